Context: an optimization exercise on an open-source flow, tuned for small area. The choices shown serve that exercise and are no tape-out recipe.
RTL that was checked went through simulation tests only; none was proved equivalent to the original.
Order is by start time. A run may have started before the one above it ended, and the first run may already hold edits.
Some runs may be left out. An edit can pass the tests and still lose a function that they never use.
Only the layout flow was run in run 1; the RTL was not checked for function there.

<file path="flow/design.v">
module not_gate (
	input a,
	output out
);
	assign out = !a;
endmodule
module xor_gatelevel_gate (
input a, b,
output out
);
wire not_a_out, not_b_out;
wire and_1_out, and_2_out;
not_gate not_1(.a(a), .out(not_a_out));
not_gate not_2(.a(b), .out(not_b_out));
and_gate and_1(.a(not_a_out), .b(b), .out(and_1_out));
and_gate and_2(.a(a), .b(not_b_out), .out(and_2_out));
or_gate or_1(.a(and_1_out), .b(and_2_out), .out(out));
endmodule
module xnor_gatelevel_gate (
    input a, b,
    output out
);
    wire not_a_out, not_b_out;
    wire and_1_out, and_2_out;
    not_gate NOT1 (.a(a), .out(not_a_out));
    not_gate NOT2 (.a(b), .out(not_b_out));
    and_gate AND1 (.a(not_a_out), .b(not_b_out), .out(and_1_out));
    and_gate AND2 (.a(a), .b(b), .out(and_2_out));
    or_gate OR1 (.a(and_1_out), .b(and_2_out), .out(out));
endmodule
module full_adder_gatelevel_module (
input a, b, cin,
output sum, cout
);
wire xor_out_1;
wire xnor_out_1;
wire not_out_1;
wire and_out_1, and_out_2, and_out_3, and_out_4;
wire or_out_1, and_out_5;
not_gate not_1(.a(a), .out(not_out_1));
xor_gatelevel_gate xor_2(.a(b),.b(cin), .out(xor_out_1));
xnor_gatelevel_gate xnor_1(.a(b), .b(cin), .out(xnor_out_1));
and_gate and_1(.a(not_out_1), .b(xor_out_1), .out(and_out_1));
and_gate and_2(.a(a), .b(xnor_out_1), .out(and_out_2));
or_gate or_1(.a(and_out_1), .b(and_out_2), .out(sum));
and_gate and_3(.a(b),.b(cin),.out(and_out_3));
and_gate and_4(.a(not_out_1),.b(and_out_3),.out(and_out_4));
or_gate or_2(.a(b), .b(cin), .out(or_out_1));
and_gate and_5(.a(a), .b(or_out_1), .out(and_out_5));
or_gate or_3(.a(and_out_5), .b(and_out_4), .out(cout));
endmodule
module sixteen_bit_ripple_carry_adder_module (
input [15:0] a, b,       
input cin,               
output [15:0] sum,       
output cout              
);
wire cout_1, cout_2, cout_3, cout_4, cout_5, cout_6, cout_7;
wire cout_8, cout_9, cout_10, cout_11, cout_12, cout_13, cout_14, cout_15;  
full_adder_gatelevel_module full_adder_0(.a(a[0]), .b(b[0]), .cin(cin), .sum(sum[0]), .cout(cout_1));
full_adder_gatelevel_module full_adder_1(.a(a[1]), .b(b[1]), .cin(cout_1), .sum(sum[1]), .cout(cout_2));
full_adder_gatelevel_module full_adder_2(.a(a[2]), .b(b[2]), .cin(cout_2), .sum(sum[2]), .cout(cout_3));
full_adder_gatelevel_module full_adder_3(.a(a[3]), .b(b[3]), .cin(cout_3), .sum(sum[3]), .cout(cout_4));
full_adder_gatelevel_module full_adder_4(.a(a[4]), .b(b[4]), .cin(cout_4), .sum(sum[4]), .cout(cout_5));
full_adder_gatelevel_module full_adder_5(.a(a[5]), .b(b[5]), .cin(cout_5), .sum(sum[5]), .cout(cout_6));
full_adder_gatelevel_module full_adder_6(.a(a[6]), .b(b[6]), .cin(cout_6), .sum(sum[6]), .cout(cout_7));
full_adder_gatelevel_module full_adder_7(.a(a[7]), .b(b[7]), .cin(cout_7), .sum(sum[7]), .cout(cout_8));
full_adder_gatelevel_module full_adder_8(.a(a[8]), .b(b[8]), .cin(cout_8), .sum(sum[8]), .cout(cout_9));
full_adder_gatelevel_module full_adder_9(.a(a[9]), .b(b[9]), .cin(cout_9), .sum(sum[9]), .cout(cout_10));
full_adder_gatelevel_module full_adder_10(.a(a[10]), .b(b[10]), .cin(cout_10), .sum(sum[10]), .cout(cout_11));
full_adder_gatelevel_module full_adder_11(.a(a[11]), .b(b[11]), .cin(cout_11), .sum(sum[11]), .cout(cout_12));
full_adder_gatelevel_module full_adder_12(.a(a[12]), .b(b[12]), .cin(cout_12), .sum(sum[12]), .cout(cout_13));
full_adder_gatelevel_module full_adder_13(.a(a[13]), .b(b[13]), .cin(cout_13), .sum(sum[13]), .cout(cout_14));
full_adder_gatelevel_module full_adder_14(.a(a[14]), .b(b[14]), .cin(cout_14), .sum(sum[14]), .cout(cout_15));
full_adder_gatelevel_module full_adder_15(.a(a[15]), .b(b[15]), .cin(cout_15), .sum(sum[15]), .cout(cout));
endmodule
module eight_bit_multiplier_structural_module (
input [7:0] a,           
input [7:0] b,           
output [15:0] result
);
wire [7:0] and_layer_0, and_layer_1, and_layer_2, and_layer_3;
wire [7:0] and_layer_4, and_layer_5, and_layer_6, and_layer_7;
wire [15:0] partialSum1, partialSum2, partialSum3, partialSum4, partialSum5, partialSum6, partialSum7;
wire cout_1, cout_2, cout_3, cout_4, cout_5, cout_6;
and_gate and_00(.a(a[0]), .b(b[0]), .out(and_layer_0[0]));
and_gate and_10(.a(a[1]), .b(b[0]), .out(and_layer_0[1]));
and_gate and_20(.a(a[2]), .b(b[0]), .out(and_layer_0[2]));
and_gate and_30(.a(a[3]), .b(b[0]), .out(and_layer_0[3]));
and_gate and_40(.a(a[4]), .b(b[0]), .out(and_layer_0[4]));
and_gate and_50(.a(a[5]), .b(b[0]), .out(and_layer_0[5]));
and_gate and_60(.a(a[6]), .b(b[0]), .out(and_layer_0[6]));
and_gate and_70(.a(a[7]), .b(b[0]), .out(and_layer_0[7]));
and_gate and_01(.a(a[0]), .b(b[1]), .out(and_layer_1[0]));
and_gate and_11(.a(a[1]), .b(b[1]), .out(and_layer_1[1]));
and_gate and_21(.a(a[2]), .b(b[1]), .out(and_layer_1[2]));
and_gate and_31(.a(a[3]), .b(b[1]), .out(and_layer_1[3]));
and_gate and_41(.a(a[4]), .b(b[1]), .out(and_layer_1[4]));
and_gate and_51(.a(a[5]), .b(b[1]), .out(and_layer_1[5]));
and_gate and_61(.a(a[6]), .b(b[1]), .out(and_layer_1[6]));
and_gate and_71(.a(a[7]), .b(b[1]), .out(and_layer_1[7]));
and_gate and_02(.a(a[0]), .b(b[2]), .out(and_layer_2[0]));
and_gate and_12(.a(a[1]), .b(b[2]), .out(and_layer_2[1]));
and_gate and_22(.a(a[2]), .b(b[2]), .out(and_layer_2[2]));
and_gate and_32(.a(a[3]), .b(b[2]), .out(and_layer_2[3]));
and_gate and_42(.a(a[4]), .b(b[2]), .out(and_layer_2[4]));
and_gate and_52(.a(a[5]), .b(b[2]), .out(and_layer_2[5]));
and_gate and_62(.a(a[6]), .b(b[2]), .out(and_layer_2[6]));
and_gate and_72(.a(a[7]), .b(b[2]), .out(and_layer_2[7]));
and_gate and_03(.a(a[0]), .b(b[3]), .out(and_layer_3[0]));
and_gate and_13(.a(a[1]), .b(b[3]), .out(and_layer_3[1]));
and_gate and_23(.a(a[2]), .b(b[3]), .out(and_layer_3[2]));
and_gate and_33(.a(a[3]), .b(b[3]), .out(and_layer_3[3]));
and_gate and_43(.a(a[4]), .b(b[3]), .out(and_layer_3[4]));
and_gate and_53(.a(a[5]), .b(b[3]), .out(and_layer_3[5]));
and_gate and_63(.a(a[6]), .b(b[3]), .out(and_layer_3[6]));
and_gate and_73(.a(a[7]), .b(b[3]), .out(and_layer_3[7]));
and_gate and_04(.a(a[0]), .b(b[4]), .out(and_layer_4[0]));
and_gate and_14(.a(a[1]), .b(b[4]), .out(and_layer_4[1]));
and_gate and_24(.a(a[2]), .b(b[4]), .out(and_layer_4[2]));
and_gate and_34(.a(a[3]), .b(b[4]), .out(and_layer_4[3]));
and_gate and_44(.a(a[4]), .b(b[4]), .out(and_layer_4[4]));
and_gate and_54(.a(a[5]), .b(b[4]), .out(and_layer_4[5]));
and_gate and_64(.a(a[6]), .b(b[4]), .out(and_layer_4[6]));
and_gate and_74(.a(a[7]), .b(b[4]), .out(and_layer_4[7]));
and_gate and_05(.a(a[0]), .b(b[5]), .out(and_layer_5[0]));
and_gate and_15(.a(a[1]), .b(b[5]), .out(and_layer_5[1]));
and_gate and_25(.a(a[2]), .b(b[5]), .out(and_layer_5[2]));
and_gate and_35(.a(a[3]), .b(b[5]), .out(and_layer_5[3]));
and_gate and_45(.a(a[4]), .b(b[5]), .out(and_layer_5[4]));
and_gate and_55(.a(a[5]), .b(b[5]), .out(and_layer_5[5]));
and_gate and_65(.a(a[6]), .b(b[5]), .out(and_layer_5[6]));
and_gate and_75(.a(a[7]), .b(b[5]), .out(and_layer_5[7]));
and_gate and_06(.a(a[0]), .b(b[6]), .out(and_layer_6[0]));
and_gate and_16(.a(a[1]), .b(b[6]), .out(and_layer_6[1]));
and_gate and_26(.a(a[2]), .b(b[6]), .out(and_layer_6[2]));
and_gate and_36(.a(a[3]), .b(b[6]), .out(and_layer_6[3]));
and_gate and_46(.a(a[4]), .b(b[6]), .out(and_layer_6[4]));
and_gate and_56(.a(a[5]), .b(b[6]), .out(and_layer_6[5]));
and_gate and_66(.a(a[6]), .b(b[6]), .out(and_layer_6[6]));
and_gate and_76(.a(a[7]), .b(b[6]), .out(and_layer_6[7]));
and_gate and_07(.a(a[0]), .b(b[7]), .out(and_layer_7[0]));
and_gate and_17(.a(a[1]), .b(b[7]), .out(and_layer_7[1]));
and_gate and_27(.a(a[2]), .b(b[7]), .out(and_layer_7[2]));
and_gate and_37(.a(a[3]), .b(b[7]), .out(and_layer_7[3]));
and_gate and_47(.a(a[4]), .b(b[7]), .out(and_layer_7[4]));
and_gate and_57(.a(a[5]), .b(b[7]), .out(and_layer_7[5]));
and_gate and_67(.a(a[6]), .b(b[7]), .out(and_layer_7[6]));
and_gate and_77(.a(a[7]), .b(b[7]), .out(and_layer_7[7]));
sixteen_bit_ripple_carry_adder_module first_step(
    .a({8'b00000000, and_layer_0}),
    .b({7'b0000000, and_layer_1, 1'b0}),
    .cin(1'b0),
    .sum(partialSum1),
    .cout(cout_1)
);
sixteen_bit_ripple_carry_adder_module second_step(
    .a(partialSum1),
    .b({6'b000000, and_layer_2, 2'b00}),
    .cin(1'b0),
    .sum(partialSum2),
    .cout(cout_2)
);
sixteen_bit_ripple_carry_adder_module third_step(
    .a(partialSum2),
    .b({5'b00000, and_layer_3, 3'b000}),
    .cin(1'b0),
    .sum(partialSum3),
    .cout(cout_3)
);
sixteen_bit_ripple_carry_adder_module fourth_step(
    .a(partialSum3),
    .b({4'b0000, and_layer_4, 4'b0000}),
    .cin(1'b0),
    .sum(partialSum4),
    .cout(cout_4)
);
sixteen_bit_ripple_carry_adder_module fifth_step(
    .a(partialSum4),
    .b({3'b000, and_layer_5, 5'b000}),
    .cin(1'b0),
    .sum(partialSum5),
    .cout(cout_5)
);
sixteen_bit_ripple_carry_adder_module sixth_step(
    .a(partialSum5),
    .b({2'b00, and_layer_6, 6'b000000}),
    .cin(1'b0),
    .sum(partialSum6),
    .cout(cout_6)
);
sixteen_bit_ripple_carry_adder_module seventh_step(
    .a(partialSum6),
    .b({1'b0, and_layer_7, 7'b0000000}),
    .cin(1'b0),
    .sum(partialSum7),
    .cout()
);
assign result = partialSum7;
endmodule
module computation_module (
input [7:0] x0, x1, x2, x3, x4, x5, x6, x7,
input [7:0] w0, w1, w2, w3, w4, w5, w6, w7,
output [7:0] result
);
wire [15:0] o0, o1, o2, o3, o4, o5, o6, o7, o8, o9, o10, o11, o12, o13, o14;
eight_bit_multiplier_structural_module ebm1 (.a(x0), .b(w0), .result(o0));
eight_bit_multiplier_structural_module ebm2 (.a(x1), .b(w1), .result(o1));
sixteen_bit_ripple_carry_adder_module sba1 (.a(o0), .b(o1), .cin(0), .sum(o2), .cout());
eight_bit_multiplier_structural_module ebm3 (.a(x2), .b(w2), .result(o3));
sixteen_bit_ripple_carry_adder_module sba2 (.a(o2), .b(o3), .cin(0), .sum(o4), .cout());
eight_bit_multiplier_structural_module ebm4 (.a(x3), .b(w3), .result(o5));
sixteen_bit_ripple_carry_adder_module sba3 (.a(o4), .b(o5), .cin(0), .sum(o6), .cout());
eight_bit_multiplier_structural_module ebm5 (.a(x4), .b(w4), .result(o7));
sixteen_bit_ripple_carry_adder_module sba4 (.a(o6), .b(o7), .cin(0), .sum(o8), .cout());
eight_bit_multiplier_structural_module ebm6 (.a(x5), .b(w5), .result(o9));
sixteen_bit_ripple_carry_adder_module sba5 (.a(o8), .b(o9), .cin(0), .sum(o10), .cout());
eight_bit_multiplier_structural_module ebm7 (.a(x6), .b(w6), .result(o11));
sixteen_bit_ripple_carry_adder_module sba6 (.a(o10), .b(o11), .cin(0), .sum(o12), .cout());
eight_bit_multiplier_structural_module ebm8 (.a(x7), .b(w7), .result(o13));
sixteen_bit_ripple_carry_adder_module sba7 (.a(o12), .b(o13), .cin(0), .sum(o14), .cout());
assign result = o14[7:0];
endmodule
module d_flip_flop_en_asyncRst (
    input d,
    input clk, rst, en,
    output reg q
);
    always @(posedge clk or posedge rst) begin
        if (rst) begin
            q <= 1'b0;
        end
        else if (en) begin
            q <= d;
        end
    end
endmodule
module d_flip_flop_8bit (
    input [7:0] d,
    input clk, rst, en,
    output [7:0] q
);
    d_flip_flop_en_asyncRst dff0 (.d(d[0]), .clk(clk), .rst(rst), .en(en), .q(q[0]));
    d_flip_flop_en_asyncRst dff1 (.d(d[1]), .clk(clk), .rst(rst), .en(en), .q(q[1]));
    d_flip_flop_en_asyncRst dff2 (.d(d[2]), .clk(clk), .rst(rst), .en(en), .q(q[2]));
    d_flip_flop_en_asyncRst dff3 (.d(d[3]), .clk(clk), .rst(rst), .en(en), .q(q[3]));
    d_flip_flop_en_asyncRst dff4 (.d(d[4]), .clk(clk), .rst(rst), .en(en), .q(q[4]));
    d_flip_flop_en_asyncRst dff5 (.d(d[5]), .clk(clk), .rst(rst), .en(en), .q(q[5]));
    d_flip_flop_en_asyncRst dff6 (.d(d[6]), .clk(clk), .rst(rst), .en(en), .q(q[6]));
    d_flip_flop_en_asyncRst dff7 (.d(d[7]), .clk(clk), .rst(rst), .en(en), .q(q[7]));
endmodule
module memory_module (
    input [127:0] in,        
    input clk, rst, en, mode,    
    output [127:0] out       
);
    wire [7:0] q [0:15];     
    wire write_enable, read_enable;
    wire not_mode;
    wire [127:0] mux_out;
    wire [7:0] out_reset;
    not_gate notmode (.a(mode), .out(not_mode));
    and_gate writeenable (.a(en), .b(mode), .out(write_enable));
    and_gate readenable (.a(en), .b(not_mode), .out(read_enable));
    d_flip_flop_8bit mem0 (.d(write_enable ? in[7:0] : q[0]), .clk(clk), .rst(rst), .en(en), .q(q[0]));
    d_flip_flop_8bit mem1 (.d(write_enable ? in[15:8] : q[1]), .clk(clk), .rst(rst), .en(en), .q(q[1]));
    d_flip_flop_8bit mem2 (.d(write_enable ? in[23:16] : q[2]), .clk(clk), .rst(rst), .en(en), .q(q[2]));
    d_flip_flop_8bit mem3 (.d(write_enable ? in[31:24] : q[3]), .clk(clk), .rst(rst), .en(en), .q(q[3]));
    d_flip_flop_8bit mem4 (.d(write_enable ? in[39:32] : q[4]), .clk(clk), .rst(rst), .en(en), .q(q[4]));
    d_flip_flop_8bit mem5 (.d(write_enable ? in[47:40] : q[5]), .clk(clk), .rst(rst), .en(en), .q(q[5]));
    d_flip_flop_8bit mem6 (.d(write_enable ? in[55:48] : q[6]), .clk(clk), .rst(rst), .en(en), .q(q[6]));
    d_flip_flop_8bit mem7 (.d(write_enable ? in[63:56] : q[7]), .clk(clk), .rst(rst), .en(en), .q(q[7]));
    d_flip_flop_8bit mem8 (.d(write_enable ? in[71:64] : q[8]), .clk(clk), .rst(rst), .en(en), .q(q[8]));
    d_flip_flop_8bit mem9 (.d(write_enable ? in[79:72] : q[9]), .clk(clk), .rst(rst), .en(en), .q(q[9]));
    d_flip_flop_8bit mem10 (.d(write_enable ? in[87:80] : q[10]), .clk(clk), .rst(rst), .en(en), .q(q[10]));
    d_flip_flop_8bit mem11 (.d(write_enable ? in[95:88] : q[11]), .clk(clk), .rst(rst), .en(en), .q(q[11]));
    d_flip_flop_8bit mem12 (.d(write_enable ? in[103:96] : q[12]), .clk(clk), .rst(rst), .en(en), .q(q[12]));
    d_flip_flop_8bit mem13 (.d(write_enable ? in[111:104] : q[13]), .clk(clk), .rst(rst), .en(en), .q(q[13]));
    d_flip_flop_8bit mem14 (.d(write_enable ? in[119:112] : q[14]), .clk(clk), .rst(rst), .en(en), .q(q[14]));
    d_flip_flop_8bit mem15 (.d(write_enable ? in[127:120] : q[15]), .clk(clk), .rst(rst), .en(en), .q(q[15]));  
    assign out_reset = 8'b0;
    assign mux_out[7:0]     = (en == 1'b0) ? out_reset : (read_enable ? q[0] : 8'b0);    
    assign mux_out[15:8]    = (en == 1'b0) ? out_reset : (read_enable ? q[1] : 8'b0);  
    assign mux_out[23:16]   = (en == 1'b0) ? out_reset : (read_enable ? q[2] : 8'b0);  
    assign mux_out[31:24]   = (en == 1'b0) ? out_reset : (read_enable ? q[3] : 8'b0);  
    assign mux_out[39:32]   = (en == 1'b0) ? out_reset : (read_enable ? q[4] : 8'b0);  
    assign mux_out[47:40]   = (en == 1'b0) ? out_reset : (read_enable ? q[5] : 8'b0);  
    assign mux_out[55:48]   = (en == 1'b0) ? out_reset : (read_enable ? q[6] : 8'b0);  
    assign mux_out[63:56]   = (en == 1'b0) ? out_reset : (read_enable ? q[7] : 8'b0);  
    assign mux_out[71:64]   = (en == 1'b0) ? out_reset : (read_enable ? q[8] : 8'b0);  
    assign mux_out[79:72]   = (en == 1'b0) ? out_reset : (read_enable ? q[9] : 8'b0);  
    assign mux_out[87:80]   = (en == 1'b0) ? out_reset : (read_enable ? q[10] : 8'b0);  
    assign mux_out[95:88]   = (en == 1'b0) ? out_reset : (read_enable ? q[11] : 8'b0);  
    assign mux_out[103:96]  = (en == 1'b0) ? out_reset : (read_enable ? q[12] : 8'b0);  
    assign mux_out[111:104] = (en == 1'b0) ? out_reset : (read_enable ? q[13] : 8'b0);  
    assign mux_out[119:112] = (en == 1'b0) ? out_reset : (read_enable ? q[14] : 8'b0);
    assign mux_out[127:120] = (en == 1'b0) ? out_reset : (read_enable ? q[15] : 8'b0);  
    d_flip_flop_8bit out_ff0 (.d(mux_out[7:0]), .clk(clk), .rst(rst), .en(1'b1), .q(out[7:0]));
    d_flip_flop_8bit out_ff1 (.d(mux_out[15:8]), .clk(clk), .rst(rst), .en(1'b1), .q(out[15:8]));
    d_flip_flop_8bit out_ff2 (.d(mux_out[23:16]), .clk(clk), .rst(rst), .en(1'b1), .q(out[23:16]));
    d_flip_flop_8bit out_ff3 (.d(mux_out[31:24]), .clk(clk), .rst(rst), .en(1'b1), .q(out[31:24]));
    d_flip_flop_8bit out_ff4 (.d(mux_out[39:32]), .clk(clk), .rst(rst), .en(1'b1), .q(out[39:32]));
    d_flip_flop_8bit out_ff5 (.d(mux_out[47:40]), .clk(clk), .rst(rst), .en(1'b1), .q(out[47:40]));
    d_flip_flop_8bit out_ff6 (.d(mux_out[55:48]), .clk(clk), .rst(rst), .en(1'b1), .q(out[55:48]));
    d_flip_flop_8bit out_ff7 (.d(mux_out[63:56]), .clk(clk), .rst(rst), .en(1'b1), .q(out[63:56]));
    d_flip_flop_8bit out_ff8 (.d(mux_out[71:64]), .clk(clk), .rst(rst), .en(1'b1), .q(out[71:64]));
    d_flip_flop_8bit out_ff9 (.d(mux_out[79:72]), .clk(clk), .rst(rst), .en(1'b1), .q(out[79:72]));
    d_flip_flop_8bit out_ff10 (.d(mux_out[87:80]), .clk(clk), .rst(rst), .en(1'b1), .q(out[87:80]));
    d_flip_flop_8bit out_ff11 (.d(mux_out[95:88]), .clk(clk), .rst(rst), .en(1'b1), .q(out[95:88]));
    d_flip_flop_8bit out_ff12 (.d(mux_out[103:96]), .clk(clk), .rst(rst), .en(1'b1), .q(out[103:96]));
    d_flip_flop_8bit out_ff13 (.d(mux_out[111:104]), .clk(clk), .rst(rst), .en(1'b1), .q(out[111:104]));
    d_flip_flop_8bit out_ff14 (.d(mux_out[119:112]), .clk(clk), .rst(rst), .en(1'b1), .q(out[119:112]));
    d_flip_flop_8bit out_ff15 (.d(mux_out[127:120]), .clk(clk), .rst(rst), .en(1'b1), .q(out[127:120]));
endmodule
module controller_module (
	input clk, rst, 
	input init,
	output reg [1:0] out, state, next_state
);
	parameter S0 = 0, S1 = 1, S2 = 2, S3 = 3;
	always @(*) begin
		if (rst == 1'b1) begin
			next_state = S0;
		end
		else begin
			case (state)
				S0: next_state = init ? S1 : S0;
				S1: next_state = init ? S0 : S2;
				S2: next_state = init ? S0 : S3;
				S3: next_state = init ? S0 : S3;
				default: next_state = S0;
			endcase
		end
	end
	always @(*) begin
		case (state)
			S0: out = S0;
			S1: out = S1;
			S2: out = S2;
			S3: out = S3;
			default: out = S0;
		endcase
	end
	always @(posedge clk) begin
	    state <= next_state;
	end
endmodule
module submodule_gatelevel_module (
    input [3:0] in,
    output [3:0] out
);
    wire not_1_out, not_2_out, not_3_out, not_4_out, not_5_out;
    wire and_1_out, and_2_out, and_3_out, and_4_out, and_5_out, and_6_out, and_7_out, and_8_out, and_9_out, and_10_out;
    wire or_1_out, or_2_out;
    not_gate not_1(.a(in[3]), .out(not_1_out));  
    not_gate not_2(.a(in[2]), .out(not_2_out));  
    not_gate not_3(.a(in[1]), .out(not_3_out));  
    not_gate not_4(.a(in[0]), .out(not_4_out));  
    and_gate and_1(.a(in[2]), .b(in[1]), .out(and_1_out));  
    and_gate and_2(.a(in[2]), .b(in[0]), .out(and_2_out));  
    or_gate or_1(.a(in[3]), .b(and_1_out), .out(or_1_out));  
    or_gate or_2(.a(or_1_out), .b(and_2_out), .out(out[3]));
    and_gate and_3(.a(in[3]), .b(in[0]), .out(and_3_out));  
    and_gate and_4(.a(in[2]), .b(not_4_out), .out(and_4_out));  
    and_gate and_5(.a(and_4_out), .b(not_3_out), .out(and_5_out));  
    or_gate or_3(.a(and_3_out), .b(and_5_out), .out(out[2]));
    not_gate not_5(.a(and_4_out), .out(not_5_out));  
    and_gate and_6(.a(not_5_out), .b(in[1]), .out(and_6_out));  
    and_gate and_7(.a(in[3]), .b(not_4_out), .out(and_7_out));  
    or_gate or_4(.a(and_6_out), .b(and_7_out), .out(out[1])); 
    and_gate and_8(.a(not_1_out), .b(not_2_out), .out(and_8_out));
    and_gate and_9(.a(and_8_out),.b(in[0]), .out(and_9_out));
    and_gate and_10(.a(and_1_out),.b(not_4_out),.out(and_10_out));
    or_gate or_5(.a(and_7_out), .b(and_9_out), .out(or_2_out));
    or_gate or_6(.a(or_2_out), .b(and_10_out), .out(out[0]));
endmodule
module binary_to_BCD_converter_structural_module (
    input [7:0] eight_bit_input,
    output [11:0] BCD_code
);
    wire [18:0] t;
    assign BCD_code[0] = eight_bit_input[0];
    assign BCD_code[11:10]= 2'b00;
    submodule_gatelevel_module C1 (.in({1'b0, eight_bit_input[7:5]}), .out(t[3:0]));
    submodule_gatelevel_module C2 (.in({t[2:0], eight_bit_input[4]}), .out(t[7:4]));
    submodule_gatelevel_module C3 (.in({t[6:4], eight_bit_input[3]}), .out(t[11:8]));
    submodule_gatelevel_module C4 (.in({t[10:8], eight_bit_input[2]}), .out(t[15:12]));
    submodule_gatelevel_module C5 (.in({t[14:12], eight_bit_input[1]}), .out(BCD_code[4:1]));
    submodule_gatelevel_module C6 (.in({1'b0, t[3], t[7], t[11]}), .out({BCD_code[9], t[18:16]}));
    submodule_gatelevel_module C7 (.in(t[18:15]), .out(BCD_code[8:5]));
endmodule
module BCD_to_7segment_gatelevel (
    input wire [3:0] BCD,
    output wire A, B, C, D, E, F, G
);
    reg [6:0] gfedcba;
    always @(*) begin
        case (BCD)
            4'd0: gfedcba = 7'b1000000;
            4'd1: gfedcba = 7'b1111001;
            4'd2: gfedcba = 7'b0100100;
            4'd3: gfedcba = 7'b0110000;
            4'd4: gfedcba = 7'b0011001;
            4'd5: gfedcba = 7'b0010010;
            4'd6: gfedcba = 7'b0000010;
            4'd7: gfedcba = 7'b1111000;
            4'd8: gfedcba = 7'b0000000;
            4'd9: gfedcba = 7'b0010000;
            default: gfedcba = 7'b1111111;
        endcase
    end
    assign {G, F, E, D, C, B, A} = gfedcba;
endmodule
module counter_3bit_structural (
    input clk, rst,
    output reg [2:0] count
);
    always @(posedge clk or posedge rst) begin
        if (rst)
            count <= 3'b000;
        else
            count <= count + 3'b001;
    end
endmodule
module com_decoder (
    input [2:0] cnt_scan,
    output [7:0] com
);
    assign com = 8'b00000001 << cnt_scan;
endmodule
module seg_mux (
    input [2:0] cnt_scan,
    input [6:0] seg0, seg1, seg2, seg3, seg4, seg5, seg6, seg7,
    output reg [6:0] seven_seg
);
    always @(*) begin
        case (cnt_scan)
            3'd0: seven_seg = seg0;
            3'd1: seven_seg = seg1;
            3'd2: seven_seg = seg2;
            3'd3: seven_seg = seg3;
            3'd4: seven_seg = seg4;
            3'd5: seven_seg = seg5;
            3'd6: seven_seg = seg6;
            default: seven_seg = seg7;
        endcase
    end
endmodule
module seven_segment_controller_structural (
    input clk, rst,
    input [6:0] seg0, seg1, seg2, seg3, seg4, seg5, seg6, seg7,  
    output [7:0] com,     
    output [6:0] seven_seg  
);
    wire [2:0] cnt_scan;  
    counter_3bit_structural counter (
        .clk(clk),
        .rst(rst),
        .count(cnt_scan)
    );
    com_decoder com_dec (
        .cnt_scan(cnt_scan),
        .com(com)
    );
    seg_mux seg_decoder (
        .cnt_scan(cnt_scan),
        .seg0(seg0), .seg1(seg1), .seg2(seg2), .seg3(seg3),
        .seg4(seg4), .seg5(seg5), .seg6(seg6), .seg7(seg7),
        .seven_seg(seven_seg)
    );
endmodule
module display_module (
    input clk,                   
    input rst,                   
    input [7:0] binary_value,    
    output [7:0] com,            
    output [6:0] seven_seg       
);
    wire [11:0] BCD_code;        
    wire [6:0] seg0, seg1, seg2;  
    binary_to_BCD_converter_structural_module binary_to_BCD (
        .eight_bit_input(binary_value),
        .BCD_code(BCD_code)
    );
    BCD_to_7segment_gatelevel BCD_to_7seg_hundreds (
        .BCD(BCD_code[11:8]),    
        .A(seg0[0]), .B(seg0[1]), .C(seg0[2]),
        .D(seg0[3]), .E(seg0[4]), .F(seg0[5]), .G(seg0[6])
    );
    BCD_to_7segment_gatelevel BCD_to_7seg_tens (
        .BCD(BCD_code[7:4]),     
        .A(seg1[0]), .B(seg1[1]), .C(seg1[2]),
        .D(seg1[3]), .E(seg1[4]), .F(seg1[5]), .G(seg1[6])
    );
    BCD_to_7segment_gatelevel BCD_to_7seg_units (
        .BCD(BCD_code[3:0]),     
        .A(seg2[0]), .B(seg2[1]), .C(seg2[2]),
        .D(seg2[3]), .E(seg2[4]), .F(seg2[5]), .G(seg2[6])
    );
    seven_segment_controller_structural seven_seg_ctrl (
        .clk(clk),
        .rst(rst),
        .seg0(seg0), 
        .seg1(seg1), 
        .seg2(seg2), 
        .seg3(7'b0000000), 
        .seg4(7'b0000000), 
        .seg5(7'b0000000), 
        .seg6(7'b0000000), 
        .seg7(7'b0000000),
        .com(com),
        .seven_seg(seven_seg)
    );
endmodule
module top_module (
    input clk,                   
    input rst,                   
    input en,                    
    input init,                  
    input [127:0] in_data,       
    output [6:0] seven_seg,      
    output [7:0] com             
);
    wire [127:0] mem_out;         
    wire [7:0] computation_result;  
    wire [127:0] mem_input_mux;   
    wire [7:0] display_mux;       
    wire mode, mem_en;            
    wire [1:0] state, next_state;  
    wire [1:0] controller_out;    
    controller_module ctrl_inst (
        .clk(clk),
        .rst(rst),
        .init(init),
        .out(controller_out),
        .state(state),
        .next_state(next_state)
    );
    mux2_1_128bit mem_input_mux_inst (
        .a(128'b0),            
        .b(in_data),           
        .sel(controller_out == 2'b00 || controller_out == 2'b01),  
        .out(mem_input_mux)
    );
    memory_module mem_inst (
        .in(mem_input_mux),
        .clk(clk),
        .rst(rst),
        .en(mem_en),
        .mode(mode),
        .out(mem_out)
    );
    and_gate mem_enable_logic (
        .a(en),
        .b(controller_out != 2'b00),  
        .out(mem_en)
    );
    or_gate mem_mode_logic (
        .a(controller_out == 2'b01),  
        .b(1'b0),                     
        .out(mode)
    );
    computation_module comp_inst (
        .x0(mem_out[7:0]), 
        .x1(mem_out[15:8]), 
        .x2(mem_out[23:16]), 
        .x3(mem_out[31:24]), 
        .x4(mem_out[39:32]), 
        .x5(mem_out[47:40]), 
        .x6(mem_out[55:48]), 
        .x7(mem_out[63:56]),
        .w0(mem_out[71:64]), 
        .w1(mem_out[79:72]), 
        .w2(mem_out[87:80]), 
        .w3(mem_out[95:88]), 
        .w4(mem_out[103:96]), 
        .w5(mem_out[111:104]), 
        .w6(mem_out[119:112]), 
        .w7(mem_out[127:120]),
        .result(computation_result)
    );
    mux2_1_8bit display_mux_inst (
        .a(mem_out[7:0]),           
        .b(computation_result),     
        .sel(controller_out == 2'b11),  
        .out(display_mux)
    );
    display_module disp_inst (
        .clk(clk),
        .rst(rst),
        .binary_value(display_mux),
        .com(com),
        .seven_seg(seven_seg)
    );
endmodule
module mux2_1_128bit (
    input [127:0] a, b,    
    input sel,             
    output [127:0] out     
);
    assign out = sel ? b : a;
endmodule
module mux2_1_8bit (
    input [7:0] a, b,      
    input sel,             
    output [7:0] out       
);
    assign out = sel ? b : a;
endmodule
module and_gate (
    input a, b,            
    output out             
);
    assign out = a & b;
endmodule
module or_gate (
    input a, b,            
    output out             
);
    assign out = a | b;
endmodule
</file>
<file path="flow/run.sh">
#!/bin/bash
# synth_recipe.tcl (not shown) runs the flow's synth.tcl, then flattens the netlist and writes it again
# the make line also repeats each setting of config.mk as NAME=value (left out here)
make -C /OpenROAD-flow-scripts/flow DESIGN_CONFIG=/design/flow/config.mk WORK_HOME=/design/flow/orfs CLKGATE_MAP_FILE= SYNTH_SCRIPT=/design/flow/synth_recipe.tcl finish
</file>
<file path="flow/config.mk">
export PLATFORM = sky130hd
export DESIGN_NAME = top_module
export DESIGN_NICKNAME = top_module
export VERILOG_FILES = /design/flow/design.v
export SDC_FILE = /design/flow/constraint.sdc
export NUM_CORES = 4
export LEC_CHECK = 0
export CAP_MARGIN = 20
export CORE_MARGIN = 2
export CORE_UTILIZATION = 40
export SLEW_MARGIN = 20
</file>
<file path="flow/constraint.sdc">
create_clock -name core_clock -period 18.0 [get_ports {clk}]
set_input_delay 3.6000 -clock core_clock [delete_from_list [all_inputs] [get_ports {clk}]]
set_output_delay 3.6000 -clock core_clock [all_outputs]
set_load 0.01 [all_outputs]
</file>
==> impl_metrics.env, run 1 <==
export IMPL_cp_depth=48
export IMPL_fillers=5366
export IMPL_drc=0
export IMPL_io_pin_count=147
export IMPL_ys_seq_area_frac=0.293
export IMPL_postSynthCellCount=2402
export IMPL_synth_fp_nets=2941
export IMPL_grt_max_degree=118
export IMPL_antenna_found_initial=1
export IMPL_placedCellCount=3247
export IMPL_period_minus_slack_ns=16.31
export IMPL_rsz0062_at_grt="false"
export IMPL_ant_nets=0
export IMPL_wl_per_cell_um=16.4
export IMPL_synthTopCellsByArea="dfrtp_1 (29%), ha_1 (23%), mux2_2 (7.4%)"
export IMPL_ys_flop_type="dfrtp_1"
export IMPL_dp_hpwl_mm=43.9
export IMPL_syn_avg_cell_area_sq_um=9.28
export IMPL_whs_ns=0.492
export IMPL_final_cell_mix="ha_1 (407), inv_1 (401), nand2_1 (277), dfrtp_1 (259), xnor2_1 (148)"
export IMPL_syn2layout_area_growth_pct=14.5
export IMPL_cp_end_kind="primary output"
export IMPL_cp_required_ns=14.40
export IMPL_final_period_utilization=0.906
export IMPL_clkTransAtPathRegs_ns=0.06
export IMPL_arrival_ns=12.71
export IMPL_regArea_sq_um=6530
export IMPL_maxClockFrequency_mhz=61.3
export IMPL_synth_area_sq_um=22300
export IMPL_post_cts_setup_buffer_count=0
export IMPL_skew_ns=0.0299
export IMPL_cp_slowest_cell="mux2i_1"
export IMPL_final_common_cell="ha_1"
export IMPL_grt_pass1_wl_mm=86.9
export IMPL_wl_mm=54.1
export IMPL_grt_usage=0.192
export IMPL_numClockSinks=261
export IMPL_slew_violations=0
export IMPL_yosysTopAreaCellShare=0.291
export IMPL_drive_above_1_share=0.0861
export IMPL_cts_made_buffers=30
export IMPL_setup_viol=0
export IMPL_worstSetupStartpoint="mem_inst.out_ff9.dff0.q"
export IMPL_num_vias=15900
export IMPL_die_h_um=240
export IMPL_synth_seq_cells=261
export IMPL_r2r_slack_ns=14.69
export IMPL_holdCritPathClass="reg2reg"
export IMPL_outcome="no timing/DRC/antenna violations"
export IMPL_synth_edf_count=0
export IMPL_multi_input_area_sq_um=14000
export IMPL_cts_resized=0
export IMPL_synth_top_area_cell="dfrtp_1"
export IMPL_clockRootBuffer="clkbuf_16"
export IMPL_layout_nets=3070
export IMPL_core_area_sq_um=55100
export IMPL_cts_tree="yes"
export IMPL_via_per_inst=4.81
export IMPL_overflow=0
export IMPL_hold_viol_final=0
export IMPL_setup_tns_ns=0
export IMPL_timing_worst_setup_path_type="reg2out"
export IMPL_reg_top3="disp_inst.seven_seg_ctrl.counter.count: 3 flops, ctrl_inst.state: 2 flops"
export IMPL_cp_max_fo=11
export IMPL_r2r_end="mem_inst.mem12.dff4.q"
export IMPL_grt_pass1_vias=16400
export IMPL_cts_buffer_depth=3
export IMPL_synth_cell_types=61
export IMPL_clk_latency_ns=0.60
export IMPL_crit_family="XOR/XNOR gates"
export IMPL_dieArea_sq_um=57600
export IMPL_drv_cap=0
export IMPL_rows=86
export IMPL_postCtsHoldBufs=0
export IMPL_gp_congestion=0.880
export IMPL_fp_dieW_um=240
export IMPL_path_buf_inv=7
export IMPL_ff2ff_path_depth=4
export IMPL_drtPass1Iterations=5
export IMPL_fin_cells=3304
export IMPL_start_util=0.405
export IMPL_worst_setup_path_start_kind="flop"
export IMPL_drt_iter0_drc=786
export IMPL_crit_path_end="seven_seg[6]"
export IMPL_maxSlewHeadroom=0.321
export IMPL_regMostFlops="disp_inst.seven_seg_ctrl.counter.count"
export IMPL_synth_warnings=13
export IMPL_crit_top_cell="ha_1"
export IMPL_max_stage_delay_ns=0.86
export IMPL_htree_levels=1
export IMPL_synth_async_reset_ratio=0.992
export IMPL_rr_startpoint="ctrl_inst.state[1]"
export IMPL_largest_reg_flops=3
export IMPL_port_buffers=146
export IMPL_worst_slew_pin_slew_ns=0.990
## layer usage
layer  GRT usage  vias to the layer above  wire [um]
met5           0                        -          0
met4      0.0375                        0        923
met3      0.0250                       48       2100
met2       0.319                      229      24600
met1       0.270                     7689      26500
li1            -                     7941          -
## cell usage after synthesis (all sizes together), types with 2 or more instances
cell type,count
o21a,14
xor2,99
nand4,2
xor3,3
a21boi,4
and2,110
inv,402
o2111ai,5
nor2,69
a21o,39
o211ai,2
nand3,8
a31oi,5
dfrtp,259
and3,130
nand2b,3
or3,3
nor3,2
o22ai,2
nand2,277
or2,4
xnor2,151
dfxtp,2
a21oi,39
clkbuf,48
nor2b,3
ha,407
o21ai,79
buf,7
mux2i,50
xnor3,10
o31ai,3
mux2,148
## per-stage QoR
stage / cell area [sq um] / util / worst slack, ns
after floorplan: 22300 / - / 4.47
after global placement: 24500 / 0.445 / 2.66
after detailed placement: 24500 / 0.445 / 2.34
after CTS: 25500 / 0.463 / 1.62
after global routing: 25500 / 0.463 / 0.732
final: 25500 / 0.463 / 1.69
## cell families (layout without fill, tap and decap cells)
family / after synthesis / after routing / share of synthesized area
compound gates: 203 / 203 / 0.0577
xor+xnor: 263 / 263 / 0.113
fa+ha+maj: 407 / 407 / 0.228
buf+inv: 457 / 610 / 0.0781
flops: 261 / 261 / 0.293
mux: 198 / 198 / 0.0974
other cells: 0 / 1 / 0
simple gates: 613 / 613 / 0.133
## worst min-delay path by stage
| stage | from | endpoint | slack (ns) | depth (start not counted) |
|---|---|---|---|---|
| floorplan | disp_inst.seven_seg_ctrl.counter.count[0] | disp_inst.seven_seg_ctrl.counter.count[0] | 0.46 | 1 |
| global placement | mem_inst.mem12.dff7.q | mem_inst.mem12.dff7.q | 0.48 | 1 |
| detailed placement | mem_inst.mem7.dff7.q | mem_inst.mem7.dff7.q | 0.49 | 1 |
| CTS | mem_inst.mem13.dff1.q | mem_inst.out_ff13.dff1.q | 0.49 | 1 |
| global route | mem_inst.mem2.dff1.q | mem_inst.mem2.dff1.q | 0.51 | 1 |
| finish | mem_inst.mem9.dff2.q | mem_inst.out_ff9.dff2.q | 0.49 | 1 |
## area by class of cell
cell class | instances | area share
timing repair buffer | 152 | 0.0590
inverter | 402 | 0.0594
clock inverter | 13 | 0.00549
tap | 748 | 0.0367
antenna | 1 | 0.0000981
multi-input combinational | 1684 | 0.550
clock buffer | 43 | 0.0337
sequential | 261 | 0.256
Power of run 1 is not shown: the default activity estimate is doubtful for this run.
==> run 2, diff against run 1 <==
==> flow/design.v (replaced) <==
module g_a21o (input A1, A2, B1, output X);
    assign X = (A1&A2) | (B1);
endmodule
module g_a221o (input A1, A2, B1, B2, C1, output X);
    assign X = (B1&B2) | (A1&A2) | (C1);
endmodule
module g_a311oi (input A1, A2, A3, B1, C1, output Y);
    assign Y = (~A1&~B1&~C1) | (~A2&~B1&~C1) | (~A3&~B1&~C1);
endmodule
module g_a31oi (input A1, A2, A3, B1, output Y);
    assign Y = (~A1&~B1) | (~A2&~B1) | (~A3&~B1);
endmodule
module g_a32oi (input A1, A2, A3, B1, B2, output Y);
    assign Y = (~A1&~B1) | (~A1&~B2) | (~A2&~B1) | (~A3&~B1) | (~A2&~B2) | (~A3&~B2);
endmodule
module g_and2 (input A, B, output X);
    assign X = (A&B);
endmodule
module g_and3 (input A, B, C, output X);
    assign X = (A&B&C);
endmodule
module g_inv (input A, output Y);
    assign Y = (~A);
endmodule
module g_nand2 (input A, B, output Y);
    assign Y = (~A) | (~B);
endmodule
module g_nand2b (input A_N, B, output Y);
    assign Y = (A_N) | (~B);
endmodule
module g_nand3 (input A, B, C, output Y);
    assign Y = (~A) | (~B) | (~C);
endmodule
module g_nand4 (input A, B, C, D, output Y);
    assign Y = (~A) | (~B) | (~C) | (~D);
endmodule
module g_nor2 (input A, B, output Y);
    assign Y = (~A&~B);
endmodule
module g_o211a (input A1, A2, B1, C1, output X);
    assign X = (A1&B1&C1) | (A2&B1&C1);
endmodule
module g_o21a (input A1, A2, B1, output X);
    assign X = (A1&B1) | (A2&B1);
endmodule
module g_o21ai (input A1, A2, B1, output Y);
    assign Y = (~A1&~A2) | (~B1);
endmodule
module g_or2 (input A, B, output X);
    assign X = (A) | (B);
endmodule
module g_xnor2 (input A, B, output Y);
    assign Y = (~A&~B) | (A&B);
endmodule
module g_xor2 (input A, B, output X);
    assign X = (A&~B) | (~A&B);
endmodule
module dot8 (input [63:0] x, input [63:0] w, output [7:0] r);
    wire n1, n2, n3, n4, n5, n6, n7, n8, n9, n10, n11, n12, n13, n14, n15, n16, n17, n18, n19, n20, n21, n22, n23, n24, n25, n26, n27, n28, n29, n30, n31, n32, n33, n34, n35, n36, n37, n38, n39, n40, n41, n42, n43, n44, n45, n46, n47, n48, n49, n50, n51, n52, n53, n54, n55, n56, n57, n58, n59, n60, n61, n62, n63, n64, n65, n66, n67, n68, n69, n70, n71, n72, n73, n74, n75, n76, n77, n78, n79, n80, n81, n82, n83, n84, n85, n86, n87, n88, n89, n90, n91, n92, n93, n94, n95, n96, n97, n98, n99, n100, n101, n102, n103, n104, n105, n106, n107, n108, n109, n110, n111, n112, n113, n114, n115, n116, n117, n118, n119, n120, n121, n122, n123, n124, n125, n126, n127, n128, n129, n130, n131, n132, n133, n134, n135, n136, n137, n138, n139, n140, n141, n142, n143, n144, n145, n146, n147, n148, n149, n150, n151, n152, n153, n154, n155, n156, n157, n158, n159, n160, n161, n162, n163, n164, n165, n166, n167, n168, n169, n170, n171, n172, n173, n174, n175, n176, n177, n178, n179, n180, n181, n182, n183, n184, n185, n186, n187, n188, n189, n190, n191, n192, n193, n194, n195, n196, n197, n198, n199, n200, n201, n202, n203, n204, n205, n206, n207, n208, n209, n210, n211, n212, n213, n214, n215, n216, n217, n218, n219, n220, n221, n222, n223, n224, n225, n226, n227, n228, n229, n230, n231, n232, n233, n234, n235, n236, n237, n238, n239, n240, n241, n242, n243, n244, n245, n246, n247, n248, n249, n250, n251, n252, n253, n254, n255, n256, n257, n258, n259, n260, n261, n262, n263, n264, n265, n266, n267, n268, n269, n270, n271, n272, n273, n274, n275, n276, n277, n278, n279, n280, n281, n282, n283, n284, n285, n286, n287, n288, n289, n290, n291, n292, n293, n294, n295, n296, n297, n298, n299, n300, n301, n302, n303, n304, n305, n306, n307, n308, n309, n310, n311, n312, n313, n314, n315, n316, n317, n318, n319, n320, n321, n322, n323, n324, n325, n326, n327, n328, n329, n330, n331, n332, n333, n334, n335, n336, n337, n338, n339, n340, n341, n342, n343, n344, n345, n346, n347, n348, n349, n350, n351, n352, n353, n354, n355, n356, n357, n358, n359, n360, n361, n362, n363, n364, n365, n366, n367, n368, n369, n370, n371, n372, n373, n374, n375, n376, n377, n378, n379, n380, n381, n382, n383, n384, n385, n386, n387, n388, n389, n390, n391, n392, n393, n394, n395, n396, n397, n398, n399, n400, n401, n402, n403, n404, n405, n406, n407, n408, n409, n410, n411, n412, n413, n414, n415, n416, n417, n418, n419, n420, n421, n422, n423, n424, n425, n426, n427, n428, n429, n430, n431, n432, n433, n434, n435, n436, n437, n438, n439, n440, n441, n442, n443, n444, n445, n446, n447, n448, n449, n450, n451, n452, n453, n454, n455, n456, n457, n458, n459, n460, n461, n462, n463, n464, n465, n466, n467, n468, n469, n470, n471, n472, n473, n474, n475, n476, n477, n478, n479, n480, n481, n482, n483, n484, n485, n486, n487, n488, n489, n490, n491, n492, n493, n494, n495, n496, n497, n498, n499, n500, n501, n502, n503, n504, n505, n506, n507, n508, n509, n510, n511, n512, n513, n514, n515, n516, n517, n518, n519, n520, n521, n522, n523, n524, n525, n526, n527, n528, n529, n530, n531, n532, n533, n534, n535, n536, n537, n538, n539, n540, n541, n542, n543, n544, n545, n546, n547, n548, n549, n550, n551, n552, n553, n554, n555, n556, n557, n558, n559, n560, n561, n562, n563, n564, n565, n566, n567, n568, n569, n570, n571, n572, n573, n574, n575, n576, n577, n578, n579, n580, n581, n582, n583, n584, n585, n586, n587, n588, n589, n590, n591, n592, n593, n594, n595, n596, n597, n598, n599, n600, n601, n602, n603, n604, n605, n606, n607, n608, n609, n610, n611, n612, n613, n614, n615, n616, n617, n618, n619, n620, n621, n622, n623, n624, n625, n626, n627, n628, n629, n630, n631, n632, n633, n634, n635, n636, n637, n638, n639, n640, n641, n642, n643, n644, n645, n646, n647, n648, n649, n650, n651, n652, n653, n654, n655, n656, n657, n658, n659, n660, n661, n662, n663, n664, n665, n666, n667, n668, n669, n670, n671, n672, n673, n674, n675, n676, n677, n678, n679, n680, n681, n682, n683, n684, n685, n686, n687, n688, n689, n690, n691, n692, n693, n694, n695, n696, n697, n698, n699, n700, n701, n702, n703, n704, n705, n706, n707, n708, n709, n710, n711, n712, n713, n714, n715, n716, n717, n718, n719, n720, n721, n722, n723, n724, n725, n726, n727, n728, n729, n730, n731, n732, n733, n734, n735, n736, n737, n738, n739, n740, n741, n742, n743, n744, n745, n746, n747, n748, n749;
    g_nand2 cn1 (.A(x[0]), .B(w[0]), .Y(n1));
    g_nand2 cn2 (.A(x[0]), .B(w[1]), .Y(n2));
    g_nand2 cn3 (.A(x[0]), .B(w[2]), .Y(n3));
    g_nand2 cn4 (.A(x[0]), .B(w[3]), .Y(n4));
    g_nand2 cn5 (.A(x[0]), .B(w[4]), .Y(n5));
    g_nand2 cn6 (.A(x[0]), .B(w[5]), .Y(n6));
    g_nand2 cn7 (.A(x[0]), .B(w[6]), .Y(n7));
    g_nand2 cn8 (.A(x[0]), .B(w[7]), .Y(n8));
    g_nand2 cn9 (.A(x[1]), .B(w[0]), .Y(n9));
    g_nand2 cn10 (.A(x[1]), .B(w[1]), .Y(n10));
    g_nand2 cn11 (.A(x[1]), .B(w[2]), .Y(n11));
    g_nand2 cn12 (.A(x[1]), .B(w[3]), .Y(n12));
    g_nand2 cn13 (.A(x[1]), .B(w[4]), .Y(n13));
    g_nand2 cn14 (.A(x[1]), .B(w[5]), .Y(n14));
    g_nand2 cn15 (.A(x[1]), .B(w[6]), .Y(n15));
    g_nand2 cn16 (.A(x[2]), .B(w[0]), .Y(n16));
    g_nand2 cn17 (.A(x[2]), .B(w[1]), .Y(n17));
    g_nand2 cn18 (.A(x[2]), .B(w[2]), .Y(n18));
    g_nand2 cn19 (.A(x[2]), .B(w[3]), .Y(n19));
    g_nand2 cn20 (.A(x[2]), .B(w[4]), .Y(n20));
    g_nand2 cn21 (.A(x[2]), .B(w[5]), .Y(n21));
    g_nand2 cn22 (.A(x[3]), .B(w[0]), .Y(n22));
    g_nand2 cn23 (.A(x[3]), .B(w[1]), .Y(n23));
    g_nand2 cn24 (.A(x[3]), .B(w[2]), .Y(n24));
    g_nand2 cn25 (.A(x[3]), .B(w[3]), .Y(n25));
    g_nand2 cn26 (.A(x[3]), .B(w[4]), .Y(n26));
    g_nand2 cn27 (.A(x[4]), .B(w[0]), .Y(n27));
    g_nand2 cn28 (.A(x[4]), .B(w[1]), .Y(n28));
    g_nand2 cn29 (.A(x[4]), .B(w[2]), .Y(n29));
    g_nand2 cn30 (.A(x[4]), .B(w[3]), .Y(n30));
    g_nand2 cn31 (.A(x[5]), .B(w[0]), .Y(n31));
    g_nand2 cn32 (.A(x[5]), .B(w[1]), .Y(n32));
    g_nand2 cn33 (.A(x[5]), .B(w[2]), .Y(n33));
    g_nand2 cn34 (.A(x[6]), .B(w[0]), .Y(n34));
    g_nand2 cn35 (.A(x[6]), .B(w[1]), .Y(n35));
    g_nand2 cn36 (.A(x[7]), .B(w[0]), .Y(n36));
    g_nand2 cn37 (.A(x[8]), .B(w[8]), .Y(n37));
    g_nand2 cn38 (.A(x[8]), .B(w[9]), .Y(n38));
    g_nand2 cn39 (.A(x[8]), .B(w[10]), .Y(n39));
    g_nand2 cn40 (.A(x[8]), .B(w[11]), .Y(n40));
    g_nand2 cn41 (.A(x[8]), .B(w[12]), .Y(n41));
    g_nand2 cn42 (.A(x[8]), .B(w[13]), .Y(n42));
    g_nand2 cn43 (.A(x[8]), .B(w[14]), .Y(n43));
    g_nand2 cn44 (.A(x[8]), .B(w[15]), .Y(n44));
    g_nand2 cn45 (.A(x[9]), .B(w[8]), .Y(n45));
    g_nand2 cn46 (.A(x[9]), .B(w[9]), .Y(n46));
    g_nand2 cn47 (.A(x[9]), .B(w[10]), .Y(n47));
    g_nand2 cn48 (.A(x[9]), .B(w[11]), .Y(n48));
    g_nand2 cn49 (.A(x[9]), .B(w[12]), .Y(n49));
    g_nand2 cn50 (.A(x[9]), .B(w[13]), .Y(n50));
    g_nand2 cn51 (.A(x[9]), .B(w[14]), .Y(n51));
    g_nand2 cn52 (.A(x[10]), .B(w[8]), .Y(n52));
    g_nand2 cn53 (.A(x[10]), .B(w[9]), .Y(n53));
    g_nand2 cn54 (.A(x[10]), .B(w[10]), .Y(n54));
    g_nand2 cn55 (.A(x[10]), .B(w[11]), .Y(n55));
    g_nand2 cn56 (.A(x[10]), .B(w[12]), .Y(n56));
    g_nand2 cn57 (.A(x[10]), .B(w[13]), .Y(n57));
    g_nand2 cn58 (.A(x[11]), .B(w[8]), .Y(n58));
    g_nand2 cn59 (.A(x[11]), .B(w[9]), .Y(n59));
    g_nand2 cn60 (.A(x[11]), .B(w[10]), .Y(n60));
    g_nand2 cn61 (.A(x[11]), .B(w[11]), .Y(n61));
    g_nand2 cn62 (.A(x[11]), .B(w[12]), .Y(n62));
    g_nand2 cn63 (.A(x[12]), .B(w[8]), .Y(n63));
    g_nand2 cn64 (.A(x[12]), .B(w[9]), .Y(n64));
    g_nand2 cn65 (.A(x[12]), .B(w[10]), .Y(n65));
    g_nand2 cn66 (.A(x[12]), .B(w[11]), .Y(n66));
    g_nand2 cn67 (.A(x[13]), .B(w[8]), .Y(n67));
    g_nand2 cn68 (.A(x[13]), .B(w[9]), .Y(n68));
    g_nand2 cn69 (.A(x[13]), .B(w[10]), .Y(n69));
    g_nand2 cn70 (.A(x[14]), .B(w[8]), .Y(n70));
    g_nand2 cn71 (.A(x[14]), .B(w[9]), .Y(n71));
    g_nand2 cn72 (.A(x[15]), .B(w[8]), .Y(n72));
    g_nand2 cn73 (.A(x[16]), .B(w[16]), .Y(n73));
    g_nand2 cn74 (.A(x[16]), .B(w[17]), .Y(n74));
    g_nand2 cn75 (.A(x[16]), .B(w[18]), .Y(n75));
    g_nand2 cn76 (.A(x[16]), .B(w[19]), .Y(n76));
    g_nand2 cn77 (.A(x[16]), .B(w[20]), .Y(n77));
    g_nand2 cn78 (.A(x[16]), .B(w[21]), .Y(n78));
    g_nand2 cn79 (.A(x[16]), .B(w[22]), .Y(n79));
    g_nand2 cn80 (.A(x[16]), .B(w[23]), .Y(n80));
    g_nand2 cn81 (.A(x[17]), .B(w[16]), .Y(n81));
    g_nand2 cn82 (.A(x[17]), .B(w[17]), .Y(n82));
    g_nand2 cn83 (.A(x[17]), .B(w[18]), .Y(n83));
    g_nand2 cn84 (.A(x[17]), .B(w[19]), .Y(n84));
    g_nand2 cn85 (.A(x[17]), .B(w[20]), .Y(n85));
    g_nand2 cn86 (.A(x[17]), .B(w[21]), .Y(n86));
    g_nand2 cn87 (.A(x[17]), .B(w[22]), .Y(n87));
    g_nand2 cn88 (.A(x[18]), .B(w[16]), .Y(n88));
    g_nand2 cn89 (.A(x[18]), .B(w[17]), .Y(n89));
    g_nand2 cn90 (.A(x[18]), .B(w[18]), .Y(n90));
    g_nand2 cn91 (.A(x[18]), .B(w[19]), .Y(n91));
    g_nand2 cn92 (.A(x[18]), .B(w[20]), .Y(n92));
    g_nand2 cn93 (.A(x[18]), .B(w[21]), .Y(n93));
    g_nand2 cn94 (.A(x[19]), .B(w[16]), .Y(n94));
    g_nand2 cn95 (.A(x[19]), .B(w[17]), .Y(n95));
    g_nand2 cn96 (.A(x[19]), .B(w[18]), .Y(n96));
    g_nand2 cn97 (.A(x[19]), .B(w[19]), .Y(n97));
    g_nand2 cn98 (.A(x[19]), .B(w[20]), .Y(n98));
    g_nand2 cn99 (.A(x[20]), .B(w[16]), .Y(n99));
    g_nand2 cn100 (.A(x[20]), .B(w[17]), .Y(n100));
    g_nand2 cn101 (.A(x[20]), .B(w[18]), .Y(n101));
    g_nand2 cn102 (.A(x[20]), .B(w[19]), .Y(n102));
    g_nand2 cn103 (.A(x[21]), .B(w[16]), .Y(n103));
    g_nand2 cn104 (.A(x[21]), .B(w[17]), .Y(n104));
    g_nand2 cn105 (.A(x[21]), .B(w[18]), .Y(n105));
    g_nand2 cn106 (.A(x[22]), .B(w[16]), .Y(n106));
    g_nand2 cn107 (.A(x[22]), .B(w[17]), .Y(n107));
    g_nand2 cn108 (.A(x[23]), .B(w[16]), .Y(n108));
    g_nand2 cn109 (.A(x[24]), .B(w[24]), .Y(n109));
    g_nand2 cn110 (.A(x[24]), .B(w[25]), .Y(n110));
    g_nand2 cn111 (.A(x[24]), .B(w[26]), .Y(n111));
    g_nand2 cn112 (.A(x[24]), .B(w[27]), .Y(n112));
    g_nand2 cn113 (.A(x[24]), .B(w[28]), .Y(n113));
    g_nand2 cn114 (.A(x[24]), .B(w[29]), .Y(n114));
    g_nand2 cn115 (.A(x[24]), .B(w[30]), .Y(n115));
    g_nand2 cn116 (.A(x[24]), .B(w[31]), .Y(n116));
    g_nand2 cn117 (.A(x[25]), .B(w[24]), .Y(n117));
    g_nand2 cn118 (.A(x[25]), .B(w[25]), .Y(n118));
    g_nand2 cn119 (.A(x[25]), .B(w[26]), .Y(n119));
    g_nand2 cn120 (.A(x[25]), .B(w[27]), .Y(n120));
    g_nand2 cn121 (.A(x[25]), .B(w[28]), .Y(n121));
    g_nand2 cn122 (.A(x[25]), .B(w[29]), .Y(n122));
    g_nand2 cn123 (.A(x[25]), .B(w[30]), .Y(n123));
    g_nand2 cn124 (.A(x[26]), .B(w[24]), .Y(n124));
    g_nand2 cn125 (.A(x[26]), .B(w[25]), .Y(n125));
    g_nand2 cn126 (.A(x[26]), .B(w[26]), .Y(n126));
    g_nand2 cn127 (.A(x[26]), .B(w[27]), .Y(n127));
    g_nand2 cn128 (.A(x[26]), .B(w[28]), .Y(n128));
    g_nand2 cn129 (.A(x[26]), .B(w[29]), .Y(n129));
    g_nand2 cn130 (.A(x[27]), .B(w[24]), .Y(n130));
    g_nand2 cn131 (.A(x[27]), .B(w[25]), .Y(n131));
    g_nand2 cn132 (.A(x[27]), .B(w[26]), .Y(n132));
    g_nand2 cn133 (.A(x[27]), .B(w[27]), .Y(n133));
    g_nand2 cn134 (.A(x[27]), .B(w[28]), .Y(n134));
    g_nand2 cn135 (.A(x[28]), .B(w[24]), .Y(n135));
    g_nand2 cn136 (.A(x[28]), .B(w[25]), .Y(n136));
    g_nand2 cn137 (.A(x[28]), .B(w[26]), .Y(n137));
    g_nand2 cn138 (.A(x[28]), .B(w[27]), .Y(n138));
    g_nand2 cn139 (.A(x[29]), .B(w[24]), .Y(n139));
    g_nand2 cn140 (.A(x[29]), .B(w[25]), .Y(n140));
    g_nand2 cn141 (.A(x[29]), .B(w[26]), .Y(n141));
    g_nand2 cn142 (.A(x[30]), .B(w[24]), .Y(n142));
    g_nand2 cn143 (.A(x[30]), .B(w[25]), .Y(n143));
    g_nand2 cn144 (.A(x[31]), .B(w[24]), .Y(n144));
    g_nand2 cn145 (.A(x[32]), .B(w[32]), .Y(n145));
    g_nand2 cn146 (.A(x[32]), .B(w[33]), .Y(n146));
    g_nand2 cn147 (.A(x[32]), .B(w[34]), .Y(n147));
    g_nand2 cn148 (.A(x[32]), .B(w[35]), .Y(n148));
    g_nand2 cn149 (.A(x[32]), .B(w[36]), .Y(n149));
    g_nand2 cn150 (.A(x[32]), .B(w[37]), .Y(n150));
    g_nand2 cn151 (.A(x[32]), .B(w[38]), .Y(n151));
    g_nand2 cn152 (.A(x[32]), .B(w[39]), .Y(n152));
    g_nand2 cn153 (.A(x[33]), .B(w[32]), .Y(n153));
    g_nand2 cn154 (.A(x[33]), .B(w[33]), .Y(n154));
    g_nand2 cn155 (.A(x[33]), .B(w[34]), .Y(n155));
    g_nand2 cn156 (.A(x[33]), .B(w[35]), .Y(n156));
    g_nand2 cn157 (.A(x[33]), .B(w[36]), .Y(n157));
    g_nand2 cn158 (.A(x[33]), .B(w[37]), .Y(n158));
    g_nand2 cn159 (.A(x[33]), .B(w[38]), .Y(n159));
    g_nand2 cn160 (.A(x[34]), .B(w[32]), .Y(n160));
    g_nand2 cn161 (.A(x[34]), .B(w[33]), .Y(n161));
    g_nand2 cn162 (.A(x[34]), .B(w[34]), .Y(n162));
    g_nand2 cn163 (.A(x[34]), .B(w[35]), .Y(n163));
    g_nand2 cn164 (.A(x[34]), .B(w[36]), .Y(n164));
    g_nand2 cn165 (.A(x[34]), .B(w[37]), .Y(n165));
    g_nand2 cn166 (.A(x[35]), .B(w[32]), .Y(n166));
    g_nand2 cn167 (.A(x[35]), .B(w[33]), .Y(n167));
    g_nand2 cn168 (.A(x[35]), .B(w[34]), .Y(n168));
    g_nand2 cn169 (.A(x[35]), .B(w[35]), .Y(n169));
    g_nand2 cn170 (.A(x[35]), .B(w[36]), .Y(n170));
    g_nand2 cn171 (.A(x[36]), .B(w[32]), .Y(n171));
    g_nand2 cn172 (.A(x[36]), .B(w[33]), .Y(n172));
    g_nand2 cn173 (.A(x[36]), .B(w[34]), .Y(n173));
    g_nand2 cn174 (.A(x[36]), .B(w[35]), .Y(n174));
    g_nand2 cn175 (.A(x[37]), .B(w[32]), .Y(n175));
    g_nand2 cn176 (.A(x[37]), .B(w[33]), .Y(n176));
    g_nand2 cn177 (.A(x[37]), .B(w[34]), .Y(n177));
    g_nand2 cn178 (.A(x[38]), .B(w[32]), .Y(n178));
    g_nand2 cn179 (.A(x[38]), .B(w[33]), .Y(n179));
    g_nand2 cn180 (.A(x[39]), .B(w[32]), .Y(n180));
    g_nand2 cn181 (.A(x[40]), .B(w[40]), .Y(n181));
    g_nand2 cn182 (.A(x[40]), .B(w[41]), .Y(n182));
    g_nand2 cn183 (.A(x[40]), .B(w[42]), .Y(n183));
    g_nand2 cn184 (.A(x[40]), .B(w[43]), .Y(n184));
    g_nand2 cn185 (.A(x[40]), .B(w[44]), .Y(n185));
    g_nand2 cn186 (.A(x[40]), .B(w[45]), .Y(n186));
    g_nand2 cn187 (.A(x[40]), .B(w[46]), .Y(n187));
    g_nand2 cn188 (.A(x[40]), .B(w[47]), .Y(n188));
    g_nand2 cn189 (.A(x[41]), .B(w[40]), .Y(n189));
    g_nand2 cn190 (.A(x[41]), .B(w[41]), .Y(n190));
    g_nand2 cn191 (.A(x[41]), .B(w[42]), .Y(n191));
    g_nand2 cn192 (.A(x[41]), .B(w[43]), .Y(n192));
    g_nand2 cn193 (.A(x[41]), .B(w[44]), .Y(n193));
    g_nand2 cn194 (.A(x[41]), .B(w[45]), .Y(n194));
    g_nand2 cn195 (.A(x[41]), .B(w[46]), .Y(n195));
    g_nand2 cn196 (.A(x[42]), .B(w[40]), .Y(n196));
    g_nand2 cn197 (.A(x[42]), .B(w[41]), .Y(n197));
    g_nand2 cn198 (.A(x[42]), .B(w[42]), .Y(n198));
    g_nand2 cn199 (.A(x[42]), .B(w[43]), .Y(n199));
    g_nand2 cn200 (.A(x[42]), .B(w[44]), .Y(n200));
    g_nand2 cn201 (.A(x[42]), .B(w[45]), .Y(n201));
    g_nand2 cn202 (.A(x[43]), .B(w[40]), .Y(n202));
    g_nand2 cn203 (.A(x[43]), .B(w[41]), .Y(n203));
    g_nand2 cn204 (.A(x[43]), .B(w[42]), .Y(n204));
    g_nand2 cn205 (.A(x[43]), .B(w[43]), .Y(n205));
    g_nand2 cn206 (.A(x[43]), .B(w[44]), .Y(n206));
    g_nand2 cn207 (.A(x[44]), .B(w[40]), .Y(n207));
    g_nand2 cn208 (.A(x[44]), .B(w[41]), .Y(n208));
    g_nand2 cn209 (.A(x[44]), .B(w[42]), .Y(n209));
    g_nand2 cn210 (.A(x[44]), .B(w[43]), .Y(n210));
    g_nand2 cn211 (.A(x[45]), .B(w[40]), .Y(n211));
    g_nand2 cn212 (.A(x[45]), .B(w[41]), .Y(n212));
    g_nand2 cn213 (.A(x[45]), .B(w[42]), .Y(n213));
    g_nand2 cn214 (.A(x[46]), .B(w[40]), .Y(n214));
    g_nand2 cn215 (.A(x[46]), .B(w[41]), .Y(n215));
    g_nand2 cn216 (.A(x[47]), .B(w[40]), .Y(n216));
    g_nand2 cn217 (.A(x[48]), .B(w[48]), .Y(n217));
    g_nand2 cn218 (.A(x[48]), .B(w[49]), .Y(n218));
    g_nand2 cn219 (.A(x[48]), .B(w[50]), .Y(n219));
    g_nand2 cn220 (.A(x[48]), .B(w[51]), .Y(n220));
    g_nand2 cn221 (.A(x[48]), .B(w[52]), .Y(n221));
    g_nand2 cn222 (.A(x[48]), .B(w[53]), .Y(n222));
    g_nand2 cn223 (.A(x[48]), .B(w[54]), .Y(n223));
    g_nand2 cn224 (.A(x[48]), .B(w[55]), .Y(n224));
    g_nand2 cn225 (.A(x[49]), .B(w[48]), .Y(n225));
    g_nand2 cn226 (.A(x[49]), .B(w[49]), .Y(n226));
    g_nand2 cn227 (.A(x[49]), .B(w[50]), .Y(n227));
    g_nand2 cn228 (.A(x[49]), .B(w[51]), .Y(n228));
    g_nand2 cn229 (.A(x[49]), .B(w[52]), .Y(n229));
    g_nand2 cn230 (.A(x[49]), .B(w[53]), .Y(n230));
    g_nand2 cn231 (.A(x[49]), .B(w[54]), .Y(n231));
    g_nand2 cn232 (.A(x[50]), .B(w[48]), .Y(n232));
    g_nand2 cn233 (.A(x[50]), .B(w[49]), .Y(n233));
    g_nand2 cn234 (.A(x[50]), .B(w[50]), .Y(n234));
    g_nand2 cn235 (.A(x[50]), .B(w[51]), .Y(n235));
    g_nand2 cn236 (.A(x[50]), .B(w[52]), .Y(n236));
    g_nand2 cn237 (.A(x[50]), .B(w[53]), .Y(n237));
    g_nand2 cn238 (.A(x[51]), .B(w[48]), .Y(n238));
    g_nand2 cn239 (.A(x[51]), .B(w[49]), .Y(n239));
    g_nand2 cn240 (.A(x[51]), .B(w[50]), .Y(n240));
    g_nand2 cn241 (.A(x[51]), .B(w[51]), .Y(n241));
    g_nand2 cn242 (.A(x[51]), .B(w[52]), .Y(n242));
    g_nand2 cn243 (.A(x[52]), .B(w[48]), .Y(n243));
    g_nand2 cn244 (.A(x[52]), .B(w[49]), .Y(n244));
    g_nand2 cn245 (.A(x[52]), .B(w[50]), .Y(n245));
    g_nand2 cn246 (.A(x[52]), .B(w[51]), .Y(n246));
    g_nand2 cn247 (.A(x[53]), .B(w[48]), .Y(n247));
    g_nand2 cn248 (.A(x[53]), .B(w[49]), .Y(n248));
    g_nand2 cn249 (.A(x[53]), .B(w[50]), .Y(n249));
    g_nand2 cn250 (.A(x[54]), .B(w[48]), .Y(n250));
    g_nand2 cn251 (.A(x[54]), .B(w[49]), .Y(n251));
    g_nand2 cn252 (.A(x[55]), .B(w[48]), .Y(n252));
    g_nand2 cn253 (.A(x[56]), .B(w[56]), .Y(n253));
    g_nand2 cn254 (.A(x[56]), .B(w[57]), .Y(n254));
    g_nand2 cn255 (.A(x[56]), .B(w[58]), .Y(n255));
    g_nand2 cn256 (.A(x[56]), .B(w[59]), .Y(n256));
    g_nand2 cn257 (.A(x[56]), .B(w[60]), .Y(n257));
    g_nand2 cn258 (.A(x[56]), .B(w[61]), .Y(n258));
    g_nand2 cn259 (.A(x[56]), .B(w[62]), .Y(n259));
    g_nand2 cn260 (.A(x[56]), .B(w[63]), .Y(n260));
    g_nand2 cn261 (.A(x[57]), .B(w[56]), .Y(n261));
    g_nand2 cn262 (.A(x[57]), .B(w[57]), .Y(n262));
    g_nand2 cn263 (.A(x[57]), .B(w[58]), .Y(n263));
    g_nand2 cn264 (.A(x[57]), .B(w[59]), .Y(n264));
    g_nand2 cn265 (.A(x[57]), .B(w[60]), .Y(n265));
    g_nand2 cn266 (.A(x[57]), .B(w[61]), .Y(n266));
    g_nand2 cn267 (.A(x[57]), .B(w[62]), .Y(n267));
    g_nand2 cn268 (.A(x[58]), .B(w[56]), .Y(n268));
    g_nand2 cn269 (.A(x[58]), .B(w[57]), .Y(n269));
    g_nand2 cn270 (.A(x[58]), .B(w[58]), .Y(n270));
    g_nand2 cn271 (.A(x[58]), .B(w[59]), .Y(n271));
    g_nand2 cn272 (.A(x[58]), .B(w[60]), .Y(n272));
    g_nand2 cn273 (.A(x[58]), .B(w[61]), .Y(n273));
    g_nand2 cn274 (.A(x[59]), .B(w[56]), .Y(n274));
    g_nand2 cn275 (.A(x[59]), .B(w[57]), .Y(n275));
    g_nand2 cn276 (.A(x[59]), .B(w[58]), .Y(n276));
    g_nand2 cn277 (.A(x[59]), .B(w[59]), .Y(n277));
    g_nand2 cn278 (.A(x[59]), .B(w[60]), .Y(n278));
    g_nand2 cn279 (.A(x[60]), .B(w[56]), .Y(n279));
    g_nand2 cn280 (.A(x[60]), .B(w[57]), .Y(n280));
    g_nand2 cn281 (.A(x[60]), .B(w[58]), .Y(n281));
    g_nand2 cn282 (.A(x[60]), .B(w[59]), .Y(n282));
    g_nand2 cn283 (.A(x[61]), .B(w[56]), .Y(n283));
    g_nand2 cn284 (.A(x[61]), .B(w[57]), .Y(n284));
    g_nand2 cn285 (.A(x[61]), .B(w[58]), .Y(n285));
    g_nand2 cn286 (.A(x[62]), .B(w[56]), .Y(n286));
    g_nand2 cn287 (.A(x[62]), .B(w[57]), .Y(n287));
    g_nand2 cn288 (.A(x[63]), .B(w[56]), .Y(n288));
    fa cn289 (.a(n1), .b(n109), .c(n145), .s(n289), .co(n290));
    fa cn291 (.a(n181), .b(n217), .c(n253), .s(n291), .co(n292));
    fa cn293 (.a(n37), .b(n73), .c(n289), .s(n293), .co(n294));
    g_xnor2 cn295 (.A(n291), .B(n293), .Y(n295));
    g_or2 cn296 (.A(n291), .B(n293), .X(n296));
    fa cn297 (.a(n110), .b(n117), .c(n146), .s(n297), .co(n298));
    fa cn299 (.a(n153), .b(n182), .c(n189), .s(n299), .co(n300));
    fa cn301 (.a(n2), .b(n218), .c(n225), .s(n301), .co(n302));
    fa cn303 (.a(n254), .b(n261), .c(n38), .s(n303), .co(n304));
    fa cn305 (.a(n45), .b(n74), .c(n81), .s(n305), .co(n306));
    fa cn307 (.a(n9), .b(n290), .c(n292), .s(n307), .co(n308));
    fa cn309 (.a(n297), .b(n299), .c(n301), .s(n309), .co(n310));
    fa cn311 (.a(n303), .b(n305), .c(n294), .s(n311), .co(n312));
    fa cn313 (.a(n307), .b(n309), .c(n296), .s(n313), .co(n314));
    g_xnor2 cn315 (.A(n311), .B(n313), .Y(n315));
    g_or2 cn316 (.A(n311), .B(n313), .X(n316));
    fa cn317 (.a(n10), .b(n111), .c(n118), .s(n317), .co(n318));
    fa cn319 (.a(n124), .b(n147), .c(n154), .s(n319), .co(n320));
    fa cn321 (.a(n16), .b(n160), .c(n183), .s(n321), .co(n322));
    fa cn323 (.a(n190), .b(n196), .c(n219), .s(n323), .co(n324));
    fa cn325 (.a(n226), .b(n232), .c(n255), .s(n325), .co(n326));
    fa cn327 (.a(n262), .b(n268), .c(n3), .s(n327), .co(n328));
    fa cn329 (.a(n39), .b(n46), .c(n52), .s(n329), .co(n330));
    fa cn331 (.a(n75), .b(n82), .c(n88), .s(n331), .co(n332));
    fa cn333 (.a(n298), .b(n300), .c(n302), .s(n333), .co(n334));
    fa cn335 (.a(n304), .b(n306), .c(n317), .s(n335), .co(n336));
    fa cn337 (.a(n319), .b(n321), .c(n323), .s(n337), .co(n338));
    fa cn339 (.a(n325), .b(n327), .c(n329), .s(n339), .co(n340));
    fa cn341 (.a(n331), .b(n308), .c(n310), .s(n341), .co(n342));
    fa cn343 (.a(n333), .b(n335), .c(n337), .s(n343), .co(n344));
    fa cn345 (.a(n339), .b(n312), .c(n341), .s(n345), .co(n346));
    fa cn347 (.a(n343), .b(n314), .c(n345), .s(n347), .co(n348));
    g_xnor2 cn349 (.A(n316), .B(n347), .Y(n349));
    g_or2 cn350 (.A(n316), .B(n347), .X(n350));
    fa cn351 (.a(n11), .b(n112), .c(n119), .s(n351), .co(n352));
    fa cn353 (.a(n125), .b(n130), .c(n148), .s(n353), .co(n354));
    fa cn355 (.a(n155), .b(n161), .c(n166), .s(n355), .co(n356));
    fa cn357 (.a(n17), .b(n184), .c(n191), .s(n357), .co(n358));
    fa cn359 (.a(n197), .b(n202), .c(n22), .s(n359), .co(n360));
    fa cn361 (.a(n220), .b(n227), .c(n233), .s(n361), .co(n362));
    fa cn363 (.a(n238), .b(n256), .c(n263), .s(n363), .co(n364));
    fa cn365 (.a(n269), .b(n274), .c(n4), .s(n365), .co(n366));
    fa cn367 (.a(n40), .b(n47), .c(n53), .s(n367), .co(n368));
    fa cn369 (.a(n58), .b(n76), .c(n83), .s(n369), .co(n370));
    fa cn371 (.a(n89), .b(n94), .c(n318), .s(n371), .co(n372));
    fa cn373 (.a(n320), .b(n322), .c(n324), .s(n373), .co(n374));
    fa cn375 (.a(n326), .b(n328), .c(n330), .s(n375), .co(n376));
    fa cn377 (.a(n332), .b(n351), .c(n353), .s(n377), .co(n378));
    fa cn379 (.a(n355), .b(n357), .c(n359), .s(n379), .co(n380));
    fa cn381 (.a(n361), .b(n363), .c(n365), .s(n381), .co(n382));
    fa cn383 (.a(n367), .b(n369), .c(n334), .s(n383), .co(n384));
    fa cn385 (.a(n336), .b(n338), .c(n340), .s(n385), .co(n386));
    fa cn387 (.a(n371), .b(n373), .c(n375), .s(n387), .co(n388));
    fa cn389 (.a(n377), .b(n379), .c(n381), .s(n389), .co(n390));
    fa cn391 (.a(n342), .b(n383), .c(n344), .s(n391), .co(n392));
    fa cn393 (.a(n385), .b(n387), .c(n389), .s(n393), .co(n394));
    fa cn395 (.a(n346), .b(n391), .c(n393), .s(n395), .co(n396));
    fa cn397 (.a(n348), .b(n395), .c(n350), .s(n397), .co(n398));
    fa cn399 (.a(n113), .b(n12), .c(n120), .s(n399), .co(n400));
    fa cn401 (.a(n126), .b(n131), .c(n135), .s(n401), .co(n402));
    fa cn403 (.a(n149), .b(n156), .c(n162), .s(n403), .co(n404));
    fa cn405 (.a(n167), .b(n171), .c(n18), .s(n405), .co(n406));
    fa cn407 (.a(n185), .b(n192), .c(n198), .s(n407), .co(n408));
    fa cn409 (.a(n203), .b(n207), .c(n221), .s(n409), .co(n410));
    fa cn411 (.a(n228), .b(n23), .c(n234), .s(n411), .co(n412));
    fa cn413 (.a(n239), .b(n243), .c(n257), .s(n413), .co(n414));
    fa cn415 (.a(n264), .b(n27), .c(n270), .s(n415), .co(n416));
    fa cn417 (.a(n275), .b(n279), .c(n41), .s(n417), .co(n418));
    fa cn419 (.a(n48), .b(n5), .c(n54), .s(n419), .co(n420));
    fa cn421 (.a(n59), .b(n63), .c(n77), .s(n421), .co(n422));
    fa cn423 (.a(n84), .b(n90), .c(n95), .s(n423), .co(n424));
    fa cn425 (.a(n99), .b(n352), .c(n354), .s(n425), .co(n426));
    fa cn427 (.a(n356), .b(n358), .c(n360), .s(n427), .co(n428));
    fa cn429 (.a(n362), .b(n364), .c(n366), .s(n429), .co(n430));
    fa cn431 (.a(n368), .b(n370), .c(n399), .s(n431), .co(n432));
    fa cn433 (.a(n401), .b(n403), .c(n405), .s(n433), .co(n434));
    fa cn435 (.a(n407), .b(n409), .c(n411), .s(n435), .co(n436));
    fa cn437 (.a(n413), .b(n415), .c(n417), .s(n437), .co(n438));
    fa cn439 (.a(n419), .b(n421), .c(n423), .s(n439), .co(n440));
    fa cn441 (.a(n372), .b(n374), .c(n376), .s(n441), .co(n442));
    fa cn443 (.a(n378), .b(n380), .c(n382), .s(n443), .co(n444));
    fa cn445 (.a(n425), .b(n427), .c(n429), .s(n445), .co(n446));
    fa cn447 (.a(n431), .b(n433), .c(n435), .s(n447), .co(n448));
    fa cn449 (.a(n437), .b(n439), .c(n384), .s(n449), .co(n450));
    fa cn451 (.a(n386), .b(n388), .c(n441), .s(n451), .co(n452));
    fa cn453 (.a(n390), .b(n443), .c(n445), .s(n453), .co(n454));
    fa cn455 (.a(n447), .b(n449), .c(n392), .s(n455), .co(n456));
    fa cn457 (.a(n451), .b(n394), .c(n453), .s(n457), .co(n458));
    fa cn459 (.a(n455), .b(n396), .c(n457), .s(n459), .co(n460));
    g_xnor2 cn461 (.A(n459), .B(n398), .Y(n461));
    g_or2 cn462 (.A(n459), .B(n398), .X(n462));
    fa cn463 (.a(n100), .b(n103), .c(n114), .s(n463), .co(n464));
    fa cn465 (.a(n121), .b(n127), .c(n13), .s(n465), .co(n466));
    fa cn467 (.a(n132), .b(n136), .c(n139), .s(n467), .co(n468));
    fa cn469 (.a(n150), .b(n157), .c(n163), .s(n469), .co(n470));
    fa cn471 (.a(n168), .b(n172), .c(n175), .s(n471), .co(n472));
    fa cn473 (.a(n186), .b(n19), .c(n193), .s(n473), .co(n474));
    fa cn475 (.a(n199), .b(n204), .c(n208), .s(n475), .co(n476));
    fa cn477 (.a(n211), .b(n222), .c(n229), .s(n477), .co(n478));
    fa cn479 (.a(n235), .b(n24), .c(n240), .s(n479), .co(n480));
    fa cn481 (.a(n244), .b(n247), .c(n258), .s(n481), .co(n482));
    fa cn483 (.a(n265), .b(n271), .c(n276), .s(n483), .co(n484));
    fa cn485 (.a(n28), .b(n280), .c(n283), .s(n485), .co(n486));
    fa cn487 (.a(n31), .b(n42), .c(n49), .s(n487), .co(n488));
    fa cn489 (.a(n55), .b(n6), .c(n60), .s(n489), .co(n490));
    fa cn491 (.a(n64), .b(n67), .c(n78), .s(n491), .co(n492));
    fa cn493 (.a(n85), .b(n91), .c(n96), .s(n493), .co(n494));
    fa cn495 (.a(n400), .b(n402), .c(n404), .s(n495), .co(n496));
    fa cn497 (.a(n406), .b(n408), .c(n410), .s(n497), .co(n498));
    fa cn499 (.a(n412), .b(n414), .c(n416), .s(n499), .co(n500));
    fa cn501 (.a(n418), .b(n420), .c(n422), .s(n501), .co(n502));
    fa cn503 (.a(n424), .b(n463), .c(n465), .s(n503), .co(n504));
    fa cn505 (.a(n467), .b(n469), .c(n471), .s(n505), .co(n506));
    fa cn507 (.a(n473), .b(n475), .c(n477), .s(n507), .co(n508));
    fa cn509 (.a(n479), .b(n481), .c(n483), .s(n509), .co(n510));
    fa cn511 (.a(n485), .b(n487), .c(n489), .s(n511), .co(n512));
    fa cn513 (.a(n491), .b(n493), .c(n426), .s(n513), .co(n514));
    fa cn515 (.a(n428), .b(n430), .c(n432), .s(n515), .co(n516));
    fa cn517 (.a(n434), .b(n436), .c(n438), .s(n517), .co(n518));
    fa cn519 (.a(n440), .b(n495), .c(n497), .s(n519), .co(n520));
    fa cn521 (.a(n499), .b(n501), .c(n503), .s(n521), .co(n522));
    fa cn523 (.a(n505), .b(n507), .c(n509), .s(n523), .co(n524));
    fa cn525 (.a(n511), .b(n442), .c(n444), .s(n525), .co(n526));
    fa cn527 (.a(n446), .b(n513), .c(n448), .s(n527), .co(n528));
    fa cn529 (.a(n515), .b(n517), .c(n519), .s(n529), .co(n530));
    fa cn531 (.a(n521), .b(n523), .c(n450), .s(n531), .co(n532));
    fa cn533 (.a(n452), .b(n454), .c(n525), .s(n533), .co(n534));
    fa cn535 (.a(n527), .b(n529), .c(n531), .s(n535), .co(n536));
    fa cn537 (.a(n456), .b(n458), .c(n533), .s(n537), .co(n538));
    fa cn539 (.a(n535), .b(n460), .c(n537), .s(n539), .co(n540));
    g_xnor2 cn541 (.A(n462), .B(n539), .Y(n541));
    g_or2 cn542 (.A(n462), .B(n539), .X(n542));
    fa cn543 (.a(n101), .b(n104), .c(n106), .s(n543), .co(n544));
    fa cn545 (.a(n115), .b(n122), .c(n128), .s(n545), .co(n546));
    fa cn547 (.a(n133), .b(n137), .c(n14), .s(n547), .co(n548));
    fa cn549 (.a(n140), .b(n142), .c(n151), .s(n549), .co(n550));
    fa cn551 (.a(n158), .b(n164), .c(n169), .s(n551), .co(n552));
    fa cn553 (.a(n173), .b(n176), .c(n178), .s(n553), .co(n554));
    fa cn555 (.a(n187), .b(n194), .c(n20), .s(n555), .co(n556));
    fa cn557 (.a(n200), .b(n205), .c(n209), .s(n557), .co(n558));
    fa cn559 (.a(n212), .b(n214), .c(n223), .s(n559), .co(n560));
    fa cn561 (.a(n230), .b(n236), .c(n241), .s(n561), .co(n562));
    fa cn563 (.a(n245), .b(n248), .c(n25), .s(n563), .co(n564));
    fa cn565 (.a(n250), .b(n259), .c(n266), .s(n565), .co(n566));
    fa cn567 (.a(n272), .b(n277), .c(n281), .s(n567), .co(n568));
    fa cn569 (.a(n284), .b(n286), .c(n29), .s(n569), .co(n570));
    fa cn571 (.a(n32), .b(n34), .c(n43), .s(n571), .co(n572));
    fa cn573 (.a(n50), .b(n56), .c(n61), .s(n573), .co(n574));
    fa cn575 (.a(n65), .b(n68), .c(n7), .s(n575), .co(n576));
    fa cn577 (.a(n70), .b(n79), .c(n86), .s(n577), .co(n578));
    fa cn579 (.a(n92), .b(n97), .c(n464), .s(n579), .co(n580));
    fa cn581 (.a(n466), .b(n468), .c(n470), .s(n581), .co(n582));
    fa cn583 (.a(n472), .b(n474), .c(n476), .s(n583), .co(n584));
    fa cn585 (.a(n478), .b(n480), .c(n482), .s(n585), .co(n586));
    fa cn587 (.a(n484), .b(n486), .c(n488), .s(n587), .co(n588));
    fa cn589 (.a(n490), .b(n492), .c(n494), .s(n589), .co(n590));
    fa cn591 (.a(n543), .b(n545), .c(n547), .s(n591), .co(n592));
    fa cn593 (.a(n549), .b(n551), .c(n553), .s(n593), .co(n594));
    fa cn595 (.a(n555), .b(n557), .c(n559), .s(n595), .co(n596));
    fa cn597 (.a(n561), .b(n563), .c(n565), .s(n597), .co(n598));
    fa cn599 (.a(n567), .b(n569), .c(n571), .s(n599), .co(n600));
    fa cn601 (.a(n573), .b(n575), .c(n577), .s(n601), .co(n602));
    fa cn603 (.a(n496), .b(n498), .c(n500), .s(n603), .co(n604));
    fa cn605 (.a(n502), .b(n504), .c(n506), .s(n605), .co(n606));
    fa cn607 (.a(n508), .b(n510), .c(n512), .s(n607), .co(n608));
    fa cn609 (.a(n579), .b(n581), .c(n583), .s(n609), .co(n610));
    fa cn611 (.a(n585), .b(n587), .c(n589), .s(n611), .co(n612));
    fa cn613 (.a(n591), .b(n593), .c(n595), .s(n613), .co(n614));
    fa cn615 (.a(n597), .b(n599), .c(n601), .s(n615), .co(n616));
    fa cn617 (.a(n514), .b(n516), .c(n518), .s(n617), .co(n618));
    fa cn619 (.a(n520), .b(n603), .c(n522), .s(n619), .co(n620));
    fa cn621 (.a(n524), .b(n605), .c(n607), .s(n621), .co(n622));
    fa cn623 (.a(n609), .b(n611), .c(n613), .s(n623), .co(n624));
    fa cn625 (.a(n615), .b(n526), .c(n528), .s(n625), .co(n626));
    fa cn627 (.a(n530), .b(n617), .c(n619), .s(n627), .co(n628));
    fa cn629 (.a(n621), .b(n532), .c(n623), .s(n629), .co(n630));
    fa cn631 (.a(n534), .b(n625), .c(n627), .s(n631), .co(n632));
    fa cn633 (.a(n536), .b(n629), .c(n538), .s(n633), .co(n634));
    fa cn635 (.a(n631), .b(n540), .c(n633), .s(n635), .co(n636));
    g_xnor2 cn637 (.A(n542), .B(n635), .Y(n637));
    g_or2 cn638 (.A(n542), .B(n635), .X(n638));
    g_xor2 cn639 (.A(n102), .B(n105), .X(n639));
    g_xor2 cn640 (.A(n107), .B(n108), .X(n640));
    g_xor2 cn641 (.A(n116), .B(n123), .X(n641));
    g_xor2 cn642 (.A(n129), .B(n134), .X(n642));
    g_xor2 cn643 (.A(n138), .B(n141), .X(n643));
    g_xor2 cn644 (.A(n143), .B(n144), .X(n644));
    g_xor2 cn645 (.A(n15), .B(n152), .X(n645));
    g_xor2 cn646 (.A(n159), .B(n165), .X(n646));
    g_xor2 cn647 (.A(n170), .B(n174), .X(n647));
    g_xor2 cn648 (.A(n177), .B(n179), .X(n648));
    g_xor2 cn649 (.A(n180), .B(n188), .X(n649));
    g_xor2 cn650 (.A(n195), .B(n201), .X(n650));
    g_xor2 cn651 (.A(n206), .B(n21), .X(n651));
    g_xor2 cn652 (.A(n210), .B(n213), .X(n652));
    g_xor2 cn653 (.A(n215), .B(n216), .X(n653));
    g_xor2 cn654 (.A(n224), .B(n231), .X(n654));
    g_xor2 cn655 (.A(n237), .B(n242), .X(n655));
    g_xor2 cn656 (.A(n246), .B(n249), .X(n656));
    g_xor2 cn657 (.A(n251), .B(n252), .X(n657));
    g_xor2 cn658 (.A(n26), .B(n260), .X(n658));
    g_xor2 cn659 (.A(n267), .B(n273), .X(n659));
    g_xor2 cn660 (.A(n278), .B(n282), .X(n660));
    g_xor2 cn661 (.A(n285), .B(n287), .X(n661));
    g_xor2 cn662 (.A(n288), .B(n30), .X(n662));
    g_xor2 cn663 (.A(n33), .B(n35), .X(n663));
    g_xor2 cn664 (.A(n36), .B(n44), .X(n664));
    g_xor2 cn665 (.A(n51), .B(n57), .X(n665));
    g_xor2 cn666 (.A(n62), .B(n66), .X(n666));
    g_xor2 cn667 (.A(n69), .B(n71), .X(n667));
    g_xor2 cn668 (.A(n72), .B(n8), .X(n668));
    g_xor2 cn669 (.A(n80), .B(n87), .X(n669));
    g_xor2 cn670 (.A(n93), .B(n98), .X(n670));
    g_xor2 cn671 (.A(n639), .B(n640), .X(n671));
    g_xor2 cn672 (.A(n641), .B(n642), .X(n672));
    g_xor2 cn673 (.A(n643), .B(n644), .X(n673));
    g_xor2 cn674 (.A(n645), .B(n646), .X(n674));
    g_xor2 cn675 (.A(n647), .B(n648), .X(n675));
    g_xor2 cn676 (.A(n649), .B(n650), .X(n676));
    g_xor2 cn677 (.A(n651), .B(n652), .X(n677));
    g_xor2 cn678 (.A(n653), .B(n654), .X(n678));
    g_xor2 cn679 (.A(n655), .B(n656), .X(n679));
    g_xor2 cn680 (.A(n657), .B(n658), .X(n680));
    g_xor2 cn681 (.A(n659), .B(n660), .X(n681));
    g_xor2 cn682 (.A(n661), .B(n662), .X(n682));
    g_xor2 cn683 (.A(n663), .B(n664), .X(n683));
    g_xor2 cn684 (.A(n665), .B(n666), .X(n684));
    g_xor2 cn685 (.A(n667), .B(n668), .X(n685));
    g_xor2 cn686 (.A(n669), .B(n670), .X(n686));
    g_xor2 cn687 (.A(n544), .B(n546), .X(n687));
    g_xor2 cn688 (.A(n548), .B(n550), .X(n688));
    g_xor2 cn689 (.A(n552), .B(n554), .X(n689));
    g_xor2 cn690 (.A(n556), .B(n558), .X(n690));
    g_xor2 cn691 (.A(n560), .B(n562), .X(n691));
    g_xor2 cn692 (.A(n564), .B(n566), .X(n692));
    g_xor2 cn693 (.A(n568), .B(n570), .X(n693));
    g_xor2 cn694 (.A(n572), .B(n574), .X(n694));
    g_xor2 cn695 (.A(n576), .B(n578), .X(n695));
    g_xor2 cn696 (.A(n671), .B(n672), .X(n696));
    g_xor2 cn697 (.A(n673), .B(n674), .X(n697));
    g_xor2 cn698 (.A(n675), .B(n676), .X(n698));
    g_xor2 cn699 (.A(n677), .B(n678), .X(n699));
    g_xor2 cn700 (.A(n679), .B(n680), .X(n700));
    g_xor2 cn701 (.A(n681), .B(n682), .X(n701));
    g_xor2 cn702 (.A(n683), .B(n684), .X(n702));
    g_xor2 cn703 (.A(n685), .B(n686), .X(n703));
    g_xor2 cn704 (.A(n687), .B(n688), .X(n704));
    g_xor2 cn705 (.A(n689), .B(n690), .X(n705));
    g_xor2 cn706 (.A(n691), .B(n692), .X(n706));
    g_xor2 cn707 (.A(n693), .B(n694), .X(n707));
    g_xor2 cn708 (.A(n695), .B(n696), .X(n708));
    g_xor2 cn709 (.A(n697), .B(n698), .X(n709));
    g_xor2 cn710 (.A(n699), .B(n700), .X(n710));
    g_xor2 cn711 (.A(n701), .B(n702), .X(n711));
    g_xor2 cn712 (.A(n703), .B(n580), .X(n712));
    g_xor2 cn713 (.A(n582), .B(n584), .X(n713));
    g_xor2 cn714 (.A(n586), .B(n588), .X(n714));
    g_xor2 cn715 (.A(n590), .B(n592), .X(n715));
    g_xor2 cn716 (.A(n594), .B(n596), .X(n716));
    g_xor2 cn717 (.A(n598), .B(n600), .X(n717));
    g_xor2 cn718 (.A(n602), .B(n704), .X(n718));
    g_xor2 cn719 (.A(n705), .B(n706), .X(n719));
    g_xor2 cn720 (.A(n707), .B(n708), .X(n720));
    g_xor2 cn721 (.A(n709), .B(n710), .X(n721));
    g_xor2 cn722 (.A(n711), .B(n712), .X(n722));
    g_xor2 cn723 (.A(n713), .B(n714), .X(n723));
    g_xor2 cn724 (.A(n715), .B(n716), .X(n724));
    g_xor2 cn725 (.A(n717), .B(n718), .X(n725));
    g_xor2 cn726 (.A(n719), .B(n604), .X(n726));
    g_xor2 cn727 (.A(n720), .B(n721), .X(n727));
    g_xor2 cn728 (.A(n606), .B(n608), .X(n728));
    g_xor2 cn729 (.A(n610), .B(n612), .X(n729));
    g_xor2 cn730 (.A(n722), .B(n723), .X(n730));
    g_xor2 cn731 (.A(n614), .B(n616), .X(n731));
    g_xor2 cn732 (.A(n724), .B(n725), .X(n732));
    g_xor2 cn733 (.A(n726), .B(n727), .X(n733));
    g_xor2 cn734 (.A(n728), .B(n729), .X(n734));
    g_xor2 cn735 (.A(n730), .B(n731), .X(n735));
    g_xor2 cn736 (.A(n732), .B(n618), .X(n736));
    g_xor2 cn737 (.A(n733), .B(n620), .X(n737));
    g_xor2 cn738 (.A(n622), .B(n734), .X(n738));
    g_xor2 cn739 (.A(n624), .B(n735), .X(n739));
    g_xor2 cn740 (.A(n736), .B(n737), .X(n740));
    g_xor2 cn741 (.A(n738), .B(n739), .X(n741));
    g_xor2 cn742 (.A(n626), .B(n628), .X(n742));
    g_xor2 cn743 (.A(n740), .B(n630), .X(n743));
    g_xor2 cn744 (.A(n741), .B(n742), .X(n744));
    g_xor2 cn745 (.A(n743), .B(n632), .X(n745));
    g_xor2 cn746 (.A(n744), .B(n745), .X(n746));
    g_xor2 cn747 (.A(n634), .B(n746), .X(n747));
    g_xor2 cn748 (.A(n747), .B(n636), .X(n748));
    g_xor2 cn749 (.A(n748), .B(n638), .X(n749));
    assign r = {n749, n637, n541, n461, n397, n349, n315, n295};
endmodule
module fa (input a, input b, input c, output s, output co);
    assign s = a ^ b ^ c;
    assign co = (a & b) | (a & c) | (b & c);
endmodule
module ctl (state, cnt, m, qv, en, init, rst, dr, q0, state_n, cnt_n, m_n, qv_n, write, seg, com);
    input [1:0] state;
    wire [1:0] state;
    input [2:0] cnt;
    wire [2:0] cnt;
    input m;
    wire m;
    input qv;
    wire qv;
    input en;
    wire en;
    input init;
    wire init;
    input rst;
    wire rst;
    input [7:0] dr;
    wire [7:0] dr;
    input [7:0] q0;
    wire [7:0] q0;
    output [1:0] state_n;
    wire [1:0] state_n;
    output [2:0] cnt_n;
    wire [2:0] cnt_n;
    output m_n;
    wire m_n;
    output qv_n;
    wire qv_n;
    output write;
    wire write;
    output [6:0] seg;
    wire [6:0] seg;
    output [7:0] com;
    wire [7:0] com;
    wire _000_;
    wire _001_;
    wire _002_;
    wire _003_;
    wire _004_;
    wire _005_;
    wire _006_;
    wire _007_;
    wire _008_;
    wire _009_;
    wire _010_;
    wire _011_;
    wire _012_;
    wire _013_;
    wire _014_;
    wire _015_;
    wire _016_;
    wire _017_;
    wire _018_;
    wire _019_;
    wire _020_;
    wire _021_;
    wire _022_;
    wire _023_;
    wire _024_;
    wire _025_;
    wire _026_;
    wire _027_;
    wire _028_;
    wire _029_;
    wire _030_;
    wire _031_;
    wire _032_;
    wire _033_;
    wire _034_;
    wire _035_;
    wire _036_;
    wire _037_;
    wire _038_;
    wire _039_;
    wire _040_;
    wire _041_;
    wire _042_;
    wire _043_;
    wire _044_;
    wire _045_;
    wire _046_;
    wire _047_;
    wire _048_;
    wire _049_;
    wire _050_;
    wire _051_;
    wire _052_;
    wire _053_;
    wire _054_;
    wire _055_;
    wire _056_;
    wire _057_;
    wire _058_;
    wire _059_;
    wire _060_;
    wire _061_;
    wire _062_;
    wire _063_;
    wire _064_;
    wire _065_;
    wire _066_;
    wire _067_;
    wire _068_;
    wire _069_;
    wire _070_;
    wire _071_;
    wire _072_;
    wire _073_;
    wire _074_;
    wire _075_;
    wire _076_;
    wire _077_;
    wire _078_;
    wire _079_;
    wire _080_;
    wire _081_;
    wire _082_;
    wire _083_;
    wire _084_;
    wire _085_;
    wire _086_;
    wire _087_;
    wire _088_;
    wire _089_;
    wire _090_;
    wire _091_;
    wire _092_;
    wire _093_;
    wire _094_;
    wire _095_;
    wire _096_;
    wire _097_;
    wire _098_;
    wire _099_;
    wire _100_;
    wire _101_;
    wire _102_;
    wire _103_;
    wire _104_;
    wire _105_;
    wire _106_;
    wire _107_;
    wire _108_;
    wire _109_;
    wire _110_;
    wire _111_;
    wire _112_;
    wire _113_;
    wire _114_;
    wire _115_;
    wire _116_;
    wire _117_;
    wire _118_;
    wire _119_;
    wire _120_;
    wire _121_;
    wire _122_;
    wire _123_;
    wire _124_;
    wire _125_;
    wire _126_;
    wire _127_;
    wire _128_;
    wire _129_;
    wire _130_;
    wire _131_;
    g_inv c_132_ (.A(cnt[1]), .Y(_086_));
    g_nor2 c_133_ (.A(cnt[0]), .B(_086_), .Y(_087_));
    g_inv c_134_ (.A(_087_), .Y(_088_));
    g_nor2 c_135_ (.A(cnt[2]), .B(_088_), .Y(com[2]));
    g_nand2 c_136_ (.A(_086_), .B(cnt[0]), .Y(_089_));
    g_nor2 c_137_ (.A(cnt[2]), .B(_089_), .Y(com[1]));
    g_inv c_138_ (.A(cnt[0]), .Y(cnt_n[0]));
    g_nand2 c_139_ (.A(cnt_n[0]), .B(_086_), .Y(_090_));
    g_nor2 c_140_ (.A(cnt[2]), .B(_090_), .Y(com[0]));
    g_inv c_141_ (.A(state[1]), .Y(_091_));
    g_inv c_142_ (.A(state[0]), .Y(_092_));
    g_nor2 c_143_ (.A(_091_), .B(_092_), .Y(_093_));
    g_inv c_144_ (.A(_093_), .Y(_094_));
    g_nand2 c_145_ (.A(_094_), .B(q0[5]), .Y(_095_));
    g_o21ai c_146_ (.A1(dr[5]), .A2(_094_), .B1(_095_), .Y(_096_));
    g_nand2 c_147_ (.A(_096_), .B(m), .Y(_097_));
    g_nand2b c_148_ (.A_N(q0[7]), .B(_094_), .Y(_098_));
    g_nand2b c_149_ (.A_N(dr[7]), .B(_093_), .Y(_099_));
    g_nand3 c_150_ (.A(_098_), .B(m), .C(_099_), .Y(_100_));
    g_inv c_151_ (.A(_100_), .Y(_101_));
    g_nor2 c_152_ (.A(_097_), .B(_101_), .Y(_102_));
    g_nand2b c_153_ (.A_N(q0[4]), .B(_094_), .Y(_103_));
    g_nand2 c_154_ (.A(_093_), .B(dr[4]), .Y(_104_));
    g_nand3 c_155_ (.A(_103_), .B(m), .C(_104_), .Y(_105_));
    g_inv c_156_ (.A(_105_), .Y(_106_));
    g_nand2b c_157_ (.A_N(q0[6]), .B(_094_), .Y(_107_));
    g_nand2 c_158_ (.A(_093_), .B(dr[6]), .Y(_108_));
    g_and3 c_159_ (.A(_107_), .B(m), .C(_108_), .X(_109_));
    g_inv c_160_ (.A(_109_), .Y(_110_));
    g_nand2 c_161_ (.A(_101_), .B(_097_), .Y(_111_));
    g_inv c_162_ (.A(_111_), .Y(_112_));
    g_nor2 c_163_ (.A(_110_), .B(_112_), .Y(_113_));
    g_o21ai c_164_ (.A1(_102_), .A2(_106_), .B1(_113_), .Y(_114_));
    g_nand2 c_165_ (.A(_110_), .B(_097_), .Y(_115_));
    g_inv c_166_ (.A(_115_), .Y(_116_));
    g_nor2 c_167_ (.A(_100_), .B(_116_), .Y(_117_));
    g_and2 c_168_ (.A(_114_), .B(_117_), .X(_118_));
    g_o21ai c_169_ (.A1(_109_), .A2(_111_), .B1(_114_), .Y(_119_));
    g_xor2 c_170_ (.A(_105_), .B(_119_), .X(_120_));
    g_nand2b c_171_ (.A_N(q0[3]), .B(_094_), .Y(_121_));
    g_nand2 c_172_ (.A(_093_), .B(dr[3]), .Y(_122_));
    g_nand3 c_173_ (.A(_121_), .B(m), .C(_122_), .Y(_123_));
    g_inv c_174_ (.A(_123_), .Y(_124_));
    g_nor2 c_175_ (.A(_102_), .B(_112_), .Y(_125_));
    g_nand2 c_176_ (.A(_113_), .B(_105_), .Y(_126_));
    g_nand3 c_177_ (.A(_116_), .B(_101_), .C(_106_), .Y(_127_));
    g_nand2 c_178_ (.A(_126_), .B(_127_), .Y(_128_));
    g_nor2 c_179_ (.A(_125_), .B(_128_), .Y(_129_));
    g_inv c_180_ (.A(_129_), .Y(_130_));
    g_nor2 c_181_ (.A(_124_), .B(_130_), .Y(_131_));
    g_inv c_182_ (.A(_131_), .Y(_000_));
    g_nor2 c_183_ (.A(_120_), .B(_000_), .Y(_001_));
    g_inv c_184_ (.A(_001_), .Y(_002_));
    g_inv c_185_ (.A(_102_), .Y(_003_));
    g_nand2 c_186_ (.A(_128_), .B(_003_), .Y(_004_));
    g_o21a c_187_ (.A1(_123_), .A2(_130_), .B1(_004_), .X(_005_));
    g_nand2 c_188_ (.A(_002_), .B(_005_), .Y(_006_));
    g_inv c_189_ (.A(_119_), .Y(_007_));
    g_inv c_190_ (.A(_006_), .Y(_008_));
    g_nand2 c_191_ (.A(_008_), .B(_118_), .Y(_009_));
    g_o21ai c_192_ (.A1(_007_), .A2(_008_), .B1(_009_), .Y(_010_));
    g_nand2 c_193_ (.A(_093_), .B(dr[2]), .Y(_011_));
    g_o211a c_194_ (.A1(q0[2]), .A2(_093_), .B1(m), .C1(_011_), .X(_012_));
    g_nand3 c_195_ (.A(_128_), .B(_123_), .C(_003_), .Y(_013_));
    g_nand2 c_196_ (.A(_120_), .B(_013_), .Y(_014_));
    g_nand2 c_197_ (.A(_002_), .B(_014_), .Y(_015_));
    g_nor2 c_198_ (.A(_012_), .B(_015_), .Y(_016_));
    g_nand2 c_199_ (.A(_005_), .B(_124_), .Y(_017_));
    g_nand3 c_200_ (.A(_002_), .B(_013_), .C(_017_), .Y(_018_));
    g_nand2 c_201_ (.A(_016_), .B(_018_), .Y(_019_));
    g_nand3 c_202_ (.A(_002_), .B(_012_), .C(_014_), .Y(_020_));
    g_a21o c_203_ (.A1(_000_), .A2(_004_), .B1(_014_), .X(_021_));
    g_and2 c_204_ (.A(_020_), .B(_021_), .X(_022_));
    g_nand3 c_205_ (.A(_010_), .B(_019_), .C(_022_), .Y(_023_));
    g_o21ai c_206_ (.A1(_006_), .A2(_117_), .B1(_023_), .Y(_024_));
    g_xnor2 c_207_ (.A(_118_), .B(_024_), .Y(_025_));
    g_nand2 c_208_ (.A(_025_), .B(com[1]), .Y(_026_));
    g_nand2 c_209_ (.A(_093_), .B(dr[1]), .Y(_027_));
    g_o211a c_210_ (.A1(q0[1]), .A2(_093_), .B1(m), .C1(_027_), .X(_028_));
    g_nor2 c_211_ (.A(_012_), .B(_021_), .Y(_029_));
    g_nor2 c_212_ (.A(_018_), .B(_029_), .Y(_030_));
    g_inv c_213_ (.A(_030_), .Y(_031_));
    g_nand2 c_214_ (.A(_031_), .B(_019_), .Y(_032_));
    g_a221o c_215_ (.A1(_016_), .A2(_018_), .B1(_022_), .B2(_012_), .C1(_029_), .X(_033_));
    g_o21ai c_216_ (.A1(_028_), .A2(_032_), .B1(_033_), .Y(_034_));
    g_o21ai c_217_ (.A1(_012_), .A2(_015_), .B1(_021_), .Y(_035_));
    g_nand2 c_218_ (.A(_035_), .B(_030_), .Y(_036_));
    g_inv c_219_ (.A(_036_), .Y(_037_));
    g_nand2b c_220_ (.A_N(_028_), .B(_037_), .Y(_038_));
    g_nand2 c_221_ (.A(_034_), .B(_038_), .Y(_039_));
    g_nand2 c_222_ (.A(_039_), .B(com[2]), .Y(_040_));
    g_nand2 c_223_ (.A(_026_), .B(_040_), .Y(_041_));
    g_inv c_224_ (.A(_032_), .Y(_042_));
    g_o21ai c_225_ (.A1(_028_), .A2(_033_), .B1(_042_), .Y(_043_));
    g_nand2 c_226_ (.A(_043_), .B(_036_), .Y(_044_));
    g_nand2 c_227_ (.A(_044_), .B(com[1]), .Y(_045_));
    g_nand2 c_228_ (.A(_094_), .B(q0[0]), .Y(_046_));
    g_o21ai c_229_ (.A1(dr[0]), .A2(_094_), .B1(_046_), .Y(_047_));
    g_nand3 c_230_ (.A(_047_), .B(m), .C(com[2]), .Y(_048_));
    g_nand2 c_231_ (.A(_019_), .B(_022_), .Y(_049_));
    g_nand2 c_232_ (.A(_049_), .B(_119_), .Y(_050_));
    g_inv c_233_ (.A(_010_), .Y(_051_));
    g_nand2 c_234_ (.A(_050_), .B(_051_), .Y(_052_));
    g_nand2 c_235_ (.A(_052_), .B(com[0]), .Y(_053_));
    g_nand3 c_236_ (.A(_045_), .B(_048_), .C(_053_), .Y(_054_));
    g_inv c_237_ (.A(_054_), .Y(_055_));
    g_nand2 c_238_ (.A(_034_), .B(_033_), .Y(_056_));
    g_nor2 c_239_ (.A(_037_), .B(_042_), .Y(_057_));
    g_nand2 c_240_ (.A(_057_), .B(_028_), .Y(_058_));
    g_a311oi c_241_ (.A1(_056_), .A2(_058_), .A3(_038_), .B1(cnt[2]), .C1(_088_), .Y(_059_));
    g_nand3 c_242_ (.A(_051_), .B(_007_), .C(_049_), .Y(_060_));
    g_nand2 c_243_ (.A(_060_), .B(_023_), .Y(_061_));
    g_a32oi c_244_ (.A1(com[0]), .A2(_101_), .A3(_051_), .B1(_061_), .B2(com[1]), .Y(_062_));
    g_nand2b c_245_ (.A_N(_059_), .B(_062_), .Y(_063_));
    g_inv c_246_ (.A(_063_), .Y(_064_));
    g_nor2 c_247_ (.A(_055_), .B(_064_), .Y(_065_));
    g_inv c_248_ (.A(_041_), .Y(_066_));
    g_inv c_249_ (.A(_057_), .Y(_067_));
    g_nand4 c_250_ (.A(_043_), .B(_087_), .C(_067_), .D(_038_), .Y(_068_));
    g_nor2 c_251_ (.A(cnt_n[0]), .B(_086_), .Y(_069_));
    g_nor2 c_252_ (.A(cnt[2]), .B(_069_), .Y(_070_));
    g_o21ai c_253_ (.A1(_007_), .A2(_117_), .B1(_051_), .Y(_071_));
    g_nand4 c_254_ (.A(_071_), .B(com[1]), .C(_050_), .D(_023_), .Y(_072_));
    g_and3 c_255_ (.A(_068_), .B(_070_), .C(_072_), .X(_073_));
    g_o21ai c_256_ (.A1(_055_), .A2(_066_), .B1(_073_), .Y(_074_));
    g_o21ai c_257_ (.A1(_054_), .A2(_041_), .B1(_064_), .Y(_075_));
    g_nor2 c_258_ (.A(_074_), .B(_075_), .Y(seg[0]));
    g_a21o c_259_ (.A1(_041_), .A2(_065_), .B1(seg[0]), .X(seg[3]));
    g_nor2 c_260_ (.A(_054_), .B(_063_), .Y(_076_));
    g_nor2 c_261_ (.A(_066_), .B(_065_), .Y(_077_));
    g_inv c_262_ (.A(_077_), .Y(_078_));
    g_nor2 c_263_ (.A(_076_), .B(_078_), .Y(seg[1]));
    g_inv c_264_ (.A(cnt[2]), .Y(_079_));
    g_inv c_265_ (.A(_069_), .Y(_080_));
    g_nor2 c_266_ (.A(_079_), .B(_080_), .Y(com[7]));
    g_nor2 c_267_ (.A(_070_), .B(com[7]), .Y(cnt_n[2]));
    g_nand2 c_268_ (.A(_078_), .B(_073_), .Y(_081_));
    g_nor2 c_269_ (.A(_076_), .B(_081_), .Y(seg[5]));
    g_inv c_270_ (.A(rst), .Y(_082_));
    g_nand2b c_271_ (.A_N(init), .B(_082_), .Y(_083_));
    g_nor2 c_272_ (.A(state[1]), .B(state[0]), .Y(_084_));
    g_nand3 c_273_ (.A(_084_), .B(_082_), .C(init), .Y(_085_));
    g_o21ai c_274_ (.A1(_091_), .A2(_083_), .B1(_085_), .Y(state_n[0]));
    g_nand2 c_275_ (.A(_088_), .B(_089_), .Y(cnt_n[1]));
    g_nor2 c_276_ (.A(_079_), .B(_089_), .Y(com[5]));
    g_nor2 c_277_ (.A(_079_), .B(_088_), .Y(com[6]));
    g_nor2 c_278_ (.A(_079_), .B(_090_), .Y(com[4]));
    g_nand2 c_279_ (.A(_075_), .B(_055_), .Y(seg[4]));
    g_a31oi c_280_ (.A1(_063_), .A2(_040_), .A3(_026_), .B1(_081_), .Y(seg[6]));
    g_nor2 c_281_ (.A(cnt[2]), .B(_080_), .Y(com[3]));
    g_and3 c_282_ (.A(_091_), .B(state[0]), .C(en), .X(write));
    g_or2 c_283_ (.A(qv), .B(write), .X(qv_n));
    g_and3 c_284_ (.A(state[1]), .B(en), .C(qv), .X(m_n));
    g_nor2 c_285_ (.A(_084_), .B(_083_), .Y(state_n[1]));
    g_and3 c_286_ (.A(_063_), .B(_055_), .C(_066_), .X(seg[2]));
endmodule
module top_module (
    input clk,
    input rst,
    input en,
    input init,
    input [127:0] in_data,
    output [6:0] seven_seg,
    output [7:0] com
);
    reg [1:0] state;
    reg [2:0] cnt;
    reg       m, qv;
    reg [7:0] dr, q0;
    wire [1:0] state_n;
    wire [2:0] cnt_n;
    wire m_n, qv_n, write;
    wire [7:0] dot_r;
    dot8 u_dot (.x(in_data[63:0]), .w(in_data[127:64]), .r(dot_r));
    ctl u_ctl (.state(state), .cnt(cnt), .m(m), .qv(qv), .en(en), .init(init),
               .rst(rst), .dr(dr), .q0(q0), .state_n(state_n), .cnt_n(cnt_n),
               .m_n(m_n), .qv_n(qv_n), .write(write), .seg(seven_seg), .com(com));
    always @(posedge clk)
        state <= state_n;
    always @(posedge clk or posedge rst) begin
        if (rst) begin
            cnt <= 3'd0;
            m   <= 1'b0;
            qv  <= 1'b0;
        end else begin
            cnt <= cnt_n;
            m   <= m_n;
            qv  <= qv_n;
        end
    end
    always @(posedge clk) begin
        if (write) begin
            dr <= dot_r;
            q0 <= in_data[7:0];
        end
    end
endmodule
--- a/flow/config.mk
+++ b/flow/config.mk
@@ -9,3 +9,5 @@
 export CORE_MARGIN = 2
 export CORE_UTILIZATION = 40
 export SLEW_MARGIN = 20
+export SYNTH_HIERARCHICAL = 1
+export SYNTH_MINIMUM_KEEP_SIZE = 0
==> run 2 against run 1 <==
Net effect: final cell count decreased by 66%; cell area fell by 66%; critical endpoint is now dr[7]; sequential share of layout area down 18 points; synthesized area is 69% lower; first-iteration DRC count shrank 65%; still clean.
==> impl_metrics.env, run 2 <==
export IMPL_fp_dieW_um=136
export IMPL_hold_viol_final=0
export IMPL_num_vias=5669
export IMPL_synth_edf_count=16
export IMPL_worst_setup_path_start_kind="primary input"
export IMPL_grt_pass1_wl_mm=32.9
export IMPL_ys_seq_area_frac=0.0929
export IMPL_syn2layout_area_growth_pct=25.4
export IMPL_post_cts_setup_buffer_count=0
export IMPL_final_critical_path_setup_slack_ns=9.25
export IMPL_dieArea_sq_um=18400
export IMPL_cts_tree="yes"
export IMPL_final_common_cell="nand2_1"
export IMPL_multi_input_area_sq_um=6120
export IMPL_port_buffers=146
export IMPL_via_per_inst=5.00
export IMPL_synth_warnings=7
export IMPL_syn_avg_cell_area_sq_um=9.06
export IMPL_grt_usage=0.236
export IMPL_final_cell_mix="nand2_1 (327), fa_1 (169), clkdlybuf4s50_1 (146), xor2_1 (112), nor2_1 (32)"
export IMPL_reg_top3="dr: 8 flops, q0: 8 flops, cnt: 3 flops"
export IMPL_dp_hpwl_mm=18.5
export IMPL_drtPass1Iterations=5
export IMPL_setup_viol=0
export IMPL_drc=0
export IMPL_arrival_ns=8.75
export IMPL_clockRootBuffer="clkbuf_16"
export IMPL_postSynthCellCount=767
export IMPL_cp_end_kind="flop"
export IMPL_synthTopCellsByCount="nand2_1 (327), fa_1 (169), xor2_1 (112)"
export IMPL_cts_made_buffers=3
export IMPL_yosysTopAreaCellShare=0.487
export IMPL_post_synth_top_count_cell="nand2_1"
export IMPL_overflow=0
export IMPL_wl_mm=20.5
export IMPL_cp_required_ns=18.00
export IMPL_skew_ns=0.00176
export IMPL_fillers=1635
export IMPL_gp_congestion=0.910
export IMPL_synth_async_reset_ratio=0.217
export IMPL_clkTransAtPathRegs_ns=0.05
export IMPL_synth_cell_types=24
export IMPL_drive_above_1_share=0.00330
export IMPL_wl_met2_mm=10.9
export IMPL_final_period_utilization=0.486
export IMPL_core_area_sq_um=17100
export IMPL_numClockSinks=23
export IMPL_rsz0062_at_grt="false"
export IMPL_layout_nets=1211
export IMPL_cts_resized=0
export IMPL_wl_met3_mm=1.03
export IMPL_fin_area_sq_um=8710
export IMPL_cp_max_fo=6
export IMPL_io_pin_count=147
export IMPL_slew_violations=0
export IMPL_maxSlewHeadroom=0.519
export IMPL_grt_max_degree=18
export IMPL_dp_slack_ns=8.98
export IMPL_htree_levels=1
export IMPL_timing_worst_setup_path_type="in2reg"
export IMPL_wl_per_cell_um=18.1
export IMPL_highest_layer="met4"
export IMPL_drv_cap=0
export IMPL_met1_length_mm=8.23
export IMPL_worst_slew_pin_slew_ns=0.722
export IMPL_postCtsHoldBufs=0
export IMPL_grt_pass1_vias=6108
export IMPL_synth_fp_nets=1068
export IMPL_synth_seq_cells=23
export IMPL_die_h_um=136
export IMPL_holdCritPathClass="reg2reg"
export IMPL_cts_buffer_depth=2
export IMPL_start_util=0.406
export IMPL_synthTopCellsByArea="fa_1 (49%), nand2_1 (18%), xor2_1 (14%)"
export IMPL_maxClockFrequency_mhz=114
export IMPL_rows=48
export IMPL_synth_area_sq_um=6950
export IMPL_drt_iter0_drc=274
export IMPL_outcome="no timing/DRC/antenna violations"
export IMPL_diodes=0
export IMPL_regArea_sq_um=646
export IMPL_post_dp_cell_area_sq_um=8630
export IMPL_synth_top_area_cell="fa_1"
export IMPL_antenna_found_initial=0
export IMPL_period_minus_slack_ns=8.75
export IMPL_ys_flop_type="edfxtp_1"
export IMPL_clk_latency_ns=0.25
export IMPL_setup_tns_ns=0
export IMPL_ant_nets=0
-- run 2: changes by cell type after synthesis, sizes merged, moves of 108 or more --
cell and change:
ha -407, inv -371, dfrtp -254, fa +169
mux2 -148, xnor2 -144, and3 -125, and2 -108
-- run 2: critical path: stages --
cell             delay [ns]
clkdlybuf4s50_1        0.74
nand2_1                0.14
fa_1                   0.58
fa_1                   0.47
fa_1                   0.47
fa_1                   0.58
fa_1                   0.44
fa_1                   0.41
fa_1                   0.42
fa_1                   0.49
or2_1                  0.25
xor2_1                 0.16
-- run 2: path summary, 6_finish.rpt --
path	start	end	depth (start not counted)	slack, ns
min in group asynchronous	rst	cnt[0]	2	3.58
worst max-delay path	in_data[66]	dr[7]	12	9.25
worst min-delay path	qv	qv	1	0.46
worst max register to register	state[1]	q0[7]	2	16.60
worst min register to register	qv	qv	1	0.46
max in group asynchronous	rst	qv	2	14.26
-- run 2: per-module statistics from Yosys (local to each module, per instance), excerpt --
module | copies in the design | cells | flip-flops and latches | cell area [sq um]
g_xnor2 | 7 | 1 | 0 | 8.76
g_and3 | 5 | 1 | 0 | 6.26
g_nand2 | 327 | 1 | 0 | 3.75
top_module | 1 | 24 | 23 | 649
g_xor2 | 112 | 1 | 0 | 8.76
g_a21o | 2 | 1 | 0 | 7.51
g_and2 | 2 | 1 | 0 | 6.26
g_nand3 | 12 | 1 | 0 | 5.00
g_nor2 | 32 | 1 | 0 | 3.75
g_a31oi | 1 | 1 | 0 | 6.26
-- run 2: per-layer routing --
| layer | GRT usage | vias to the layer above |
|---|---|---|
| li1 | - | 2622 |
| met1 | 0.303 | 2836 |
| met2 | 0.441 | 190 |
| met3 | 0.0168 | 21 |
| met4 | 0.0469 | 0 |
| met5 | 0 | - |
-- run 2: per-stage QoR --
step / cells / hold slack [ns] / util
2_1_floorplan: 767 / 0.424 / -
3_3_place_gp: 1130 / 0.441 / 0.504
3_5_place_dp: 1130 / 0.447 / 0.504
4_1_cts: 1134 / 0.464 / 0.509
5_1_grt: 1134 / 0.495 / 0.509
6_report: 1134 / 0.461 / 0.509
-- run 2: area by class of cell --
class	count	share of cell area
inverter	31	0.0134
tap	225	0.0323
sequential	23	0.0741
clock buffer	4	0.00905
multi-input combinational	705	0.703
timing repair buffer	146	0.168
-- run 2: kinds of logic after synthesis --
group / after synthesis / synth area share
AO/OA/AOI/OAI: 22 / 0.0204
XOR/XNOR: 119 / 0.150
adder cells (fa/ha/maj): 169 / 0.487
buffers and inverters: 39 / 0.0254
flip-flops: 23 / 0.0929
AND/OR/NAND/NOR: 395 / 0.224
Power of run 2 is not shown: the default activity estimate is doubtful for this run.
==> run 3, diff against run 2 <==
==> flow/flow/run.sh (new file) <==
#!/bin/bash
# Standard layout, with the port buffers made of the smallest buffer cell.
set -e
cp standard.sh standard_sh.log
export BUFFER_PORTS_ARGS="-buffer_cell sky130_fd_sc_hd__buf_1"
bash standard.sh > standard.log 2>&1
==> flow/standard.sh (new file) <==
#!/bin/bash
# synth_recipe.tcl (not shown) runs the flow's synth.tcl, then flattens the netlist and writes it again
# the make line also repeats each setting of config.mk as NAME=value (left out here)
make -C /OpenROAD-flow-scripts/flow DESIGN_CONFIG=/design/flow/config.mk WORK_HOME=/design/flow/orfs CLKGATE_MAP_FILE= SYNTH_SCRIPT=/design/flow/synth_recipe.tcl "${@:-finish}"
removed: flow/run.sh
==> run 3 against run 2 <==
Net effect: utilization shrank 5.3 points; clock-buffer cell count shrank 1; non-clock buffer count is the same; final cell count is the same; die area is the same; cell area shrank 10%; critical endpoint unchanged.
==> impl_metrics.env, run 3 <==
export IMPL_worst_slew_pin_slew_ns=0.725
export IMPL_rows=48
export IMPL_final_common_cell="nand2_1"
export IMPL_maxClockFrequency_mhz=119
export IMPL_start_util=0.406
export IMPL_post_cts_setup_buffer_count=0
export IMPL_postCtsHoldBufs=0
export IMPL_syn2layout_area_growth_pct=12.2
export IMPL_drv_cap=0
export IMPL_core_area_sq_um=17100
export IMPL_drtPass1Iterations=5
export IMPL_via_per_inst=4.92
export IMPL_outcome="no timing/DRC/antenna violations"
export IMPL_wl_per_cell_um=17.6
export IMPL_cts_made_buffers=3
export IMPL_grt_max_degree=18
export IMPL_cts_resized=0
export IMPL_dieArea_sq_um=18400
export IMPL_crit_chain="buf_1, nand2_1, fa_1, fa_1, fa_1, fa_1, fa_1, fa_1, fa_1, fa_1, or2_1, xor2_1"
export IMPL_synth_cell_types=24
export IMPL_drt_iter0_drc=208
export IMPL_antenna_found_initial=0
export IMPL_arrival_ns=8.41
export IMPL_worst_setup_path_start_kind="primary input"
export IMPL_ys_flop_type="edfxtp_1"
export IMPL_clkTransAtPathRegs_ns=0.06
export IMPL_layout_nets=1211
export IMPL_grt_usage=0.230
export IMPL_gp_congestion=0.909
export IMPL_final_period_utilization=0.467
export IMPL_diodes=0
export IMPL_synth_seq_cells=23
export IMPL_yosysTopAreaCellShare=0.487
export IMPL_synth_area_sq_um=6950
export IMPL_cp_max_fo=8
export IMPL_dp_hpwl_mm=17.9
export IMPL_synth_warnings=7
export IMPL_drive_above_1_share=0.00440
export IMPL_reg_top3="dr: 8 flops, q0: 8 flops, cnt: 3 flops"
export IMPL_ys_seq_area_frac=0.0929
export IMPL_period_minus_slack_ns=8.41
export IMPL_slew_violations=0
export IMPL_setup_tns_ns=0
export IMPL_overflow=0
export IMPL_holdCritPathClass="reg2reg"
export IMPL_cp_end_kind="flop"
export IMPL_skew_ns=0.00194
export IMPL_grt_pass1_wl_mm=31.7
export IMPL_post_synth_top_count_cell="nand2_1"
export IMPL_port_buffers=146
export IMPL_ant_nets=0
export IMPL_final_cell_mix="nand2_1 (327), fa_1 (169), buf_1 (146), xor2_1 (112), nor2_1 (32)"
export IMPL_synthTopCellsByCount="nand2_1 (327), fa_1 (169), xor2_1 (112)"
export IMPL_num_vias=5584
export IMPL_postSynthCellCount=767
export IMPL_numClockSinks=23
export IMPL_io_pin_count=147
export IMPL_syn_avg_cell_area_sq_um=9.06
export IMPL_max_stage_delay_ns=0.58
export IMPL_rsz0062_at_grt="false"
export IMPL_grt_pass1_vias=6148
export IMPL_htree_levels=1
export IMPL_cp_slowest_cell="fa_1"
export IMPL_crit_top_cell="fa_1"
export IMPL_synth_top_area_cell="fa_1"
export IMPL_maxSlewHeadroom=0.516
export IMPL_synth_edf_count=16
export IMPL_fin_util=0.455
export IMPL_synth_fp_nets=1068
export IMPL_clockRootBuffer="clkbuf_16"
export IMPL_synth_async_reset_ratio=0.217
export IMPL_synthTopCellsByArea="fa_1 (49%), nand2_1 (18%), xor2_1 (14%)"
export IMPL_clk_latency_ns=0.26
export IMPL_timing_worst_setup_path_type="in2reg"
export IMPL_cp_required_ns=18.00
export IMPL_cts_tree="yes"
export IMPL_setup_viol=0
export IMPL_drc=0
export IMPL_die_h_um=136
export IMPL_hold_viol_final=0
export IMPL_cts_buffer_depth=2
export IMPL_fp_dieW_um=136
export IMPL_wl_mm=19.9
==> run 3: critical path: cells and delay by family <==
kind,cells,cell delay [ns]
xor+xnor,1,0.15
simple gates,2,0.41
buf+inv,1,0.41
fa+ha+maj,8,3.84
==> run 3: worst paths after layout <==
| kind | slack, ns | to | depth (start not counted) | startpoint |
|---|---|---|---|---|
| min reg2reg | 0.46 | qv | 1 | qv |
| max reg2reg | 16.59 | q0[7] | 2 | state[1] |
| max in group asynchronous | 14.60 | m | 2 | rst |
| min | 0.46 | qv | 1 | qv |
| min in group asynchronous | 3.23 | cnt[2] | 2 | rst |
| max | 9.59 | dr[7] | 12 | in_data[1] |
==> run 3: area by class of cell <==
cell class	instances	area, sq um
inverter	31	116
clock buffer	3	75.1
sequential	23	646
timing repair buffer	146	548
fill	1740	9320
clock inverter	1	5.00
tap	225	282
multi-input combinational	705	6120
==> run 3: per-layer routing <==
metal,vias to the layer above,global-route usage,share of wire
met3,32,0.0262,0.054
li1,2622,-,-
met4,0,0.0747,0.034
met2,175,0.419,0.52
met5,-,0,0
met1,2755,0.283,0.40
==> run 3: cells by family (layout without fill, tap and decap cells) <==
logic type	Yosys count	in the layout	synth area share
simple gates	395	395	0.224
fa+ha+maj	169	169	0.487
xor+xnor	119	119	0.150
buf+inv	39	181	0.0254
flops	23	23	0.0929
compound gates	22	22	0.0204
==> run 3: per-stage QoR <==
stage                     worst slack, ns  cells  cell area, sq um  hold slack (ns)
after global routing                 9.25   1134              7800            0.467
after CTS                            9.56   1134              7800            0.462
final                                9.59   1134              7800            0.458
after global placement               9.30   1130              7720            0.440
after detailed placement             9.28   1130              7720            0.444
after floorplan                      9.84    767              6950            0.424
==> run 3: per-module statistics from Yosys (local to each module, per instance), a selection <==
| module | cell area, sq um | cells inside |
|---|---|---|
| dot8 | 60.1 | 8 |
| g_xnor2 | 8.76 | 1 |
| g_a32oi | 8.76 | 1 |
| g_nand2 | 3.75 | 1 |
| g_xor2 | 8.76 | 1 |
| g_nand4 | 6.26 | 1 |
| g_a221o | 10.0 | 1 |
| g_a311oi | 8.76 | 1 |
| g_nor2 | 3.75 | 1 |
| g_a31oi | 6.26 | 1 |
| g_o211a | 10.0 | 1 |
| g_a21o | 7.51 | 1 |
| g_o21a | 7.51 | 1 |
Power of run 3 is not shown: the default activity estimate is doubtful for this run.
==> run 4, diff against run 3 <==
--- a/flow/config.mk
+++ b/flow/config.mk
@@ -7,7 +7,8 @@
 export LEC_CHECK = 0
 export CAP_MARGIN = 20
 export CORE_MARGIN = 2
-export CORE_UTILIZATION = 40
+export CORE_UTILIZATION = 60
+export CTS_BUF_LIST = sky130_fd_sc_hd__clkbuf_8
 export SLEW_MARGIN = 20
 export SYNTH_HIERARCHICAL = 1
 export SYNTH_MINIMUM_KEEP_SIZE = 0
==> run 4 against run 3 <==
Net effect: global-route usage increased by 12 points; first-iteration DRC count increased by 94%; sequential share of layout area increased by 0.14 points; clock skew decreased by 0.0012 ns; final cell count decreased by 7.2%; routed wire length increased by 2.8%; critical path depth increased by 15; critical endpoint is now seven_seg[6].
==> impl_metrics.env, run 4 <==
export IMPL_outcome="no timing/DRC/antenna violations"
export IMPL_drtPass1Iterations=8
export IMPL_grtUsageMet1=0.436
export IMPL_r2r_end="q0[1]"
export IMPL_crit_top_cell="inv_1"
export IMPL_cts_buffer_depth=2
export IMPL_slew_violations=0
export IMPL_overflow=0
export IMPL_synth_warnings=7
export IMPL_arrival_ns=5.01
export IMPL_cp_max_fo=9
export IMPL_grt_usage=0.346
export IMPL_synth_cell_types=24
export IMPL_cts_made_buffers=3
export IMPL_muxShareOfSynthArea=0
export IMPL_period_minus_slack_ns=8.61
export IMPL_drive_above_1_share=0.00440
export IMPL_max_stage_delay_ns=0.53
export IMPL_wl_mm=20.5
export IMPL_post_synth_fa_ha_maj_area_fraction=0.487
export IMPL_timing_worst_setup_path_type="reg2out"
export IMPL_skew_ns=0.000722
export IMPL_fillers=926
export IMPL_dieArea_sq_um=12500
export IMPL_final_cell_mix="nand2_1 (327), fa_1 (169), buf_1 (146), xor2_1 (112), nor2_1 (32)"
export IMPL_hp_start="qv"
export IMPL_maxClockFrequency_mhz=116
export IMPL_worst_slew_pin_slew_ns=0.762
export IMPL_busiest_layer="met2"
export IMPL_via_per_inst=5.54
export IMPL_core_area_sq_um=11400
export IMPL_synth_top_area_cell="fa_1"
export IMPL_layout_nets=1211
export IMPL_postCtsHoldBufs=0
export IMPL_r2r_slack_ns=16.54
export IMPL_ys_flop_type="edfxtp_1"
export IMPL_antenna_found_initial=0
export IMPL_cts_resized=0
export IMPL_yosysTopAreaCellShare=0.487
export IMPL_postSynthCellCount=767
export IMPL_synth_edf_count=16
export IMPL_maxSlewHeadroom=0.492
export IMPL_dp_hpwl_mm=18.4
export IMPL_reg_top3="dr: 8 flops, q0: 8 flops, cnt: 3 flops"
export IMPL_synth_compound_area_frac=0.0204
export IMPL_drt_iter0_drc=404
export IMPL_synth_xor_area_share=0.150
export IMPL_synth_area_sq_um=6950
export IMPL_yosys_area_share_simple=0.224
export IMPL_drv_cap=0
export IMPL_ys_seq_area_frac=0.0929
export IMPL_met3_usage=0.0435
export IMPL_htree_levels=1
export IMPL_cp_required_ns=14.40
export IMPL_io_pin_count=147
export IMPL_start_util=0.611
export IMPL_final_period_utilization=0.478
export IMPL_post_cts_setup_buffer_count=0
export IMPL_met2_usage=0.612
export IMPL_hold_viol_final=0
export IMPL_clk_latency_ns=0.27
export IMPL_post_synth_top_count_cell="nand2_1"
export IMPL_fp_dieW_um=112
export IMPL_num_vias=5832
export IMPL_gp_congestion=0.986
export IMPL_clkTransAtPathRegs_ns=0.08
export IMPL_min_to="qv"
export IMPL_drc=0
export IMPL_synthTopCellsByArea="fa_1 (49%), nand2_1 (18%), xor2_1 (14%)"
export IMPL_rows=39
export IMPL_worst_setup_path_start_kind="flop"
export IMPL_grt_max_degree=18
export IMPL_setup_tns_ns=0
export IMPL_numClockSinks=23
export IMPL_synth_top_family_by_area="adder cells"
export IMPL_die_h_um=112
export IMPL_cp_end_kind="primary output"
export IMPL_synthTopCellsByCount="nand2_1 (327), fa_1 (169), xor2_1 (112)"
export IMPL_setup_viol=0
export IMPL_hold_depth=1
export IMPL_rr_startpoint="state[1]"
export IMPL_cp_slowest_cell="nor2_1"
export IMPL_rsz0062_at_grt="false"
export IMPL_synth_seq_cells=23
export IMPL_holdCritPathClass="reg2reg"
export IMPL_ff2ff_path_depth=2
export IMPL_clockRootBuffer="clkbuf_8"
export IMPL_syn_avg_cell_area_sq_um=9.06
export IMPL_ant_nets=0
export IMPL_synth_fp_nets=1068
export IMPL_synth_async_reset_ratio=0.217
export IMPL_cts_tree="yes"
export IMPL_grt_pass1_wl_mm=32.6
export IMPL_final_common_cell="nand2_1"
export IMPL_wl_per_cell_um=19.5
export IMPL_port_buffers=146
export IMPL_syn2layout_area_growth_pct=10.3
export IMPL_grt_pass1_vias=6262
export IMPL_diodes=0
==> run 4: cell count changes in the layout (fill, tap and decap cells not counted), sizes merged <==
| cell | previous run | this run |
|---|---|---|
| clkinv | 1 | 0 |
| clkinvlp | 0 | 1 |
==> run 4: critical path, delay by kind of cell, from the launching register on <==
kind / cells / cell delay (ns)
AND/OR/NAND/NOR: 12 / 1.84
AO/OA/AOI/OAI: 7 / 1.36
buffers and inverters: 7 / 0.95
flip-flops: 1 / 0.35
XOR/XNOR: 1 / 0.23
==> run 4: how the worst max path moves through the flow <==
stage	startpoint	endpoint	slack, ns
2_1_floorplan	in_data[1]	dr[7]	9.84
3_3_place_gp	in_data[1]	dr[7]	9.32
3_5_place_dp	in_data[2]	dr[7]	9.29
4_1_cts	state[1]	seven_seg[6]	9.44
5_1_grt	state[1]	seven_seg[6]	8.85
6_report	state[1]	seven_seg[6]	9.39
==> run 4: layer usage <==
layer,vias to the layer above,share of wire,wire [um]
li1,2625,-,-
met2,254,0.52,10600
met3,46,0.057,1170
met4,0,0.042,865
met1,2907,0.38,7830
met5,-,0,0
==> run 4: cell type report <==
type	instances	area, sq um	share of cell area
Clock buffer	3	41.3	0.00539
Clock inverter	1	7.51	0.000980
Inverter	31	116	0.0152
Multi-Input combinational cell	705	6120	0.799
Sequential cell	23	646	0.0843
Tap cell	143	179	0.0234
Timing Repair Buffer	146	548	0.0715
==> run 4: cell families after synthesis <==
| group | count (synthesis) |
|---|---|
| compound gates | 22 |
| buf+inv | 39 |
| fa+ha+maj | 169 |
| flops | 23 |
| simple gates | 395 |
| xor+xnor | 119 |
==> run 4: through the flow <==
stage               utilization  instance area (sq um)  hold WS, ns  setup WS, ns  cells
floorplan                     -                   6950        0.424          9.84    767
global placement          0.670                   7610        0.440          9.32   1048
detailed placement        0.670                   7610        0.447          9.29   1048
CTS                       0.674                   7660        0.471          9.44   1052
global route              0.674                   7660        0.504          8.85   1052
finish                    0.674                   7660        0.476          9.39   1052
==> run 4: modules after synthesis (local to each module, per instance), a selection <==
module	cells inside	times used
g_or2	1	7
g_nand2b	1	8
g_inv	1	30
g_a32oi	1	1
g_a31oi	1	1
g_xor2	1	112
g_nor2	1	32
g_nand3	1	12
g_nand2	1	327
g_a21o	1	2
g_and2	1	2
g_o21ai	1	13
fa	1	169
top_module	24	1
g_a311oi	1	1
Power of run 4 is not shown: the default activity estimate is doubtful for this run.
==> run 5, diff against run 4 <==
--- a/flow/config.mk
+++ b/flow/config.mk
@@ -8,7 +8,7 @@
 export CAP_MARGIN = 20
 export CORE_MARGIN = 2
 export CORE_UTILIZATION = 60
-export CTS_BUF_LIST = sky130_fd_sc_hd__clkbuf_8
+export CTS_BUF_LIST = sky130_fd_sc_hd__clkbuf_4 sky130_fd_sc_hd__clkbuf_8
 export SLEW_MARGIN = 20
 export SYNTH_HIERARCHICAL = 1
 export SYNTH_MINIMUM_KEEP_SIZE = 0
==> run 5 against run 4 <==
Net effect: clock skew did not move; via count did not move; critical path type unchanged; final cell count did not move; register-to-register slack barely moved; hold slack did not move; clock-buffer cell count did not move; synthesized cell count did not move; largest cell class unchanged; worst setup slack did not move.
==> impl_metrics.env, run 5 <==
export IMPL_arrival_ns=5.01
export IMPL_setup_tns_ns=0
export IMPL_worst_slew_pin_slew_ns=0.762
export IMPL_holdCritPathClass="reg2reg"
export IMPL_skew_ns=0.000722
export IMPL_fin_area_sq_um=7660
export IMPL_fp_dieW_um=112
export IMPL_ys_flop_type="edfxtp_1"
export IMPL_dp_hpwl_mm=18.4
export IMPL_postSynthCellCount=767
export IMPL_grt_max_degree=18
export IMPL_maxClockFrequency_mhz=116
export IMPL_synth_seq_cells=23
export IMPL_synthTopCellsByArea="fa_1 (49%), nand2_1 (18%), xor2_1 (14%)"
export IMPL_crit_path_end="seven_seg[6]"
export IMPL_cp_end_kind="primary output"
export IMPL_worstSetupStartpoint="state[1]"
export IMPL_die_h_um=112
export IMPL_synth_top_area_cell="fa_1"
export IMPL_drive_above_1_share=0.00440
export IMPL_clockRootBuffer="clkbuf_8"
export IMPL_cts_buffer_depth=2
export IMPL_via_per_inst=5.54
export IMPL_overflow=0
export IMPL_post_synth_top_count_cell="nand2_1"
export IMPL_cts_resized=0
export IMPL_drtPass1Iterations=8
export IMPL_post_dp_cell_area_sq_um=7610
export IMPL_hp_start="qv"
export IMPL_ys_seq_area_frac=0.0929
export IMPL_ant_nets=0
export IMPL_outcome="no timing/DRC/antenna violations"
export IMPL_r2r_end="q0[1]"
export IMPL_diodes=0
export IMPL_rows=39
export IMPL_postCtsHoldBufs=0
export IMPL_final_common_cell="nand2_1"
export IMPL_grt_usage=0.346
export IMPL_dieArea_sq_um=12500
export IMPL_final_period_utilization=0.478
export IMPL_reg_top3="dr: 8 flops, q0: 8 flops, cnt: 3 flops"
export IMPL_grt_pass1_vias=6262
export IMPL_start_util=0.611
export IMPL_setup_viol=0
export IMPL_synth_cell_types=24
export IMPL_synth_edf_count=16
export IMPL_numClockSinks=23
export IMPL_wl_mm=20.5
export IMPL_maxSlewHeadroom=0.492
export IMPL_grt_pass1_wl_mm=32.6
export IMPL_synth_fp_nets=1068
export IMPL_ff2ff_path_depth=2
export IMPL_drv_cap=0
export IMPL_period_minus_slack_ns=8.61
export IMPL_layout_nets=1211
export IMPL_synthTopCellsByCount="nand2_1 (327), fa_1 (169), xor2_1 (112)"
export IMPL_timing_worst_setup_path_type="reg2out"
export IMPL_rsz0062_at_grt="false"
export IMPL_clk_latency_ns=0.27
export IMPL_cp_required_ns=14.40
export IMPL_port_buffers=146
export IMPL_yosysTopAreaCellShare=0.487
export IMPL_cts_made_buffers=3
export IMPL_rr_startpoint="state[1]"
export IMPL_synth_area_sq_um=6950
export IMPL_post_cts_setup_buffer_count=0
export IMPL_clkTransAtPathRegs_ns=0.08
export IMPL_cp_max_fo=9
export IMPL_num_vias=5832
export IMPL_r2r_slack_ns=16.54
export IMPL_antenna_found_initial=0
export IMPL_syn_avg_cell_area_sq_um=9.06
export IMPL_synth_async_reset_ratio=0.217
export IMPL_drc=0
export IMPL_drt_iter0_drc=404
export IMPL_gp_congestion=0.986
export IMPL_syn2layout_area_growth_pct=10.3
export IMPL_synth_warnings=7
export IMPL_htree_levels=1
export IMPL_wl_per_cell_um=19.5
export IMPL_final_cell_mix="nand2_1 (327), fa_1 (169), buf_1 (146), xor2_1 (112), nor2_1 (32)"
export IMPL_slew_violations=0
export IMPL_io_pin_count=147
export IMPL_worst_setup_path_start_kind="flop"
export IMPL_hold_viol_final=0
export IMPL_core_area_sq_um=11400
export IMPL_cts_tree="yes"
## run 5: final cells by class
| cell class | instances | area [sq um] |
|---|---|---|
| multi-input cells | 705 | 6120 |
| flip-flops and latches | 23 | 646 |
| fillers | 926 | 3710 |
| well taps | 143 | 179 |
| repair buffers | 146 | 548 |
| inverters | 31 | 116 |
| clock inverters | 1 | 7.51 |
| clock buffers | 3 | 41.3 |
## run 5: critical path: stages, from the launching register on
cell and delay, ns:
dfxtp_1 0.35, inv_1 0.08, nor2_1 0.53, inv_1 0.32
nand2b_1 0.19, nand3_1 0.12, inv_1 0.16, nand2_1 0.10
inv_1 0.09, nor2_1 0.06, o21ai_1 0.09, o21ai_1 0.14
xor2_1 0.23, nand2_1 0.12, a21o_1 0.19, and2_1 0.18
a221o_1 0.41, o21ai_1 0.12, nand2_1 0.08, a311oi_1 0.27
nand2b_1 0.19, inv_1 0.07, nor2_1 0.14, nor2_1 0.06
inv_1 0.07, nand2_1 0.07, a31oi_1 0.14, buf_1 0.16
## run 5: routing by layer
layer	track usage	vias to the layer above	wire length (um)	share of wire
li1	-	2625	-	-
met1	0.436	2907	7830	0.38
met2	0.612	254	10600	0.52
met3	0.0435	46	1170	0.057
met4	0.138	0	865	0.042
met5	0	-	0	0
## run 5: worst min-delay path by stage
stage | endpoint | slack (ns) | cells past startpoint
floorplan | qv | 0.42 | 1
global placement | qv | 0.44 | 1
detailed placement | qv | 0.45 | 1
CTS | qv | 0.47 | 1
global route | qv | 0.50 | 1
finish | qv | 0.48 | 1
## run 5: metrics by stage
| stage | util | hold WS [ns] | std cells | setup WS (ns) |
|---|---|---|---|---|
| after global routing | 0.674 | 0.504 | 1052 | 8.85 |
| after global placement | 0.670 | 0.440 | 1048 | 9.32 |
| after detailed placement | 0.670 | 0.447 | 1048 | 9.29 |
| after floorplan | - | 0.424 | 767 | 9.84 |
| final | 0.674 | 0.476 | 1052 | 9.39 |
| after CTS | 0.674 | 0.471 | 1052 | 9.44 |
## run 5: logic make-up (layout without fill, tap and decap cells)
group / count (synthesis) / count (layout) / share of synthesized area
compound gates: 22 / 22 / 0.0204
xor+xnor: 119 / 119 / 0.150
fa+ha+maj: 169 / 169 / 0.487
buf+inv: 39 / 181 / 0.0254
flops: 23 / 23 / 0.0929
simple gates: 395 / 395 / 0.224
## run 5: per-module statistics from Yosys, one instance, submodules excluded, excerpt
module / flip-flops and latches / cells / area (sq um)
g_a221o: 0 / 1 / 10.0
g_nand2: 0 / 1 / 3.75
g_a21o: 0 / 1 / 7.51
g_xor2: 0 / 1 / 8.76
g_or2: 0 / 1 / 6.26
g_xnor2: 0 / 1 / 8.76
Power of run 5 is not shown: the default activity estimate is doubtful for this run.
==> run 6, diff against run 5 <==
--- a/flow/design.v
+++ b/flow/design.v
@@ -1,15 +1,15 @@
 module g_a21o (input A1, A2, B1, output X);
     assign X = (A1&A2) | (B1);
 endmodule
-module g_a221o (input A1, A2, B1, B2, C1, output X);
-    assign X = (B1&B2) | (A1&A2) | (C1);
-endmodule
-module g_a311oi (input A1, A2, A3, B1, C1, output Y);
-    assign Y = (~A1&~B1&~C1) | (~A2&~B1&~C1) | (~A3&~B1&~C1);
+module g_a22o (input A1, A2, B1, B2, output X);
+    assign X = (B1&B2) | (A1&A2);
 endmodule
 module g_a31oi (input A1, A2, A3, B1, output Y);
     assign Y = (~A1&~B1) | (~A2&~B1) | (~A3&~B1);
 endmodule
+module g_a32o (input A1, A2, A3, B1, B2, output X);
+    assign X = (A1&A2&A3) | (B1&B2);
+endmodule
 module g_a32oi (input A1, A2, A3, B1, B2, output Y);
     assign Y = (~A1&~B1) | (~A1&~B2) | (~A2&~B1) | (~A3&~B1) | (~A2&~B2) | (~A3&~B2);
 endmodule
@@ -25,27 +25,24 @@
 module g_nand2 (input A, B, output Y);
     assign Y = (~A) | (~B);
 endmodule
-module g_nand2b (input A_N, B, output Y);
-    assign Y = (A_N) | (~B);
-endmodule
 module g_nand3 (input A, B, C, output Y);
     assign Y = (~A) | (~B) | (~C);
 endmodule
-module g_nand4 (input A, B, C, D, output Y);
-    assign Y = (~A) | (~B) | (~C) | (~D);
-endmodule
 module g_nor2 (input A, B, output Y);
     assign Y = (~A&~B);
 endmodule
-module g_o211a (input A1, A2, B1, C1, output X);
-    assign X = (A1&B1&C1) | (A2&B1&C1);
-endmodule
 module g_o21a (input A1, A2, B1, output X);
     assign X = (A1&B1) | (A2&B1);
 endmodule
 module g_o21ai (input A1, A2, B1, output Y);
     assign Y = (~A1&~A2) | (~B1);
 endmodule
+module g_o21bai (input A1, A2, B1_N, output Y);
+    assign Y = (~A1&~A2) | (B1_N);
+endmodule
+module g_o22ai (input A1, A2, B1, B2, output Y);
+    assign Y = (~B1&~B2) | (~A1&~A2);
+endmodule
 module g_or2 (input A, B, output X);
     assign X = (A) | (B);
 endmodule
@@ -782,187 +779,135 @@
     wire _103_;
     wire _104_;
     wire _105_;
-    wire _106_;
-    wire _107_;
-    wire _108_;
-    wire _109_;
-    wire _110_;
-    wire _111_;
-    wire _112_;
-    wire _113_;
-    wire _114_;
-    wire _115_;
-    wire _116_;
-    wire _117_;
-    wire _118_;
-    wire _119_;
-    wire _120_;
-    wire _121_;
-    wire _122_;
-    wire _123_;
-    wire _124_;
-    wire _125_;
-    wire _126_;
-    wire _127_;
-    wire _128_;
-    wire _129_;
-    wire _130_;
-    wire _131_;
-    g_inv c_132_ (.A(cnt[1]), .Y(_086_));
-    g_nor2 c_133_ (.A(cnt[0]), .B(_086_), .Y(_087_));
-    g_inv c_134_ (.A(_087_), .Y(_088_));
-    g_nor2 c_135_ (.A(cnt[2]), .B(_088_), .Y(com[2]));
-    g_nand2 c_136_ (.A(_086_), .B(cnt[0]), .Y(_089_));
-    g_nor2 c_137_ (.A(cnt[2]), .B(_089_), .Y(com[1]));
-    g_inv c_138_ (.A(cnt[0]), .Y(cnt_n[0]));
-    g_nand2 c_139_ (.A(cnt_n[0]), .B(_086_), .Y(_090_));
-    g_nor2 c_140_ (.A(cnt[2]), .B(_090_), .Y(com[0]));
-    g_inv c_141_ (.A(state[1]), .Y(_091_));
-    g_inv c_142_ (.A(state[0]), .Y(_092_));
-    g_nor2 c_143_ (.A(_091_), .B(_092_), .Y(_093_));
-    g_inv c_144_ (.A(_093_), .Y(_094_));
-    g_nand2 c_145_ (.A(_094_), .B(q0[5]), .Y(_095_));
-    g_o21ai c_146_ (.A1(dr[5]), .A2(_094_), .B1(_095_), .Y(_096_));
-    g_nand2 c_147_ (.A(_096_), .B(m), .Y(_097_));
-    g_nand2b c_148_ (.A_N(q0[7]), .B(_094_), .Y(_098_));
-    g_nand2b c_149_ (.A_N(dr[7]), .B(_093_), .Y(_099_));
-    g_nand3 c_150_ (.A(_098_), .B(m), .C(_099_), .Y(_100_));
-    g_inv c_151_ (.A(_100_), .Y(_101_));
-    g_nor2 c_152_ (.A(_097_), .B(_101_), .Y(_102_));
-    g_nand2b c_153_ (.A_N(q0[4]), .B(_094_), .Y(_103_));
-    g_nand2 c_154_ (.A(_093_), .B(dr[4]), .Y(_104_));
-    g_nand3 c_155_ (.A(_103_), .B(m), .C(_104_), .Y(_105_));
-    g_inv c_156_ (.A(_105_), .Y(_106_));
-    g_nand2b c_157_ (.A_N(q0[6]), .B(_094_), .Y(_107_));
-    g_nand2 c_158_ (.A(_093_), .B(dr[6]), .Y(_108_));
-    g_and3 c_159_ (.A(_107_), .B(m), .C(_108_), .X(_109_));
-    g_inv c_160_ (.A(_109_), .Y(_110_));
-    g_nand2 c_161_ (.A(_101_), .B(_097_), .Y(_111_));
-    g_inv c_162_ (.A(_111_), .Y(_112_));
-    g_nor2 c_163_ (.A(_110_), .B(_112_), .Y(_113_));
-    g_o21ai c_164_ (.A1(_102_), .A2(_106_), .B1(_113_), .Y(_114_));
-    g_nand2 c_165_ (.A(_110_), .B(_097_), .Y(_115_));
-    g_inv c_166_ (.A(_115_), .Y(_116_));
-    g_nor2 c_167_ (.A(_100_), .B(_116_), .Y(_117_));
-    g_and2 c_168_ (.A(_114_), .B(_117_), .X(_118_));
-    g_o21ai c_169_ (.A1(_109_), .A2(_111_), .B1(_114_), .Y(_119_));
-    g_xor2 c_170_ (.A(_105_), .B(_119_), .X(_120_));
-    g_nand2b c_171_ (.A_N(q0[3]), .B(_094_), .Y(_121_));
-    g_nand2 c_172_ (.A(_093_), .B(dr[3]), .Y(_122_));
-    g_nand3 c_173_ (.A(_121_), .B(m), .C(_122_), .Y(_123_));
-    g_inv c_174_ (.A(_123_), .Y(_124_));
-    g_nor2 c_175_ (.A(_102_), .B(_112_), .Y(_125_));
-    g_nand2 c_176_ (.A(_113_), .B(_105_), .Y(_126_));
-    g_nand3 c_177_ (.A(_116_), .B(_101_), .C(_106_), .Y(_127_));
-    g_nand2 c_178_ (.A(_126_), .B(_127_), .Y(_128_));
-    g_nor2 c_179_ (.A(_125_), .B(_128_), .Y(_129_));
-    g_inv c_180_ (.A(_129_), .Y(_130_));
-    g_nor2 c_181_ (.A(_124_), .B(_130_), .Y(_131_));
-    g_inv c_182_ (.A(_131_), .Y(_000_));
-    g_nor2 c_183_ (.A(_120_), .B(_000_), .Y(_001_));
-    g_inv c_184_ (.A(_001_), .Y(_002_));
-    g_inv c_185_ (.A(_102_), .Y(_003_));
-    g_nand2 c_186_ (.A(_128_), .B(_003_), .Y(_004_));
-    g_o21a c_187_ (.A1(_123_), .A2(_130_), .B1(_004_), .X(_005_));
-    g_nand2 c_188_ (.A(_002_), .B(_005_), .Y(_006_));
-    g_inv c_189_ (.A(_119_), .Y(_007_));
-    g_inv c_190_ (.A(_006_), .Y(_008_));
-    g_nand2 c_191_ (.A(_008_), .B(_118_), .Y(_009_));
-    g_o21ai c_192_ (.A1(_007_), .A2(_008_), .B1(_009_), .Y(_010_));
-    g_nand2 c_193_ (.A(_093_), .B(dr[2]), .Y(_011_));
-    g_o211a c_194_ (.A1(q0[2]), .A2(_093_), .B1(m), .C1(_011_), .X(_012_));
-    g_nand3 c_195_ (.A(_128_), .B(_123_), .C(_003_), .Y(_013_));
-    g_nand2 c_196_ (.A(_120_), .B(_013_), .Y(_014_));
-    g_nand2 c_197_ (.A(_002_), .B(_014_), .Y(_015_));
-    g_nor2 c_198_ (.A(_012_), .B(_015_), .Y(_016_));
-    g_nand2 c_199_ (.A(_005_), .B(_124_), .Y(_017_));
-    g_nand3 c_200_ (.A(_002_), .B(_013_), .C(_017_), .Y(_018_));
-    g_nand2 c_201_ (.A(_016_), .B(_018_), .Y(_019_));
-    g_nand3 c_202_ (.A(_002_), .B(_012_), .C(_014_), .Y(_020_));
-    g_a21o c_203_ (.A1(_000_), .A2(_004_), .B1(_014_), .X(_021_));
-    g_and2 c_204_ (.A(_020_), .B(_021_), .X(_022_));
-    g_nand3 c_205_ (.A(_010_), .B(_019_), .C(_022_), .Y(_023_));
-    g_o21ai c_206_ (.A1(_006_), .A2(_117_), .B1(_023_), .Y(_024_));
-    g_xnor2 c_207_ (.A(_118_), .B(_024_), .Y(_025_));
-    g_nand2 c_208_ (.A(_025_), .B(com[1]), .Y(_026_));
-    g_nand2 c_209_ (.A(_093_), .B(dr[1]), .Y(_027_));
-    g_o211a c_210_ (.A1(q0[1]), .A2(_093_), .B1(m), .C1(_027_), .X(_028_));
-    g_nor2 c_211_ (.A(_012_), .B(_021_), .Y(_029_));
-    g_nor2 c_212_ (.A(_018_), .B(_029_), .Y(_030_));
-    g_inv c_213_ (.A(_030_), .Y(_031_));
-    g_nand2 c_214_ (.A(_031_), .B(_019_), .Y(_032_));
-    g_a221o c_215_ (.A1(_016_), .A2(_018_), .B1(_022_), .B2(_012_), .C1(_029_), .X(_033_));
-    g_o21ai c_216_ (.A1(_028_), .A2(_032_), .B1(_033_), .Y(_034_));
-    g_o21ai c_217_ (.A1(_012_), .A2(_015_), .B1(_021_), .Y(_035_));
-    g_nand2 c_218_ (.A(_035_), .B(_030_), .Y(_036_));
-    g_inv c_219_ (.A(_036_), .Y(_037_));
-    g_nand2b c_220_ (.A_N(_028_), .B(_037_), .Y(_038_));
-    g_nand2 c_221_ (.A(_034_), .B(_038_), .Y(_039_));
-    g_nand2 c_222_ (.A(_039_), .B(com[2]), .Y(_040_));
-    g_nand2 c_223_ (.A(_026_), .B(_040_), .Y(_041_));
-    g_inv c_224_ (.A(_032_), .Y(_042_));
-    g_o21ai c_225_ (.A1(_028_), .A2(_033_), .B1(_042_), .Y(_043_));
-    g_nand2 c_226_ (.A(_043_), .B(_036_), .Y(_044_));
-    g_nand2 c_227_ (.A(_044_), .B(com[1]), .Y(_045_));
-    g_nand2 c_228_ (.A(_094_), .B(q0[0]), .Y(_046_));
-    g_o21ai c_229_ (.A1(dr[0]), .A2(_094_), .B1(_046_), .Y(_047_));
-    g_nand3 c_230_ (.A(_047_), .B(m), .C(com[2]), .Y(_048_));
-    g_nand2 c_231_ (.A(_019_), .B(_022_), .Y(_049_));
-    g_nand2 c_232_ (.A(_049_), .B(_119_), .Y(_050_));
-    g_inv c_233_ (.A(_010_), .Y(_051_));
-    g_nand2 c_234_ (.A(_050_), .B(_051_), .Y(_052_));
-    g_nand2 c_235_ (.A(_052_), .B(com[0]), .Y(_053_));
-    g_nand3 c_236_ (.A(_045_), .B(_048_), .C(_053_), .Y(_054_));
-    g_inv c_237_ (.A(_054_), .Y(_055_));
-    g_nand2 c_238_ (.A(_034_), .B(_033_), .Y(_056_));
-    g_nor2 c_239_ (.A(_037_), .B(_042_), .Y(_057_));
-    g_nand2 c_240_ (.A(_057_), .B(_028_), .Y(_058_));
-    g_a311oi c_241_ (.A1(_056_), .A2(_058_), .A3(_038_), .B1(cnt[2]), .C1(_088_), .Y(_059_));
-    g_nand3 c_242_ (.A(_051_), .B(_007_), .C(_049_), .Y(_060_));
-    g_nand2 c_243_ (.A(_060_), .B(_023_), .Y(_061_));
-    g_a32oi c_244_ (.A1(com[0]), .A2(_101_), .A3(_051_), .B1(_061_), .B2(com[1]), .Y(_062_));
-    g_nand2b c_245_ (.A_N(_059_), .B(_062_), .Y(_063_));
-    g_inv c_246_ (.A(_063_), .Y(_064_));
-    g_nor2 c_247_ (.A(_055_), .B(_064_), .Y(_065_));
-    g_inv c_248_ (.A(_041_), .Y(_066_));
-    g_inv c_249_ (.A(_057_), .Y(_067_));
-    g_nand4 c_250_ (.A(_043_), .B(_087_), .C(_067_), .D(_038_), .Y(_068_));
-    g_nor2 c_251_ (.A(cnt_n[0]), .B(_086_), .Y(_069_));
-    g_nor2 c_252_ (.A(cnt[2]), .B(_069_), .Y(_070_));
-    g_o21ai c_253_ (.A1(_007_), .A2(_117_), .B1(_051_), .Y(_071_));
-    g_nand4 c_254_ (.A(_071_), .B(com[1]), .C(_050_), .D(_023_), .Y(_072_));
-    g_and3 c_255_ (.A(_068_), .B(_070_), .C(_072_), .X(_073_));
-    g_o21ai c_256_ (.A1(_055_), .A2(_066_), .B1(_073_), .Y(_074_));
-    g_o21ai c_257_ (.A1(_054_), .A2(_041_), .B1(_064_), .Y(_075_));
-    g_nor2 c_258_ (.A(_074_), .B(_075_), .Y(seg[0]));
-    g_a21o c_259_ (.A1(_041_), .A2(_065_), .B1(seg[0]), .X(seg[3]));
-    g_nor2 c_260_ (.A(_054_), .B(_063_), .Y(_076_));
-    g_nor2 c_261_ (.A(_066_), .B(_065_), .Y(_077_));
-    g_inv c_262_ (.A(_077_), .Y(_078_));
-    g_nor2 c_263_ (.A(_076_), .B(_078_), .Y(seg[1]));
-    g_inv c_264_ (.A(cnt[2]), .Y(_079_));
-    g_inv c_265_ (.A(_069_), .Y(_080_));
-    g_nor2 c_266_ (.A(_079_), .B(_080_), .Y(com[7]));
-    g_nor2 c_267_ (.A(_070_), .B(com[7]), .Y(cnt_n[2]));
-    g_nand2 c_268_ (.A(_078_), .B(_073_), .Y(_081_));
-    g_nor2 c_269_ (.A(_076_), .B(_081_), .Y(seg[5]));
-    g_inv c_270_ (.A(rst), .Y(_082_));
-    g_nand2b c_271_ (.A_N(init), .B(_082_), .Y(_083_));
-    g_nor2 c_272_ (.A(state[1]), .B(state[0]), .Y(_084_));
-    g_nand3 c_273_ (.A(_084_), .B(_082_), .C(init), .Y(_085_));
-    g_o21ai c_274_ (.A1(_091_), .A2(_083_), .B1(_085_), .Y(state_n[0]));
-    g_nand2 c_275_ (.A(_088_), .B(_089_), .Y(cnt_n[1]));
-    g_nor2 c_276_ (.A(_079_), .B(_089_), .Y(com[5]));
-    g_nor2 c_277_ (.A(_079_), .B(_088_), .Y(com[6]));
-    g_nor2 c_278_ (.A(_079_), .B(_090_), .Y(com[4]));
-    g_nand2 c_279_ (.A(_075_), .B(_055_), .Y(seg[4]));
-    g_a31oi c_280_ (.A1(_063_), .A2(_040_), .A3(_026_), .B1(_081_), .Y(seg[6]));
-    g_nor2 c_281_ (.A(cnt[2]), .B(_080_), .Y(com[3]));
-    g_and3 c_282_ (.A(_091_), .B(state[0]), .C(en), .X(write));
-    g_or2 c_283_ (.A(qv), .B(write), .X(qv_n));
-    g_and3 c_284_ (.A(state[1]), .B(en), .C(qv), .X(m_n));
-    g_nor2 c_285_ (.A(_084_), .B(_083_), .Y(state_n[1]));
-    g_and3 c_286_ (.A(_063_), .B(_055_), .C(_066_), .X(seg[2]));
+    g_inv c_106_ (.A(cnt[1]), .Y(_064_));
+    g_nand2 c_107_ (.A(_064_), .B(cnt[0]), .Y(_065_));
+    g_nor2 c_108_ (.A(cnt[2]), .B(_065_), .Y(com[1]));
+    g_inv c_109_ (.A(cnt[2]), .Y(_066_));
+    g_nor2 c_110_ (.A(cnt[0]), .B(cnt[1]), .Y(_067_));
+    g_inv c_111_ (.A(_067_), .Y(_068_));
+    g_nor2 c_112_ (.A(_066_), .B(_068_), .Y(com[4]));
+    g_inv c_113_ (.A(cnt[0]), .Y(cnt_n[0]));
+    g_nand2 c_114_ (.A(cnt_n[0]), .B(cnt[1]), .Y(_069_));
+    g_nor2 c_115_ (.A(cnt[2]), .B(_069_), .Y(com[2]));
+    g_nor2 c_116_ (.A(cnt[2]), .B(_068_), .Y(com[0]));
+    g_nor2 c_117_ (.A(cnt_n[0]), .B(_064_), .Y(_070_));
+    g_inv c_118_ (.A(_070_), .Y(_071_));
+    g_nor2 c_119_ (.A(_066_), .B(_071_), .Y(com[7]));
+    g_nor2 c_120_ (.A(_066_), .B(_065_), .Y(com[5]));
+    g_nor2 c_121_ (.A(_066_), .B(_069_), .Y(com[6]));
+    g_nand2 c_122_ (.A(state[0]), .B(state[1]), .Y(_072_));
+    g_nand2 c_123_ (.A(_072_), .B(q0[1]), .Y(_073_));
+    g_o21ai c_124_ (.A1(dr[1]), .A2(_072_), .B1(_073_), .Y(_074_));
+    g_nand2 c_125_ (.A(_072_), .B(q0[4]), .Y(_075_));
+    g_o21ai c_126_ (.A1(dr[4]), .A2(_072_), .B1(_075_), .Y(_076_));
+    g_nand2 c_127_ (.A(_072_), .B(q0[6]), .Y(_077_));
+    g_o21ai c_128_ (.A1(dr[6]), .A2(_072_), .B1(_077_), .Y(_078_));
+    g_inv c_129_ (.A(_078_), .Y(_079_));
+    g_nor2 c_130_ (.A(_076_), .B(_079_), .Y(_080_));
+    g_inv c_131_ (.A(_080_), .Y(_081_));
+    g_nand2 c_132_ (.A(_072_), .B(q0[5]), .Y(_082_));
+    g_o21ai c_133_ (.A1(dr[5]), .A2(_072_), .B1(_082_), .Y(_083_));
+    g_inv c_134_ (.A(_083_), .Y(_084_));
+    g_inv c_135_ (.A(dr[7]), .Y(_085_));
+    g_nand2 c_136_ (.A(_072_), .B(q0[7]), .Y(_086_));
+    g_o21ai c_137_ (.A1(_085_), .A2(_072_), .B1(_086_), .Y(_087_));
+    g_nand2 c_138_ (.A(_084_), .B(_087_), .Y(_088_));
+    g_inv c_139_ (.A(_087_), .Y(_089_));
+    g_nand2 c_140_ (.A(_089_), .B(_083_), .Y(_090_));
+    g_nand2 c_141_ (.A(_072_), .B(q0[3]), .Y(_091_));
+    g_o21ai c_142_ (.A1(dr[3]), .A2(_072_), .B1(_091_), .Y(_092_));
+    g_nand3 c_143_ (.A(_088_), .B(_090_), .C(_092_), .Y(_093_));
+    g_nand2 c_144_ (.A(_093_), .B(_088_), .Y(_094_));
+    g_a21o c_145_ (.A1(_088_), .A2(_090_), .B1(_092_), .X(_095_));
+    g_nand2 c_146_ (.A(_095_), .B(_093_), .Y(_096_));
+    g_o21ai c_147_ (.A1(_081_), .A2(_094_), .B1(_096_), .Y(_097_));
+    g_nand2 c_148_ (.A(_072_), .B(q0[2]), .Y(_098_));
+    g_o21ai c_149_ (.A1(dr[2]), .A2(_072_), .B1(_098_), .Y(_099_));
+    g_inv c_150_ (.A(_099_), .Y(_100_));
+    g_a31oi c_151_ (.A1(_094_), .A2(_076_), .A3(_079_), .B1(_100_), .Y(_101_));
+    g_inv c_152_ (.A(_094_), .Y(_102_));
+    g_nand2 c_153_ (.A(_079_), .B(_076_), .Y(_103_));
+    g_nand2 c_154_ (.A(_102_), .B(_103_), .Y(_104_));
+    g_nand2 c_155_ (.A(_104_), .B(_081_), .Y(_105_));
+    g_xor2 c_156_ (.A(_096_), .B(_105_), .X(_000_));
+    g_nand3 c_157_ (.A(_102_), .B(_095_), .C(_080_), .Y(_001_));
+    g_nand2 c_158_ (.A(_001_), .B(_097_), .Y(_002_));
+    g_nand2 c_159_ (.A(_002_), .B(_105_), .Y(_003_));
+    g_nand3 c_160_ (.A(_000_), .B(_003_), .C(_101_), .Y(_004_));
+    g_a22o c_161_ (.A1(_097_), .A2(_101_), .B1(_004_), .B2(_000_), .X(_005_));
+    g_nor2 c_162_ (.A(_074_), .B(_005_), .Y(_006_));
+    g_inv c_163_ (.A(_006_), .Y(_007_));
+    g_nand2 c_164_ (.A(_005_), .B(_074_), .Y(_008_));
+    g_nand2 c_165_ (.A(_007_), .B(_008_), .Y(_009_));
+    g_o21ai c_166_ (.A1(_102_), .A2(_103_), .B1(_003_), .Y(_010_));
+    g_nand2 c_167_ (.A(_010_), .B(_100_), .Y(_011_));
+    g_nand2 c_168_ (.A(_004_), .B(_011_), .Y(_012_));
+    g_inv c_169_ (.A(_012_), .Y(_013_));
+    g_nand3 c_170_ (.A(_013_), .B(_002_), .C(_074_), .Y(_014_));
+    g_nor2 c_171_ (.A(_100_), .B(_000_), .Y(_015_));
+    g_nor2 c_172_ (.A(_010_), .B(_015_), .Y(_016_));
+    g_inv c_173_ (.A(_016_), .Y(_017_));
+    g_nand2 c_174_ (.A(_089_), .B(_078_), .Y(_018_));
+    g_nand2 c_175_ (.A(_079_), .B(_087_), .Y(_019_));
+    g_nand2 c_176_ (.A(_018_), .B(_019_), .Y(_020_));
+    g_nand2 c_177_ (.A(_017_), .B(_020_), .Y(_021_));
+    g_o21a c_178_ (.A1(_083_), .A2(_003_), .B1(_021_), .X(_022_));
+    g_nand2 c_179_ (.A(_089_), .B(_092_), .Y(_023_));
+    g_nand2 c_180_ (.A(_083_), .B(_078_), .Y(_024_));
+    g_a32oi c_181_ (.A1(_022_), .A2(_019_), .A3(_023_), .B1(_089_), .B2(_024_), .Y(_025_));
+    g_o21ai c_182_ (.A1(_017_), .A2(_025_), .B1(com[1]), .Y(_026_));
+    g_nand3 c_183_ (.A(com[0]), .B(_087_), .C(_078_), .Y(_027_));
+    g_nand2 c_184_ (.A(_026_), .B(_027_), .Y(_028_));
+    g_a32o c_185_ (.A1(com[2]), .A2(_009_), .A3(_014_), .B1(_028_), .B2(_022_), .X(_029_));
+    g_nand2 c_186_ (.A(_029_), .B(m), .Y(_030_));
+    g_nand2 c_187_ (.A(_009_), .B(com[2]), .Y(_031_));
+    g_o21ai c_188_ (.A1(_074_), .A2(_002_), .B1(cnt[1]), .Y(_032_));
+    g_xor2 c_189_ (.A(_083_), .B(_078_), .X(_033_));
+    g_o21ai c_190_ (.A1(_033_), .A2(_016_), .B1(cnt[0]), .Y(_034_));
+    g_nand2 c_191_ (.A(_003_), .B(_018_), .Y(_035_));
+    g_nor2 c_192_ (.A(_035_), .B(_017_), .Y(_036_));
+    g_o22ai c_193_ (.A1(_012_), .A2(_032_), .B1(_034_), .B2(_036_), .Y(_037_));
+    g_nand3 c_194_ (.A(_031_), .B(_037_), .C(m), .Y(_038_));
+    g_inv c_195_ (.A(m), .Y(_039_));
+    g_nand2 c_196_ (.A(_007_), .B(_013_), .Y(_040_));
+    g_nand2 c_197_ (.A(_006_), .B(_012_), .Y(_041_));
+    g_o21ai c_198_ (.A1(_084_), .A2(_035_), .B1(_021_), .Y(_042_));
+    g_o21a c_199_ (.A1(_084_), .A2(_021_), .B1(com[1]), .X(_043_));
+    g_a32oi c_200_ (.A1(_040_), .A2(com[2]), .A3(_041_), .B1(_042_), .B2(_043_), .Y(_044_));
+    g_nor2 c_201_ (.A(_039_), .B(_044_), .Y(_045_));
+    g_nor2 c_202_ (.A(cnt[2]), .B(_070_), .Y(_046_));
+    g_nand3 c_203_ (.A(_030_), .B(_038_), .C(_046_), .Y(_047_));
+    g_nand2 c_204_ (.A(_072_), .B(q0[0]), .Y(_048_));
+    g_o21ai c_205_ (.A1(dr[0]), .A2(_072_), .B1(_048_), .Y(_049_));
+    g_nand2 c_206_ (.A(_014_), .B(_005_), .Y(_050_));
+    g_a22o c_207_ (.A1(com[2]), .A2(_049_), .B1(_050_), .B2(com[1]), .X(_051_));
+    g_nand2 c_208_ (.A(_045_), .B(_051_), .Y(_052_));
+    g_a32oi c_209_ (.A1(_030_), .A2(_038_), .A3(_045_), .B1(_047_), .B2(_052_), .Y(seg[6]));
+    g_a31oi c_210_ (.A1(_025_), .A2(_066_), .A3(_067_), .B1(_051_), .Y(_053_));
+    g_inv c_211_ (.A(_053_), .Y(_054_));
+    g_nand3 c_212_ (.A(seg[6]), .B(m), .C(_054_), .Y(_055_));
+    g_nand3 c_213_ (.A(_029_), .B(m), .C(_044_), .Y(_056_));
+    g_nand2 c_214_ (.A(_055_), .B(_056_), .Y(seg[5]));
+    g_nand3 c_215_ (.A(_030_), .B(_038_), .C(_045_), .Y(_057_));
+    g_o21ai c_216_ (.A1(_039_), .A2(_053_), .B1(_057_), .Y(seg[4]));
+    g_o21ai c_217_ (.A1(_053_), .A2(seg[6]), .B1(seg[4]), .Y(_058_));
+    g_inv c_218_ (.A(_058_), .Y(seg[3]));
+    g_nor2 c_219_ (.A(_054_), .B(_056_), .Y(seg[2]));
+    g_and2 c_220_ (.A(_058_), .B(_045_), .X(seg[1]));
+    g_nor2 c_221_ (.A(_047_), .B(_058_), .Y(seg[0]));
+    g_nor2 c_222_ (.A(_046_), .B(com[7]), .Y(cnt_n[2]));
+    g_nor2 c_223_ (.A(_067_), .B(_070_), .Y(cnt_n[1]));
+    g_nor2 c_224_ (.A(state[1]), .B(init), .Y(_059_));
+    g_inv c_225_ (.A(init), .Y(_060_));
+    g_nor2 c_226_ (.A(state[0]), .B(state[1]), .Y(_061_));
+    g_o21bai c_227_ (.A1(_060_), .A2(_061_), .B1_N(rst), .Y(_062_));
+    g_nor2 c_228_ (.A(_059_), .B(_062_), .Y(state_n[0]));
+    g_nor2 c_229_ (.A(cnt[2]), .B(_071_), .Y(com[3]));
+    g_nand2 c_230_ (.A(state[0]), .B(en), .Y(_063_));
+    g_nor2 c_231_ (.A(state[1]), .B(_063_), .Y(write));
+    g_or2 c_232_ (.A(qv), .B(write), .X(qv_n));
+    g_and3 c_233_ (.A(state[1]), .B(en), .C(qv), .X(m_n));
+    g_nor2 c_234_ (.A(_061_), .B(_062_), .Y(state_n[1]));
 endmodule
 module top_module (
     input clk,
--- a/flow/config.mk
+++ b/flow/config.mk
@@ -8,7 +8,7 @@
 export CAP_MARGIN = 20
 export CORE_MARGIN = 2
 export CORE_UTILIZATION = 60
-export CTS_BUF_LIST = sky130_fd_sc_hd__clkbuf_4 sky130_fd_sc_hd__clkbuf_8
+export CTS_BUF_LIST = sky130_fd_sc_hd__clkbuf_8
 export SLEW_MARGIN = 20
 export SYNTH_HIERARCHICAL = 1
 export SYNTH_MINIMUM_KEEP_SIZE = 0
==> run 6 against run 5 <==
Net effect: still clean on timing, DRC and antenna; utilization is 1.3 points higher; critical path depth is 15 lower; largest cell class unchanged; sequential share of layout area is 0.14 points higher; critical endpoint is now dr[7]; via count is 2.6% lower.
==> impl_metrics.env, run 6 <==
export IMPL_period_minus_slack_ns=8.54
export IMPL_diodes=0
export IMPL_numClockSinks=23
export IMPL_cp_required_ns=18.00
export IMPL_rows=38
export IMPL_slew_violations=0
export IMPL_wl_mm=19.6
export IMPL_reg_top3="dr: 8 flops, q0: 8 flops, cnt: 3 flops"
export IMPL_setup_tns_ns=0
export IMPL_crit_family="adder cells"
export IMPL_drt_iter0_drc=443
export IMPL_ys_flop_type="edfxtp_1"
export IMPL_synthTopCellsByArea="fa_1 (50%), nand2_1 (18%), xor2_1 (15%)"
export IMPL_postSynthCellCount=741
export IMPL_timing_worst_setup_path_type="in2reg"
export IMPL_post_dp_cell_area_sq_um=7490
export IMPL_clkTransAtPathRegs_ns=0.07
export IMPL_final_cell_mix="nand2_1 (328), fa_1 (169), buf_1 (146), xor2_1 (113), nor2_1 (26)"
export IMPL_final_common_cell="nand2_1"
export IMPL_worst_setup_path_start_kind="primary input"
export IMPL_synth_warnings=7
export IMPL_layout_nets=1186
export IMPL_synth_seq_cells=23
export IMPL_cts_buffer_depth=2
export IMPL_overflow=0
export IMPL_placedCellCount=1020
export IMPL_synth_top_area_cell="fa_1"
export IMPL_htree_levels=1
export IMPL_maxSlewHeadroom=0.596
export IMPL_via_per_inst=5.55
export IMPL_drive_above_1_share=0.00452
export IMPL_synth_fp_nets=1042
export IMPL_worst_slew_pin_slew_ns=0.605
export IMPL_yosysTopAreaCellShare=0.496
export IMPL_synth_cell_types=23
export IMPL_synth_edf_count=16
export IMPL_path_buf_inv=1
export IMPL_antenna_found_initial=0
export IMPL_hold_viol_final=0
export IMPL_cts_resized=0
export IMPL_synth_async_reset_ratio=0.217
export IMPL_clk_latency_ns=0.26
export IMPL_fin_cells=1024
export IMPL_ys_seq_area_frac=0.0946
export IMPL_fin_area_sq_um=7540
export IMPL_fillers=893
export IMPL_regArea_sq_um=646
export IMPL_cts_tree="yes"
export IMPL_rsz0062_at_grt="false"
export IMPL_ant_nets=0
export IMPL_cp_end_kind="flop"
export IMPL_cp_slowest_cell="fa_1"
export IMPL_arrival_ns=8.55
export IMPL_max_stage_delay_ns=0.60
export IMPL_post_cts_setup_buffer_count=0
export IMPL_outcome="no timing/DRC/antenna violations"
export IMPL_post_synth_top_count_cell="nand2_1"
export IMPL_wl_per_cell_um=19.1
export IMPL_skew_ns=0.00199
export IMPL_crit_top_cell="fa_1"
export IMPL_io_pin_count=147
export IMPL_dp_hpwl_mm=17.5
export IMPL_num_vias=5680
export IMPL_core_area_sq_um=11000
export IMPL_final_period_utilization=0.475
export IMPL_fin_util=0.686
export IMPL_synth_area_sq_um=6820
export IMPL_drc=0
export IMPL_maxClockFrequency_mhz=117
export IMPL_holdCritPathClass="reg2reg"
export IMPL_cp_max_fo=7
export IMPL_grt_usage=0.336
export IMPL_setup_viol=0
export IMPL_synthTopCellsByCount="nand2_1 (328), fa_1 (169), xor2_1 (113)"
export IMPL_clockRootBuffer="clkbuf_8"
export IMPL_postCtsHoldBufs=0
export IMPL_syn2layout_area_growth_pct=10.5
export IMPL_crit_chain="buf_1, nand2_1, fa_1, fa_1, fa_1, fa_1, fa_1, fa_1, fa_1, fa_1, or2_1, xor2_1"
export IMPL_die_h_um=111
export IMPL_start_util=0.621
export IMPL_drv_cap=0
export IMPL_cts_made_buffers=3
export IMPL_grt_max_degree=18
export IMPL_port_buffers=146
export IMPL_dieArea_sq_um=12200
export IMPL_fp_dieW_um=111
export IMPL_multi_input_area_sq_um=6040
export IMPL_gp_congestion=0.964
export IMPL_drtPass1Iterations=5
export IMPL_grt_pass1_wl_mm=31.7
export IMPL_syn_avg_cell_area_sq_um=9.21
export IMPL_grt_pass1_vias=6198
==> run 6: cell type report <==
type / instances / share of cell area
clock buffer: 3 / 0.00548
clock inverter: 1 / 0.000498
inverter: 20 / 0.00996
multi-input combinational: 690 / 0.802
sequential: 23 / 0.0856
tap: 140 / 0.0232
timing repair buffer: 147 / 0.0737
==> run 6: worst paths after layout <==
| path | start | end | slack, ns | cells after the start |
|---|---|---|---|---|
| worst max-delay path | in_data[65] | dr[7] | 9.46 | 12 |
| worst max register to register | state[0] | dr[7] | 16.93 | 3 |
| worst min register to register | qv | qv | 0.48 | 1 |
| max in group asynchronous | rst | qv | 14.61 | 2 |
| min in group asynchronous | rst | cnt[2] | 3.22 | 2 |
| worst min-delay path | qv | qv | 0.48 | 1 |
==> run 6: layer usage <==
metal	track usage	up-vias	wire length (um)
met5	0	-	0
met4	0.115	0	706
met3	0.0384	40	1140
met2	0.604	243	10200
met1	0.424	2838	7550
li1	-	2559	-
==> run 6: Yosys stat by module, one instance, submodules excluded, excerpt <==
module	flops+latches	area, sq um	cells
fa	0	20.0	1
g_a21o	0	7.51	1
g_a22o	0	8.76	1
g_a31oi	0	6.26	1
g_a32o	0	10.0	1
g_and2	0	6.26	1
g_and3	0	6.26	1
g_nand2	0	3.75	1
g_nor2	0	3.75	1
g_o21a	0	7.51	1
g_o21ai	0	5.00	1
g_o21bai	0	7.51	1
g_o22ai	0	6.26	1
g_or2	0	6.26	1
top_module	23	649	24
==> run 6: cell families after synthesis <==
group | share of synthesized area
xor gates and xnor gates | 0.153
DFF | 0.0946
buffers and inverters | 0.0198
and+or+nand+nor | 0.210
adders and majority gates | 0.496
AOI/OAI and AO/OA | 0.0268
==> run 6: worst reg2reg max path: stages (launching register included) <==
cell     delay [ns]
dfxtp_1        0.36
nand2_1        0.06
nor2_1         0.10
buf_4          0.25
==> run 6: through the flow <==
step | setup slack, ns | hold slack [ns]
2_1_floorplan | 9.84 | 0.424
3_3_place_gp | 9.29 | 0.447
3_5_place_dp | 9.19 | 0.455
4_1_cts | 9.47 | 0.479
5_1_grt | 9.14 | 0.494
6_report | 9.46 | 0.478
Power of run 6 is not shown: the default activity estimate is doubtful for this run.
==> run 7, diff against run 6 <==
--- a/flow/design.v
+++ b/flow/design.v
@@ -924,7 +924,8 @@
     reg [7:0] dr, q0;
     wire [1:0] state_n;
     wire [2:0] cnt_n;
-    wire m_n, qv_n, write;
+    wire m_n, qv_n, write, write_n;
+    wire [7:0] dr_d, q0_d;
     wire [7:0] dot_r;
     dot8 u_dot (.x(in_data[63:0]), .w(in_data[127:64]), .r(dot_r));
     ctl u_ctl (.state(state), .cnt(cnt), .m(m), .qv(qv), .en(en), .init(init),
@@ -943,10 +944,16 @@
             qv  <= qv_n;
         end
     end
-    always @(posedge clk) begin
-        if (write) begin
-            dr <= dot_r;
-            q0 <= in_data[7:0];
+    g_inv u_wn (.A(write), .Y(write_n));
+    genvar k;
+    generate
+        for (k = 0; k < 8; k = k + 1) begin : hold
+            g_a22o u_dr (.A1(write), .A2(dot_r[k]), .B1(write_n), .B2(dr[k]), .X(dr_d[k]));
+            g_a22o u_q0 (.A1(write), .A2(in_data[k]), .B1(write_n), .B2(q0[k]), .X(q0_d[k]));
         end
+    endgenerate
+    always @(posedge clk) begin
+        dr <= dr_d;
+        q0 <= q0_d;
     end
 endmodule
==> run 7 against run 6 <==
Net effect: global-route usage up 0.91 points; still clean; non-clock buffer count stayed put; highest routed layer unchanged; hold slack better by 0.0032 ns; register-to-register slack got worse by 0.39 ns; flip-flop and latch count unchanged.
==> impl_metrics.env, run 7 <==
export IMPL_overflow=0
export IMPL_fillers=925
export IMPL_drive_above_1_share=0.00444
export IMPL_ys_flop_type="dfxtp_1"
export IMPL_synth_area_sq_um=6810
export IMPL_cts_made_buffers=3
export IMPL_final_cell_mix="nand2_1 (328), fa_1 (169), buf_1 (146), xor2_1 (113), nor2_1 (26)"
export IMPL_path_buf_inv=1
export IMPL_synth_warnings=7
export IMPL_synthTopCellsByArea="fa_1 (50%), nand2_1 (18%), xor2_1 (15%)"
export IMPL_drt_iter0_drc=585
export IMPL_postSynthCellCount=758
export IMPL_reg_top3="dr: 8 flops, q0: 8 flops, cnt: 3 flops"
export IMPL_maxClockFrequency_mhz=119
export IMPL_grt_usage=0.345
export IMPL_port_buffers=146
export IMPL_wl_per_cell_um=19.3
export IMPL_gp_congestion=0.957
export IMPL_dp_slack_ns=9.33
export IMPL_fp_dieW_um=111
export IMPL_cts_tree="yes"
export IMPL_outcome="no timing/DRC/antenna violations"
export IMPL_dieArea_sq_um=12200
export IMPL_hold_depth=1
export IMPL_final_common_cell="nand2_1"
export IMPL_setup_tns_ns=0
export IMPL_clockRootBuffer="clkbuf_8"
export IMPL_die_h_um=111
export IMPL_skew_ns=0.00325
export IMPL_arrival_ns=8.60
export IMPL_htree_levels=1
export IMPL_clkTransAtPathRegs_ns=0.07
export IMPL_fin_area_sq_um=7520
export IMPL_num_vias=5837
export IMPL_post_synth_top_count_cell="nand2_1"
export IMPL_synth_cell_types=22
export IMPL_cp_end_kind="flop"
export IMPL_syn2layout_area_growth_pct=10.5
export IMPL_cp_required_ns=18.16
export IMPL_clk_latency_ns=0.27
export IMPL_multi_input_area_sq_um=6180
export IMPL_ys_seq_area_frac=0.0713
export IMPL_period_minus_slack_ns=8.43
export IMPL_postCtsHoldBufs=0
export IMPL_drv_cap=0
export IMPL_worst_setup_path_start_kind="primary input"
export IMPL_rows=38
export IMPL_io_pin_count=147
export IMPL_grt_pass1_wl_mm=32.7
export IMPL_cts_buffer_depth=2
export IMPL_cts_resized=0
export IMPL_layout_nets=1203
export IMPL_post_dp_cell_area_sq_um=7480
export IMPL_whs_ns=0.482
export IMPL_dp_hpwl_mm=17.9
export IMPL_antenna_found_initial=0
export IMPL_crit_family="adder cells"
export IMPL_hold_viol_final=0
export IMPL_cp_max_fo=6
export IMPL_ff2ff_path_depth=5
export IMPL_start_util=0.623
export IMPL_timing_worst_setup_path_type="in2reg"
export IMPL_ant_nets=0
export IMPL_synth_edf_count=0
export IMPL_yosysTopAreaCellShare=0.497
export IMPL_synth_seq_cells=23
export IMPL_slew_violations=0
export IMPL_synth_top_area_cell="fa_1"
export IMPL_cp_slowest_cell="fa_1"
export IMPL_max_stage_delay_ns=0.58
export IMPL_crit_top_cell="fa_1"
export IMPL_crit_chain="buf_1, nand2_1, fa_1, fa_1, fa_1, fa_1, fa_1, fa_1, fa_1, fa_1, or2_1, xor2_1, a22o_1"
export IMPL_cp_depth=13
export IMPL_core_area_sq_um=10900
export IMPL_via_per_inst=5.61
export IMPL_setup_viol=0
export IMPL_wl_mm=20.1
export IMPL_syn_avg_cell_area_sq_um=8.98
export IMPL_post_cts_setup_buffer_count=0
export IMPL_numClockSinks=23
export IMPL_rsz0062_at_grt="false"
export IMPL_grt_max_degree=19
export IMPL_grt_pass1_vias=6353
export IMPL_maxSlewHeadroom=0.618
export IMPL_worst_slew_pin_slew_ns=0.573
export IMPL_drc=0
export IMPL_synth_async_reset_ratio=0.217
export IMPL_final_critical_path_setup_slack_ns=9.57
export IMPL_synth_fp_nets=1059
export IMPL_final_period_utilization=0.468
export IMPL_regArea_sq_um=485
export IMPL_holdCritPathClass="reg2reg"
export IMPL_synthTopCellsByCount="nand2_1 (328), fa_1 (169), xor2_1 (113)"
export IMPL_diodes=0
export IMPL_drtPass1Iterations=7
## run 7: kinds of logic after synthesis
logic type,count (synthesis),share of synthesized area
xor gates and xnor gates,119,0.153
DFF,23,0.0713
AOI/OAI and AO/OA,45,0.0474
adders and majority gates,169,0.497
buffers and inverters,29,0.0204
and+or+nand+nor,373,0.211
## run 7: path summary, 6_finish.rpt
path                          end        start  slack (ns)
hold reg to reg                qv           qv        0.48
hold / removal                 qv           qv        0.48
setup / recovery            dr[7]  in_data[66]        9.57
max in group asynchronous  cnt[1]          rst       14.62
setup reg to reg            q0[5]     state[0]       16.54
min in group asynchronous  cnt[2]          rst        3.21
## run 7: routing by layer
layer / GRT usage / vias to the layer above / wire [um]
met4: 0.108 / 0 / 684
met2: 0.629 / 248 / 10400
met3: 0.0291 / 38 / 1160
li1: - / 2627 / -
met5: 0 / - / 0
met1: 0.438 / 2924 / 7800
## run 7: Yosys stat by module, one instance, submodules excluded, excerpt
| module | cells inside | flops+latches | area [sq um] | times used |
|---|---|---|---|---|
| g_a21o | 1 | 0 | 7.51 | 1 |
| g_and3 | 1 | 0 | 6.26 | 1 |
| g_inv | 1 | 0 | 3.75 | 20 |
| g_xnor2 | 1 | 0 | 8.76 | 6 |
| g_a31oi | 1 | 0 | 6.26 | 2 |
| g_a22o | 1 | 0 | 8.76 | 18 |
| g_o21bai | 1 | 0 | 7.51 | 1 |
| fa | 1 | 0 | 20.0 | 169 |
| g_nand3 | 1 | 0 | 5.00 | 10 |
## run 7: stage by stage
step | util | instances
after global placement | 0.684 | 1037
after detailed placement | 0.684 | 1037
after global routing | 0.688 | 1041
after floorplan | - | 758
after CTS | 0.688 | 1041
final | 0.688 | 1041
## run 7: area by class of cell
cell class / count / share of cell area
well taps: 140 / 0.0233
inverters: 21 / 0.0105
repair buffers: 147 / 0.0738
multi-input cells: 706 / 0.822
flip-flops and latches: 23 / 0.0645
clock inverters: 1 / 0.000499
clock buffers: 3 / 0.00549
## run 7: worst reg2reg max path, delay by kind of cell, from the launching register on
family          cells  cell delay (ns)
compound gates      1             0.32
buf+inv             2             0.53
flops               1             0.36
simple gates        2             0.16
Power of run 7 is not shown: the default activity estimate is doubtful for this run.
==> run 8, diff against run 7 <==
--- a/flow/design.v
+++ b/flow/design.v
@@ -1,5 +1,5 @@
-module g_a21o (input A1, A2, B1, output X);
-    assign X = (A1&A2) | (B1);
+module g_a21oi (input A1, A2, B1, output Y);
+    assign Y = (~A1&~B1) | (~A2&~B1);
 endmodule
 module g_a22o (input A1, A2, B1, B2, output X);
     assign X = (B1&B2) | (A1&A2);
@@ -7,9 +7,6 @@
 module g_a31oi (input A1, A2, A3, B1, output Y);
     assign Y = (~A1&~B1) | (~A2&~B1) | (~A3&~B1);
 endmodule
-module g_a32o (input A1, A2, A3, B1, B2, output X);
-    assign X = (A1&A2&A3) | (B1&B2);
-endmodule
 module g_a32oi (input A1, A2, A3, B1, B2, output Y);
     assign Y = (~A1&~B1) | (~A1&~B2) | (~A2&~B1) | (~A3&~B1) | (~A2&~B2) | (~A3&~B2);
 endmodule
@@ -25,24 +22,45 @@
 module g_nand2 (input A, B, output Y);
     assign Y = (~A) | (~B);
 endmodule
+module g_nand2b (input A_N, B, output Y);
+    assign Y = (A_N) | (~B);
+endmodule
 module g_nand3 (input A, B, C, output Y);
     assign Y = (~A) | (~B) | (~C);
 endmodule
 module g_nor2 (input A, B, output Y);
     assign Y = (~A&~B);
 endmodule
+module g_nor2b (input A, B_N, output Y);
+    assign Y = (~A&B_N);
+endmodule
+module g_nor3 (input A, B, C, output Y);
+    assign Y = (~A&~B&~C);
+endmodule
 module g_o21a (input A1, A2, B1, output X);
     assign X = (A1&B1) | (A2&B1);
 endmodule
 module g_o21ai (input A1, A2, B1, output Y);
     assign Y = (~A1&~A2) | (~B1);
 endmodule
-module g_o21bai (input A1, A2, B1_N, output Y);
-    assign Y = (~A1&~A2) | (B1_N);
+module g_o221a (input A1, A2, B1, B2, C1, output X);
+    assign X = (A1&B1&C1) | (A2&B1&C1) | (A1&B2&C1) | (A2&B2&C1);
+endmodule
+module g_o221ai (input A1, A2, B1, B2, C1, output Y);
+    assign Y = (~B1&~B2) | (~A1&~A2) | (~C1);
 endmodule
 module g_o22ai (input A1, A2, B1, B2, output Y);
     assign Y = (~B1&~B2) | (~A1&~A2);
 endmodule
+module g_o311ai (input A1, A2, A3, B1, C1, output Y);
+    assign Y = (~A1&~A2&~A3) | (~B1) | (~C1);
+endmodule
+module g_o31ai (input A1, A2, A3, B1, output Y);
+    assign Y = (~A1&~A2&~A3) | (~B1);
+endmodule
+module g_o41a (input A1, A2, A3, A4, B1, output X);
+    assign X = (A1&B1) | (A2&B1) | (A3&B1) | (A4&B1);
+endmodule
 module g_or2 (input A, B, output X);
     assign X = (A) | (B);
 endmodule
@@ -765,149 +783,121 @@
     wire _089_;
     wire _090_;
     wire _091_;
-    wire _092_;
-    wire _093_;
-    wire _094_;
-    wire _095_;
-    wire _096_;
-    wire _097_;
-    wire _098_;
-    wire _099_;
-    wire _100_;
-    wire _101_;
-    wire _102_;
-    wire _103_;
-    wire _104_;
-    wire _105_;
-    g_inv c_106_ (.A(cnt[1]), .Y(_064_));
-    g_nand2 c_107_ (.A(_064_), .B(cnt[0]), .Y(_065_));
-    g_nor2 c_108_ (.A(cnt[2]), .B(_065_), .Y(com[1]));
-    g_inv c_109_ (.A(cnt[2]), .Y(_066_));
-    g_nor2 c_110_ (.A(cnt[0]), .B(cnt[1]), .Y(_067_));
-    g_inv c_111_ (.A(_067_), .Y(_068_));
-    g_nor2 c_112_ (.A(_066_), .B(_068_), .Y(com[4]));
-    g_inv c_113_ (.A(cnt[0]), .Y(cnt_n[0]));
-    g_nand2 c_114_ (.A(cnt_n[0]), .B(cnt[1]), .Y(_069_));
-    g_nor2 c_115_ (.A(cnt[2]), .B(_069_), .Y(com[2]));
-    g_nor2 c_116_ (.A(cnt[2]), .B(_068_), .Y(com[0]));
-    g_nor2 c_117_ (.A(cnt_n[0]), .B(_064_), .Y(_070_));
-    g_inv c_118_ (.A(_070_), .Y(_071_));
-    g_nor2 c_119_ (.A(_066_), .B(_071_), .Y(com[7]));
-    g_nor2 c_120_ (.A(_066_), .B(_065_), .Y(com[5]));
-    g_nor2 c_121_ (.A(_066_), .B(_069_), .Y(com[6]));
-    g_nand2 c_122_ (.A(state[0]), .B(state[1]), .Y(_072_));
-    g_nand2 c_123_ (.A(_072_), .B(q0[1]), .Y(_073_));
-    g_o21ai c_124_ (.A1(dr[1]), .A2(_072_), .B1(_073_), .Y(_074_));
-    g_nand2 c_125_ (.A(_072_), .B(q0[4]), .Y(_075_));
-    g_o21ai c_126_ (.A1(dr[4]), .A2(_072_), .B1(_075_), .Y(_076_));
-    g_nand2 c_127_ (.A(_072_), .B(q0[6]), .Y(_077_));
-    g_o21ai c_128_ (.A1(dr[6]), .A2(_072_), .B1(_077_), .Y(_078_));
-    g_inv c_129_ (.A(_078_), .Y(_079_));
-    g_nor2 c_130_ (.A(_076_), .B(_079_), .Y(_080_));
-    g_inv c_131_ (.A(_080_), .Y(_081_));
-    g_nand2 c_132_ (.A(_072_), .B(q0[5]), .Y(_082_));
-    g_o21ai c_133_ (.A1(dr[5]), .A2(_072_), .B1(_082_), .Y(_083_));
-    g_inv c_134_ (.A(_083_), .Y(_084_));
-    g_inv c_135_ (.A(dr[7]), .Y(_085_));
-    g_nand2 c_136_ (.A(_072_), .B(q0[7]), .Y(_086_));
-    g_o21ai c_137_ (.A1(_085_), .A2(_072_), .B1(_086_), .Y(_087_));
-    g_nand2 c_138_ (.A(_084_), .B(_087_), .Y(_088_));
-    g_inv c_139_ (.A(_087_), .Y(_089_));
-    g_nand2 c_140_ (.A(_089_), .B(_083_), .Y(_090_));
-    g_nand2 c_141_ (.A(_072_), .B(q0[3]), .Y(_091_));
-    g_o21ai c_142_ (.A1(dr[3]), .A2(_072_), .B1(_091_), .Y(_092_));
-    g_nand3 c_143_ (.A(_088_), .B(_090_), .C(_092_), .Y(_093_));
-    g_nand2 c_144_ (.A(_093_), .B(_088_), .Y(_094_));
-    g_a21o c_145_ (.A1(_088_), .A2(_090_), .B1(_092_), .X(_095_));
-    g_nand2 c_146_ (.A(_095_), .B(_093_), .Y(_096_));
-    g_o21ai c_147_ (.A1(_081_), .A2(_094_), .B1(_096_), .Y(_097_));
-    g_nand2 c_148_ (.A(_072_), .B(q0[2]), .Y(_098_));
-    g_o21ai c_149_ (.A1(dr[2]), .A2(_072_), .B1(_098_), .Y(_099_));
-    g_inv c_150_ (.A(_099_), .Y(_100_));
-    g_a31oi c_151_ (.A1(_094_), .A2(_076_), .A3(_079_), .B1(_100_), .Y(_101_));
-    g_inv c_152_ (.A(_094_), .Y(_102_));
-    g_nand2 c_153_ (.A(_079_), .B(_076_), .Y(_103_));
-    g_nand2 c_154_ (.A(_102_), .B(_103_), .Y(_104_));
-    g_nand2 c_155_ (.A(_104_), .B(_081_), .Y(_105_));
-    g_xor2 c_156_ (.A(_096_), .B(_105_), .X(_000_));
-    g_nand3 c_157_ (.A(_102_), .B(_095_), .C(_080_), .Y(_001_));
-    g_nand2 c_158_ (.A(_001_), .B(_097_), .Y(_002_));
-    g_nand2 c_159_ (.A(_002_), .B(_105_), .Y(_003_));
-    g_nand3 c_160_ (.A(_000_), .B(_003_), .C(_101_), .Y(_004_));
-    g_a22o c_161_ (.A1(_097_), .A2(_101_), .B1(_004_), .B2(_000_), .X(_005_));
-    g_nor2 c_162_ (.A(_074_), .B(_005_), .Y(_006_));
-    g_inv c_163_ (.A(_006_), .Y(_007_));
-    g_nand2 c_164_ (.A(_005_), .B(_074_), .Y(_008_));
-    g_nand2 c_165_ (.A(_007_), .B(_008_), .Y(_009_));
-    g_o21ai c_166_ (.A1(_102_), .A2(_103_), .B1(_003_), .Y(_010_));
-    g_nand2 c_167_ (.A(_010_), .B(_100_), .Y(_011_));
-    g_nand2 c_168_ (.A(_004_), .B(_011_), .Y(_012_));
-    g_inv c_169_ (.A(_012_), .Y(_013_));
-    g_nand3 c_170_ (.A(_013_), .B(_002_), .C(_074_), .Y(_014_));
-    g_nor2 c_171_ (.A(_100_), .B(_000_), .Y(_015_));
-    g_nor2 c_172_ (.A(_010_), .B(_015_), .Y(_016_));
-    g_inv c_173_ (.A(_016_), .Y(_017_));
-    g_nand2 c_174_ (.A(_089_), .B(_078_), .Y(_018_));
-    g_nand2 c_175_ (.A(_079_), .B(_087_), .Y(_019_));
-    g_nand2 c_176_ (.A(_018_), .B(_019_), .Y(_020_));
-    g_nand2 c_177_ (.A(_017_), .B(_020_), .Y(_021_));
-    g_o21a c_178_ (.A1(_083_), .A2(_003_), .B1(_021_), .X(_022_));
-    g_nand2 c_179_ (.A(_089_), .B(_092_), .Y(_023_));
-    g_nand2 c_180_ (.A(_083_), .B(_078_), .Y(_024_));
-    g_a32oi c_181_ (.A1(_022_), .A2(_019_), .A3(_023_), .B1(_089_), .B2(_024_), .Y(_025_));
-    g_o21ai c_182_ (.A1(_017_), .A2(_025_), .B1(com[1]), .Y(_026_));
-    g_nand3 c_183_ (.A(com[0]), .B(_087_), .C(_078_), .Y(_027_));
-    g_nand2 c_184_ (.A(_026_), .B(_027_), .Y(_028_));
-    g_a32o c_185_ (.A1(com[2]), .A2(_009_), .A3(_014_), .B1(_028_), .B2(_022_), .X(_029_));
-    g_nand2 c_186_ (.A(_029_), .B(m), .Y(_030_));
-    g_nand2 c_187_ (.A(_009_), .B(com[2]), .Y(_031_));
-    g_o21ai c_188_ (.A1(_074_), .A2(_002_), .B1(cnt[1]), .Y(_032_));
-    g_xor2 c_189_ (.A(_083_), .B(_078_), .X(_033_));
-    g_o21ai c_190_ (.A1(_033_), .A2(_016_), .B1(cnt[0]), .Y(_034_));
-    g_nand2 c_191_ (.A(_003_), .B(_018_), .Y(_035_));
-    g_nor2 c_192_ (.A(_035_), .B(_017_), .Y(_036_));
-    g_o22ai c_193_ (.A1(_012_), .A2(_032_), .B1(_034_), .B2(_036_), .Y(_037_));
-    g_nand3 c_194_ (.A(_031_), .B(_037_), .C(m), .Y(_038_));
-    g_inv c_195_ (.A(m), .Y(_039_));
-    g_nand2 c_196_ (.A(_007_), .B(_013_), .Y(_040_));
-    g_nand2 c_197_ (.A(_006_), .B(_012_), .Y(_041_));
-    g_o21ai c_198_ (.A1(_084_), .A2(_035_), .B1(_021_), .Y(_042_));
-    g_o21a c_199_ (.A1(_084_), .A2(_021_), .B1(com[1]), .X(_043_));
-    g_a32oi c_200_ (.A1(_040_), .A2(com[2]), .A3(_041_), .B1(_042_), .B2(_043_), .Y(_044_));
-    g_nor2 c_201_ (.A(_039_), .B(_044_), .Y(_045_));
-    g_nor2 c_202_ (.A(cnt[2]), .B(_070_), .Y(_046_));
-    g_nand3 c_203_ (.A(_030_), .B(_038_), .C(_046_), .Y(_047_));
-    g_nand2 c_204_ (.A(_072_), .B(q0[0]), .Y(_048_));
-    g_o21ai c_205_ (.A1(dr[0]), .A2(_072_), .B1(_048_), .Y(_049_));
-    g_nand2 c_206_ (.A(_014_), .B(_005_), .Y(_050_));
-    g_a22o c_207_ (.A1(com[2]), .A2(_049_), .B1(_050_), .B2(com[1]), .X(_051_));
-    g_nand2 c_208_ (.A(_045_), .B(_051_), .Y(_052_));
-    g_a32oi c_209_ (.A1(_030_), .A2(_038_), .A3(_045_), .B1(_047_), .B2(_052_), .Y(seg[6]));
-    g_a31oi c_210_ (.A1(_025_), .A2(_066_), .A3(_067_), .B1(_051_), .Y(_053_));
-    g_inv c_211_ (.A(_053_), .Y(_054_));
-    g_nand3 c_212_ (.A(seg[6]), .B(m), .C(_054_), .Y(_055_));
-    g_nand3 c_213_ (.A(_029_), .B(m), .C(_044_), .Y(_056_));
-    g_nand2 c_214_ (.A(_055_), .B(_056_), .Y(seg[5]));
-    g_nand3 c_215_ (.A(_030_), .B(_038_), .C(_045_), .Y(_057_));
-    g_o21ai c_216_ (.A1(_039_), .A2(_053_), .B1(_057_), .Y(seg[4]));
-    g_o21ai c_217_ (.A1(_053_), .A2(seg[6]), .B1(seg[4]), .Y(_058_));
-    g_inv c_218_ (.A(_058_), .Y(seg[3]));
-    g_nor2 c_219_ (.A(_054_), .B(_056_), .Y(seg[2]));
-    g_and2 c_220_ (.A(_058_), .B(_045_), .X(seg[1]));
-    g_nor2 c_221_ (.A(_047_), .B(_058_), .Y(seg[0]));
-    g_nor2 c_222_ (.A(_046_), .B(com[7]), .Y(cnt_n[2]));
-    g_nor2 c_223_ (.A(_067_), .B(_070_), .Y(cnt_n[1]));
-    g_nor2 c_224_ (.A(state[1]), .B(init), .Y(_059_));
-    g_inv c_225_ (.A(init), .Y(_060_));
-    g_nor2 c_226_ (.A(state[0]), .B(state[1]), .Y(_061_));
-    g_o21bai c_227_ (.A1(_060_), .A2(_061_), .B1_N(rst), .Y(_062_));
-    g_nor2 c_228_ (.A(_059_), .B(_062_), .Y(state_n[0]));
-    g_nor2 c_229_ (.A(cnt[2]), .B(_071_), .Y(com[3]));
-    g_nand2 c_230_ (.A(state[0]), .B(en), .Y(_063_));
-    g_nor2 c_231_ (.A(state[1]), .B(_063_), .Y(write));
-    g_or2 c_232_ (.A(qv), .B(write), .X(qv_n));
-    g_and3 c_233_ (.A(state[1]), .B(en), .C(qv), .X(m_n));
-    g_nor2 c_234_ (.A(_061_), .B(_062_), .Y(state_n[1]));
+    g_inv c_092_ (.A(cnt[0]), .Y(cnt_n[0]));
+    g_nor3 c_093_ (.A(cnt_n[0]), .B(cnt[1]), .C(cnt[2]), .Y(com[1]));
+    g_inv c_094_ (.A(cnt[2]), .Y(_050_));
+    g_nor2 c_095_ (.A(cnt[0]), .B(cnt[1]), .Y(_051_));
+    g_inv c_096_ (.A(_051_), .Y(_052_));
+    g_nor2 c_097_ (.A(_050_), .B(_052_), .Y(com[4]));
+    g_inv c_098_ (.A(cnt[1]), .Y(_053_));
+    g_nor3 c_099_ (.A(cnt[0]), .B(_053_), .C(cnt[2]), .Y(com[2]));
+    g_nor2 c_100_ (.A(cnt[2]), .B(_052_), .Y(com[0]));
+    g_nor2 c_101_ (.A(cnt_n[0]), .B(_053_), .Y(_054_));
+    g_inv c_102_ (.A(_054_), .Y(_055_));
+    g_nor2 c_103_ (.A(_050_), .B(_055_), .Y(com[7]));
+    g_nor3 c_104_ (.A(cnt_n[0]), .B(cnt[1]), .C(_050_), .Y(com[5]));
+    g_nor3 c_105_ (.A(cnt[0]), .B(_053_), .C(_050_), .Y(com[6]));
+    g_nand2 c_106_ (.A(state[0]), .B(state[1]), .Y(_056_));
+    g_inv c_107_ (.A(_056_), .Y(_057_));
+    g_nand2 c_108_ (.A(dr[5]), .B(_057_), .Y(_058_));
+    g_o21ai c_109_ (.A1(q0[5]), .A2(_057_), .B1(_058_), .Y(_059_));
+    g_inv c_110_ (.A(_059_), .Y(_060_));
+    g_o22ai c_111_ (.A1(q0[7]), .A2(_057_), .B1(dr[7]), .B2(_056_), .Y(_061_));
+    g_inv c_112_ (.A(_061_), .Y(_062_));
+    g_o22ai c_113_ (.A1(_060_), .A2(_061_), .B1(_059_), .B2(_062_), .Y(_063_));
+    g_nand2 c_114_ (.A(dr[3]), .B(_057_), .Y(_064_));
+    g_o21ai c_115_ (.A1(q0[3]), .A2(_057_), .B1(_064_), .Y(_065_));
+    g_nor2 c_116_ (.A(_063_), .B(_065_), .Y(_066_));
+    g_a21oi c_117_ (.A1(_059_), .A2(_062_), .B1(_066_), .Y(_067_));
+    g_nand2 c_118_ (.A(dr[6]), .B(_057_), .Y(_068_));
+    g_o21ai c_119_ (.A1(q0[6]), .A2(_057_), .B1(_068_), .Y(_069_));
+    g_nor2 c_120_ (.A(q0[4]), .B(_057_), .Y(_070_));
+    g_a21oi c_121_ (.A1(dr[4]), .A2(_057_), .B1(_070_), .Y(_071_));
+    g_nor2 c_122_ (.A(_069_), .B(_071_), .Y(_072_));
+    g_nand2 c_123_ (.A(_067_), .B(_072_), .Y(_073_));
+    g_and2 c_124_ (.A(_063_), .B(_065_), .X(_074_));
+    g_o21ai c_125_ (.A1(_066_), .A2(_074_), .B1(_073_), .Y(_075_));
+    g_o21a c_126_ (.A1(_073_), .A2(_074_), .B1(_075_), .X(_076_));
+    g_nand2 c_127_ (.A(_069_), .B(_071_), .Y(_077_));
+    g_o21ai c_128_ (.A1(_067_), .A2(_072_), .B1(_077_), .Y(_078_));
+    g_nor2 c_129_ (.A(_076_), .B(_078_), .Y(_079_));
+    g_inv c_130_ (.A(_079_), .Y(_080_));
+    g_inv c_131_ (.A(_069_), .Y(_081_));
+    g_nand2 c_132_ (.A(dr[2]), .B(_057_), .Y(_082_));
+    g_o21ai c_133_ (.A1(q0[2]), .A2(_057_), .B1(_082_), .Y(_083_));
+    g_nor2 c_134_ (.A(_066_), .B(_074_), .Y(_084_));
+    g_nor2 c_135_ (.A(_084_), .B(_078_), .Y(_085_));
+    g_a21oi c_136_ (.A1(_084_), .A2(_078_), .B1(_085_), .Y(_086_));
+    g_o22ai c_137_ (.A1(_067_), .A2(_077_), .B1(_083_), .B2(_086_), .Y(_087_));
+    g_nor2 c_138_ (.A(_079_), .B(_087_), .Y(_088_));
+    g_inv c_139_ (.A(_088_), .Y(_089_));
+    g_o221ai c_140_ (.A1(_061_), .A2(_069_), .B1(_062_), .B2(_081_), .C1(_089_), .Y(_090_));
+    g_o21ai c_141_ (.A1(_060_), .A2(_080_), .B1(_090_), .Y(_091_));
+    g_nor2 c_142_ (.A(_059_), .B(_069_), .Y(_000_));
+    g_o21ai c_143_ (.A1(_062_), .A2(_065_), .B1(_081_), .Y(_001_));
+    g_o22ai c_144_ (.A1(_062_), .A2(_000_), .B1(_091_), .B2(_001_), .Y(_002_));
+    g_nand2 c_145_ (.A(_088_), .B(_002_), .Y(_003_));
+    g_a32oi c_146_ (.A1(_062_), .A2(_081_), .A3(com[0]), .B1(com[1]), .B2(_003_), .Y(_004_));
+    g_nor2 c_147_ (.A(_091_), .B(_004_), .Y(_005_));
+    g_inv c_148_ (.A(_083_), .Y(_006_));
+    g_o21ai c_149_ (.A1(_067_), .A2(_077_), .B1(_006_), .Y(_007_));
+    g_inv c_150_ (.A(_007_), .Y(_008_));
+    g_o22ai c_151_ (.A1(_075_), .A2(_007_), .B1(_086_), .B2(_008_), .Y(_009_));
+    g_nand2 c_152_ (.A(dr[1]), .B(_057_), .Y(_010_));
+    g_o21ai c_153_ (.A1(q0[1]), .A2(_057_), .B1(_010_), .Y(_011_));
+    g_nand2 c_154_ (.A(_009_), .B(_011_), .Y(_012_));
+    g_inv c_155_ (.A(_012_), .Y(_013_));
+    g_nor2 c_156_ (.A(_009_), .B(_011_), .Y(_014_));
+    g_o21ai c_157_ (.A1(_013_), .A2(_014_), .B1(com[2]), .Y(_015_));
+    g_o22ai c_158_ (.A1(_006_), .A2(_089_), .B1(_083_), .B2(_088_), .Y(_016_));
+    g_inv c_159_ (.A(_016_), .Y(_017_));
+    g_nor3 c_160_ (.A(_011_), .B(_017_), .C(_076_), .Y(_018_));
+    g_nor2 c_161_ (.A(_015_), .B(_018_), .Y(_019_));
+    g_o21ai c_162_ (.A1(_005_), .A2(_019_), .B1(m), .Y(_020_));
+    g_o21ai c_163_ (.A1(_062_), .A2(_069_), .B1(_080_), .Y(_021_));
+    g_o21ai c_164_ (.A1(_059_), .A2(_021_), .B1(_090_), .Y(_022_));
+    g_or2 c_165_ (.A(_059_), .B(_090_), .X(_023_));
+    g_o22ai c_166_ (.A1(_012_), .A2(_017_), .B1(_013_), .B2(_016_), .Y(_024_));
+    g_a32oi c_167_ (.A1(com[1]), .A2(_022_), .A3(_023_), .B1(com[2]), .B2(_024_), .Y(_025_));
+    g_nand2b c_168_ (.A_N(_020_), .B(_025_), .Y(_026_));
+    g_nor2 c_169_ (.A(dr[0]), .B(_056_), .Y(_027_));
+    g_a21oi c_170_ (.A1(q0[0]), .A2(_056_), .B1(_027_), .Y(_028_));
+    g_o21ai c_171_ (.A1(_009_), .A2(_018_), .B1(com[1]), .Y(_029_));
+    g_o41a c_172_ (.A1(cnt[0]), .A2(_053_), .A3(cnt[2]), .A4(_028_), .B1(_029_), .X(_030_));
+    g_o31ai c_173_ (.A1(cnt[2]), .A2(_052_), .A3(_002_), .B1(_030_), .Y(_031_));
+    g_inv c_174_ (.A(m), .Y(_032_));
+    g_or2 c_175_ (.A(_032_), .B(_025_), .X(_033_));
+    g_inv c_176_ (.A(_015_), .Y(_034_));
+    g_nand2 c_177_ (.A(_076_), .B(_011_), .Y(_035_));
+    g_a21oi c_178_ (.A1(_059_), .A2(_069_), .B1(_000_), .Y(_036_));
+    g_o221a c_179_ (.A1(_088_), .A2(_036_), .B1(_087_), .B2(_021_), .C1(cnt[0]), .X(_037_));
+    g_a31oi c_180_ (.A1(cnt[1]), .A2(_035_), .A3(_016_), .B1(_037_), .Y(_038_));
+    g_nor2 c_181_ (.A(cnt[2]), .B(_054_), .Y(_039_));
+    g_o311ai c_182_ (.A1(_032_), .A2(_034_), .A3(_038_), .B1(_039_), .C1(_020_), .Y(_040_));
+    g_nor2 c_183_ (.A(_033_), .B(_040_), .Y(_041_));
+    g_o21a c_184_ (.A1(_033_), .A2(_030_), .B1(_040_), .X(_042_));
+    g_nor2 c_185_ (.A(_041_), .B(_042_), .Y(seg[6]));
+    g_nand3 c_186_ (.A(m), .B(_031_), .C(seg[6]), .Y(_043_));
+    g_nand2 c_187_ (.A(_026_), .B(_043_), .Y(seg[5]));
+    g_inv c_188_ (.A(_041_), .Y(_044_));
+    g_nand2 c_189_ (.A(m), .B(_031_), .Y(_045_));
+    g_nand2 c_190_ (.A(_044_), .B(_045_), .Y(seg[4]));
+    g_o21ai c_191_ (.A1(_044_), .A2(_031_), .B1(_043_), .Y(seg[3]));
+    g_nor2 c_192_ (.A(_026_), .B(_031_), .Y(seg[2]));
+    g_nor2 c_193_ (.A(_033_), .B(seg[3]), .Y(seg[1]));
+    g_nor2b c_194_ (.A(_040_), .B_N(seg[3]), .Y(seg[0]));
+    g_nor2 c_195_ (.A(com[7]), .B(_039_), .Y(cnt_n[2]));
+    g_nor2 c_196_ (.A(_051_), .B(_054_), .Y(cnt_n[1]));
+    g_nor2 c_197_ (.A(state[0]), .B(state[1]), .Y(_046_));
+    g_inv c_198_ (.A(_046_), .Y(_047_));
+    g_a21oi c_199_ (.A1(init), .A2(_047_), .B1(rst), .Y(_048_));
+    g_o21a c_200_ (.A1(state[1]), .A2(init), .B1(_048_), .X(state_n[0]));
+    g_nor2 c_201_ (.A(cnt[2]), .B(_055_), .Y(com[3]));
+    g_nand2 c_202_ (.A(state[0]), .B(en), .Y(_049_));
+    g_nor2 c_203_ (.A(state[1]), .B(_049_), .Y(write));
+    g_or2 c_204_ (.A(qv), .B(write), .X(qv_n));
+    g_and3 c_205_ (.A(state[1]), .B(qv), .C(en), .X(m_n));
+    g_nor2b c_206_ (.A(_046_), .B_N(_048_), .Y(state_n[1]));
 endmodule
 module top_module (
     input clk,
==> flow/flow/run.sh (replaced) <==
#!/bin/bash
# Standard layout with two changes: port buffers of the smallest buffer
# cell, and logic cells reset to drive strength 1 after the standard
# synthesis (downsize.tcl; registers are left as they are).
set -e
F=$(cd "$(dirname "$0")" && pwd)
export BUFFER_PORTS_ARGS="-buffer_cell sky130_fd_sc_hd__buf_1"
bash standard.sh synth > standard_synth.log 2>&1
ODB=$(ls $PWD/orfs/results/*/top_module/base/1_synth.odb)
ODB=$ODB BASES="$(cat $F/bases.txt)" openroad -no_init -exit $F/downsize.tcl > downsize.log 2>&1
bash standard.sh > standard.log 2>&1
==> flow/flow/bases.txt (new file) <==
a2111o a2111oi a211o a211oi a21bo a21boi a21o a21oi a221o a221oi a222oi a22o a22oi a2bb2o a2bb2oi a311o a311oi a31o a31oi a32o a32oi a41o a41oi and2 and2b and3 and3b and4 and4b and4bb inv maj3 mux2 mux2i mux4 nand2 nand2b nand3 nand3b nand4 nand4b nand4bb nor2 nor2b nor3 nor3b nor4 nor4b nor4bb o2111a o2111ai o211a o211ai o21a o21ai o21ba o21bai o221a o221ai o22a o22ai o2bb2a o2bb2ai o311a o311ai o31a o31ai o32a o32ai o41a o41ai or2 or2b or3 or3b or4 or4b or4bb xnor2 xnor3 xor2 xor3
==> flow/flow/downsize.tcl (new file) <==
# Gives every logic cell of the synthesised netlist drive strength 1: the
# design's logic is written as one-cell modules that the standard synthesis
# maps separately, and its ABC pass upsizes some of them. Later repair steps
# upsize again wherever timing or slew needs it.
set odb $::env(ODB)
read_db $odb
set db [ord::get_db]
set block [ord::get_db_block]
set bases [split [string trim $::env(BASES)]]
set n 0
foreach inst [$block getInsts] {
  set mname [[$inst getMaster] getName]
  if {[regexp {^sky130_fd_sc_hd__([a-z0-9]+)_([0-9]+)$} $mname -> base sz]} {
    if {$sz ne "1" && [lsearch -exact $bases $base] >= 0} {
      set m1 [$db findMaster sky130_fd_sc_hd__${base}_1]
      if {$m1 ne "NULL"} {
        puts "downsize [$inst getName] $mname"
        $inst swapMaster $m1
        incr n
      }
    }
  }
}
puts "downsized $n cells"
write_db $odb
==> run 8 against run 7 <==
Net effect: clock skew shrank 0.0016 ns; clock-buffer cell count is the same; non-clock buffer count is the same; die area shrank 0.44%; global-route usage shrank 0.36 points; routed wire length shrank 1.7%; hold slack gained 0.0010 ns; critical path type is now reg2out; highest routed layer unchanged.
==> impl_metrics.env, run 8 <==
export IMPL_syn2layout_area_growth_pct=10.6
export IMPL_wl_per_cell_um=19.2
export IMPL_setup_tns_ns=0
export IMPL_fin_cells=1027
export IMPL_cts_resized=0
export IMPL_slew_violations=0
export IMPL_dieArea_sq_um=12200
export IMPL_hp_start="qv"
export IMPL_outcome="no timing/DRC/antenna violations"
export IMPL_io_pin_count=147
export IMPL_cp_required_ns=14.40
export IMPL_gp_congestion=0.968
export IMPL_ant_nets=0
export IMPL_drt_iter0_drc=444
export IMPL_htree_levels=1
export IMPL_fillers=908
export IMPL_r2r_slack_ns=16.56
export IMPL_maxClockFrequency_mhz=115
export IMPL_final_common_cell="nand2_1"
export IMPL_antenna_found_initial=0
export IMPL_worst_setup_path_start_kind="flop"
export IMPL_ff2ff_path_depth=5
export IMPL_synth_warnings=7
export IMPL_rows=38
export IMPL_final_period_utilization=0.481
export IMPL_postSynthCellCount=744
export IMPL_num_vias=5781
export IMPL_synth_area_sq_um=6780
export IMPL_fp_dieW_um=110
export IMPL_via_per_inst=5.63
export IMPL_hold_viol_final=0
export IMPL_skew_ns=0.00167
export IMPL_grt_max_degree=19
export IMPL_synth_fp_nets=1045
export IMPL_clk_latency_ns=0.27
export IMPL_maxSlewHeadroom=0.601
export IMPL_start_util=0.620
export IMPL_reg_top3="dr: 8 flops, q0: 8 flops, cnt: 3 flops"
export IMPL_whs_ns=0.483
export IMPL_core_area_sq_um=10900
export IMPL_period_minus_slack_ns=8.67
export IMPL_cp_max_fo=13
export IMPL_diodes=0
export IMPL_holdCritPathClass="reg2reg"
export IMPL_dp_hpwl_mm=17.5
export IMPL_final_cell_mix="nand2_1 (303), fa_1 (169), buf_1 (146), xor2_1 (111), nor2_1 (27)"
export IMPL_die_h_um=110
export IMPL_grt_pass1_wl_mm=30.2
export IMPL_cp_end_kind="primary output"
export IMPL_post_cts_setup_buffer_count=0
export IMPL_crit_path_end="seven_seg[0]"
export IMPL_rsz0062_at_grt="false"
export IMPL_numClockSinks=23
export IMPL_overflow=0
export IMPL_arrival_ns=5.07
export IMPL_clkTransAtPathRegs_ns=0.08
export IMPL_post_dp_cell_area_sq_um=7450
export IMPL_worstSetupStartpoint="state[1]"
export IMPL_drc=0
export IMPL_rr_startpoint="state[0]"
export IMPL_drtPass1Iterations=5
export IMPL_cts_made_buffers=3
export IMPL_cts_tree="yes"
export IMPL_grt_pass1_vias=5941
export IMPL_syn_avg_cell_area_sq_um=9.11
export IMPL_grt_usage=0.342
export IMPL_drive_above_1_share=0.00451
export IMPL_layout_nets=1189
export IMPL_r2r_end="dr[0]"
export IMPL_worst_slew_pin_slew_ns=0.599
export IMPL_wl_mm=19.7
export IMPL_drv_cap=0
export IMPL_postCtsHoldBufs=0
export IMPL_port_buffers=146
export IMPL_fin_area_sq_um=7490
export IMPL_cts_buffer_depth=2
export IMPL_timing_worst_setup_path_type="reg2out"
export IMPL_clockRootBuffer="clkbuf_8"
export IMPL_placedCellCount=1023
export IMPL_setup_viol=0
[run 8: cell count changes in the layout (fill, tap and decap cells not counted), moves of 2 or more]
cell | previous run | this run
a22o_1 | 18 | 16
nand2_1 | 328 | 303
or2_1 | 7 | 9
o22ai_1 | 1 | 7
nor2b_1 | 0 | 2
nor3_1 | 0 | 5
a21oi_1 | 0 | 6
xor2_1 | 113 | 111
nand3_1 | 10 | 1
[run 8: critical path, stage by stage (launching register included)]
cell and delay [ns]:
dfxtp_1 0.39, nand2_1 0.20, inv_1 0.35, nand2_1 0.09, o21ai_1 0.28, inv_1 0.11
o22ai_1 0.17, nor2_1 0.10, a21oi_1 0.28, o21ai_1 0.15, a21oi_1 0.23, o22ai_1 0.14
nor2_1 0.25, inv_1 0.10, o221ai_1 0.12, o21ai_1 0.14, o22ai_1 0.22, nand2_1 0.08
a32oi_1 0.15, nor2_1 0.07, o21ai_1 0.15, o311ai_1 0.16, o21a_1 0.14, nor2_1 0.13
nand3_1 0.12, o21ai_1 0.18, nor2b_1 0.15, buf_1 0.15
[run 8: metal layers]
layer / vias to the layer above / routed length, um / global-route usage
met2: 240 / 10300 / 0.626
met5: - / 0 / 0
li1: 2605 / - / -
met1: 2909 / 7600 / 0.435
met3: 27 / 1340 / 0.0376
met4: 0 / 469 / 0.0839
[run 8: metrics by stage]
| stage | worst slack [ns] | util |
|---|---|---|
| finish | 9.33 | 0.685 |
| global route | 8.83 | 0.685 |
| CTS | 9.42 | 0.685 |
| detailed placement | 9.22 | 0.681 |
| global placement | 9.29 | 0.681 |
| floorplan | 9.82 | - |
[run 8: worst min-delay path by stage]
stage	endpoint	slack (ns)	cells after the start
floorplan	qv	0.42	1
global placement	qv	0.44	1
detailed placement	qv	0.46	1
CTS	qv	0.49	1
global route	qv	0.49	1
finish	qv	0.48	1
[run 8: area by class of cell]
class	count	area, sq um	share of cell area
Multi-Input combinational cell	692	6150	0.821
Inverter	21	78.8	0.0105
Sequential cell	23	485	0.0648
Clock inverter	1	3.75	0.000501
Clock buffer	3	41.3	0.00551
Tap cell	140	175	0.0234
Timing Repair Buffer	147	556	0.0741
Power of run 8 is not shown: the default activity estimate is doubtful for this run.
==> run 9, diff against run 8 <==
--- a/flow/design.v
+++ b/flow/design.v
@@ -1,6 +1,12 @@
+module g_a21boi (input A1, A2, B1_N, output Y);
+    assign Y = (~A1&B1_N) | (~A2&B1_N);
+endmodule
 module g_a21oi (input A1, A2, B1, output Y);
     assign Y = (~A1&~B1) | (~A2&~B1);
 endmodule
+module g_a221oi (input A1, A2, B1, B2, C1, output Y);
+    assign Y = (~A1&~B1&~C1) | (~A1&~B2&~C1) | (~A2&~B1&~C1) | (~A2&~B2&~C1);
+endmodule
 module g_a22o (input A1, A2, B1, B2, output X);
     assign X = (B1&B2) | (A1&A2);
 endmodule
@@ -10,9 +16,6 @@
 module g_a32oi (input A1, A2, A3, B1, B2, output Y);
     assign Y = (~A1&~B1) | (~A1&~B2) | (~A2&~B1) | (~A3&~B1) | (~A2&~B2) | (~A3&~B2);
 endmodule
-module g_and2 (input A, B, output X);
-    assign X = (A&B);
-endmodule
 module g_and3 (input A, B, C, output X);
     assign X = (A&B&C);
 endmodule
@@ -22,12 +25,6 @@
 module g_nand2 (input A, B, output Y);
     assign Y = (~A) | (~B);
 endmodule
-module g_nand2b (input A_N, B, output Y);
-    assign Y = (A_N) | (~B);
-endmodule
-module g_nand3 (input A, B, C, output Y);
-    assign Y = (~A) | (~B) | (~C);
-endmodule
 module g_nor2 (input A, B, output Y);
     assign Y = (~A&~B);
 endmodule
@@ -37,33 +34,33 @@
 module g_nor3 (input A, B, C, output Y);
     assign Y = (~A&~B&~C);
 endmodule
+module g_o2111ai (input A1, A2, B1, C1, D1, output Y);
+    assign Y = (~A1&~A2) | (~B1) | (~C1) | (~D1);
+endmodule
+module g_o211a (input A1, A2, B1, C1, output X);
+    assign X = (A1&B1&C1) | (A2&B1&C1);
+endmodule
 module g_o21a (input A1, A2, B1, output X);
     assign X = (A1&B1) | (A2&B1);
 endmodule
 module g_o21ai (input A1, A2, B1, output Y);
     assign Y = (~A1&~A2) | (~B1);
 endmodule
-module g_o221a (input A1, A2, B1, B2, C1, output X);
-    assign X = (A1&B1&C1) | (A2&B1&C1) | (A1&B2&C1) | (A2&B2&C1);
-endmodule
-module g_o221ai (input A1, A2, B1, B2, C1, output Y);
-    assign Y = (~B1&~B2) | (~A1&~A2) | (~C1);
+module g_o21bai (input A1, A2, B1_N, output Y);
+    assign Y = (~A1&~A2) | (B1_N);
 endmodule
 module g_o22ai (input A1, A2, B1, B2, output Y);
     assign Y = (~B1&~B2) | (~A1&~A2);
 endmodule
-module g_o311ai (input A1, A2, A3, B1, C1, output Y);
-    assign Y = (~A1&~A2&~A3) | (~B1) | (~C1);
-endmodule
-module g_o31ai (input A1, A2, A3, B1, output Y);
-    assign Y = (~A1&~A2&~A3) | (~B1);
-endmodule
-module g_o41a (input A1, A2, A3, A4, B1, output X);
-    assign X = (A1&B1) | (A2&B1) | (A3&B1) | (A4&B1);
+module g_o32a (input A1, A2, A3, B1, B2, output X);
+    assign X = (A1&B1) | (A1&B2) | (A2&B1) | (A3&B1) | (A2&B2) | (A3&B2);
 endmodule
 module g_or2 (input A, B, output X);
     assign X = (A) | (B);
 endmodule
+module g_or3 (input A, B, C, output X);
+    assign X = (A) | (B) | (C);
+endmodule
 module g_xnor2 (input A, B, output Y);
     assign Y = (~A&~B) | (A&B);
 endmodule
@@ -540,7 +537,7 @@
     fa cn633 (.a(n536), .b(n629), .c(n538), .s(n633), .co(n634));
     fa cn635 (.a(n631), .b(n540), .c(n633), .s(n635), .co(n636));
     g_xnor2 cn637 (.A(n542), .B(n635), .Y(n637));
-    g_or2 cn638 (.A(n542), .B(n635), .X(n638));
+    g_nor2 cn638 (.A(n542), .B(n635), .Y(n638));
     g_xor2 cn639 (.A(n102), .B(n105), .X(n639));
     g_xor2 cn640 (.A(n107), .B(n108), .X(n640));
     g_xor2 cn641 (.A(n116), .B(n123), .X(n641));
@@ -651,7 +648,7 @@
     g_xor2 cn746 (.A(n744), .B(n745), .X(n746));
     g_xor2 cn747 (.A(n634), .B(n746), .X(n747));
     g_xor2 cn748 (.A(n747), .B(n636), .X(n748));
-    g_xor2 cn749 (.A(n748), .B(n638), .X(n749));
+    g_xnor2 cn749 (.A(n748), .B(n638), .Y(n749));
     assign r = {n749, n637, n541, n461, n397, n349, n315, n295};
 endmodule
 module fa (input a, input b, input c, output s, output co);
@@ -781,123 +778,119 @@
     wire _087_;
     wire _088_;
     wire _089_;
-    wire _090_;
-    wire _091_;
-    g_inv c_092_ (.A(cnt[0]), .Y(cnt_n[0]));
-    g_nor3 c_093_ (.A(cnt_n[0]), .B(cnt[1]), .C(cnt[2]), .Y(com[1]));
-    g_inv c_094_ (.A(cnt[2]), .Y(_050_));
-    g_nor2 c_095_ (.A(cnt[0]), .B(cnt[1]), .Y(_051_));
-    g_inv c_096_ (.A(_051_), .Y(_052_));
-    g_nor2 c_097_ (.A(_050_), .B(_052_), .Y(com[4]));
-    g_inv c_098_ (.A(cnt[1]), .Y(_053_));
-    g_nor3 c_099_ (.A(cnt[0]), .B(_053_), .C(cnt[2]), .Y(com[2]));
-    g_nor2 c_100_ (.A(cnt[2]), .B(_052_), .Y(com[0]));
-    g_nor2 c_101_ (.A(cnt_n[0]), .B(_053_), .Y(_054_));
-    g_inv c_102_ (.A(_054_), .Y(_055_));
-    g_nor2 c_103_ (.A(_050_), .B(_055_), .Y(com[7]));
-    g_nor3 c_104_ (.A(cnt_n[0]), .B(cnt[1]), .C(_050_), .Y(com[5]));
-    g_nor3 c_105_ (.A(cnt[0]), .B(_053_), .C(_050_), .Y(com[6]));
-    g_nand2 c_106_ (.A(state[0]), .B(state[1]), .Y(_056_));
+    g_inv c_090_ (.A(cnt[0]), .Y(cnt_n[0]));
+    g_nor3 c_091_ (.A(cnt_n[0]), .B(cnt[1]), .C(cnt[2]), .Y(com[1]));
+    g_inv c_092_ (.A(cnt[2]), .Y(_048_));
+    g_nor2 c_093_ (.A(cnt[0]), .B(cnt[1]), .Y(_049_));
+    g_inv c_094_ (.A(_049_), .Y(_050_));
+    g_nor2 c_095_ (.A(_048_), .B(_050_), .Y(com[4]));
+    g_inv c_096_ (.A(cnt[1]), .Y(_051_));
+    g_nor3 c_097_ (.A(cnt[0]), .B(_051_), .C(cnt[2]), .Y(com[2]));
+    g_nor2 c_098_ (.A(cnt[2]), .B(_050_), .Y(com[0]));
+    g_nor2 c_099_ (.A(cnt_n[0]), .B(_051_), .Y(_052_));
+    g_inv c_100_ (.A(_052_), .Y(_053_));
+    g_nor2 c_101_ (.A(_048_), .B(_053_), .Y(com[7]));
+    g_nor3 c_102_ (.A(cnt_n[0]), .B(cnt[1]), .C(_048_), .Y(com[5]));
+    g_nor3 c_103_ (.A(cnt[0]), .B(_051_), .C(_048_), .Y(com[6]));
+    g_nand2 c_104_ (.A(state[0]), .B(state[1]), .Y(_054_));
+    g_inv c_105_ (.A(_054_), .Y(_055_));
+    g_o22ai c_106_ (.A1(q0[7]), .A2(_055_), .B1(dr[7]), .B2(_054_), .Y(_056_));
     g_inv c_107_ (.A(_056_), .Y(_057_));
-    g_nand2 c_108_ (.A(dr[5]), .B(_057_), .Y(_058_));
-    g_o21ai c_109_ (.A1(q0[5]), .A2(_057_), .B1(_058_), .Y(_059_));
-    g_inv c_110_ (.A(_059_), .Y(_060_));
-    g_o22ai c_111_ (.A1(q0[7]), .A2(_057_), .B1(dr[7]), .B2(_056_), .Y(_061_));
-    g_inv c_112_ (.A(_061_), .Y(_062_));
-    g_o22ai c_113_ (.A1(_060_), .A2(_061_), .B1(_059_), .B2(_062_), .Y(_063_));
-    g_nand2 c_114_ (.A(dr[3]), .B(_057_), .Y(_064_));
-    g_o21ai c_115_ (.A1(q0[3]), .A2(_057_), .B1(_064_), .Y(_065_));
-    g_nor2 c_116_ (.A(_063_), .B(_065_), .Y(_066_));
-    g_a21oi c_117_ (.A1(_059_), .A2(_062_), .B1(_066_), .Y(_067_));
-    g_nand2 c_118_ (.A(dr[6]), .B(_057_), .Y(_068_));
-    g_o21ai c_119_ (.A1(q0[6]), .A2(_057_), .B1(_068_), .Y(_069_));
-    g_nor2 c_120_ (.A(q0[4]), .B(_057_), .Y(_070_));
-    g_a21oi c_121_ (.A1(dr[4]), .A2(_057_), .B1(_070_), .Y(_071_));
-    g_nor2 c_122_ (.A(_069_), .B(_071_), .Y(_072_));
-    g_nand2 c_123_ (.A(_067_), .B(_072_), .Y(_073_));
-    g_and2 c_124_ (.A(_063_), .B(_065_), .X(_074_));
-    g_o21ai c_125_ (.A1(_066_), .A2(_074_), .B1(_073_), .Y(_075_));
-    g_o21a c_126_ (.A1(_073_), .A2(_074_), .B1(_075_), .X(_076_));
-    g_nand2 c_127_ (.A(_069_), .B(_071_), .Y(_077_));
-    g_o21ai c_128_ (.A1(_067_), .A2(_072_), .B1(_077_), .Y(_078_));
-    g_nor2 c_129_ (.A(_076_), .B(_078_), .Y(_079_));
-    g_inv c_130_ (.A(_079_), .Y(_080_));
-    g_inv c_131_ (.A(_069_), .Y(_081_));
-    g_nand2 c_132_ (.A(dr[2]), .B(_057_), .Y(_082_));
-    g_o21ai c_133_ (.A1(q0[2]), .A2(_057_), .B1(_082_), .Y(_083_));
-    g_nor2 c_134_ (.A(_066_), .B(_074_), .Y(_084_));
-    g_nor2 c_135_ (.A(_084_), .B(_078_), .Y(_085_));
-    g_a21oi c_136_ (.A1(_084_), .A2(_078_), .B1(_085_), .Y(_086_));
-    g_o22ai c_137_ (.A1(_067_), .A2(_077_), .B1(_083_), .B2(_086_), .Y(_087_));
-    g_nor2 c_138_ (.A(_079_), .B(_087_), .Y(_088_));
-    g_inv c_139_ (.A(_088_), .Y(_089_));
-    g_o221ai c_140_ (.A1(_061_), .A2(_069_), .B1(_062_), .B2(_081_), .C1(_089_), .Y(_090_));
-    g_o21ai c_141_ (.A1(_060_), .A2(_080_), .B1(_090_), .Y(_091_));
-    g_nor2 c_142_ (.A(_059_), .B(_069_), .Y(_000_));
-    g_o21ai c_143_ (.A1(_062_), .A2(_065_), .B1(_081_), .Y(_001_));
-    g_o22ai c_144_ (.A1(_062_), .A2(_000_), .B1(_091_), .B2(_001_), .Y(_002_));
-    g_nand2 c_145_ (.A(_088_), .B(_002_), .Y(_003_));
-    g_a32oi c_146_ (.A1(_062_), .A2(_081_), .A3(com[0]), .B1(com[1]), .B2(_003_), .Y(_004_));
-    g_nor2 c_147_ (.A(_091_), .B(_004_), .Y(_005_));
-    g_inv c_148_ (.A(_083_), .Y(_006_));
-    g_o21ai c_149_ (.A1(_067_), .A2(_077_), .B1(_006_), .Y(_007_));
-    g_inv c_150_ (.A(_007_), .Y(_008_));
-    g_o22ai c_151_ (.A1(_075_), .A2(_007_), .B1(_086_), .B2(_008_), .Y(_009_));
-    g_nand2 c_152_ (.A(dr[1]), .B(_057_), .Y(_010_));
-    g_o21ai c_153_ (.A1(q0[1]), .A2(_057_), .B1(_010_), .Y(_011_));
-    g_nand2 c_154_ (.A(_009_), .B(_011_), .Y(_012_));
-    g_inv c_155_ (.A(_012_), .Y(_013_));
-    g_nor2 c_156_ (.A(_009_), .B(_011_), .Y(_014_));
-    g_o21ai c_157_ (.A1(_013_), .A2(_014_), .B1(com[2]), .Y(_015_));
-    g_o22ai c_158_ (.A1(_006_), .A2(_089_), .B1(_083_), .B2(_088_), .Y(_016_));
-    g_inv c_159_ (.A(_016_), .Y(_017_));
-    g_nor3 c_160_ (.A(_011_), .B(_017_), .C(_076_), .Y(_018_));
-    g_nor2 c_161_ (.A(_015_), .B(_018_), .Y(_019_));
-    g_o21ai c_162_ (.A1(_005_), .A2(_019_), .B1(m), .Y(_020_));
-    g_o21ai c_163_ (.A1(_062_), .A2(_069_), .B1(_080_), .Y(_021_));
-    g_o21ai c_164_ (.A1(_059_), .A2(_021_), .B1(_090_), .Y(_022_));
-    g_or2 c_165_ (.A(_059_), .B(_090_), .X(_023_));
-    g_o22ai c_166_ (.A1(_012_), .A2(_017_), .B1(_013_), .B2(_016_), .Y(_024_));
-    g_a32oi c_167_ (.A1(com[1]), .A2(_022_), .A3(_023_), .B1(com[2]), .B2(_024_), .Y(_025_));
-    g_nand2b c_168_ (.A_N(_020_), .B(_025_), .Y(_026_));
-    g_nor2 c_169_ (.A(dr[0]), .B(_056_), .Y(_027_));
-    g_a21oi c_170_ (.A1(q0[0]), .A2(_056_), .B1(_027_), .Y(_028_));
-    g_o21ai c_171_ (.A1(_009_), .A2(_018_), .B1(com[1]), .Y(_029_));
-    g_o41a c_172_ (.A1(cnt[0]), .A2(_053_), .A3(cnt[2]), .A4(_028_), .B1(_029_), .X(_030_));
-    g_o31ai c_173_ (.A1(cnt[2]), .A2(_052_), .A3(_002_), .B1(_030_), .Y(_031_));
-    g_inv c_174_ (.A(m), .Y(_032_));
-    g_or2 c_175_ (.A(_032_), .B(_025_), .X(_033_));
-    g_inv c_176_ (.A(_015_), .Y(_034_));
-    g_nand2 c_177_ (.A(_076_), .B(_011_), .Y(_035_));
-    g_a21oi c_178_ (.A1(_059_), .A2(_069_), .B1(_000_), .Y(_036_));
-    g_o221a c_179_ (.A1(_088_), .A2(_036_), .B1(_087_), .B2(_021_), .C1(cnt[0]), .X(_037_));
-    g_a31oi c_180_ (.A1(cnt[1]), .A2(_035_), .A3(_016_), .B1(_037_), .Y(_038_));
-    g_nor2 c_181_ (.A(cnt[2]), .B(_054_), .Y(_039_));
-    g_o311ai c_182_ (.A1(_032_), .A2(_034_), .A3(_038_), .B1(_039_), .C1(_020_), .Y(_040_));
-    g_nor2 c_183_ (.A(_033_), .B(_040_), .Y(_041_));
-    g_o21a c_184_ (.A1(_033_), .A2(_030_), .B1(_040_), .X(_042_));
-    g_nor2 c_185_ (.A(_041_), .B(_042_), .Y(seg[6]));
-    g_nand3 c_186_ (.A(m), .B(_031_), .C(seg[6]), .Y(_043_));
-    g_nand2 c_187_ (.A(_026_), .B(_043_), .Y(seg[5]));
-    g_inv c_188_ (.A(_041_), .Y(_044_));
-    g_nand2 c_189_ (.A(m), .B(_031_), .Y(_045_));
-    g_nand2 c_190_ (.A(_044_), .B(_045_), .Y(seg[4]));
-    g_o21ai c_191_ (.A1(_044_), .A2(_031_), .B1(_043_), .Y(seg[3]));
-    g_nor2 c_192_ (.A(_026_), .B(_031_), .Y(seg[2]));
-    g_nor2 c_193_ (.A(_033_), .B(seg[3]), .Y(seg[1]));
-    g_nor2b c_194_ (.A(_040_), .B_N(seg[3]), .Y(seg[0]));
-    g_nor2 c_195_ (.A(com[7]), .B(_039_), .Y(cnt_n[2]));
-    g_nor2 c_196_ (.A(_051_), .B(_054_), .Y(cnt_n[1]));
-    g_nor2 c_197_ (.A(state[0]), .B(state[1]), .Y(_046_));
-    g_inv c_198_ (.A(_046_), .Y(_047_));
-    g_a21oi c_199_ (.A1(init), .A2(_047_), .B1(rst), .Y(_048_));
-    g_o21a c_200_ (.A1(state[1]), .A2(init), .B1(_048_), .X(state_n[0]));
-    g_nor2 c_201_ (.A(cnt[2]), .B(_055_), .Y(com[3]));
-    g_nand2 c_202_ (.A(state[0]), .B(en), .Y(_049_));
-    g_nor2 c_203_ (.A(state[1]), .B(_049_), .Y(write));
-    g_or2 c_204_ (.A(qv), .B(write), .X(qv_n));
-    g_and3 c_205_ (.A(state[1]), .B(qv), .C(en), .X(m_n));
-    g_nor2b c_206_ (.A(_046_), .B_N(_048_), .Y(state_n[1]));
+    g_nand2 c_108_ (.A(dr[4]), .B(_055_), .Y(_058_));
+    g_o21ai c_109_ (.A1(q0[4]), .A2(_055_), .B1(_058_), .Y(_059_));
+    g_nand2 c_110_ (.A(dr[5]), .B(_055_), .Y(_060_));
+    g_o21ai c_111_ (.A1(q0[5]), .A2(_055_), .B1(_060_), .Y(_061_));
+    g_nor2 c_112_ (.A(q0[6]), .B(_055_), .Y(_062_));
+    g_a21oi c_113_ (.A1(dr[6]), .A2(_055_), .B1(_062_), .Y(_063_));
+    g_nor2 c_114_ (.A(_059_), .B(_063_), .Y(_064_));
+    g_nand2 c_115_ (.A(dr[3]), .B(_055_), .Y(_065_));
+    g_o21ai c_116_ (.A1(q0[3]), .A2(_055_), .B1(_065_), .Y(_066_));
+    g_nand2 c_117_ (.A(_064_), .B(_066_), .Y(_067_));
+    g_o21ai c_118_ (.A1(_057_), .A2(_061_), .B1(_067_), .Y(_068_));
+    g_nor2 c_119_ (.A(_064_), .B(_066_), .Y(_069_));
+    g_a21oi c_120_ (.A1(_057_), .A2(_061_), .B1(_069_), .Y(_070_));
+    g_nand2 c_121_ (.A(_068_), .B(_070_), .Y(_071_));
+    g_nor3 c_122_ (.A(_057_), .B(_061_), .C(_067_), .Y(_072_));
+    g_inv c_123_ (.A(_061_), .Y(_073_));
+    g_or3 c_124_ (.A(_056_), .B(_073_), .C(_066_), .X(_074_));
+    g_nand2 c_125_ (.A(_059_), .B(_063_), .Y(_075_));
+    g_o21ai c_126_ (.A1(_059_), .A2(_063_), .B1(_075_), .Y(_076_));
+    g_nor2 c_127_ (.A(_076_), .B(_071_), .Y(_077_));
+    g_a21oi c_128_ (.A1(_076_), .A2(_071_), .B1(_077_), .Y(_078_));
+    g_o211a c_129_ (.A1(_071_), .A2(_072_), .B1(_074_), .C1(_078_), .X(_079_));
+    g_nand2 c_130_ (.A(dr[2]), .B(_055_), .Y(_080_));
+    g_o21ai c_131_ (.A1(q0[2]), .A2(_055_), .B1(_080_), .Y(_081_));
+    g_nor2 c_132_ (.A(_075_), .B(_074_), .Y(_082_));
+    g_nor3 c_133_ (.A(_079_), .B(_081_), .C(_082_), .Y(_083_));
+    g_nor2 c_134_ (.A(_078_), .B(_082_), .Y(_084_));
+    g_nor2 c_135_ (.A(_083_), .B(_084_), .Y(_085_));
+    g_inv c_136_ (.A(_085_), .Y(_086_));
+    g_o21ai c_137_ (.A1(_059_), .A2(_057_), .B1(_086_), .Y(_087_));
+    g_nor2 c_138_ (.A(_061_), .B(_087_), .Y(_088_));
+    g_a21oi c_139_ (.A1(_061_), .A2(_087_), .B1(_088_), .Y(_089_));
+    g_o21a c_140_ (.A1(_057_), .A2(_073_), .B1(_063_), .X(_000_));
+    g_a21boi c_141_ (.A1(_059_), .A2(_089_), .B1_N(_000_), .Y(_001_));
+    g_nand2 c_142_ (.A(_057_), .B(_001_), .Y(_002_));
+    g_o21ai c_143_ (.A1(_057_), .A2(_001_), .B1(_002_), .Y(_003_));
+    g_inv c_144_ (.A(_003_), .Y(_004_));
+    g_nor2 c_145_ (.A(q0[1]), .B(_055_), .Y(_005_));
+    g_a21oi c_146_ (.A1(dr[1]), .A2(_055_), .B1(_005_), .Y(_006_));
+    g_o21a c_147_ (.A1(_068_), .A2(_070_), .B1(_071_), .X(_007_));
+    g_inv c_148_ (.A(_081_), .Y(_008_));
+    g_o21bai c_149_ (.A1(_008_), .A2(_084_), .B1_N(_083_), .Y(_009_));
+    g_o21ai c_150_ (.A1(_079_), .A2(_007_), .B1(_009_), .Y(_010_));
+    g_nor2 c_151_ (.A(_006_), .B(_010_), .Y(_011_));
+    g_nor2 c_152_ (.A(_079_), .B(_081_), .Y(_012_));
+    g_nor3 c_153_ (.A(_082_), .B(_007_), .C(_012_), .Y(_013_));
+    g_a21oi c_154_ (.A1(_008_), .A2(_084_), .B1(_013_), .Y(_014_));
+    g_nor2 c_155_ (.A(_011_), .B(_014_), .Y(_015_));
+    g_o21ai c_156_ (.A1(q0[0]), .A2(_055_), .B1(com[2]), .Y(_016_));
+    g_a21oi c_157_ (.A1(dr[0]), .A2(_055_), .B1(_016_), .Y(_017_));
+    g_a221oi c_158_ (.A1(com[0]), .A2(_004_), .B1(com[1]), .B2(_015_), .C1(_017_), .Y(_018_));
+    g_inv c_159_ (.A(m), .Y(_019_));
+    g_nand2 c_160_ (.A(_086_), .B(_004_), .Y(_020_));
+    g_nand2 c_161_ (.A(_085_), .B(_003_), .Y(_021_));
+    g_nor3 c_162_ (.A(_011_), .B(_014_), .C(_006_), .Y(_022_));
+    g_a21oi c_163_ (.A1(_006_), .A2(_014_), .B1(_022_), .Y(_023_));
+    g_o22ai c_164_ (.A1(_050_), .A2(_002_), .B1(_051_), .B2(_023_), .Y(_024_));
+    g_a31oi c_165_ (.A1(_020_), .A2(_021_), .A3(cnt[0]), .B1(_024_), .Y(_025_));
+    g_nor2 c_166_ (.A(_019_), .B(_025_), .Y(_026_));
+    g_a21oi c_167_ (.A1(_006_), .A2(_010_), .B1(_011_), .Y(_027_));
+    g_nor2 c_168_ (.A(_056_), .B(_061_), .Y(_028_));
+    g_o21ai c_169_ (.A1(_063_), .A2(_028_), .B1(cnt[0]), .Y(_029_));
+    g_o32a c_170_ (.A1(_051_), .A2(_014_), .A3(_027_), .B1(_001_), .B2(_029_), .X(_030_));
+    g_o21ai c_171_ (.A1(_056_), .A2(_061_), .B1(_000_), .Y(_031_));
+    g_nand2 c_172_ (.A(_009_), .B(_022_), .Y(_032_));
+    g_o21ai c_173_ (.A1(_009_), .A2(_022_), .B1(_032_), .Y(_033_));
+    g_a32oi c_174_ (.A1(com[1]), .A2(_031_), .A3(_089_), .B1(com[2]), .B2(_033_), .Y(_034_));
+    g_or2 c_175_ (.A(_019_), .B(_034_), .X(_035_));
+    g_o2111ai c_176_ (.A1(_019_), .A2(_030_), .B1(_048_), .C1(_053_), .D1(_035_), .Y(_036_));
+    g_inv c_177_ (.A(_036_), .Y(_037_));
+    g_nor2 c_178_ (.A(_037_), .B(_018_), .Y(_038_));
+    g_inv c_179_ (.A(_025_), .Y(_039_));
+    g_o22ai c_180_ (.A1(_019_), .A2(_018_), .B1(_039_), .B2(_035_), .Y(seg[4]));
+    g_nand2 c_181_ (.A(_025_), .B(seg[4]), .Y(_040_));
+    g_nor2 c_182_ (.A(_038_), .B(_040_), .Y(seg[0]));
+    g_a21oi c_183_ (.A1(_026_), .A2(_038_), .B1(seg[0]), .Y(_041_));
+    g_nand2 c_184_ (.A(_026_), .B(_037_), .Y(_042_));
+    g_o21ai c_185_ (.A1(_018_), .A2(_041_), .B1(_042_), .Y(seg[5]));
+    g_inv c_186_ (.A(_041_), .Y(seg[3]));
+    g_and3 c_187_ (.A(_026_), .B(_037_), .C(_018_), .X(seg[2]));
+    g_nor2 c_188_ (.A(_035_), .B(seg[3]), .Y(seg[1]));
+    g_a21oi c_189_ (.A1(_048_), .A2(_053_), .B1(com[7]), .Y(cnt_n[2]));
+    g_nor2 c_190_ (.A(_049_), .B(_052_), .Y(cnt_n[1]));
+    g_nor2 c_191_ (.A(state[0]), .B(state[1]), .Y(_043_));
+    g_inv c_192_ (.A(_043_), .Y(_044_));
+    g_a21oi c_193_ (.A1(init), .A2(_044_), .B1(rst), .Y(_045_));
+    g_o21a c_194_ (.A1(state[1]), .A2(init), .B1(_045_), .X(state_n[0]));
+    g_nand2 c_195_ (.A(_026_), .B(_038_), .Y(_046_));
+    g_o21ai c_196_ (.A1(_026_), .A2(_036_), .B1(_046_), .Y(seg[6]));
+    g_nor2 c_197_ (.A(cnt[2]), .B(_053_), .Y(com[3]));
+    g_nand2 c_198_ (.A(state[0]), .B(en), .Y(_047_));
+    g_nor2 c_199_ (.A(state[1]), .B(_047_), .Y(write));
+    g_or2 c_200_ (.A(qv), .B(write), .X(qv_n));
+    g_and3 c_201_ (.A(state[1]), .B(qv), .C(en), .X(m_n));
+    g_nor2b c_202_ (.A(_043_), .B_N(_045_), .Y(state_n[1]));
 endmodule
 module top_module (
     input clk,
==> run 9 against run 8 <==
Net effect: worst setup slack gained 0.059 ns; synthesized area decreased by 0.30%; critical path depth grew 1; global-route usage rose by 0.96 points; register-to-register slack got worse by 0.02 ns; largest cell class unchanged; critical endpoint is now seven_seg[1]; flip-flop and latch count unchanged.
==> impl_metrics.env, run 9 <==
export IMPL_outcome="no timing/DRC/antenna violations"
export IMPL_slew_violations=0
export IMPL_io_pin_count=147
export IMPL_die_h_um=110
export IMPL_cts_resized=0
export IMPL_fillers=950
export IMPL_holdCritPathClass="reg2reg"
export IMPL_rows=38
export IMPL_syn_avg_cell_area_sq_um=9.11
export IMPL_crit_top_cell="nor2_1"
export IMPL_postSynthCellCount=742
export IMPL_wl_per_cell_um=19.5
export IMPL_drt_iter0_drc=529
export IMPL_drtPass1Iterations=5
export IMPL_final_period_utilization=0.478
export IMPL_cp_slowest_cell="a221oi_1"
export IMPL_clockRootBuffer="clkbuf_8"
export IMPL_synth_fp_nets=1043
export IMPL_cp_required_ns=14.40
export IMPL_via_per_inst=5.63
export IMPL_numClockSinks=23
export IMPL_cp_end_kind="primary output"
export IMPL_skew_ns=0.00150
export IMPL_max_stage_delay_ns=0.49
export IMPL_cts_buffer_depth=2
export IMPL_wl_mm=20.0
export IMPL_num_vias=5771
export IMPL_post_cts_setup_buffer_count=0
export IMPL_overflow=0
export IMPL_grt_max_degree=19
export IMPL_final_cell_mix="nand2_1 (304), fa_1 (169), buf_1 (146), xor2_1 (110), nor2_1 (27)"
export IMPL_setup_tns_ns=0
export IMPL_synth_warnings=7
export IMPL_gp_congestion=0.993
export IMPL_grt_pass1_vias=5968
export IMPL_port_buffers=146
export IMPL_worst_slew_pin_slew_ns=0.632
export IMPL_layout_nets=1187
export IMPL_final_common_cell="nand2_1"
export IMPL_cts_tree="yes"
export IMPL_arrival_ns=5.01
export IMPL_synth_area_sq_um=6760
export IMPL_clkTransAtPathRegs_ns=0.08
export IMPL_drive_above_1_share=0.00565
export IMPL_postCtsHoldBufs=0
export IMPL_hold_viol_final=0
export IMPL_grt_pass1_wl_mm=31.0
export IMPL_antenna_found_initial=0
export IMPL_timing_worst_setup_path_type="reg2out"
export IMPL_dieArea_sq_um=12100
export IMPL_dp_hpwl_mm=17.7
export IMPL_worst_setup_path_start_kind="flop"
export IMPL_diodes=0
export IMPL_grt_usage=0.351
export IMPL_reg_top3="dr: 8 flops, q0: 8 flops, cnt: 3 flops"
export IMPL_clk_latency_ns=0.26
export IMPL_start_util=0.618
export IMPL_setup_viol=0
export IMPL_drc=0
export IMPL_syn2layout_area_growth_pct=10.6
export IMPL_drv_cap=0
export IMPL_htree_levels=1
export IMPL_maxSlewHeadroom=0.579
export IMPL_period_minus_slack_ns=8.61
export IMPL_cp_max_fo=15
export IMPL_maxClockFrequency_mhz=116
export IMPL_rsz0062_at_grt="false"
export IMPL_core_area_sq_um=10900
export IMPL_ant_nets=0
export IMPL_fp_dieW_um=110
export IMPL_cts_made_buffers=3
[run 9: critical path, delay by kind of cell, from the launching register on]
kind            cells  cell delay (ns)
compound gates     11             2.31
buf+inv             5             0.77
simple gates       12             1.28
flops               1             0.39
[run 9: cell type report]
| type | instances | area (sq um) | area share |
|---|---|---|---|
| Tap cell | 140 | 175 | 0.0234 |
| Inverter | 18 | 67.6 | 0.00904 |
| Timing Repair Buffer | 147 | 556 | 0.0743 |
| Clock buffer | 3 | 41.3 | 0.00552 |
| Multi-Input combinational cell | 693 | 6140 | 0.822 |
| Clock inverter | 1 | 5.00 | 0.000670 |
| Sequential cell | 23 | 485 | 0.0650 |
[run 9: worst paths after layout]
check | start | end | slack (ns) | cells past startpoint
max | state[1] | seven_seg[1] | 9.39 | 28
min | qv | qv | 0.47 | 1
max reg2reg | state[0] | dr[3] | 16.54 | 5
min reg2reg | qv | qv | 0.47 | 1
max in group asynchronous | rst | m | 14.63 | 2
min in group asynchronous | rst | cnt[2] | 3.21 | 2
[run 9: per-layer routing]
metal	global-route usage	vias up	part of all wire
met5	0	-	0
met4	0.122	0	0.039
met3	0.0576	44	0.073
met2	0.613	249	0.50
met1	0.446	2875	0.38
li1	-	2603	-
[run 9: per-stage QoR]
stage / std cells / hold slack (ns) / instance area, sq um / setup slack [ns] / util
2_1_floorplan: 742 / 0.422 / 6760 / 9.99 / -
3_3_place_gp: 1021 / 0.441 / 7430 / 9.48 / 0.679
3_5_place_dp: 1021 / 0.444 / 7430 / 9.42 / 0.679
4_1_cts: 1025 / 0.467 / 7470 / 9.51 / 0.683
5_1_grt: 1025 / 0.473 / 7470 / 8.81 / 0.683
6_report: 1025 / 0.466 / 7470 / 9.39 / 0.683
Power of run 9 is not shown: the default activity estimate is doubtful for this run.

[separate check: timing with driven ports]
The flow's constraints put no driver on any port. The routed layouts listed below were extracted and timed again, unchanged, in two steps. Step 1 assumes that a clkbuf_16 drives the clock port and a buf_2 every other input. Step 2 adds t to the input delays and takes it off the output delays; t is the mean of the earliest and latest rising clock arrival at the registers after step 1. Input paths then give back, and output paths get back, about the clock's delay inside the block. a / b / c = ideal / step 1 / step 2; a / b = the first two.
run | shift t [ns] | setup slack, ns | hold slack, ns | worst slew at a driven data input, ns | pins driven straight from the clock port
run 1 | 0.643 | 1.692 / 1.637 / 2.280 | 0.492 / 0.492 / 0.492 | 0.10 | 1
run 2 | 0.284 | 9.248 / 9.253 / 8.969 | 0.461 / 0.461 / 0.461 | 0.05 | 1
run 3 | 0.287 | 9.593 / 9.598 / 9.311 | 0.458 / 0.458 / 0.458 | 0.06 | 1
run 4 | 0.301 | 9.390 / 9.360 / 9.292 | 0.476 / 0.476 / 0.476 | 0.05 | 1
run 5 | 0.301 | 9.390 / 9.360 / 9.292 | 0.476 / 0.476 / 0.476 | 0.05 | 1
run 6 | 0.287 | 9.456 / 9.457 / 9.169 | 0.478 / 0.478 / 0.478 | 0.04 | 1
run 7 | 0.296 | 9.567 / 9.567 / 9.271 | 0.482 / 0.482 / 0.482 | 0.04 | 1
run 8 | 0.289 | 9.334 / 9.309 / 9.209 | 0.483 / 0.483 / 0.483 | 0.04 | 1
run 9 | 0.286 | 9.394 / 9.369 / 9.349 | 0.466 / 0.466 / 0.466 | 0.04 | 1
After both steps setup and hold are still met in every run listed. For run 7, which loses most, drivers alone change the setup slack by 0.000 ns; drivers and shift together by -0.296 ns.
